Context: an optimization exercise on an open-source flow, tuned for small area, a short achievable clock period and few clock cycles. The choices shown serve that exercise and are no tape-out recipe. Function was checked by simulation only, so behaviour that the tests miss may differ from the original. The runs stand in the order in which they began. Some may have run side by side, so a run need not build on the results above it, and the first need not be the original design. The series may have gaps, and a smaller design here may also do less where the tests do not look. Power is estimated from default activity; no workload was simulated.

==> design.v <==
module top_v1b (
    input clk,
    input rst,
    input wr,
    input [2:0] address,
    input [7:0] wdata,
    output [7:0] rdata,
    output busy
);
reg [7:0] dataBufferIn[0:4];
wire [7:0] dataBufferOut[0:4];
assign rdata = (address <= 3'd4) ? dataBufferOut[address] : 8'd0;
always @(posedge clk) if (wr && (address <= 3'd4)) dataBufferIn[address] <= wdata;
reg Status;  
wire [1:0] Operation = dataBufferIn[4][1:0];
reg [6:0] Seq;  
assign busy = Status;
wire [14:0] A = { dataBufferIn[0][6:0], dataBufferIn[1] };
wire [14:0] B = { dataBufferIn[2][6:0], dataBufferIn[3] };
wire Asign = dataBufferIn[0][7];
wire Bsign = dataBufferIn[2][7];
wire Xsign = Asign ^ Bsign;
wire [14:0] Apos = (Asign == 0) ? A : -A;
wire [14:0] Bpos = (Bsign == 0) ? B : -B;
reg [31:0] Ax;  
reg [31:0] Bx;  
reg [31:0] X;  
assign dataBufferOut[0] = X[31:24];
assign dataBufferOut[1] = X[23:16];
assign dataBufferOut[2] = X[15:8];
assign dataBufferOut[3] = X[7:0];
assign dataBufferOut[4] = { 7'b0, Status };
always @(posedge clk) begin
    if (rst) begin
        Seq <= 7'd0;
        Status <= 1'b0;
    end
    else if (wr && (address == 3'd4)) begin
        Seq <= 7'd0;  
        Status <= 1'b1;
    end
    else if (Status == 1'b1) begin
        Seq <= Seq + 7'd1;
        case (Operation)
        0: begin 
            if (Seq == 7'd0) begin  
                X <= 32'd0;
                Bx <= { 17'd0, Bpos };  
                Ax[14:0] <= Apos;  
            end else if (Seq <= 7'd16) begin 
                if (Ax[0] == 1'b1) X <= X + Bx;
                Ax[14:0] <= Ax[14:0] >> 1;
                Bx <= Bx << 1;
            end else begin
                Status <= 0;  
            end
        end  
        1: begin 
            if (Seq == 7'd0) begin  
                X <= 32'd0;
                Ax <= { 17'd0, Apos };  
                Bx <= { 3'd0, Bpos, 14'd0 };  
            end else if (Seq <= 7'd30) begin  
                if (Seq[0] == 1'd1) begin  
                    if (Bx <= Ax) begin
                        X <= X | (1 << 30-((Seq-1)/2));
                        Ax <= Ax - Bx;
                    end
                end else begin  
                    Bx <= Bx >> 1;
                    if (Ax[14:0] == 15'd0) Seq <= 7'd31;
                end
            end else if (Seq == 7'd31) begin
                X[14:0] <= Ax[14:0];  
            end else begin  
                if (Xsign) begin
                    X[31:16] <= { 1'b1, -X[30:16] };
                    X[15:0] <= -X[15:0];
                end
                Status <= 0;
            end
        end  
        2: begin 
            if (Seq == 7'd0) begin  
                X <= 32'd0;
                Ax <= { 17'd0, Apos };  
                Bx <= { 3'd0, Bpos, 14'd0 };  
            end else if (Seq <= 7'd62) begin  
                if (Seq[0] == 1'd1) begin  
                    if (Bx <= Ax) begin
                        X <= X | (1 << 30-((Seq-1)/2));
                        Ax <= Ax - Bx;
                    end
                end else begin  
                    if (Ax[29:0] == 30'd0) Seq <= 7'd63;
                    if (Seq == 7'd30) begin  
                        Ax <= Ax << 16; 
                        Bx <= Bx << 15;
                    end else Bx <= Bx >> 1;
                end
            end else begin  
                Status <= 0;
            end
        end  
        3: begin
            if (Seq == 7'd0) begin  
                Ax <= { 1'd0, Apos, 16'd0 };  
                X <= 32'd0;  
                Bx <= 32'h40000000;  
            end else if (Seq <= 7'd34) begin  
                if (Seq[0] == 1'd1) begin  
                    if (Bx == 32'd0) begin
                        Seq <= 7'd35;
                    end else if (Ax >= (X + Bx)) begin
                        Ax <= Ax - (X + Bx);
                        X <= X + (Bx << 1);
                    end
                end else begin  
                    X <= X >> 1;
                    Bx <= Bx >> 2;
                end
            end else begin  
                Status <= 1'b0;
                X <= X << 8;  
            end
        end  
    endcase  
    end
end  
endmodule
==> run.sh <==
#!/bin/bash
# synth_recipe.tcl (not shown) runs the flow's synth.tcl, then flattens the netlist and writes it again
# the make line also repeats each setting of config.mk as NAME=value (left out here)
make -C /OpenROAD-flow-scripts/flow DESIGN_CONFIG=/design/flow/config.mk WORK_HOME=/design/flow/orfs CLKGATE_MAP_FILE= SYNTH_SCRIPT=/design/flow/synth_recipe.tcl finish
==> config.mk <==
export PLATFORM = sky130hd
export DESIGN_NAME = top_v1b
export DESIGN_NICKNAME = top_v1b
export VERILOG_FILES = /design/flow/design.v
export SDC_FILE = /design/flow/constraint.sdc
export NUM_CORES = 4
export LEC_CHECK = 0
export CAP_MARGIN = 20
export CORE_MARGIN = 2
export CORE_UTILIZATION = 40
export PLACE_DENSITY = 0.6
export SLEW_MARGIN = 20
==> constraint.sdc <==
create_clock -name core_clock -period 8.0 [get_ports {clk}]
set_input_delay 1.6000 -clock core_clock [delete_from_list [all_inputs] [get_ports {clk}]]
set_output_delay 1.6000 -clock core_clock [all_outputs]
set_load 0.01 [all_outputs]
==> notes.md, run 1 <==
* Status: timing/DRC/antenna clean
* GRT met2 Usage at 53.1%
* Simple-Gate Fraction of Synth Area at 19.8%
* Die height at 214 um
* CTS Buf Count at 17
* Clock latency on the worst-skew pair at 0.48 ns
* Slew @ Worst Pin at 1.07 ns
* DRC viols at 0
* CP max FO at 17
* # hold bufs at CTS at 0
* Die width at 214 um
* WP data arrival at 6.63 ns
* # Post-CTS Setup Buffers at 0
* # IOs at 23
* Final Max Tran Viols at 0
* TritonCTS clock tree: built
* Fin. Hold Viols at 0
* First-pass GRT wire length at 116000 um
* Placed Area at 18400 sq um
* Layout cell share with drive strength beyond 1 at 6.76%
* Post-synthesis mux area share at 3.04%
* Syn Std Cell Area at 17600 sq um
* Flop pwr share at 39.3%
* Leak at 7.20 nW
* Via count at 19100
* Antenna viol nets, final at 0
* Number of flops mapped to enable cells by yosys at 130
* Finished Cell Area at 19000 sq um
* HPWL after DPL at 62700 um
* Register bit total from synthesis at 138
* Largest family of logic cells by synthesized area: compound AO/OA/AOI/OAI gates
* Num Clock Sinks at 138
* Synth Net Count at 2380
* Port Buf Inserts at 22
* # Max-Cap Violations at 0
* GRT Residual Overflow at 0
* DR iter-0 viols at 3063
* Global route hottest layer: met2
* Synth Area in Adders at 10.6%
* Met1 usage at 45.6%
* RSZ-0062 raised after global routing: false
* Xor-xnor portion of the synthesized cell area at 6.73%
* GR Util met3 at 6.94%
* Post-synthesis cell type count at 106
* Row cnt at 76
* Initial core utilization at 40.7%
* Max VDD drop at 0.000149 V
* Worst rel slew slack at 27.8%
* # H-tree levels at 4
* First-pass iteration count of the detailed router at 8
* Area fraction in compound gates after synthesis at 32.5%
* Worst setup EP type: flop
* Setup TNS at 0 ns
* Ys Warns at 1
* Final WL at 81000 um
* Critical Path RT at 8.15 ns
* Area delta synth->final at 8.24%
* Antenna diodes at 0
* Gr usage total at 35.0%
* NetSw at 712 uW
* Mean Syn Cell Area at 7.91 sq um
* Crit path kind: reg -> reg
* Int Power at 1.40 mW
* Number of gates resized after CTS at 0
* Nets@finish at 2350
* # fillers at 4457
* Largest net degree at the start of global routing at 51
* Clock skew at 0.0159 ns
* Drt via density at 6.85
* Core Box Area at 43200 sq um
* Share of synthesized flip-flops with an asynchronous set or reset at 0%
* Root buf cell: clkbuf_16
* Tcrit/Tclk final at 81.0%
* Setup-failing EPs final at 0
* Vias in the first global route at 17400
* WL per Instance at 29.0 um
* PD cells at 111 nW/um^2
* Worst min path class: reg -> reg
* F_max at 0.154 GHz
* Clock network fraction of design power at 40.0%
* Gate Count Post-Synth at 2221
* Die Area at 45600 sq um
* Final min period at 6.48 ns
* RD Place Congestion at 1.04
* Reg clk slew, reported paths at 0.07 ns
* Antenna violations before repair at 1
* CTS max path bufs at 2
* Sequential area share after synthesis at 23.1%
* Combinational Power Share at 20.7%
* Sw frac at 33.7%
* Startpoint types: flop
* Main synth FF type: edfxtp_1
flip-flops by register name (all words and copies together), names as in the netlist:
name and flops:
Status 1, Ax 32, Bx 32, X 32
dataBufferIn 34, Seq 7
critical path, cell delays in order, from the launching register on:
cell and delay (ns):
edfxtp_1 0.54, ha_1 0.30, inv_1 0.07, fa_1 0.21, nor2b_1 0.08, o31a_1 0.27, o211ai_1 0.31, nand2_1 0.17
a2111oi_1 0.53, o31ai_1 0.21, a31oi_1 0.23, xor2_1 0.38, ha_1 0.33, nand3_1 0.14, nor3_1 0.42, nand3_1 0.13
nor4_1 0.23, o31ai_1 0.15, a311oi_1 0.33, o22ai_1 0.27, o21a_1 0.28, nor4_2 0.26, buf_4 0.31
layer usage:
metal	vias up	part of all wire [%]	wire [um]
li1	8485	-	-
met1	9031	40	32200
met2	1317	42	34300
met3	270	11	8870
met4	2	7.0	5640
met5	-	0.019	15
synth_stat cells, drive strengths merged (25+ instances only):
| library cell | number | area [sq um] |
|---|---|---|
| o21ai | 178 | 898 |
| nor3 | 54 | 295 |
| a31oi | 28 | 181 |
| ha | 141 | 1760 |
| nand2 | 207 | 777 |
| mux2i | 32 | 320 |
| edfxtp | 130 | 3900 |
| clkbuf | 88 | 332 |
| o31ai | 25 | 206 |
| xnor2 | 74 | 648 |
| inv | 78 | 293 |
| nand3 | 51 | 260 |
| a21oi | 219 | 1100 |
| xor2 | 61 | 534 |
| nor4 | 26 | 169 |
| a21o | 74 | 556 |
| a211oi | 27 | 208 |
| nor2 | 190 | 726 |
| nor2b | 27 | 169 |
| o211ai | 57 | 433 |
| o22ai | 34 | 213 |
worst paths after layout:
| check | from | to | slack (ns) | depth (start not counted) |
|---|---|---|---|---|
| setup / recovery | X[0] | Ax[16] | 1.52 | 22 |
| hold / removal | Status | Seq[0] | 0.68 | 2 |
| setup reg to reg | X[0] | Ax[16] | 1.52 | 22 |
| hold reg to reg | Status | Seq[0] | 0.68 | 2 |
power groups by stage:
stage	Sequential, mW	Clock, mW	Combinational [mW]
2_1_floorplan	0.832	0	0.287
3_3_place_gp	0.843	0	0.419
3_5_place_dp	0.843	0	0.420
4_1_cts	0.827	0.837	0.423
5_1_grt	0.829	0.860	0.464
6_report	0.828	0.844	0.438
cells by family (layout without fill, tap and decap cells):
logic type / count (synthesis) / count (layout)
compound gates: 859 / 859
xor+xnor: 135 / 135
flops: 138 / 138
fa+ha+maj: 146 / 146
buf+inv: 190 / 173
simple gates: 709 / 709
mux: 44 / 44
area by class of cell:
class | instances | area [sq um] | area share, %
well taps | 585 | 732 | 3.85
repair buffers | 62 | 524 | 2.76
flip-flops and latches | 138 | 4070 | 21.4
multi-input cells | 1893 | 12800 | 67.4
clock inverters | 15 | 150 | 0.789
clock buffers | 17 | 425 | 2.24
inverters | 79 | 297 | 1.56
stage by stage:
stage | util (%) | setup slack [ns] | cells | hold slack (ns) | power, mW
global placement | 42.7 | 1.86 | 2756 | 0.667 | 1.26
finish | 44.1 | 1.52 | 2789 | 0.677 | 2.11
CTS | 44.0 | 1.64 | 2788 | 0.685 | 2.09
floorplan | - | 1.42 | 2221 | 0.595 | 1.12
detailed placement | 42.7 | 1.71 | 2756 | 0.673 | 1.26
global route | 44.1 | 1.18 | 2789 | 0.710 | 2.15
cell usage in the layout, fill, tap and decap left out, drive strengths merged, types with 19 or more instances in the layout:
master	count
o21ai	178
nor2	190
a211oi	27
xnor2	74
inv	88
o211ai	57
ha	141
nand3	51
and3	22
nor3	54
edfxtp	130
a221oi	20
xor2	61
a31oi	28
nor4	26
o31ai	25
o21a	19
o221ai	20
a21o	74
buf	40
nand4	22
mux2i	32
o22ai	34
nor2b	27
clkdlybuf4s50	22
or3	23
nand2	207
a21oi	219
nand2b	22
Testbench counts, summed over its fixed seeds: cycles 359,684.
==> run 2: changes to the inputs <==
==> design.v (replaced) <==
module top_v1b (
    input clk,
    input rst,
    input wr,
    input [2:0] address,
    input [7:0] wdata,
    output [7:0] rdata,
    output busy
);
localparam K = 2;
reg [7:0] ah, al, bh, bl;
always @(posedge clk) if (wr) begin
    case (address)
    3'd0: ah <= wdata;
    3'd1: al <= wdata;
    3'd2: bh <= wdata;
    3'd3: bl <= wdata;
    default: ;
    endcase
end
wire sa = ah[7];
wire sb = bh[7];
wire [14:0] ma = sa ? -{ah[6:0], al} : {ah[6:0], al};
wire [14:0] mb = sb ? -{bh[6:0], bl} : {bh[6:0], bl};
wire ma_zero = (ma == 15'd0);
wire mb_zero = (mb == 15'd0);
reg        Status;
reg [1:0]  op;
reg [4:0]  cnt;
reg        fix;      
reg [31:0] X;
reg [16:0] R;
reg [15:0] D;
assign busy = Status;
assign rdata = (address == 3'd0) ? X[31:24] :
               (address == 3'd1) ? X[23:16] :
               (address == 3'd2) ? X[15:8]  :
               (address == 3'd3) ? X[7:0]   :
               (address == 3'd4) ? {7'b0, Status} : 8'd0;
reg [31:0] x;
reg [16:0] r;
reg [15:0] d;
reg [18:0] opa, opb, sum;
reg        sub, ge;
integer i;
always @* begin
    x = X; r = R; d = D;
    for (i = 0; i < K; i = i + 1) begin
        sub = (op != 2'd0);
        if (op == 2'd0) begin
            opa = {3'b0, x[31:16]};
            opb = x[0] ? {4'b0, mb} : 19'd0;
        end else if (op == 2'd3) begin
            opa = {r[16:0], d[15:14]};
            opb = {1'b0, x[23:8], 2'b01};
        end else begin
            opa = {2'b0, r[15:0], d[15]};
            opb = {4'b0, mb};
        end
        sum = sub ? opa - opb : opa + opb;
        ge = ~sum[18];
        case (op)
        2'd0: x = {1'b0, sum[15:0], x[15:1]};
        2'd3: begin
            r = ge ? sum[16:0] : opa[16:0];
            x = {8'b0, x[22:8], ge, 8'b0};
            d = {d[13:0], 2'b00};
        end
        default: begin
            r = ge ? {1'b0, sum[15:0]} : {1'b0, opa[15:0]};
            x = {x[30:0], ge};
            d = {d[14:0], 1'b0};
        end
        endcase
    end
end
wire [14:0] q = X[14:0];
wire [15:0] qfix = (ma_zero & mb_zero) ? 16'h4000 : {1'b0, q};
wire [14:0] qneg = -qfix[14:0];
wire [15:0] rneg = -R[15:0];
always @(posedge clk) begin
    if (rst) begin
        Status <= 1'b0;
        fix <= 1'b0;
    end else if (wr && address == 3'd4) begin
        Status <= 1'b1;
        fix <= 1'b0;
        op <= wdata[1:0];
        cnt <= (wdata[1:0] == 2'd2) ? 5'd16 : 5'd8;
        R <= 17'd0;
        D <= {1'b0, ma};
        X <= (wdata[1:0] == 2'd0) ? {17'b0, ma} : 32'd0;
    end else if (Status) begin
        if (fix) begin
            X[31:16] <= (sa ^ sb) ? {1'b1, qneg} : qfix;
            X[15:0]  <= (sa ^ sb) ? rneg : R[15:0];
            Status <= 1'b0;
        end else begin
            cnt <= cnt - 5'd1;
            X <= x; R <= r; D <= d;
            if (cnt == 5'd1) begin
                if (op == 2'd1) fix <= 1'b1;
                else Status <= 1'b0;
                if (op == 2'd2) begin
                    if (mb_zero & ma_zero) X <= 32'h40000000;
                    else if (mb_zero & (ma == 15'h4000)) X <= 32'h7FFF8000;
                    else X <= {1'b0, x[30:0]};
                end
            end
        end
    end
end
endmodule
==> notes.md, run 2 <==
* Nets@finish at 1564 (was 2350)
* First-pass iteration count of the detailed router at 9 (was 8)
* WP data arrival at 8.28 ns (was 6.63 ns)
* Number of flops mapped to enable cells by yosys at 104 (was 130)
* Worst path slowest cell: or4b_4 (was edfxtp_1)
* Largest net degree at the start of global routing at 69 (was 51)
* Antenna diodes at 0 (unchanged)
* Setup-failing EPs final at 17 (was 0)
* Mean Syn Cell Area at 8.13 sq um (was 7.91 sq um)
* DRC viols at 0 (unchanged)
* Post-synthesis cell type count at 84 (was 106)
* Ys Warns at 1 (unchanged)
* Register bit total from synthesis at 106 (was 138)
* # Max-Cap Violations at 0 (unchanged)
* Total power at 1.82 mW (was 2.11 mW)
* Synth Net Count at 1429 (was 2380)
* Num Clock Sinks at 106 (was 138)
* Biggest regs: X (32), R (17), D (16)
* Largest Register: X (was dataBufferIn)
* DR iter-0 viols at 1750 (was 3063)
* Clock latency on the worst-skew pair at 0.37 ns (was 0.48 ns)
* Top post-synthesis cells by count: nand2_1, nor2_1, o21ai_0 (was a21oi_1, nand2_1, nor2_1)
* Critical Path RT at 8.19 ns (was 8.15 ns)
* CP max FO at 6 (was 17)
* Commonest non-fill, non-tap cell in the layout: buf_4 (was a21oi_1)
* CTS max path bufs at 2 (unchanged)
* Max VDD drop at 0.000119 V (was 0.000149 V)
* Via count at 11900 (was 19100)
* # IOs at 23 (unchanged)
* Initial core utilization at 40.9% (was 40.7%)
* Leak at 5.21 nW (was 7.20 nW)
* F_max at 0.124 GHz (was 0.154 GHz)
* Max FFs per register at 32 (was 34)
* Layout cell share with drive strength beyond 1 at 21.7% (was 6.76%)
* Gr usage total at 30.0% (was 35.0%)
* Sequential area share after synthesis at 28.6% (was 23.1%)
* Tcrit/Tclk final at 101% (was 81.0%)
* GRT Residual Overflow at 0 (unchanged)
* Die width at 170 um (was 214 um)
* Status: failed layout checks (was timing/DRC/antenna clean)
* # H-tree levels at 3 (was 4)
* Worst min path class: reg -> reg (unchanged)
* TritonCTS clock tree: built (unchanged)
* WHS at 0.615 ns (was 0.677 ns)
* Count leader, synth: nand2_1 (was a21oi_1)
* Final WS setup at -0.0897 ns (was 1.52 ns)
* Vias in the first global route at 11200 (was 17400)
* # hold bufs at CTS at 0 (unchanged)
* Die height at 170 um (was 214 um)
* Fin. Hold Viols at 0 (unchanged)
* Final WL at 44100 um (was 81000 um)
* Reg clk slew, reported paths at 0.08 ns (was 0.07 ns)
* # fillers at 2600 (was 4457)
* HPWL after DPL at 33600 um (was 62700 um)
* Antenna viol nets, final at 0 (unchanged)
* CTS Buf Count at 9 (was 17)
* Port Buf Inserts at 22 (unchanged)
* Row cnt at 60 (was 76)
* Synth top area share at 28.2% (was 22.2%)
* Setup TNS at -0.801 ns (was 0 ns)
* Final Max Tran Viols at 0 (unchanged)
* Dominant cells by area after synthesis: edfxtp_1, ha_1, o21ai_0, xnor2_1, nand2_1 (was edfxtp_1, ha_1, a21oi_1, o21ai_0, nand2_1)
* Synth area leader: edfxtp_1 (unchanged)
* Slew @ Worst Pin at 1.01 ns (was 1.07 ns)
* Core Box Area at 27100 sq um (was 43200 sq um)
* Root buf cell: clkbuf_16 (unchanged)
* Most used cells in the layout excluding fill and tap cells: buf_4, nand2_1, nor2_1, o21ai_0, edfxtp_1 (was a21oi_1, nand2_1, nor2_1, o21ai_0, ha_1)
* Worst path max stage delay at 0.52 ns (was 0.54 ns)
* Crit path kind: reg -> reg (unchanged)
* Violated checks: setup timing
* RSZ-0062 raised after global routing: true (was false)
* Worst rel slew slack at 32.5% (was 27.8%)
* Clock skew at 0.0177 ns (was 0.0159 ns)
* RD Place Congestion at 1.01 (was 1.04)
* PD cells at 132 nW/um^2 (was 111 nW/um^2)
* Syn Std Cell Area at 11100 sq um (was 17600 sq um)
* First-pass GRT wire length at 66000 um (was 116000 um)
* Worst setup EP type: flop (unchanged)
* Die Area at 29000 sq um (was 45600 sq um)
* WL per Instance at 23.5 um (was 29.0 um)
* Cell mode on critical path: buf_4
* Main synth FF type: edfxtp_1 (unchanged)
* Drt via density at 6.35 (was 6.85)
* Gate Count Post-Synth at 1363 (was 2221)
* Startpoint types: flop (unchanged)
* Share of synthesized flip-flops with an asynchronous set or reset at 0% (unchanged)
* Antenna violations before repair at 0 (was 1)
* Area delta synth->final at 24.2% (was 8.24%)
* Final min period at 8.09 ns (was 6.48 ns)
==> run 2: cell types whose count changed after synthesis, moves of 21 or more <==
cell	change
nor2_1	-50
nor4_1	-21
xor2_1	-25
o211ai_1	-47
nand3_1	-30
a21o_1	-64
a21oi_1	-113
ha_1	-91
nor3_1	-23
nand2_1	-57
edfxtp_1	-26
inv_1	-34
o21ai_0	-50
==> run 2: critical path, delay by kind of cell (launching register included) <==
family	cells	cell delay [ns]
DFF	1	0.41
xor gates and xnor gates	4	0.89
and+or+nand+nor	9	1.49
adders and majority gates	4	0.77
muxes	1	0.30
buffers and inverters	6	0.87
AOI/OAI and AO/OA	16	3.19
==> run 2: timing repair <==
action	in CTS	in global routing
pin swaps	6	45
gates resized for setup	8	69
setup endpoints to repair	19	26
hold endpoints to repair	0	0
buffers inserted	1	12
gates cloned	0	2
==> run 2: stage by stage <==
stage / cell area, sq um / utilization (%) / setup slack, ns / instances
finish: 13800 / 50.8 / -0.0897 / 1875
floorplan: 11200 / - / 0.00281 / 1363
CTS: 13300 / 49.0 / 0.00548 / 1862
global route: 13800 / 50.8 / -0.374 / 1875
global placement: 12900 / 47.7 / 0.0578 / 1845
detailed placement: 12900 / 47.7 / -0.0513 / 1845
==> run 2: where the power goes <==
group | total (mW) | leakage (nW) | switching (mW) | internal (mW)
clock | 0.474 | 0.152 | 0.248 | 0.226
sequential | 0.654 | 0.968 | 0.0223 | 0.631
combinational | 0.694 | 4.09 | 0.381 | 0.312
==> run 2: final cells by class <==
cell class	count	area, sq um	share of cell area [%]
tap	372	465	3.38
clock inverter	7	91.3	0.664
multi-input combinational	1119	7880	57.3
timing repair buffer	216	1760	12.8
sequential	106	3160	23.0
clock buffer	9	225	1.64
inverter	46	173	1.25
==> run 2: cells by family (layout without fill, tap and decap cells) <==
logic type               after synthesis  in the layout  share of synthesized area [%]
AO/OA/AOI/OAI                        470            470                           27.9
AND/OR/NAND/NOR                      434            434                           18.1
buffers and inverters                138            278                           4.90
flip-flops                           106            106                           28.6
XOR/XNOR                             102            102                           8.13
multiplexers                          61             61                           6.39
adder cells (fa/ha/maj)               52             52                           6.01
==> run 2: layer usage <==
layer	up-vias	part of all wire (%)	track usage, %
met2	733	44	46.6
met5	-	0	0
met4	0	5.9	15.1
met1	5634	40	40.5
met3	159	10	4.63
li1	5384	-	-
==> run 2: final timing paths <==
path	from	to	slack, ns	cells after the start
max	bl[1]	R[0]	-0.09	40
min	Status	fix	0.61	2
max reg2reg	bl[1]	R[0]	-0.09	40
min reg2reg	Status	fix	0.61	2
Testbench counts for the RTL of run 2, summed over its fixed seeds: cycles 145,735.
==> run 3: changes to the inputs <==
==> design.v (replaced) <==
module top_v1b (
    input clk,
    input rst,
    input wr,
    input [2:0] address,
    input [7:0] wdata,
    output [7:0] rdata,
    output busy
);
reg [7:0] ah, al, bh, bl;
always @(posedge clk) if (wr) begin
    case (address)
    3'd0: ah <= wdata;
    3'd1: al <= wdata;
    3'd2: bh <= wdata;
    3'd3: bl <= wdata;
    default: ;
    endcase
end
wire sa = ah[7];
wire sb = bh[7];
wire xs = sa ^ sb;
wire [14:0] ma = sa ? -{ah[6:0], al} : {ah[6:0], al};
wire [14:0] mb = sb ? -{bh[6:0], bl} : {bh[6:0], bl};
wire ma_zero = (ma == 15'd0);
wire mb_zero = (mb == 15'd0);
function [3:0] blen(input [14:0] v);
    integer j;
    begin
        blen = 4'd0;
        for (j = 0; j < 15; j = j + 1) if (v[j]) blen = j + 1;
    end
endfunction
wire [3:0] la = blen(ma);
wire [3:0] lb = blen(mb);
wire [4:0] ediff = {1'b0, la} - {1'b0, lb};      
wire       eneg = ediff[4];                      
reg        Status;
reg        o_mul, o_div, o_frc, o_sqr;           
reg [4:0]  cnt;
reg        fix;      
reg        fr;       
reg [31:0] X;
reg [16:0] Ax;
reg [15:0] Bx;
assign busy = Status;
reg [7:0] xb;
always @* case (address[1:0])
    2'd0: xb = X[31:24];
    2'd1: xb = X[23:16];
    2'd2: xb = X[15:8];
    default: xb = X[7:0];
endcase
assign rdata = address[2] ? {7'b0, Status & (address[1:0] == 2'd0)} : xb;
wire start = wr && (address == 3'd4);
wire [1:0] nop = wdata[1:0];
wire [3:0] pa = 4'd8 - {1'b0, la[3:1]} - {3'b0, la[0]};    
wire [3:0] sh = (nop == 2'd3) ? {pa[2:0], 1'b0} :
                (nop == 2'd0) ? 4'd0 - {lb[3:0]} :          
                (eneg ? 4'd0 : ediff[3:0]);
wire [15:0] bsrc = (nop == 2'd3) ? {1'b0, ma} : {1'b0, mb};
wire [15:0] bnorm = bsrc << sh;
wire [4:0] ediv = (eneg | mb_zero) ? 5'd0 : ediff + 5'd1;
wire [4:0] n0 = (nop == 2'd0) ? {1'b0, lb} :
                (nop == 2'd1) ? ediv :
                (nop == 2'd2) ? (mb_zero ? 5'd0 : ediv + 5'd16) :
                (ma_zero ? 5'd0 : {1'b0, 4'd8 - pa} + 5'd8);
reg [18:0] opa, opb;
always @* begin
    opa = 19'd0; opb = 19'd0;
    if (o_mul) begin opa = {3'b0, X[14:0], 1'b0}; opb = Bx[15] ? {2'b0, Ax} : 19'd0; end
    if (o_sqr) begin opa = {Ax, Bx[15:14]};       opb = {1'b0, X[23:8], 2'b01}; end
    if (o_div | o_frc) begin
        opa = fr ? {1'b0, Ax, 1'b0} : {2'b0, Ax};
        opb = {3'b0, Bx};
    end
end
wire [19:0] sum = o_mul ? {1'b0, opa} + {1'b0, opb} : {1'b0, opa} - {1'b0, opb};
wire ge = ~sum[19];
wire [15:0] xhi = X[30:15];
wire [15:0] xhi_inc = sum[16] ? xhi + 16'd1 : xhi;
wire [14:0] q = X[14:0];
wire [15:0] qfix = mb_zero ? (ma_zero ? 16'h4000 : 16'h7FFF) : {1'b0, q};
wire [14:0] qneg = -qfix[14:0];
wire [15:0] rneg = -Ax[15:0];
always @(posedge clk) begin
    if (start) begin
        cnt <= n0;
        fr <= (nop == 2'd2) && (ediv == 5'd0);
        Ax <= (nop == 2'd3) ? 17'd0 : {2'b0, ma};
        Bx <= bnorm;
    end else begin
        cnt <= cnt - 5'd1;
        if (cnt == 5'd17) fr <= 1'b1;
        if (o_sqr | o_div | o_frc) Ax <= ge ? sum[16:0] : opa[16:0];
        if (o_mul) Bx <= {Bx[14:0], 1'b0};
        else if (o_sqr) Bx <= {Bx[13:0], 2'b00};
        else if (!(fr || (o_frc && cnt == 5'd17))) Bx <= {1'b0, Bx[15:1]};
    end
end
always @(posedge clk) begin
    if (start) begin
        o_mul <= (nop == 2'd0);
        o_div <= (nop == 2'd1);
        o_frc <= (nop == 2'd2);
        o_sqr <= (nop == 2'd3);
    end
end
always @(posedge clk) begin
    if (rst) begin
        Status <= 1'b0;
        fix <= 1'b0;
    end else if (start) begin
        fix <= (nop == 2'd1);
        Status <= (n0 != 5'd0) || (nop == 2'd1);
        if (nop == 2'd2 && mb_zero)
            X <= ma_zero ? 32'h40000000 : (ma == 15'h4000) ? 32'h7FFF8000 : 32'h7FFFFFFF;
        else
            X <= 32'd0;
    end else if (Status) begin
        if (cnt != 5'd0) begin
            if (cnt == 5'd1 && !fix) Status <= 1'b0;
            if (o_mul) X <= {xhi_inc, sum[15:0]};
            else if (o_sqr) X <= {8'b0, X[22:8], ge, 8'b0};
            else X <= {X[30:0], ge};
        end else begin
            X[31:16] <= xs ? {1'b1, qneg} : qfix;
            X[15:0]  <= xs ? rneg : Ax[15:0];
            fix <= 1'b0;
            Status <= 1'b0;
        end
    end
end
endmodule
--- a/config.mk
+++ b/config.mk
@@ -9,4 +9,5 @@
 export CORE_MARGIN = 2
 export CORE_UTILIZATION = 40
 export PLACE_DENSITY = 0.6
+export SETUP_SLACK_MARGIN = 3.0
 export SLEW_MARGIN = 20
==> notes.md, run 3 <==
* GRT Residual Overflow at 0 (unchanged)
* WHS at 0.486 ns (was 0.615 ns)
* Tcrit/Tclk final at 62.7% (was 101%)
* Final WL at 40400 um (was 44100 um)
* Sequential area share after synthesis at 28.9% (was 28.6%)
* Layout cell share with drive strength beyond 1 at 20.9% (was 21.7%)
* Die width at 170 um (about the same)
* Synth Area in Adders at 4.88% (was 6.01%)
* Simple-Gate Fraction of Synth Area at 18.1% (about the same)
* Number of flops mapped to enable cells by yosys at 102 (was 104)
* Via count at 11400 (was 11900)
* Setup-failing EPs final at 0 (was 17)
* Final min period at 5.01 ns (was 8.09 ns)
* Max VDD drop at 0.000115 V (was 0.000119 V)
* Antenna diodes at 0 (unchanged)
* Area delta synth->final at 23.4% (was 24.2%)
* Reg clk slew, reported paths at 0.09 ns (was 0.08 ns)
* First-pass GRT wire length at 60200 um (was 66000 um)
* Port Buf Inserts at 22 (unchanged)
* Dpl cells at 1643 (was 1845)
* Final Max Tran Viols at 0 (unchanged)
* Area fraction in compound gates after synthesis at 27.2% (was 27.9%)
* Share of synthesized flip-flops with an asynchronous set or reset at 0% (unchanged)
* Start point of the critical path: o_frc (was bl[1])
* F_max at 0.199 GHz (was 0.124 GHz)
* First-pass iteration count of the detailed router at 7 (was 9)
* Non-Filler Instances at 1777 (was 1875)
* Die height at 170 um (about the same)
* RD Place Congestion at 0.929 (was 1.01)
* Root buf cell: clkbuf_16 (unchanged)
* Syn Std Cell Area at 11100 sq um (about the same)
* CP max FO at 6 (unchanged)
* Worst rel slew slack at 22.0% (was 32.5%)
* Die Area at 29000 sq um (about the same)
* Register bit total from synthesis at 109 (was 106)
* Nets@finish at 1456 (was 1564)
* Buf/Inv on CP at 3 (was 6)
* Critical path's top delay family: compound AO/OA/AOI/OAI gates (unchanged)
* Vias in the first global route at 10400 (was 11200)
* Core Box Area at 27100 sq um (unchanged)
* Slew @ Worst Pin at 1.17 ns (was 1.01 ns)
* Count leader, synth: edfxtp_1 (was nand2_1)
* Max FFs per register at 32 (unchanged)
* PD cells at 224 nW/um^2 (was 132 nW/um^2)
* Status: timing/DRC/antenna clean (was failed layout checks)
* Ys Warns at 1 (unchanged)
* Drt via density at 6.43 (was 6.35)
* Most used cells in the layout excluding fill and tap cells: buf_4, edfxtp_1, nand2_1, nor2_1, a21oi_1 (was buf_4, nand2_1, nor2_1, o21ai_0, edfxtp_1)
* DRC viols at 0 (unchanged)
* Worst R2R Start: o_frc (was bl[1])
* Antenna violations before repair at 0 (unchanged)
* Worst path slowest cell: edfxtp_1 (was or4b_4)
* Mean Syn Cell Area at 8.35 sq um (was 8.13 sq um)
* Synth top area share at 27.6% (was 28.2%)
* # hold bufs at CTS at 0 (unchanged)
* WL per Instance at 22.7 um (was 23.5 um)
* Crit path cell chain: or2_4, buf_12, a21boi_1, o2111ai_4, nor3_4, a31oi_1, xnor2_1, ha_1, buf_4, and3_1, a21oi_1, o311ai_4, a311oi_2, o21ai_0, a21o_1, a21oi_4, xnor2_4, clkbuf_16, mux2i_1, o22ai_1
* Worst Hold Launch: fix (was Status)
* Util after Layout at 50.5% (was 50.8%)
* Num Clock Sinks at 109 (was 106)
* Setup TNS at 0 ns (was -0.801 ns)
* Clock skew at 0.00947 ns (was 0.0177 ns)
* CTS Buf Count at 9 (unchanged)
* Xor-xnor portion of the synthesized cell area at 8.14% (was 8.13%)
* Row cnt at 60 (unchanged)
* Dominant cells by area after synthesis: edfxtp_1, mux2i_1, xnor2_1, ha_1, a21oi_1 (was edfxtp_1, ha_1, o21ai_0, xnor2_1, nand2_1)
* Largest family of logic cells by synthesized area: compound AO/OA/AOI/OAI gates (unchanged)
* Crit path kind: reg -> reg (unchanged)
* Worst setup EP type: flop (unchanged)
* Worst path max stage delay at 0.45 ns (was 0.52 ns)
* CTS max path bufs at 2 (unchanged)
* Leak at 5.20 nW (was 5.21 nW)
* Clock latency on the worst-skew pair at 0.38 ns (was 0.37 ns)
* Largest Register: X (unchanged)
* Worst min path class: reg -> reg (unchanged)
* Commonest non-fill, non-tap cell in the layout: buf_4 (unchanged)
* Post-synthesis cell type count at 78 (was 84)
* Fin. Hold Viols at 0 (unchanged)
* Top post-synthesis cells by count: edfxtp_1, nand2_1, nor2_1 (was nand2_1, nor2_1, o21ai_0)
* Gate Count Post-Synth at 1327 (was 1363)
* Post-synthesis mux area share at 7.68% (was 6.39%)
* Synth Net Count at 1383 (was 1429)
* Largest net degree at the start of global routing at 72 (was 69)
* HPWL after DPL at 27600 um (was 33600 um)
* TritonCTS clock tree: built (unchanged)
* Main synth FF type: edfxtp_1 (unchanged)
* Antenna viol nets, final at 0 (unchanged)
* RSZ-0062 raised after global routing: true (unchanged)
* Startpoint types: flop (unchanged)
* Biggest regs: X (32), Ax (17), Bx (16) (was X (32), R (17), D (16))
* DR iter-0 viols at 1465 (was 1750)
* Initial core utilization at 40.9% (about the same)
* Synth area leader: edfxtp_1 (unchanged)
* # Max-Cap Violations at 0 (unchanged)
* WP data arrival at 5.14 ns (was 8.28 ns)
* # H-tree levels at 3 (unchanged)
* # IOs at 23 (unchanged)
* Critical Path RT at 8.12 ns (was 8.19 ns)
* Gr usage total at 26.6% (was 30.0%)
==> run 3: changes by cell type after synthesis, sizes merged, moves of 20 or more <==
cell,delta
mux2i,+21
o21ai,-31
nor2,-39
a22oi,-22
nand2,-52
o22ai,-20
o211ai,+22
nand3,+24
and3,+21
==> run 3: final timing paths <==
| kind | slack (ns) | depth (start not counted) | endpoint |
|---|---|---|---|
| worst max-delay path | 2.99 | 20 | Ax[12] |
| worst min-delay path | 0.49 | 2 | fix |
| worst max register to register | 2.99 | 20 | Ax[12] |
| worst min register to register | 0.49 | 2 | fix |
==> run 3: cells by family (layout without fill, tap and decap cells) <==
family                   Yosys count  after routing
AO/OA/AOI/OAI                    440            440
AND/OR/NAND/NOR                  407            411
buffers and inverters            150            224
flip-flops                       109            109
XOR/XNOR                         103            103
multiplexers                      76             76
adder cells (fa/ha/maj)           42             42
==> run 3: worst register-to-register path, delay by kind of cell, from the launching register on <==
kind | cells | cell delay [ns]
compound gates | 10 | 2.18
fa+ha+maj | 1 | 0.32
buf+inv | 3 | 0.55
simple gates | 3 | 0.67
flops | 1 | 0.45
mux | 1 | 0.21
xor+xnor | 2 | 0.37
==> run 3: stage by stage <==
stage | power [mW] | setup WS, ns | instance area (sq um)
floorplan | 1.97 | 2.98 | 11200
global placement | 2.31 | 1.95 | 11700
detailed placement | 2.33 | 1.93 | 11700
CTS | 2.89 | 2.97 | 12700
global route | 3.23 | 2.79 | 13700
finish | 3.07 | 2.99 | 13700
==> run 3: power breakdown <==
part	switching, mW	internal (mW)
sequential	0.176	0.776
clock	0.268	0.231
combinational	0.894	0.724
==> run 3: repair_timing <==
action                     in CTS  in global routing
resized for setup              62                102
gates cloned                    3                  4
hold endpoints to repair        0                  0
setup endpoints to repair      63                 48
pin swaps                      23                 61
buffers inserted               47                 64
==> run 3: area by class of cell <==
| class | instances | area (sq um) |
|---|---|---|
| clock inverter | 7 | 104 |
| inverter | 45 | 169 |
| tap | 372 | 465 |
| sequential | 109 | 3200 |
| timing repair buffer | 163 | 1380 |
| multi-input combinational | 1072 | 8130 |
| fill | 2562 | 13400 |
| clock buffer | 9 | 225 |
==> run 3: routing by layer <==
| layer | GRT usage [%] | wire length (um) |
|---|---|---|
| met1 | 35.1 | 16500 |
| met2 | 44.7 | 19200 |
| met3 | 3.84 | 3250 |
| met4 | 8.81 | 1490 |
| met5 | 0 | 0 |
Testbench counts for the RTL of run 3, summed over its fixed seeds: cycles 157,093.
==> run 4: changes to the inputs <==
==> flow/run.sh (new file) <==
#!/bin/bash
# The standard layout, with two changes to how it is made:
#  - ports are buffered with buf_4 instead of the delay buffer buffer_ports picks;
#  - timing repair may resize cells across footprints.
# The make output (every ORFS step, plus ORFS's own per-step logs under orfs/logs)
# goes to flow_make.log in this folder.
set -euo pipefail
bash standard.sh MATCH_CELL_FOOTPRINT=0 "BUFFER_PORTS_ARGS=-buffer_cell sky130_fd_sc_hd__buf_4" finish > flow_make.log 2>&1
==> standard.sh (new file) <==
#!/bin/bash
# synth_recipe.tcl (not shown) runs the flow's synth.tcl, then flattens the netlist and writes it again
# the make line also repeats each setting of config.mk as NAME=value (left out here)
make -C /OpenROAD-flow-scripts/flow DESIGN_CONFIG=/design/flow/config.mk WORK_HOME=/design/flow/orfs CLKGATE_MAP_FILE= SYNTH_SCRIPT=/design/flow/synth_recipe.tcl "${@:-finish}"
--- a/config.mk
+++ b/config.mk
@@ -9,5 +9,5 @@
 export CORE_MARGIN = 2
 export CORE_UTILIZATION = 40
 export PLACE_DENSITY = 0.6
-export SETUP_SLACK_MARGIN = 3.0
+export SETUP_SLACK_MARGIN = 3.3
 export SLEW_MARGIN = 20
removed: run.sh
==> notes.md, run 4 <==
* Syn Std Cell Area at 11100 sq um (unchanged)
* Biggest regs: X (32), Ax (17), Bx (16) (unchanged)
* Largest net degree at the start of global routing at 73 (was 72)
* Ys Warns at 1 (unchanged)
* HPWL after DPL at 27100 um (was 27600 um)
* Gr usage total at 27.7% (was 26.6%)
* Synth top area share at 27.6% (unchanged)
* Initial core utilization at 40.9% (unchanged)
* Commonest non-fill, non-tap cell in the layout: buf_4 (unchanged)
* PD cells at 228 nW/um^2 (was 224 nW/um^2)
* Row cnt at 60 (unchanged)
* Die height at 170 um (unchanged)
* WL per Instance at 23.5 um (was 22.7 um)
* CTS Buf Count at 9 (unchanged)
* Non-Filler Instances at 1792 (was 1777)
* Main synth FF type: edfxtp_1 (unchanged)
* Share of synthesized flip-flops with an asynchronous set or reset at 0% (unchanged)
* Total power at 3.28 mW (was 3.07 mW)
* Port Buf Inserts at 22 (unchanged)
* Drt via density at 6.53 (was 6.43)
* DR iter-0 viols at 1415 (was 1465)
* Clock network fraction of design power at 15.1% (was 16.3%)
* R2R Path End: Ax[12] (unchanged)
* Hold depth at 2 (unchanged)
* RD Place Congestion at 0.933 (was 0.929)
* Die width at 170 um (unchanged)
* TritonCTS clock tree: built (unchanged)
* # Max-Cap Violations at 0 (unchanged)
* WP data arrival at 5.06 ns (was 5.14 ns)
* DRC viols at 0 (unchanged)
* Worst R2R Start: o_mul (was o_frc)
* Antenna diodes at 0 (unchanged)
* Count leader, synth: edfxtp_1 (unchanged)
* Sequential area share after synthesis at 28.9% (unchanged)
* Clock latency on the worst-skew pair at 0.37 ns (was 0.38 ns)
* CTS max path bufs at 2 (unchanged)
* Slew @ Worst Pin at 0.950 ns (was 1.17 ns)
* Crit path kind: reg -> reg (unchanged)
* Via count at 11700 (was 11400)
* Tcrit/Tclk final at 62.2% (was 62.7%)
* GRT Residual Overflow at 0 (unchanged)
* Final WL at 42000 um (was 40400 um)
* Nets@finish at 1471 (was 1456)
* Dpl cells at 1636 (was 1643)
* Worst min path class: reg -> reg (unchanged)
* R2R setup slack at 3.02 ns (was 2.99 ns)
* Setup TNS at 0 ns (unchanged)
* Top post-synthesis cells by count: edfxtp_1, nand2_1, nor2_1 (unchanged)
* Worst Hold Launch: fix (unchanged)
* Reg clk slew, reported paths at 0.09 ns (about the same)
* F_max at 0.201 GHz (was 0.199 GHz)
* First-pass iteration count of the detailed router at 6 (was 7)
* CP max FO at 4 (was 6)
* Placed Area at 11700 sq um (about the same)
* Gate Count Post-Synth at 1327 (unchanged)
* Int Power at 1.84 mW (was 1.73 mW)
* Die Area at 29000 sq um (unchanged)
* Largest Register: X (unchanged)
* Setup WS pre-CTS at 2.01 ns (was 1.93 ns)
* Mean Syn Cell Area at 8.35 sq um (unchanged)
* Clock skew at 0.00984 ns (was 0.00947 ns)
* Layout cell share with drive strength beyond 1 at 28.2% (was 20.9%)
* # H-tree levels at 3 (unchanged)
* Synth Net Count at 1383 (unchanged)
* Area delta synth->final at 29.9% (was 23.4%)
* Vias in the first global route at 10700 (was 10400)
* Root buf cell: clkbuf_16 (unchanged)
* Worst rel slew slack at 36.4% (was 22.0%)
* Leak at 5.45 nW (was 5.20 nW)
* RSZ-0062 raised after global routing: true (unchanged)
* Post-synthesis cell type count at 78 (unchanged)
* Dominant cells by area after synthesis: edfxtp_1, mux2i_1, xnor2_1, ha_1, a21oi_1 (unchanged)
* Finished Cell Area at 14400 sq um (was 13700 sq um)
* Num Clock Sinks at 109 (unchanged)
* Final Max Tran Viols at 0 (unchanged)
* Flop pwr share at 28.9% (was 31.0%)
* Util after Layout at 53.1% (was 50.5%)
* NetSw at 1.45 mW (was 1.34 mW)
* Max FFs per register at 32 (unchanged)
* Worst setup EP type: flop (unchanged)
* WHS at 0.472 ns (was 0.486 ns)
* Critical Path RT at 8.08 ns (was 8.12 ns)
* Core Box Area at 27100 sq um (unchanged)
* R2R cell count at 24 (was 20)
* Most used cells in the layout excluding fill and tap cells: buf_4, edfxtp_1, nand2_1, nor2_1, a21oi_1 (unchanged)
* Sw frac at 44.1% (was 43.6%)
* Status: timing/DRC/antenna clean (unchanged)
* Register bit total from synthesis at 109 (unchanged)
* Max VDD drop at 0.000131 V (was 0.000115 V)
* Fin. Hold Viols at 0 (unchanged)
* Final WS setup at 3.02 ns (was 2.99 ns)
* Antenna viol nets, final at 0 (unchanged)
* Startpoint types: flop (unchanged)
* Setup-failing EPs final at 0 (unchanged)
* Combinational Power Share at 56.1% (was 52.7%)
* Synth area leader: edfxtp_1 (unchanged)
* Number of flops mapped to enable cells by yosys at 102 (unchanged)
* Antenna violations before repair at 0 (unchanged)
* Final min period at 4.98 ns (was 5.01 ns)
* First-pass GRT wire length at 62600 um (was 60200 um)
* # IOs at 23 (unchanged)
* Hold worst-path end: fix (unchanged)
-- run 4: cell count changes in the layout (fill, tap and decap cells not counted), sizes merged --
| cell | previous run | this run |
|---|---|---|
| nand2b | 17 | 16 |
| clkdlybuf4s15 | 1 | 0 |
| buf | 141 | 177 |
| or2 | 13 | 14 |
| clkdlybuf4s50 | 19 | 0 |
| and3 | 26 | 25 |
-- run 4: cells by family after synthesis --
group / share of synthesized area, %
compound gates: 27.2
mux: 7.68
fa+ha+maj: 4.88
xor+xnor: 8.14
buf+inv: 5.15
flops: 28.9
simple gates: 18.1
-- run 4: cell type report --
cell class              count  area [sq um]
repair buffers            179          1560
clock buffers               9           225
well taps                 372           465
fillers                  2428         12700
clock inverters             7          96.3
inverters                  45           169
multi-input cells        1071          8670
flip-flops and latches    109          3200
-- run 4: power groups by stage --
stage	Combinational, mW	Clock, mW	Sequential [mW]
after global routing	1.98	0.514	0.958
after floorplan	1.14	0	0.850
final	1.84	0.495	0.948
after CTS	1.65	0.498	0.938
after detailed placement	1.41	0	0.951
after global placement	1.41	0	0.955
-- run 4: worst max path at each step --
stage / to / slack (ns) / start / depth (start not counted)
floorplan: X[31] / 3.16 / o_mul / 24
global placement: Ax[9] / 1.94 / o_mul / 19
detailed placement: Bx[9] / 2.01 / bl[2] / 18
CTS: X[31] / 3.09 / o_mul / 21
global route: Ax[5] / 2.91 / o_mul / 24
finish: Ax[12] / 3.02 / o_mul / 24
-- run 4: timing repair --
item / 4_1_cts / 5_1_grt
pin swaps: 60 / 78
gates cloned: 5 / 1
hold buffers: 0 / 0
endpoints found under the setup margin: 60 / 51
gates resized for setup: 124 / 135
setup buffers: 84 / 50
-- run 4: worst max-delay path, stage by stage (launching register included) --
cell and delay (ns):
edfxtp_1 0.44, nor2b_4 0.15, buf_6 0.13, and3_4 0.22
buf_6 0.14, a22oi_2 0.21, ha_4 0.20, inv_2 0.04
nor3_4 0.22, buf_6 0.13, and3_4 0.19, buf_4 0.12
a21oi_1 0.07, xor2_1 0.15, ha_1 0.37, and4_1 0.24
a311oi_2 0.33, o21ai_1 0.12, a21o_1 0.17, a21oi_2 0.17
xnor2_2 0.16, buf_12 0.15, buf_12 0.13, mux2i_4 0.30
o22ai_2 0.12
-- run 4: metal layers --
metal | wire length (um) | vias up | global-route usage [%]
met5 | 0 | - | 0
met3 | 3480 | 131 | 4.81
met1 | 16800 | 5707 | 36.1
li1 | - | 5244 | -
met4 | 1580 | 0 | 10.2
met2 | 20200 | 621 | 46.1
==> run 5: changes to the inputs <==
==> run.sh (new file) <==
#!/bin/bash
# synth_recipe.tcl (not shown) runs the flow's synth.tcl, then flattens the netlist and writes it again
# the make line also repeats each setting of config.mk as NAME=value (left out here)
make -C /OpenROAD-flow-scripts/flow DESIGN_CONFIG=/design/flow/config.mk WORK_HOME=/design/flow/orfs CLKGATE_MAP_FILE= SYNTH_SCRIPT=/design/flow/synth_recipe.tcl finish
--- a/config.mk
+++ b/config.mk
@@ -5,9 +5,10 @@
 export SDC_FILE = /design/flow/constraint.sdc
 export NUM_CORES = 4
 export LEC_CHECK = 0
+export ABC_AREA = 1
 export CAP_MARGIN = 20
 export CORE_MARGIN = 2
 export CORE_UTILIZATION = 40
 export PLACE_DENSITY = 0.6
-export SETUP_SLACK_MARGIN = 3.3
+export SETUP_SLACK_MARGIN = 3.4
 export SLEW_MARGIN = 20
removed: flow/run.sh
removed: standard.sh
==> notes.md, run 5 <==
* Nets@finish at 1832 (was 1471)
* Status: timing/DRC/antenna clean (unchanged)
* Worst rel slew slack at 25.3% (was 36.4%)
* CTS max path bufs at 2 (unchanged)
* Xor-xnor portion of the synthesized cell area at 4.42% (was 8.14%)
* Final min period at 4.53 ns (was 4.98 ns)
* Fin. Hold Viols at 0 (unchanged)
* CTS Buf Count at 9 (unchanged)
* Clock latency on the worst-skew pair at 0.38 ns (was 0.37 ns)
* Num Clock Sinks at 109 (unchanged)
* Area fraction in compound gates after synthesis at 18.9% (was 27.2%)
* Final WL at 43400 um (was 42000 um)
* Simple-Gate Fraction of Synth Area at 32.3% (was 18.1%)
* Slew @ Worst Pin at 1.12 ns (was 0.950 ns)
* Top post-synthesis cells by count: nand2_1, inv_1, nand3_1 (was edfxtp_1, nand2_1, nor2_1)
* Biggest regs: X (32), Ax (17), Bx (16) (unchanged)
* Most used cells in the layout excluding fill and tap cells: nand2_1, inv_1, nand3_1, nor2_1, o21ai_0 (was buf_4, edfxtp_1, nand2_1, nor2_1, a21oi_1)
* Startpoint types: primary input (was flop)
* Sequential area share after synthesis at 28.4% (was 28.9%)
* Post-synthesis mux area share at 0.177% (was 7.68%)
* Max FFs per register at 32 (unchanged)
* Core Box Area at 27800 sq um (was 27100 sq um)
* Ys Warns at 1 (unchanged)
* DR iter-0 viols at 1505 (was 1415)
* Worst setup EP type: flop (unchanged)
* Via count at 12500 (was 11700)
* WHS at 0.510 ns (was 0.472 ns)
* WL per Instance at 20.1 um (was 23.5 um)
* Initial core utilization at 40.6% (was 40.9%)
* Dominant cells by area after synthesis: edfxtp_1, nand2_1, nand3_1, inv_1, o21ai_0 (was edfxtp_1, mux2i_1, xnor2_1, ha_1, a21oi_1)
* GRT Residual Overflow at 0 (unchanged)
* Crit path kind: in -> reg (was reg -> reg)
* Largest net degree at the start of global routing at 36 (was 73)
* HPWL after DPL at 30700 um (was 27100 um)
* Port Buf Inserts at 22 (unchanged)
* Drt via density at 5.79 (was 6.53)
* Vias in the first global route at 11400 (was 10700)
* Gate Count Post-Synth at 1705 (was 1327)
* Largest Register: X (unchanged)
* Setup TNS at 0 ns (unchanged)
* Antenna viol nets, final at 0 (unchanged)
* Antenna diodes at 0 (unchanged)
* Total power at 3.05 mW (was 3.28 mW)
* RSZ-0062 raised after global routing: true (unchanged)
* Worst min path class: reg -> reg (unchanged)
* Tcrit/Tclk final at 56.6% (was 62.2%)
* F_max at 0.221 GHz (was 0.201 GHz)
* Root buf cell: clkbuf_16 (unchanged)
* DRC viols at 0 (unchanged)
* Post-synthesis cell type count at 59 (was 78)
* Die Area at 29600 sq um (was 29000 sq um)
* Die width at 172 um (was 170 um)
* Number of flops mapped to enable cells by yosys at 102 (unchanged)
* Max VDD drop at 0.000105 V (was 0.000131 V)
* Die height at 172 um (was 170 um)
* Commonest non-fill, non-tap cell in the layout: nand2_1 (was buf_4)
* Synth Net Count at 1761 (was 1383)
* # hold bufs at CTS at 0 (unchanged)
* Synth Area in Adders at 4.79% (was 4.88%)
* Register bit total from synthesis at 109 (unchanged)
* Critical Path RT at 8.17 ns (was 8.08 ns)
* Main synth FF type: edfxtp_1 (unchanged)
* Mean Syn Cell Area at 6.62 sq um (was 8.35 sq um)
* Row cnt at 61 (was 60)
* Syn Std Cell Area at 11300 sq um (was 11100 sq um)
* CP max FO at 25 (was 4)
* Synth area leader: edfxtp_1 (unchanged)
* First-pass iteration count of the detailed router at 8 (was 6)
* Gr usage total at 28.5% (was 27.7%)
* # IOs at 23 (unchanged)
* Setup-failing EPs final at 0 (unchanged)
* PD cells at 222 nW/um^2 (was 228 nW/um^2)
* # Max-Cap Violations at 0 (unchanged)
* Final Max Tran Viols at 0 (unchanged)
* Area delta synth->final at 21.6% (was 29.9%)
* Antenna violations before repair at 0 (unchanged)
* WP data arrival at 4.70 ns (was 5.06 ns)
* RD Place Congestion at 0.970 (was 0.933)
* Share of synthesized flip-flops with an asynchronous set or reset at 0% (unchanged)
* Leak at 6.15 nW (was 5.45 nW)
* Largest family of logic cells by synthesized area: simple AND/OR/NAND/NOR gates (was compound AO/OA/AOI/OAI gates)
* Reg clk slew, reported paths at 0.09 ns (about the same)
* Layout cell share with drive strength beyond 1 at 18.4% (was 28.2%)
* # fillers at 2871 (was 2428)
* Clock skew at 0.0166 ns (was 0.00984 ns)
* Final WS setup at 3.47 ns (was 3.02 ns)
* TritonCTS clock tree: built (unchanged)
* Setup WS pre-CTS at 2.02 ns (was 2.01 ns)
* Synth top area share at 27.1% (was 27.6%)
* Count leader, synth: nand2_1 (was edfxtp_1)
* # H-tree levels at 3 (unchanged)
* First-pass GRT wire length at 64500 um (was 62600 um)
* Util after Layout at 49.4% (was 53.1%)
-- run 5: cell count changes after synthesis, sizes merged, moves of 25 or more --
| cell | before | now |
|---|---|---|
| clkbuf | 88 | 38 |
| and3 | 25 | 0 |
| nand2 | 98 | 431 |
| xnor2 | 60 | 14 |
| nand3 | 44 | 199 |
| nor2 | 98 | 141 |
| o21ai | 90 | 161 |
| mux2i | 67 | 2 |
| inv | 45 | 241 |
-- run 5: area by class of cell --
cell class / count / area, sq um / area share (%)
multi-input cells: 1292 / 7730 / 56.3
flip-flops and latches: 109 / 3200 / 23.3
repair buffers: 114 / 1010 / 7.39
inverters: 246 / 983 / 7.17
well taps: 378 / 473 / 3.45
clock buffers: 10 / 229 / 1.67
clock inverters: 6 / 53.8 / 0.392
repair inverters: 4 / 33.8 / 0.246
-- run 5: logic make-up (layout without fill, tap and decap cells) --
| logic type | Yosys count | after routing |
|---|---|---|
| XOR/XNOR | 54 | 55 |
| AO/OA/AOI/OAI | 351 | 351 |
| AND/OR/NAND/NOR | 837 | 842 |
| multiplexers | 2 | 2 |
| adder cells (fa/ha/maj) | 42 | 42 |
| buffers and inverters | 310 | 380 |
| flip-flops | 109 | 109 |
-- run 5: worst paths after layout --
path	end	startpoint	slack [ns]	depth (start not counted)
max	Ax[8]	address[0]	3.47	8
min	fix	fix	0.51	2
max reg2reg	X[25]	o_sqr	3.50	26
min reg2reg	fix	fix	0.51	2
-- run 5: metal layers --
layer  track usage (%)  wire length, um
met3              5.49             3520
met4              16.5             2610
met1              35.1            17100
met5                 0                0
met2              46.4            20100
-- run 5: where the power goes --
part / leakage [nW] / switching [mW] / internal (mW) / total [mW]
sequential: 1.04 / 0.110 / 0.768 / 0.878
clock: 0.136 / 0.246 / 0.219 / 0.464
combinational: 4.97 / 1.08 / 0.627 / 1.71
-- run 5: worst max-delay path, stage by stage --
cell and delay, ns:
clkdlybuf4s15_2 0.24, nor2_4 0.17, buf_4 0.15, nand3_2 0.51
clkinv_1 0.62, buf_4 0.42, nand2_1 0.50, o22ai_1 0.47
-- run 5: repair_timing --
item / 4_1_cts / 5_1_grt
setup endpoints to repair: 102 / 64
pin swaps: 10 / 67
gates resized for setup: 67 / 165
buffers inserted: 28 / 51
cloned: 6 / 5
-- run 5: through the flow --
step | instances | cell area (sq um)
floorplan | 1705 | 11300
global placement | 2052 | 11800
detailed placement | 2052 | 11800
CTS | 2102 | 12600
global route | 2159 | 13700
finish | 2159 | 13700
==> run 6: changes to the inputs <==
--- a/design.v
+++ b/design.v
@@ -84,11 +84,15 @@
 wire [14:0] qneg = -qfix[14:0];
 wire [15:0] rneg = -Ax[15:0];
 always @(posedge clk) begin
-    if (start) begin
+    if (!Status) begin
         cnt <= n0;
         fr <= (nop == 2'd2) && (ediv == 5'd0);
         Ax <= (nop == 2'd3) ? 17'd0 : {2'b0, ma};
         Bx <= bnorm;
+        o_mul <= (nop == 2'd0);
+        o_div <= (nop == 2'd1);
+        o_frc <= (nop == 2'd2);
+        o_sqr <= (nop == 2'd3);
     end else begin
         cnt <= cnt - 5'd1;
         if (cnt == 5'd17) fr <= 1'b1;
@@ -98,14 +102,22 @@
         else if (!(fr || (o_frc && cnt == 5'd17))) Bx <= {1'b0, Bx[15:1]};
     end
 end
-always @(posedge clk) begin
-    if (start) begin
-        o_mul <= (nop == 2'd0);
-        o_div <= (nop == 2'd1);
-        o_frc <= (nop == 2'd2);
-        o_sqr <= (nop == 2'd3);
+reg [31:0] xinit, xstep;
+always @* begin
+    if (nop == 2'd2 && mb_zero)
+        xinit = ma_zero ? 32'h40000000 : (ma == 15'h4000) ? 32'h7FFF8000 : 32'h7FFFFFFF;
+    else
+        xinit = 32'd0;
+    if (cnt != 5'd0) begin
+        if (o_mul) xstep = {xhi_inc, sum[15:0]};
+        else if (o_sqr) xstep = {8'b0, X[22:8], ge, 8'b0};
+        else xstep = {X[30:0], ge};
+    end else begin
+        xstep[31:16] = xs ? {1'b1, qneg} : qfix;
+        xstep[15:0]  = xs ? rneg : Ax[15:0];
     end
 end
+always @(posedge clk) if (start | Status) X <= Status ? xstep : xinit;
 always @(posedge clk) begin
     if (rst) begin
         Status <= 1'b0;
@@ -113,19 +125,10 @@
     end else if (start) begin
         fix <= (nop == 2'd1);
         Status <= (n0 != 5'd0) || (nop == 2'd1);
-        if (nop == 2'd2 && mb_zero)
-            X <= ma_zero ? 32'h40000000 : (ma == 15'h4000) ? 32'h7FFF8000 : 32'h7FFFFFFF;
-        else
-            X <= 32'd0;
     end else if (Status) begin
         if (cnt != 5'd0) begin
             if (cnt == 5'd1 && !fix) Status <= 1'b0;
-            if (o_mul) X <= {xhi_inc, sum[15:0]};
-            else if (o_sqr) X <= {8'b0, X[22:8], ge, 8'b0};
-            else X <= {X[30:0], ge};
         end else begin
-            X[31:16] <= xs ? {1'b1, qneg} : qfix;
-            X[15:0]  <= xs ? rneg : Ax[15:0];
             fix <= 1'b0;
             Status <= 1'b0;
         end
--- a/config.mk
+++ b/config.mk
@@ -10,5 +10,5 @@
 export CORE_MARGIN = 2
 export CORE_UTILIZATION = 40
 export PLACE_DENSITY = 0.6
-export SETUP_SLACK_MARGIN = 3.4
+export SETUP_SLACK_MARGIN = 3.6
 export SLEW_MARGIN = 20
==> notes.md, run 6 <==
* Worst R2R Start: o_div (was o_sqr)
* Nets@finish at 1862 (was 1832)
* Final min period at 4.48 ns (was 4.53 ns)
* Synth Net Count at 1750 (was 1761)
* Global route hottest layer: met2 (unchanged)
* Clock skew at 0.0168 ns (was 0.0166 ns)
* Synth area leader: edfxtp_1 (unchanged)
* Port Buf Inserts at 22 (unchanged)
* Final WL at 45200 um (was 43400 um)
* Root buf cell: clkbuf_16 (unchanged)
* RD Place Congestion at 0.967 (was 0.970)
* Count leader, synth: nand2_1 (unchanged)
* Ys Warns at 1 (unchanged)
* Gr usage total at 29.0% (was 28.5%)
* NetSw at 1.36 mW (was 1.44 mW)
* DR iter-0 viols at 1604 (was 1505)
* Die width at 172 um (about the same)
* Crit path kind: reg -> reg (was in -> reg)
* Register bit total from synthesis at 109 (unchanged)
* Core Box Area at 27800 sq um (unchanged)
* Tcrit/Tclk final at 56.0% (was 56.6%)
* Met1 usage at 35.8% (was 35.1%)
* Setup-failing EPs final at 0 (unchanged)
* Vias in the first global route at 11600 (was 11400)
* Setup WS pre-CTS at 2.54 ns (was 2.02 ns)
* Final WS setup at 3.52 ns (was 3.47 ns)
* Area delta synth->final at 27.6% (was 21.6%)
* Num Clock Sinks at 109 (unchanged)
* Max FFs per register at 32 (unchanged)
* Worst setup EP type: flop (unchanged)
* R2R cell count at 25 (was 26)
* Leak at 6.45 nW (was 6.15 nW)
* Finished Cell Area at 14400 sq um (was 13700 sq um)
* Largest Register: X (unchanged)
* CTS Buf Count at 9 (unchanged)
* # hold bufs at CTS at 0 (unchanged)
* Via count at 12900 (was 12500)
* # fillers at 2734 (was 2871)
* Worst rel slew slack at 27.4% (was 25.3%)
* Placed Area at 11800 sq um (about the same)
* Start point of the critical path: o_div (was address[0])
* Clock network fraction of design power at 17.4% (was 15.2%)
* Int Power at 1.54 mW (was 1.61 mW)
* Largest net degree at the start of global routing at 46 (was 36)
* Clock latency on the worst-skew pair at 0.39 ns (was 0.38 ns)
* Fin. Hold Viols at 0 (unchanged)
* Final Max Tran Viols at 0 (unchanged)
* Antenna violations before repair at 1 (was 0)
* Sw frac at 46.9% (was 47.1%)
* R2R Path End: Ax[5] (was X[25])
* Dominant cells by area after synthesis: edfxtp_1, nand2_1, nand3_1, inv_1, o21ai_0 (unchanged)
* WL per Instance at 20.6 um (was 20.1 um)
* Syn Std Cell Area at 11300 sq um (about the same)
* Flop pwr share at 26.3% (was 28.8%)
* Commonest non-fill, non-tap cell in the layout: nand2_1 (unchanged)
* Post-synthesis cell type count at 62 (was 59)
* CTS max path bufs at 2 (unchanged)
* Worst min path class: reg -> reg (unchanged)
* Main synth FF type: edfxtp_1 (unchanged)
* # Max-Cap Violations at 0 (unchanged)
* Number of flops mapped to enable cells by yosys at 102 (unchanged)
* Top post-synthesis cells by count: nand2_1, inv_1, nand3_1 (unchanged)
* GR Util met3 at 5.93% (was 5.49%)
* Initial core utilization at 40.6% (about the same)
* First-pass iteration count of the detailed router at 8 (unchanged)
* Slew @ Worst Pin at 1.08 ns (was 1.12 ns)
* Most used cells in the layout excluding fill and tap cells: nand2_1, inv_1, nand3_1, o21ai_0, nor2_1 (was nand2_1, inv_1, nand3_1, nor2_1, o21ai_0)
* WP data arrival at 4.61 ns (was 4.70 ns)
* Reg clk slew, reported paths at 0.10 ns (was 0.09 ns)
* # IOs at 23 (unchanged)
* Share of synthesized flip-flops with an asynchronous set or reset at 0% (unchanged)
* Biggest regs: X (32), Ax (17), Bx (16) (unchanged)
* Sequential area share after synthesis at 28.4% (about the same)
* TritonCTS clock tree: built (unchanged)
* Mean Syn Cell Area at 6.66 sq um (was 6.62 sq um)
* RSZ-0062 raised after global routing: true (unchanged)
* Layout cell share with drive strength beyond 1 at 24.5% (was 18.4%)
* Antenna viol nets, final at 0 (unchanged)
* Critical Path RT at 8.13 ns (was 8.17 ns)
* CP max FO at 8 (was 25)
* Die Area at 29600 sq um (about the same)
* Combinational Power Share at 56.3% (was 56.0%)
* Die height at 172 um (about the same)
* Max VDD drop at 0.000119 V (was 0.000105 V)
* First-pass GRT wire length at 65800 um (was 64500 um)
* HPWL after DPL at 30700 um (about the same)
* Status: timing/DRC/antenna clean (unchanged)
* Startpoint types: flop (was primary input)
* Worst setup path endpoint: Ax[5] (was Ax[8])
* Setup TNS at 0 ns (unchanged)
* GRT Residual Overflow at 0 (unchanged)
* F_max at 0.223 GHz (was 0.221 GHz)
* DRC viols at 0 (unchanged)
* Synth top area share at 27.1% (about the same)
* Row cnt at 61 (unchanged)
* PD cells at 202 nW/um^2 (was 222 nW/um^2)
* R2R setup slack at 3.52 ns (was 3.50 ns)
* Drt via density at 5.89 (was 5.79)
* GRT met2 Usage at 47.9% (was 46.4%)
* Gate Count Post-Synth at 1694 (was 1705)
* # H-tree levels at 3 (unchanged)
run 6: cell count changes in the layout (fill, tap and decap cells not counted), sizes merged, moves of 12 or more:
cell	previous run	this run
inv	245	226
nand3	200	182
o21ai	161	176
xor2	41	29
buf	90	135
nor2	144	157
run 6: worst min-delay path by stage:
stage | from | end | slack (ns) | depth (start not counted)
after CTS | fix | fix | 0.51 | 2
final | fix | fix | 0.51 | 2
after global placement | fix | fix | 0.48 | 2
after detailed placement | fix | fix | 0.50 | 2
after global routing | cnt[0] | cnt[0] | 0.55 | 1
after floorplan | fix | fix | 0.47 | 2
run 6: timing repair:
| action | CTS | global route |
|---|---|---|
| gates resized for setup | 103 | 253 |
| endpoints found under the setup margin | 68 | 68 |
| hold endpoints to repair | 0 | 0 |
| pin swaps | 17 | 80 |
| setup buffers | 41 | 78 |
| cloned | 6 | 6 |
run 6: worst max-delay path, cell delays in order (launching register included):
cell	delay (ns)
edfxtp_1	0.42
buf_6	0.15
nor2_8	0.19
clkinv_8	0.10
a22oi_2	0.23
ha_2	0.23
nand3b_1	0.13
nor2_2	0.16
nand3_2	0.11
nor2_2	0.12
nand3_2	0.11
buf_6	0.16
buf_6	0.10
nor2_4	0.10
a31oi_2	0.09
xnor2_1	0.16
ha_1	0.37
a21oi_2	0.18
o21ai_2	0.08
a21oi_2	0.17
nand3_2	0.17
nand2_8	0.12
buf_12	0.15
clkinv_16	0.08
o211ai_4	0.21
o21ai_1	0.10
run 6: per-layer routing:
metal	vias to the layer above	part of all wire, %
li1	5992	-
met1	5985	39
met2	726	46
met3	207	8.5
met4	0	6.2
met5	-	0
run 6: per-stage QoR:
stage	power [mW]	instances	util, %	hold slack, ns
after CTS	2.46	2105	45.9	0.509
after global placement	1.86	2042	42.3	0.484
after global routing	3.04	2190	51.8	0.552
after floorplan	1.57	1694	-	0.466
final	2.91	2190	51.8	0.508
after detailed placement	1.86	2042	42.3	0.498
run 6: cells by family after synthesis:
| logic type | Yosys count | share of synthesized area [%] |
|---|---|---|
| simple gates | 831 | 32.6 |
| compound gates | 368 | 19.6 |
| buf+inv | 292 | 10.5 |
| flops | 109 | 28.4 |
| xor+xnor | 50 | 3.88 |
| fa+ha+maj | 42 | 4.79 |
| mux | 2 | 0.177 |
run 6: power by group through the flow:
stage	clock network [mW]	registers, mW	logic (mW)
after global placement	0	0.775	1.08
after global routing	0.524	0.768	1.75
final	0.506	0.764	1.64
after CTS	0.511	0.759	1.19
after detailed placement	0	0.775	1.09
after floorplan	0	0.733	0.841
run 6: cell type report:
cell class                      instances  area (sq um)  share of cell area (%)
Sequential cell                       109          3200                    22.3
Tap cell                              378           473                    3.28
Multi-Input combinational cell       1297          8030                    55.8
Clock inverter                          7          93.8                   0.652
Timing Repair Buffer                  156          1380                    9.57
Inverter                              227           926                    6.43
Antenna cell                            1          2.50                  0.0174
Clock buffer                            9           225                    1.56
Timing Repair inverter                  6          65.1                   0.452
Testbench counts for the RTL of run 6, summed over its fixed seeds: cycles 157,093.
==> run 7: changes to the inputs <==
--- a/config.mk
+++ b/config.mk
@@ -10,5 +10,5 @@
 export CORE_MARGIN = 2
 export CORE_UTILIZATION = 40
 export PLACE_DENSITY = 0.6
-export SETUP_SLACK_MARGIN = 3.6
+export SETUP_SLACK_MARGIN = 3.4
 export SLEW_MARGIN = 20
==> notes.md, run 7 <==
* Status: timing/DRC/antenna clean (unchanged)
* Sequential area share after synthesis at 28.4% (unchanged)
* Worst min path class: reg -> reg (unchanged)
* Setup TNS at 0 ns (unchanged)
* Synth area leader: edfxtp_1 (unchanged)
* Die width at 172 um (unchanged)
* NetSw at 1.19 mW (was 1.36 mW)
* Vias in the first global route at 11500 (was 11600)
* Critical path's top delay family: buffers and inverters (was simple AND/OR/NAND/NOR gates)
* Antenna diodes at 0 (was 1)
* Largest Register: X (unchanged)
* # H-tree levels at 3 (unchanged)
* # fillers at 2896 (was 2734)
* Fin. Hold Viols at 0 (unchanged)
* Biggest regs: X (32), Ax (17), Bx (16) (unchanged)
* Synth Net Count at 1750 (unchanged)
* Gr usage total at 28.6% (was 29.0%)
* Int Power at 1.37 mW (was 1.54 mW)
* Row cnt at 61 (unchanged)
* Slew @ Worst Pin at 1.16 ns (was 1.08 ns)
* Root buf cell: clkbuf_16 (unchanged)
* Antenna violations before repair at 0 (was 1)
* First-pass GRT wire length at 64900 um (was 65800 um)
* Leak at 5.96 nW (was 6.45 nW)
* Buf/Inv on CP at 4 (was 6)
* Register bit total from synthesis at 109 (unchanged)
* Commonest non-fill, non-tap cell in the layout: nand2_1 (unchanged)
* F_max at 0.220 GHz (was 0.223 GHz)
* RD Place Congestion at 0.967 (unchanged)
* Area delta synth->final at 16.7% (was 27.6%)
* Top post-synthesis cells by count: nand2_1, inv_1, nand3_1 (unchanged)
* Mean Syn Cell Area at 6.66 sq um (unchanged)
* CTS Buf Count at 9 (unchanged)
* Critical Path RT at 6.40 ns (was 8.13 ns)
* Core Box Area at 27800 sq um (unchanged)
* HPWL after DPL at 30700 um (unchanged)
* Reg clk slew, reported paths at 0.08 ns (was 0.10 ns)
* Number of flops mapped to enable cells by yosys at 102 (unchanged)
* Startpoint types: primary input (was flop)
* Clock latency on the worst-skew pair at 0.39 ns (about the same)
* Crit path cell chain: clkdlybuf4s50_1, inv_2, buf_4, o32ai_2, dlygate4sd2_1
* Global route hottest layer: met2 (unchanged)
* WP data arrival at 2.95 ns (was 4.61 ns)
* Max FFs per register at 32 (unchanged)
* GR Util met3 at 5.33% (was 5.93%)
* Worst setup EP type: primary output (was flop)
* CP max FO at 4 (was 8)
* Ys Warns at 1 (unchanged)
* Gate Count Post-Synth at 1694 (unchanged)
* Worst path slowest cell: clkdlybuf4s50_1 (was edfxtp_1)
* Num Clock Sinks at 109 (unchanged)
* Most used cells in the layout excluding fill and tap cells: nand2_1, inv_1, nand3_1, o21ai_0, nor2_1 (unchanged)
* Setup-failing EPs final at 0 (unchanged)
* Main synth FF type: edfxtp_1 (unchanged)
* GRT met2 Usage at 47.0% (was 47.9%)
* Worst rel slew slack at 22.6% (was 27.4%)
* DR iter-0 viols at 1484 (was 1604)
* Flop pwr share at 29.8% (was 26.3%)
* Final WS setup at 3.45 ns (was 3.52 ns)
* Share of synthesized flip-flops with an asynchronous set or reset at 0% (unchanged)
* Met1 usage at 35.8% (about the same)
* Max VDD drop at 0.000119 V (about the same)
* DRC viols at 0 (unchanged)
* Nets@finish at 1805 (was 1862)
* First-pass iteration count of the detailed router at 6 (was 8)
* Crit path kind: in -> out (was reg -> reg)
* Synth top area share at 27.1% (unchanged)
* Via count at 12400 (was 12900)
* Drt via density at 5.83 (was 5.89)
* TritonCTS clock tree: built (unchanged)
* Antenna viol nets, final at 0 (unchanged)
* Die Area at 29600 sq um (unchanged)
* RSZ-0062 raised after global routing: true (unchanged)
* Final Max Tran Viols at 0 (unchanged)
* Dominant cells by area after synthesis: edfxtp_1, nand2_1, nand3_1, inv_1, o21ai_0 (unchanged)
* Final WL at 42600 um (was 45200 um)
* Clock skew at 0.0199 ns (was 0.0168 ns)
* WL per Instance at 20.0 um (was 20.6 um)
* WHS at 0.516 ns (was 0.508 ns)
* Tcrit/Tclk final at 56.9% (was 56.0%)
* Post-synthesis cell type count at 62 (unchanged)
* Syn Std Cell Area at 11300 sq um (unchanged)
* Layout cell share with drive strength beyond 1 at 16.0% (was 24.5%)
* Combinational Power Share at 50.6% (was 56.3%)
* GRT Residual Overflow at 0 (unchanged)
* # Max-Cap Violations at 0 (unchanged)
* Largest net degree at the start of global routing at 46 (unchanged)
* Count leader, synth: nand2_1 (unchanged)
* Worst path max stage delay at 0.53 ns (was 0.42 ns)
* Clock network fraction of design power at 19.6% (was 17.4%)
* Port Buf Inserts at 22 (unchanged)
* Initial core utilization at 40.6% (unchanged)
* PD cells at 195 nW/um^2 (was 202 nW/um^2)
* # IOs at 23 (unchanged)
* Sw frac at 46.4% (was 46.9%)
* Final min period at 4.55 ns (was 4.48 ns)
* Setup WS pre-CTS at 2.54 ns (unchanged)
* CTS max path bufs at 2 (unchanged)
* Die height at 172 um (unchanged)
[run 7: cell count changes in the layout (fill, tap and decap cells not counted), moves of 7 or more]
cell and change:
a21oi_1 +9, a21oi_2 -7, buf_4 -35, buf_6 -12
inv_1 +7, inv_2 -7, nand2_1 +20, nand2_2 -14
nand3_1 +28, nand3_2 -26, nor2_1 +10, o21ai_0 +14
o21ai_2 -8
[run 7: power groups by stage]
| stage | combinational (mW) | sequential (mW) | clock, mW |
|---|---|---|---|
| 2_1_floorplan | 0.841 | 0.733 | 0 |
| 3_3_place_gp | 1.08 | 0.775 | 0 |
| 3_5_place_dp | 1.09 | 0.775 | 0 |
| 4_1_cts | 1.15 | 0.759 | 0.511 |
| 5_1_grt | 1.41 | 0.766 | 0.525 |
| 6_report | 1.30 | 0.764 | 0.503 |
[run 7: cells by family after synthesis]
family	after synthesis	share of synthesized area [%]
and+or+nand+nor	831	32.6
adders and majority gates	42	4.79
AOI/OAI and AO/OA	368	19.6
buffers and inverters	292	10.5
muxes	2	0.177
xor gates and xnor gates	50	3.88
DFF	109	28.4
[run 7: timing repair]
| action | in CTS | in global routing |
|---|---|---|
| buffers inserted | 29 | 37 |
| cloned | 5 | 3 |
| resized for setup | 63 | 113 |
| pin swaps | 7 | 31 |
| endpoints found under the setup margin | 67 | 61 |
| hold endpoints to repair | 0 | 0 |
| hold buffers | 0 | 0 |
[run 7: metal layers]
metal / up-vias / part of all wire (%) / wire (um)
met5: - / 0 / 0
li1: 5879 / - / -
met2: 663 / 46 / 19600
met3: 162 / 8.4 / 3580
met1: 5726 / 40 / 16900
met4: 0 / 5.8 / 2490
[run 7: worst reg2reg max path: cells and delay by family (launching register included)]
| kind | cells | cell delay (ns) |
|---|---|---|
| xor+xnor | 1 | 0.16 |
| flops | 1 | 0.42 |
| buf+inv | 5 | 0.58 |
| fa+ha+maj | 2 | 0.53 |
| simple gates | 16 | 1.96 |
| compound gates | 4 | 0.54 |
[run 7: path summary, 6_finish.rpt]
path	start	endpoint	slack [ns]	cells past startpoint
hold / removal	fix	fix	0.52	2
setup reg to reg	o_div	X[31]	3.55	28
hold reg to reg	fix	fix	0.52	2
setup / recovery	address[2]	rdata[0]	3.45	5
[run 7: metrics by stage]
stage                     cell area, sq um  std cells  power [mW]  utilization (%)
after floorplan                      11300       1694        1.57                -
after detailed placement             11800       2042        1.86             42.3
after CTS                            12500       2092        2.42             45.0
after global placement               11800       2042        1.86             42.3
final                                13200       2132        2.57             47.4
after global routing                 13200       2132        2.70             47.4
[run 7: area by class of cell]
| cell class | instances | area, sq um | share of cell area, % |
|---|---|---|---|
| Multi-Input combinational cell | 1297 | 7400 | 56.2 |
| Sequential cell | 109 | 3200 | 24.3 |
| Inverter | 227 | 907 | 6.89 |
| Timing Repair Buffer | 102 | 845 | 6.41 |
| Tap cell | 378 | 473 | 3.59 |
| Clock buffer | 9 | 225 | 1.71 |
| Clock inverter | 7 | 93.8 | 0.712 |
| Timing Repair inverter | 3 | 25.0 | 0.190 |
==> run 8: changes to the inputs <==
--- a/config.mk
+++ b/config.mk
@@ -10,5 +10,5 @@
 export CORE_MARGIN = 2
 export CORE_UTILIZATION = 40
 export PLACE_DENSITY = 0.6
-export SETUP_SLACK_MARGIN = 3.4
+export SETUP_SLACK_MARGIN = 3.2
 export SLEW_MARGIN = 20
==> notes.md, run 8 <==
* Status: timing/DRC/antenna clean (unchanged)
* Flop pwr share at 30.6% (was 29.8%)
* Clock skew at 0.0156 ns (was 0.0199 ns)
* Register bit total from synthesis at 109 (unchanged)
* Met1 usage at 35.6% (was 35.8%)
* First-pass iteration count of the detailed router at 6 (unchanged)
* Largest Register: X (unchanged)
* DRC viols at 0 (unchanged)
* Row cnt at 61 (unchanged)
* Most used cells in the layout excluding fill and tap cells: nand2_1, inv_1, nand3_1, o21ai_0, nor2_1 (unchanged)
* Post-synthesis cell type count at 62 (unchanged)
* # H-tree levels at 3 (unchanged)
* Share of synthesized flip-flops with an asynchronous set or reset at 0% (unchanged)
* DR iter-0 viols at 1535 (was 1484)
* Util after Layout at 46.1% (was 47.4%)
* Layout cell share with drive strength beyond 1 at 12.3% (was 16.0%)
* Area delta synth->final at 13.5% (was 16.7%)
* Startpoint types: primary input (unchanged)
* Global route hottest layer: met2 (unchanged)
* Combinational Power Share at 49.4% (was 50.6%)
* Clock network fraction of design power at 20.0% (was 19.6%)
* Drt via density at 5.82 (was 5.83)
* Die width at 172 um (unchanged)
* # hold bufs at CTS at 0 (unchanged)
* Final WL at 41800 um (was 42600 um)
* First-pass GRT wire length at 63700 um (was 64900 um)
* Setup TNS at 0 ns (unchanged)
* Ys Warns at 1 (unchanged)
* Antenna viol nets, final at 0 (unchanged)
* GRT met2 Usage at 47.0% (about the same)
* # IOs at 23 (unchanged)
* Slew @ Worst Pin at 1.07 ns (was 1.16 ns)
* RSZ-0062 raised after global routing: false (was true)
* Synth area leader: edfxtp_1 (unchanged)
* Worst setup EP type: primary output (unchanged)
* Antenna violations before repair at 0 (unchanged)
* WP data arrival at 3.11 ns (was 2.95 ns)
* Die height at 172 um (unchanged)
* Worst min path class: reg -> reg (unchanged)
* Root buf cell: clkbuf_16 (unchanged)
* Mean Syn Cell Area at 6.66 sq um (unchanged)
* GRT Residual Overflow at 0 (unchanged)
* Gr usage total at 28.0% (was 28.6%)
* NetSw at 1.15 mW (was 1.19 mW)
* Reg clk slew, reported paths at 0.09 ns (was 0.08 ns)
* Commonest non-fill, non-tap cell in the layout: nand2_1 (unchanged)
* Sw frac at 46.2% (was 46.4%)
* CTS max path bufs at 2 (unchanged)
* Core Box Area at 27800 sq um (unchanged)
* Critical Path RT at 6.40 ns (about the same)
* WHS at 0.510 ns (was 0.516 ns)
* Final Max Tran Viols at 0 (unchanged)
* Count leader, synth: nand2_1 (unchanged)
* Gate Count Post-Synth at 1694 (unchanged)
* HPWL after DPL at 30700 um (unchanged)
* Setup-failing EPs final at 0 (unchanged)
* Biggest regs: X (32), Ax (17), Bx (16) (unchanged)
* Number of flops mapped to enable cells by yosys at 102 (unchanged)
* Die Area at 29600 sq um (unchanged)
* Worst rel slew slack at 28.5% (was 22.6%)
* RD Place Congestion at 0.967 (unchanged)
* Vias in the first global route at 11200 (was 11500)
* Largest net degree at the start of global routing at 48 (was 46)
* Leak at 5.84 nW (was 5.96 nW)
* # Max-Cap Violations at 0 (unchanged)
* Dominant cells by area after synthesis: edfxtp_1, nand2_1, nand3_1, inv_1, o21ai_0 (unchanged)
* Main synth FF type: edfxtp_1 (unchanged)
* WL per Instance at 19.8 um (was 20.0 um)
* Tcrit/Tclk final at 58.8% (was 56.9%)
* Max VDD drop at 0.000119 V (about the same)
* TritonCTS clock tree: built (unchanged)
* Num Clock Sinks at 109 (unchanged)
* Final min period at 4.71 ns (was 4.55 ns)
* Antenna diodes at 0 (unchanged)
* Top post-synthesis cells by count: nand2_1, inv_1, nand3_1 (unchanged)
* Nets@finish at 1785 (was 1805)
* Sequential area share after synthesis at 28.4% (unchanged)
* Int Power at 1.34 mW (was 1.37 mW)
* Crit path kind: in -> out (unchanged)
* CTS Buf Count at 9 (unchanged)
* PD cells at 195 nW/um^2 (about the same)
* Syn Std Cell Area at 11300 sq um (unchanged)
* Initial core utilization at 40.6% (unchanged)
* Max FFs per register at 32 (unchanged)
* GR Util met3 at 4.69% (was 5.33%)
* F_max at 0.212 GHz (was 0.220 GHz)
* Synth Net Count at 1750 (unchanged)
* Clock latency on the worst-skew pair at 0.39 ns (about the same)
* Port Buf Inserts at 22 (unchanged)
* Fin. Hold Viols at 0 (unchanged)
* CP max FO at 6 (was 4)
* Via count at 12300 (was 12400)
* Synth top area share at 27.1% (unchanged)
## run 8: cell counts after synthesis
No cell type changed its count.
## run 8: stage by stage
step / instances / worst slack [ns] / cell area (sq um) / total power [mW]
after floorplan: 1694 / 3.90 / 11300 / 1.57
after global placement: 2042 / 2.56 / 11800 / 1.86
after detailed placement: 2042 / 2.54 / 11800 / 1.86
after CTS: 2072 / 3.19 / 12300 / 2.39
after global routing: 2112 / 3.15 / 12800 / 2.64
final: 2112 / 3.29 / 12800 / 2.50
## run 8: final timing paths
check	slack, ns	cells after the start	from	end
setup / recovery	3.29	6	address[2]	rdata[1]
hold / removal	0.51	2	fix	fix
setup reg to reg	3.39	25	o_div	X[29]
hold reg to reg	0.51	2	fix	fix
## run 8: power by group through the flow
| stage | clock network, mW | registers (mW) | logic (mW) |
|---|---|---|---|
| floorplan | 0 | 0.733 | 0.841 |
| global placement | 0 | 0.775 | 1.08 |
| detailed placement | 0 | 0.775 | 1.09 |
| CTS | 0.511 | 0.762 | 1.12 |
| global route | 0.524 | 0.768 | 1.35 |
| finish | 0.500 | 0.764 | 1.23 |
## run 8: kinds of logic (layout without fill, tap and decap cells)
kind of cell               count (synthesis)  in the layout  synth area share, %
AOI/OAI and AO/OA                        368            368                 19.6
xor gates and xnor gates                  50             50                 3.88
adders and majority gates                 42             42                 4.79
buffers and inverters                    292            329                 10.5
DFF                                      109            109                 28.4
muxes                                      2              2                0.177
and+or+nand+nor                          831            834                 32.6
## run 8: area by class of cell
class	instances	area [sq um]
clock buffer	9	225
sequential	109	3200
fill	2928	15000
inverter	227	912
multi-input combinational	1296	7170
timing repair inverter	1	11.3
timing repair buffer	85	719
tap	378	473
clock inverter	7	93.8
## run 8: timing repair
action / in CTS / in global routing
setup buffers: 12 / 38
resized for setup: 29 / 69
endpoints found under the setup margin: 62 / 64
pin swaps: 4 / 10
cloned: 2 / 2
## run 8: worst max-delay path, stage by stage
cell	delay (ns)
clkdlybuf4s50_1	0.49
inv_2	0.15
buf_4	0.13
o211ai_1	0.12
inv_1	0.08
clkdlybuf4s50_1	0.54
## run 8: layer usage
layer | part of all wire (%) | up-vias
met5 | 0 | -
met4 | 4.9 | 0
met3 | 7.9 | 145
met2 | 47 | 590
met1 | 41 | 5711
li1 | - | 5845
==> run 9: changes to the inputs <==
--- a/config.mk
+++ b/config.mk
@@ -10,5 +10,5 @@
 export CORE_MARGIN = 2
 export CORE_UTILIZATION = 40
 export PLACE_DENSITY = 0.6
-export SETUP_SLACK_MARGIN = 3.2
+export SETUP_SLACK_MARGIN = 3.5
 export SLEW_MARGIN = 20
==> notes.md, run 9 <==
* Sw frac at 46.5% (was 46.2%)
* Largest net degree at the start of global routing at 46 (was 48)
* Dominant cells by area after synthesis: edfxtp_1, nand2_1, nand3_1, inv_1, o21ai_0 (unchanged)
* WL per Instance at 20.2 um (was 19.8 um)
* Synth top area share at 27.1% (unchanged)
* Final min period at 4.52 ns (was 4.71 ns)
* Fin. Hold Viols at 0 (unchanged)
* Area fraction in compound gates after synthesis at 19.6% (unchanged)
* Share of synthesized flip-flops with an asynchronous set or reset at 0% (unchanged)
* CTS max path bufs at 2 (unchanged)
* Status: timing/DRC/antenna clean (unchanged)
* Synth area leader: edfxtp_1 (unchanged)
* RSZ-0062 raised after global routing: true (was false)
* Reg clk slew, reported paths at 0.10 ns (was 0.09 ns)
* CP max FO at 6 (unchanged)
* Slew @ Worst Pin at 1.13 ns (was 1.07 ns)
* Sequential area share after synthesis at 28.4% (unchanged)
* Start point of the critical path: o_div (was address[2])
* Combinational Power Share at 52.2% (was 49.4%)
* Drt via density at 5.84 (was 5.82)
* Worst path max stage delay at 0.42 ns (was 0.54 ns)
* CTS Buf Count at 9 (unchanged)
* Nets@finish at 1824 (was 1785)
* PD cells at 196 nW/um^2 (was 195 nW/um^2)
* Startpoint types: flop (was primary input)
* Largest family of logic cells by synthesized area: simple AND/OR/NAND/NOR gates (unchanged)
* Die width at 172 um (unchanged)
* GR Util met3 at 5.38% (was 4.69%)
* Xor-xnor portion of the synthesized cell area at 3.88% (unchanged)
* Worst setup path endpoint: X[23] (was rdata[1])
* Antenna viol nets, final at 0 (unchanged)
* Root buf cell: clkbuf_16 (unchanged)
* GRT Residual Overflow at 0 (unchanged)
* Post-synthesis cell type count at 62 (unchanged)
* Num Clock Sinks at 109 (unchanged)
* RD Place Congestion at 0.967 (unchanged)
* F_max at 0.221 GHz (was 0.212 GHz)
* Register bit total from synthesis at 109 (unchanged)
* # hold bufs at CTS at 0 (unchanged)
* Worst min path class: reg -> reg (unchanged)
* Clock skew at 0.0204 ns (was 0.0156 ns)
* # IOs at 23 (unchanged)
* Total power at 2.67 mW (was 2.50 mW)
* Worst path slowest cell: edfxtp_1 (was clkdlybuf4s50_1)
* Final WL at 43500 um (was 41800 um)
* Max VDD drop at 0.000119 V (about the same)
* Die height at 172 um (unchanged)
* # fillers at 2835 (was 2928)
* Mean Syn Cell Area at 6.66 sq um (unchanged)
* Port Buf Inserts at 22 (unchanged)
* Final WS setup at 3.48 ns (was 3.29 ns)
* Worst R2R Start: o_div (unchanged)
* Worst setup EP type: flop (was primary output)
* Synth Area in Adders at 4.79% (unchanged)
* DR iter-0 viols at 1593 (was 1535)
* Via count at 12600 (was 12300)
* TritonCTS clock tree: built (unchanged)
* First-pass GRT wire length at 64900 um (was 63700 um)
* Clock latency on the worst-skew pair at 0.40 ns (was 0.39 ns)
* Final Max Tran Viols at 0 (unchanged)
* Largest Register: X (unchanged)
* Post-synthesis mux area share at 0.177% (unchanged)
* NetSw at 1.24 mW (was 1.15 mW)
* FF+latch area at 3200 sq um (unchanged)
* Worst rel slew slack at 24.5% (was 28.5%)
* Core Box Area at 27800 sq um (unchanged)
* GRT met2 Usage at 47.2% (was 47.0%)
* R2R Path End: X[23] (was X[29])
* First-pass iteration count of the detailed router at 7 (was 6)
* # H-tree levels at 3 (unchanged)
* Die Area at 29600 sq um (unchanged)
* Multi-input logic area at 7660 sq um (was 7170 sq um)
* R2R setup slack at 3.48 ns (was 3.39 ns)
* Clock network fraction of design power at 19.1% (was 20.0%)
* Row cnt at 61 (unchanged)
* Setup-failing EPs final at 0 (unchanged)
* Ys Warns at 1 (unchanged)
* Simple-Gate Fraction of Synth Area at 32.6% (unchanged)
* Top post-synthesis cells by count: nand2_1, inv_1, nand3_1 (unchanged)
* Int Power at 1.43 mW (was 1.34 mW)
* Initial core utilization at 40.6% (unchanged)
* R2R cell count at 28 (was 25)
* Area delta synth->final at 20.7% (was 13.5%)
* Crit path kind: reg -> reg (was in -> out)
* Number of flops mapped to enable cells by yosys at 102 (unchanged)
* Synth Net Count at 1750 (unchanged)
* Global route hottest layer: met2 (unchanged)
* HPWL after DPL at 30700 um (unchanged)
* Flop pwr share at 28.7% (was 30.6%)
* Gate Count Post-Synth at 1694 (unchanged)
* Setup TNS at 0 ns (unchanged)
* Count leader, synth: nand2_1 (unchanged)
* Met1 usage at 35.7% (was 35.6%)
* Max FFs per register at 32 (unchanged)
* Gr usage total at 28.6% (was 28.0%)
* Critical Path RT at 8.15 ns (was 6.40 ns)
* Main synth FF type: edfxtp_1 (unchanged)
* WP data arrival at 4.67 ns (was 3.11 ns)
* Biggest regs: X (32), Ax (17), Bx (16) (unchanged)
* Commonest non-fill, non-tap cell in the layout: nand2_1 (unchanged)
* Tcrit/Tclk final at 56.5% (was 58.8%)
* # Max-Cap Violations at 0 (unchanged)
* Leak at 6.13 nW (was 5.84 nW)
* DRC viols at 0 (unchanged)
* Most used cells in the layout excluding fill and tap cells: nand2_1, inv_1, nand3_1, o21ai_0, nor2_1 (unchanged)
* Antenna violations before repair at 1 (was 0)
* Syn Std Cell Area at 11300 sq um (unchanged)
* Setup WS pre-CTS at 2.54 ns (unchanged)
* Vias in the first global route at 11500 (was 11200)
* Layout cell share with drive strength beyond 1 at 19.0% (was 12.3%)
==> run 9: cell count changes in the layout (fill, tap and decap cells not counted), sizes merged <==
cell           change
inv                -2
diode              +1
dlygate4sd2        +5
a21oi              +1
nand3              +1
clkbuf             -1
clkinv             +3
buf               +37
clkdlybuf4s50      -4
dlymetal6s2s       -2
clkinvlp           +1
==> run 9: area by class of cell <==
type,instances,area share [%]
Timing Repair inverter,3,0.156
Inverter,227,6.74
Timing Repair Buffer,120,7.47
Multi-Input combinational cell,1298,56.3
Tap cell,378,3.47
Clock buffer,9,1.65
Antenna cell,1,0.0184
Sequential cell,109,23.5
Clock inverter,7,0.689
==> run 9: what timing repair did <==
action / CTS / global route
gates resized for setup: 76 / 166
pin swaps: 7 / 52
endpoints found under the setup margin: 67 / 66
gates cloned: 5 / 4
setup buffers: 28 / 56
==> run 9: power groups by stage <==
stage	Combinational [mW]	Sequential [mW]	Clock [mW]
2_1_floorplan	0.841	0.733	0
3_3_place_gp	1.08	0.775	0
3_5_place_dp	1.09	0.775	0
4_1_cts	1.16	0.759	0.511
5_1_grt	1.51	0.769	0.524
6_report	1.39	0.766	0.509
==> run 9: how the worst min path moves through the flow <==
stage                 from      to  slack (ns)  cells after the start
floorplan              fix     fix        0.47                      2
global placement       fix     fix        0.48                      2
detailed placement     fix     fix        0.50                      2
CTS                    fix     fix        0.51                      2
global route        cnt[0]  cnt[0]        0.55                      1
finish                 fix     fix        0.52                      2
==> run 9: critical path, delay by kind of cell (launching register included) <==
kind,cells,cell delay [ns]
and+or+nand+nor,16,1.90
AOI/OAI and AO/OA,4,0.61
adders and majority gates,2,0.52
buffers and inverters,4,0.50
DFF,1,0.42
xor gates and xnor gates,2,0.31
==> run 9: through the flow <==
| stage | cell area (sq um) | hold WS, ns | cells | utilization [%] |
|---|---|---|---|---|
| 5_1_grt | 13600 | 0.552 | 2151 | 49.0 |
| 6_report | 13600 | 0.517 | 2152 | 49.0 |
| 4_1_cts | 12600 | 0.509 | 2091 | 45.2 |
| 3_3_place_gp | 11800 | 0.484 | 2042 | 42.3 |
| 2_1_floorplan | 11300 | 0.466 | 1694 | - |
| 3_5_place_dp | 11800 | 0.498 | 2042 | 42.3 |
==> run 9: per-layer routing <==
| layer | vias up | routed length [um] |
|---|---|---|
| li1 | 5926 | - |
| met1 | 5807 | 17100 |
| met2 | 658 | 20100 |
| met3 | 184 | 3720 |
| met4 | 0 | 2590 |
| met5 | - | 0 |
==> run 9: kinds of logic (layout without fill, tap and decap cells) <==
family,after synthesis,in the layout
adder cells (fa/ha/maj),42,42
AND/OR/NAND/NOR,831,835
buffers and inverters,292,366
multiplexers,2,2
other,0,1
AO/OA/AOI/OAI,368,369
XOR/XNOR,50,50
flip-flops,109,109
==> run 10: changes to the inputs <==
--- a/config.mk
+++ b/config.mk
@@ -8,7 +8,7 @@
 export ABC_AREA = 1
 export CAP_MARGIN = 20
 export CORE_MARGIN = 2
-export CORE_UTILIZATION = 40
-export PLACE_DENSITY = 0.6
-export SETUP_SLACK_MARGIN = 3.5
+export CORE_UTILIZATION = 55
+export PLACE_DENSITY = 0.75
+export SETUP_SLACK_MARGIN = 3.4
 export SLEW_MARGIN = 20
==> notes.md, run 10 <==
* Status: timing/DRC/antenna clean (unchanged)
* Crit path kind: reg -> reg (unchanged)
* Count leader, synth: nand2_1 (unchanged)
* Worst setup path endpoint: Ax[5] (was X[23])
* WP data arrival at 4.64 ns (was 4.67 ns)
* FF+latch area at 3200 sq um (unchanged)
* Startpoint types: flop (unchanged)
* Main synth FF type: edfxtp_1 (unchanged)
* Biggest regs: X (32), Ax (17), Bx (16) (unchanged)
* Final WL at 41000 um (was 43500 um)
* Core Box Area at 20200 sq um (was 27800 sq um)
* Simple-Gate Fraction of Synth Area at 32.6% (unchanged)
* Share of synthesized flip-flops with an asynchronous set or reset at 0% (unchanged)
* R2R Path End: Ax[5] (was X[23])
* Hold depth at 2 (unchanged)
* # H-tree levels at 3 (unchanged)
* Util after Layout at 64.8% (was 49.0%)
* Register bit total from synthesis at 109 (unchanged)
* Clock latency on the worst-skew pair at 0.37 ns (was 0.40 ns)
* Final min period at 4.53 ns (was 4.52 ns)
* Initial core utilization at 56.0% (was 40.6%)
* Top post-synthesis cells by count: nand2_1, inv_1, nand3_1 (unchanged)
* RSZ-0062 raised after global routing: true (unchanged)
* Synth area leader: edfxtp_1 (unchanged)
* Xor-xnor portion of the synthesized cell area at 3.88% (unchanged)
* Clock network fraction of design power at 18.5% (was 19.1%)
* Cell mode on critical path: nand3_2
* First-pass iteration count of the detailed router at 7 (unchanged)
* DR iter-0 viols at 1623 (was 1593)
* Drt via density at 6.30 (was 5.84)
* Root buf cell: clkbuf_16 (unchanged)
* Critical Path RT at 8.11 ns (was 8.15 ns)
* Ys Warns at 1 (unchanged)
* Die Area at 21700 sq um (was 29600 sq um)
* First-pass GRT wire length at 61200 um (was 64900 um)
* Fin. Hold Viols at 0 (unchanged)
* Reg clk slew, reported paths at 0.09 ns (was 0.10 ns)
* Gr usage total at 36.2% (was 28.6%)
* F_max at 0.221 GHz (about the same)
* RD Place Congestion at 1.02 (was 0.967)
* CTS Buf Count at 9 (unchanged)
* Crit path cell chain: clkinv_4, nand2_8, nor2_4, inv_2, nor3_2, a221oi_4, nand2_1, nor2_2, nand3_2, nor2_2, nand3_2, o21ai_2, xor2_1, inv_1, ha_4, a21oi_1, o2111ai_2, a21oi_2, nand3_2, nand2_8, clkinv_8, o211ai_2, o21ai_1
* # IOs at 23 (unchanged)
* Synth top area share at 27.1% (unchanged)
* TritonCTS clock tree: built (unchanged)
* Critical path's top delay family: compound AO/OA/AOI/OAI gates (was simple AND/OR/NAND/NOR gates)
* Largest Register: X (unchanged)
* Die width at 147 um (was 172 um)
* Row cnt at 52 (was 61)
* Syn Std Cell Area at 11300 sq um (unchanged)
* Worst min path class: reg -> reg (unchanged)
* Worst rel slew slack at 26.9% (was 24.5%)
* Multi-input logic area at 7440 sq um (was 7660 sq um)
* Slew @ Worst Pin at 1.09 ns (was 1.13 ns)
* Tcrit/Tclk final at 56.6% (was 56.5%)
* Antenna diodes at 0 (was 1)
* R2R setup slack at 3.47 ns (was 3.48 ns)
* Final Max Tran Viols at 0 (unchanged)
* Total power at 2.55 mW (was 2.67 mW)
* HPWL after DPL at 28400 um (was 30700 um)
* Antenna viol nets, final at 0 (unchanged)
* NetSw at 1.18 mW (was 1.24 mW)
* Start point of the critical path: o_sqr (was o_div)
* Setup-failing EPs final at 0 (unchanged)
* # fillers at 1822 (was 2835)
* Num Clock Sinks at 109 (unchanged)
* Placed Area at 11600 sq um (was 11800 sq um)
* Layout cell share with drive strength beyond 1 at 15.5% (was 19.0%)
* Combinational Power Share at 51.6% (was 52.2%)
* Worst setup EP type: flop (unchanged)
* Worst path max stage delay at 0.52 ns (was 0.42 ns)
* # Max-Cap Violations at 0 (unchanged)
* # hold bufs at CTS at 0 (unchanged)
* Setup TNS at 0 ns (unchanged)
* Dominant cells by area after synthesis: edfxtp_1, nand2_1, nand3_1, inv_1, o21ai_0 (unchanged)
* Area fraction in compound gates after synthesis at 19.6% (unchanged)
* Max FFs per register at 32 (unchanged)
* Number of flops mapped to enable cells by yosys at 102 (unchanged)
* CP max FO at 24 (was 6)
* Commonest non-fill, non-tap cell in the layout: nand2_1 (unchanged)
* Sw frac at 46.2% (was 46.5%)
* CTS max path bufs at 2 (unchanged)
* Post-synthesis mux area share at 0.177% (unchanged)
* Mean Syn Cell Area at 6.66 sq um (unchanged)
* GRT Residual Overflow at 0 (unchanged)
* Largest family of logic cells by synthesized area: simple AND/OR/NAND/NOR gates (unchanged)
* Synth Area in Adders at 4.79% (unchanged)
* Most used cells in the layout excluding fill and tap cells: nand2_1, inv_1, nand3_1, o21ai_0, nor2_1 (unchanged)
* Int Power at 1.37 mW (was 1.43 mW)
* WHS at 0.514 ns (was 0.517 ns)
* Post-synthesis cell type count at 62 (unchanged)
* Largest net degree at the start of global routing at 57 (was 46)
* Gate Count Post-Synth at 1694 (unchanged)
* Max VDD drop at 0.000134 V (was 0.000119 V)
* Vias in the first global route at 11300 (was 11500)
* WL per Instance at 20.3 um (was 20.2 um)
* Leak at 5.95 nW (was 6.13 nW)
* Sequential area share after synthesis at 28.4% (unchanged)
* R2R cell count at 23 (was 28)
* Flop pwr share at 29.9% (was 28.7%)
* DRC viols at 0 (unchanged)
* PD cells at 195 nW/um^2 (was 196 nW/um^2)
* Area delta synth->final at 15.7% (was 20.7%)
* Via count at 12700 (was 12600)
* Buf/Inv on CP at 4 (unchanged)
* Port Buf Inserts at 22 (unchanged)
* Die height at 147 um (was 172 um)
* Worst path slowest cell: edfxtp_1 (unchanged)
* Antenna violations before repair at 0 (was 1)
* Nets@finish at 1801 (was 1824)
* Finished Cell Area at 13100 sq um (was 13600 sq um)
* Critical Path Stages at 23 (was 28)
* Clock skew at 0.0123 ns (was 0.0204 ns)
* Worst R2R Start: o_sqr (was o_div)
* Synth Net Count at 1750 (unchanged)
[run 10: layout make-up]
class,count,share of cell area [%]
multi-input cells,1297,57.0
well taps,270,2.59
clock buffers,10,1.75
clock inverters,6,0.421
repair buffers,98,6.44
flip-flops and latches,109,24.5
inverters,227,7.12
repair inverters,3,0.163
[run 10: worst reg2reg max path: stages, from the launching register on]
cell and delay, ns:
edfxtp_1 0.52, clkinv_4 0.16, nand2_8 0.15, nor2_4 0.07
inv_2 0.14, nor3_2 0.07, a221oi_4 0.24, nand2_1 0.10
nor2_2 0.15, nand3_2 0.13, nor2_2 0.18, nand3_2 0.12
o21ai_2 0.16, xor2_1 0.16, inv_1 0.09, ha_4 0.27
a21oi_1 0.29, o2111ai_2 0.27, a21oi_2 0.25, nand3_2 0.16
nand2_8 0.19, clkinv_8 0.16, o211ai_2 0.19, o21ai_1 0.08
[run 10: power groups by stage]
stage	combinational (mW)	sequential (mW)	clock, mW
detailed placement	1.08	0.772	0
floorplan	0.841	0.733	0
finish	1.32	0.761	0.472
global route	1.43	0.765	0.488
CTS	1.13	0.756	0.469
global placement	1.07	0.771	0
[run 10: cell families after synthesis]
group                    Yosys count
buffers and inverters            292
XOR/XNOR                          50
flip-flops                       109
adder cells (fa/ha/maj)           42
AND/OR/NAND/NOR                  831
multiplexers                       2
AO/OA/AOI/OAI                    368
[run 10: repair_timing]
item                       in CTS  in global routing
gates resized for setup        56                113
pin swaps                       6                 37
setup buffers                  18                 47
setup endpoints to repair      67                 60
gates cloned                    4                  3
[run 10: worst min-delay path by stage]
| stage | start | end | slack, ns |
|---|---|---|---|
| floorplan | fix | fix | 0.47 |
| global placement | fix | fix | 0.48 |
| detailed placement | fix | fix | 0.50 |
| CTS | fix | fix | 0.51 |
| global route | fix | fix | 0.56 |
| finish | fix | fix | 0.51 |
[run 10: metal layers]
| metal | vias to the layer above | track usage (%) | share of wire, % |
|---|---|---|---|
| met3 | 212 | 7.45 | 11 |
| met1 | 5720 | 45.5 | 37 |
| met2 | 907 | 58.1 | 45 |
| met4 | 0 | 20.3 | 6.8 |
| li1 | 5878 | - | - |
| met5 | - | 0 | 0 |
[run 10: metrics by stage]
stage	setup slack (ns)	instances
2_1_floorplan	3.90	1694
3_3_place_gp	2.60	1932
3_5_place_dp	2.43	1932
4_1_cts	3.36	1970
5_1_grt	3.20	2020
6_report	3.47	2020
==> run 11: changes to the inputs <==
--- a/design.v
+++ b/design.v
@@ -20,10 +20,13 @@
 wire sa = ah[7];
 wire sb = bh[7];
 wire xs = sa ^ sb;
-wire [14:0] ma = sa ? -{ah[6:0], al} : {ah[6:0], al};
-wire [14:0] mb = sb ? -{bh[6:0], bl} : {bh[6:0], bl};
-wire ma_zero = (ma == 15'd0);
-wire mb_zero = (mb == 15'd0);
+wire [14:0] ra = {ah[6:0], al};
+wire [14:0] rb = {bh[6:0], bl};
+wire [14:0] ma = sa ? -ra : ra;
+wire [14:0] mb = sb ? -rb : rb;
+wire ma_zero = (ra == 15'd0);
+wire mb_zero = (rb == 15'd0);
+wire ma_4000 = (ra == 15'h4000);                 
 function [3:0] blen(input [14:0] v);
     integer j;
     begin
@@ -38,7 +41,10 @@
 reg        Status;
 reg        o_mul, o_div, o_frc, o_sqr;           
 reg [4:0]  cnt;
-reg        fix;      
+reg        dv;       
+reg        fx1;      
+reg        fx2;      
+reg        q0a, q0b;  
 reg        fr;       
 reg [31:0] X;
 reg [16:0] Ax;
@@ -65,24 +71,23 @@
                 (nop == 2'd1) ? ediv :
                 (nop == 2'd2) ? (mb_zero ? 5'd0 : ediv + 5'd16) :
                 (ma_zero ? 5'd0 : {1'b0, 4'd8 - pa} + 5'd8);
+wire [15:0] qfix = q0b ? (q0a ? 16'h4000 : 16'h7FFF) : {1'b0, X[14:0]};
 reg [18:0] opa, opb;
 always @* begin
     opa = 19'd0; opb = 19'd0;
     if (o_mul) begin opa = {3'b0, X[14:0], 1'b0}; opb = Bx[15] ? {2'b0, Ax} : 19'd0; end
     if (o_sqr) begin opa = {Ax, Bx[15:14]};       opb = {1'b0, X[23:8], 2'b01}; end
-    if (o_div | o_frc) begin
+    if (dv | o_frc) begin
         opa = fr ? {1'b0, Ax, 1'b0} : {2'b0, Ax};
         opb = {3'b0, Bx};
     end
+    if (fx1) opb = {4'b0, qfix[14:0]};
+    if (fx2) opb = {2'b0, Ax};
 end
 wire [19:0] sum = o_mul ? {1'b0, opa} + {1'b0, opb} : {1'b0, opa} - {1'b0, opb};
 wire ge = ~sum[19];
 wire [15:0] xhi = X[30:15];
 wire [15:0] xhi_inc = sum[16] ? xhi + 16'd1 : xhi;
-wire [14:0] q = X[14:0];
-wire [15:0] qfix = mb_zero ? (ma_zero ? 16'h4000 : 16'h7FFF) : {1'b0, q};
-wire [14:0] qneg = -qfix[14:0];
-wire [15:0] rneg = -Ax[15:0];
 always @(posedge clk) begin
     if (!Status) begin
         cnt <= n0;
@@ -93,45 +98,42 @@
         o_div <= (nop == 2'd1);
         o_frc <= (nop == 2'd2);
         o_sqr <= (nop == 2'd3);
+        dv <= (nop == 2'd1) && (ediv != 5'd0);
+        fx1 <= (nop == 2'd1) && (ediv == 5'd0);
+        fx2 <= 1'b0;
+        q0a <= ma_zero;
+        q0b <= mb_zero;
     end else begin
         cnt <= cnt - 5'd1;
         if (cnt == 5'd17) fr <= 1'b1;
-        if (o_sqr | o_div | o_frc) Ax <= ge ? sum[16:0] : opa[16:0];
+        if (cnt == 5'd1) dv <= 1'b0;
+        fx1 <= dv && (cnt == 5'd1);
+        fx2 <= fx1 && xs;
+        if (o_sqr | dv | o_frc) Ax <= ge ? sum[16:0] : opa[16:0];
         if (o_mul) Bx <= {Bx[14:0], 1'b0};
         else if (o_sqr) Bx <= {Bx[13:0], 2'b00};
         else if (!(fr || (o_frc && cnt == 5'd17))) Bx <= {1'b0, Bx[15:1]};
     end
 end
 reg [31:0] xinit, xstep;
+wire sp = (nop == 2'd2) && mb_zero;
 always @* begin
-    if (nop == 2'd2 && mb_zero)
-        xinit = ma_zero ? 32'h40000000 : (ma == 15'h4000) ? 32'h7FFF8000 : 32'h7FFFFFFF;
-    else
-        xinit = 32'd0;
-    if (cnt != 5'd0) begin
-        if (o_mul) xstep = {xhi_inc, sum[15:0]};
-        else if (o_sqr) xstep = {8'b0, X[22:8], ge, 8'b0};
-        else xstep = {X[30:0], ge};
-    end else begin
-        xstep[31:16] = xs ? {1'b1, qneg} : qfix;
-        xstep[15:0]  = xs ? rneg : Ax[15:0];
-    end
+    xinit = {1'b0, sp, {15{sp & ~ma_zero}}, {15{sp & ~ma_zero & ~ma_4000}}};
+    if (fx1) xstep = xs ? {1'b1, sum[14:0], X[15:0]} : {qfix, Ax[15:0]};
+    else if (fx2) xstep = {X[31:16], sum[15:0]};
+    else if (o_mul) xstep = {xhi_inc, sum[15:0]};
+    else if (o_sqr) xstep = {8'b0, X[22:8], ge, 8'b0};
+    else xstep = {X[30:0], ge};
 end
 always @(posedge clk) if (start | Status) X <= Status ? xstep : xinit;
 always @(posedge clk) begin
-    if (rst) begin
+    if (rst)
         Status <= 1'b0;
-        fix <= 1'b0;
-    end else if (start) begin
-        fix <= (nop == 2'd1);
+    else if (start)
         Status <= (n0 != 5'd0) || (nop == 2'd1);
-    end else if (Status) begin
-        if (cnt != 5'd0) begin
-            if (cnt == 5'd1 && !fix) Status <= 1'b0;
-        end else begin
-            fix <= 1'b0;
-            Status <= 1'b0;
-        end
+    else if (Status) begin
+        if (fx1) Status <= xs;
+        else if (fx2 || (cnt == 5'd1 && !o_div)) Status <= 1'b0;
     end
 end
 endmodule
--- a/config.mk
+++ b/config.mk
@@ -8,7 +8,7 @@
 export ABC_AREA = 1
 export CAP_MARGIN = 20
 export CORE_MARGIN = 2
-export CORE_UTILIZATION = 55
-export PLACE_DENSITY = 0.75
+export CORE_UTILIZATION = 40
+export PLACE_DENSITY = 0.6
 export SETUP_SLACK_MARGIN = 3.4
 export SLEW_MARGIN = 20
==> notes.md, run 11 <==
* Worst min path class: reg -> reg (unchanged)
* RD Place Congestion at 1.01 (was 1.02)
* Die Area at 28300 sq um (was 21700 sq um)
* Largest Register: X (unchanged)
* Syn Std Cell Area at 10800 sq um (was 11300 sq um)
* Count leader, synth: nand2_1 (unchanged)
* Synth top area share at 29.2% (was 27.1%)
* WL per Instance at 21.8 um (was 20.3 um)
* Multi-input logic area at 7060 sq um (was 7440 sq um)
* Antenna diodes at 0 (unchanged)
* Sequential area share after synthesis at 30.7% (was 28.4%)
* Setup-failing EPs final at 0 (unchanged)
* Status: timing/DRC/antenna clean (unchanged)
* Layout cell share with drive strength beyond 1 at 18.2% (was 15.5%)
* Gate Count Post-Synth at 1584 (was 1694)
* Final Max Tran Viols at 0 (unchanged)
* Core Box Area at 26700 sq um (was 20200 sq um)
* GRT Residual Overflow at 0 (unchanged)
* Worst path max stage delay at 0.58 ns (was 0.52 ns)
* Most used cells in the layout excluding fill and tap cells: nand2_1, inv_1, nand3_1, nor2_1, o21ai_0 (was nand2_1, inv_1, nand3_1, o21ai_0, nor2_1)
* Worst rel slew slack at 33.2% (was 26.9%)
* # Max-Cap Violations at 0 (unchanged)
* Startpoint types: primary input (was flop)
* CTS Buf Count at 17 (was 9)
* CTS max path bufs at 2 (unchanged)
* FF+latch area at 3320 sq um (was 3200 sq um)
* Hold depth at 1 (was 2)
* Max FFs per register at 32 (unchanged)
* Antenna violations before repair at 0 (unchanged)
* Clock skew at 0.0249 ns (was 0.0123 ns)
* WP data arrival at 2.97 ns (was 4.64 ns)
* Max VDD drop at 0.000133 V (was 0.000134 V)
* Number of flops mapped to enable cells by yosys at 105 (was 102)
* Synth area leader: edfxtp_1 (unchanged)
* Tcrit/Tclk final at 57.1% (was 56.6%)
* Slew @ Worst Pin at 0.999 ns (was 1.09 ns)
* Main synth FF type: edfxtp_1 (unchanged)
* HPWL after DPL at 31900 um (was 28400 um)
* Clock latency on the worst-skew pair at 0.45 ns (was 0.37 ns)
* Vias in the first global route at 11300 (about the same)
* Drt via density at 6.03 (was 6.30)
* Largest net degree at the start of global routing at 52 (was 57)
* Initial core utilization at 40.4% (was 56.0%)
* Critical Path RT at 6.40 ns (was 8.11 ns)
* Port Buf Inserts at 22 (unchanged)
* # H-tree levels at 4 (was 3)
* F_max at 0.219 GHz (was 0.221 GHz)
* Antenna viol nets, final at 0 (unchanged)
* DRC viols at 0 (unchanged)
* Top post-synthesis cells by count: nand2_1, inv_1, nand3_1 (unchanged)
* Register bit total from synthesis at 113 (was 109)
* Row cnt at 60 (was 52)
* RSZ-0062 raised after global routing: true (unchanged)
* R2R cell count at 24 (was 23)
* Dominant cells by area after synthesis: edfxtp_1, nand2_1, inv_1, nand3_1, o21ai_0 (was edfxtp_1, nand2_1, nand3_1, inv_1, o21ai_0)
* Final min period at 4.57 ns (was 4.53 ns)
* Final WL at 44000 um (was 41000 um)
* Total power at 3.30 mW (was 2.55 mW)
* # IOs at 23 (unchanged)
* Via count at 12200 (was 12700)
* Gr usage total at 30.0% (was 36.2%)
* Crit path kind: in -> out (was reg -> reg)
* DR iter-0 viols at 1624 (was 1623)
* Worst path slowest cell: clkdlybuf4s50_1 (was edfxtp_1)
* Share of synthesized flip-flops with an asynchronous set or reset at 0% (unchanged)
* CP max FO at 4 (was 24)
* Fin. Hold Viols at 0 (unchanged)
* TritonCTS clock tree: built (unchanged)
* Die width at 168 um (was 147 um)
* Num Clock Sinks at 113 (was 109)
* Commonest non-fill, non-tap cell in the layout: nand2_1 (unchanged)
* Reg clk slew, reported paths at 0.06 ns (was 0.09 ns)
* Area delta synth->final at 23.9% (was 15.7%)
* Biggest regs: X (32), Ax (17), Bx (16) (unchanged)
* Root buf cell: clkbuf_16 (unchanged)
* Leak at 5.88 nW (was 5.95 nW)
* Crit path cell chain: clkdlybuf4s50_1, inv_2, buf_4, o32ai_2, dlygate4sd2_1 (was clkinv_4, nand2_8, nor2_4, inv_2, nor3_2, a221oi_4, nand2_1, nor2_2, nand3_2, nor2_2, nand3_2, o21ai_2, xor2_1, inv_1, ha_4, a21oi_1, o2111ai_2, a21oi_2, nand3_2, nand2_8, clkinv_8, o211ai_2, o21ai_1)
* Ys Warns at 1 (unchanged)
* Nets@finish at 1718 (was 1801)
* PD cells at 247 nW/um^2 (was 195 nW/um^2)
* Mean Syn Cell Area at 6.81 sq um (was 6.66 sq um)
* Synth Net Count at 1636 (was 1750)
* First-pass iteration count of the detailed router at 6 (was 7)
* First-pass GRT wire length at 65000 um (was 61200 um)
* Worst setup EP type: primary output (was flop)
* Setup TNS at 0 ns (unchanged)
* Post-synthesis cell type count at 58 (was 62)
* Die height at 168 um (was 147 um)
* # fillers at 2672 (was 1822)
-- run 11: cell types whose count changed in the layout (fill, tap and decap cells not counted), sizes merged, moves of 14 or more --
cell	change
inv	-15
nand2	-72
nand3	-38
a21oi	+17
buf	+30
nor2	-15
xor2	+14
-- run 11: logic make-up (layout without fill, tap and decap cells) --
kind of cell	Yosys count	in the layout	synth area share (%)
and+or+nand+nor	703	705	28.1
AOI/OAI and AO/OA	396	396	21.8
buffers and inverters	280	373	10.4
DFF	113	113	30.7
xor gates and xnor gates	52	52	4.22
adders and majority gates	38	38	4.55
muxes	2	2	0.186
-- run 11: timing repair --
item / in CTS / in global routing
endpoints found under the setup margin: 75 / 67
pin swaps: 8 / 60
hold endpoints to repair: 0 / 0
resized for setup: 83 / 138
gates cloned: 1 / 4
buffers inserted: 22 / 68
hold buffers: 0 / 0
-- run 11: final timing paths --
path	slack [ns]	endpoint	start
worst max-delay path	3.43	rdata[0]	address[2]
worst max register to register	3.45	Ax[2]	o_frc
worst min register to register	0.52	cnt[0]	cnt[0]
worst min-delay path	0.52	cnt[0]	cnt[0]
-- run 11: critical path: cells and delay by family --
family | cells | cell delay [ns]
compound gates | 1 | 0.26
buf+inv | 4 | 1.11
-- run 11: area by class of cell --
class                           instances  area share, %
Tap cell                              341           3.19
Clock buffer                           17           3.18
Multi-Input combinational cell       1193           52.8
Inverter                              212           6.47
Clock inverter                         15           1.49
Timing Repair inverter                  1         0.0842
Timing Repair Buffer                  128           7.90
Sequential cell                       113           24.8
-- run 11: layer usage --
metal | GRT usage (%) | share of wire (%)
met2 | 50.7 | 48
met4 | 16.0 | 5.7
met5 | 0 | 0
met3 | 5.12 | 7.8
met1 | 36.5 | 39
-- run 11: stage by stage --
| stage | cells | cell area, sq um | hold slack, ns | utilization, % | worst slack, ns |
|---|---|---|---|---|---|
| 6_report | 2020 | 13400 | 0.519 | 50.0 | 3.43 |
| 5_1_grt | 2020 | 13400 | 0.565 | 50.0 | 3.21 |
| 4_1_cts | 1948 | 12300 | 0.522 | 45.9 | 3.39 |
| 3_5_place_dp | 1893 | 11200 | 0.519 | 42.0 | 1.59 |
| 3_3_place_gp | 1893 | 11200 | 0.500 | 42.0 | 1.61 |
| 2_1_floorplan | 1584 | 10800 | 0.472 | - | 3.91 |
-- run 11: where the power goes --
group,internal (mW),total (mW),switching [mW]
sequential,0.709,0.759,0.0500
clock,0.501,0.845,0.344
combinational,0.570,1.70,1.13
total,1.78,3.30,1.52
Testbench counts for the RTL of run 11, summed over its fixed seeds: cycles 158,091.
==> run 12: changes to the inputs <==
--- a/config.mk
+++ b/config.mk
@@ -10,5 +10,5 @@
 export CORE_MARGIN = 2
 export CORE_UTILIZATION = 40
 export PLACE_DENSITY = 0.6
-export SETUP_SLACK_MARGIN = 3.4
+export SETUP_SLACK_MARGIN = 3.2
 export SLEW_MARGIN = 20
==> notes.md, run 12 <==
* Worst R2R Start: dv (was o_frc)
* TritonCTS clock tree: built (unchanged)
* Start point of the critical path: address[2] (unchanged)
* Fin. Hold Viols at 0 (unchanged)
* Worst setup EP type: primary output (unchanged)
* Gate Count Post-Synth at 1584 (unchanged)
* # H-tree levels at 4 (unchanged)
* Drt via density at 6.05 (was 6.03)
* Critical Path RT at 6.40 ns (about the same)
* Synth area leader: edfxtp_1 (unchanged)
* Highest routed layer: met4 (unchanged)
* Final Max Tran Viols at 0 (unchanged)
* CTS max path bufs at 2 (unchanged)
* R2R setup slack at 3.38 ns (was 3.45 ns)
* Antenna diodes at 0 (unchanged)
* Simple-Gate Fraction of Synth Area at 28.1% (unchanged)
* Leak at 5.72 nW (was 5.88 nW)
* RSZ-0062 raised after global routing: false (was true)
* Post-synthesis mux area share at 0.186% (unchanged)
* Count leader, synth: nand2_1 (unchanged)
* Core Box Area at 26700 sq um (unchanged)
* DR iter-0 viols at 1643 (was 1624)
* Max FFs per register at 32 (unchanged)
* Via count at 12100 (was 12200)
* Total power at 3.20 mW (was 3.30 mW)
* Slew @ Worst Pin at 1.02 ns (was 0.999 ns)
* Clock latency on the worst-skew pair at 0.45 ns (about the same)
* Num Clock Sinks at 113 (unchanged)
* WHS at 0.516 ns (was 0.519 ns)
* Xor-xnor portion of the synthesized cell area at 4.22% (unchanged)
* Met2 wire length at 20500 um (was 21100 um)
* Synth Net Count at 1636 (unchanged)
* Root buf cell: clkbuf_16 (unchanged)
* Syn Std Cell Area at 10800 sq um (unchanged)
* Vias in the first global route at 11100 (was 11300)
* Final WL at 43400 um (was 44000 um)
* R2R cell count at 28 (was 24)
* Nets@finish at 1700 (was 1718)
* Crit path kind: in -> out (unchanged)
* Synth Area in Adders at 4.55% (unchanged)
* Hold depth at 1 (unchanged)
* DRC viols at 0 (unchanged)
* Layout cell share with drive strength beyond 1 at 15.7% (was 18.2%)
* Row cnt at 60 (unchanged)
* RD Place Congestion at 1.01 (unchanged)
* Die height at 168 um (unchanged)
* Post-synthesis cell type count at 58 (unchanged)
* Number of flops mapped to enable cells by yosys at 105 (unchanged)
* Port Buf Inserts at 22 (unchanged)
* Share of synthesized flip-flops with an asynchronous set or reset at 0% (unchanged)
* Synth top area share at 29.2% (unchanged)
* Initial core utilization at 40.4% (unchanged)
* # IOs at 23 (unchanged)
* Status: timing/DRC/antenna clean (unchanged)
* WP data arrival at 3.14 ns (was 2.97 ns)
* Setup-failing EPs final at 0 (unchanged)
* Largest Register: X (unchanged)
* # hold bufs at CTS at 0 (unchanged)
* HPWL after DPL at 31900 um (unchanged)
* Worst rel slew slack at 31.7% (was 33.2%)
* Antenna violations before repair at 0 (unchanged)
* Setup TNS at 0 ns (unchanged)
* F_max at 0.211 GHz (was 0.219 GHz)
* Biggest regs: X (32), Ax (17), Bx (16) (unchanged)
* Hold worst-path end: cnt[0] (unchanged)
* Max VDD drop at 0.000138 V (was 0.000133 V)
* Clock skew at 0.0219 ns (was 0.0249 ns)
* Register bit total from synthesis at 113 (unchanged)
* Die width at 168 um (unchanged)
* Dominant cells by area after synthesis: edfxtp_1, nand2_1, inv_1, nand3_1, o21ai_0 (unchanged)
* Worst min path class: reg -> reg (unchanged)
* Gr usage total at 29.6% (was 30.0%)
* Worst Hold Launch: cnt[0] (unchanged)
* GRT Residual Overflow at 0 (unchanged)
* Sequential area share after synthesis at 30.7% (unchanged)
* Met3 wire length at 3540 um (was 3420 um)
* DRT met1 WL at 16600 um (was 17000 um)
* Largest net degree at the start of global routing at 52 (unchanged)
* Area delta synth->final at 21.1% (was 23.9%)
* Startpoint types: primary input (unchanged)
* WL per Instance at 21.7 um (was 21.8 um)
* Main synth FF type: edfxtp_1 (unchanged)
* CP max FO at 8 (was 4)
* CTS Buf Count at 17 (unchanged)
* Largest family of logic cells by synthesized area: simple AND/OR/NAND/NOR gates (unchanged)
* Tcrit/Tclk final at 59.3% (was 57.1%)
* Reg clk slew, reported paths at 0.06 ns (about the same)
* R2R Path End: X[23] (was Ax[2])
* # Max-Cap Violations at 0 (unchanged)
* Area fraction in compound gates after synthesis at 21.8% (unchanged)
* Ys Warns at 1 (unchanged)
* Top post-synthesis cells by count: nand2_1, inv_1, nand3_1 (unchanged)
* First-pass iteration count of the detailed router at 8 (was 6)
* Most used cells in the layout excluding fill and tap cells: nand2_1, inv_1, nand3_1, nor2_1, o21ai_0 (unchanged)
* PD cells at 245 nW/um^2 (was 247 nW/um^2)
* Commonest non-fill, non-tap cell in the layout: nand2_1 (unchanged)
* First-pass GRT wire length at 64300 um (was 65000 um)
* Mean Syn Cell Area at 6.81 sq um (unchanged)
* Die Area at 28300 sq um (unchanged)
* Final min period at 4.74 ns (was 4.57 ns)
* Antenna viol nets, final at 0 (unchanged)
==> run 12: logic make-up (layout without fill, tap and decap cells) <==
logic type	after synthesis	count (layout)
AOI/OAI and AO/OA	396	396
xor gates and xnor gates	52	52
adders and majority gates	38	38
buffers and inverters	280	355
DFF	113	113
muxes	2	2
and+or+nand+nor	703	705
==> run 12: report_power, final <==
| group | internal (mW) | total [mW] | switching (mW) |
|---|---|---|---|
| combinational | 0.507 | 1.59 | 1.08 |
| clock | 0.501 | 0.845 | 0.344 |
| sequential | 0.709 | 0.759 | 0.0499 |
| total | 1.72 | 3.20 | 1.48 |
==> run 12: metal layers <==
metal / vias to the layer above / GRT usage, %
li1: 5589 / -
met1: 5614 / 35.9
met3: 186 / 5.08
met4: 0 / 16.4
met2: 732 / 50.1
met5: - / 0
==> run 12: stage by stage <==
step	util [%]	setup slack [ns]	instances	cell area [sq um]
floorplan	-	3.91	1584	10800
CTS	45.2	3.19	1937	12100
detailed placement	42.0	1.59	1893	11200
global placement	42.0	1.61	1893	11200
finish	48.9	3.26	2002	13100
global route	48.9	3.06	2002	13100
==> run 12: final cells by class <==
type | count | area (sq um)
clock buffers | 17 | 425
clock inverters | 15 | 199
fillers | 2686 | 13700
inverters | 212 | 863
multi-input cells | 1193 | 6890
flip-flops and latches | 113 | 3320
well taps | 341 | 427
repair buffers | 110 | 926
repair inverters | 1 | 11.3
==> run 12: repair_timing <==
action                     4_1_cts  5_1_grt
setup endpoints to repair       68       68
cloned                           1        5
gates resized for setup         45      129
buffers inserted                11       60
pin swaps                        6       35
==> run 12: critical path, cell delays in order <==
cell and delay [ns]:
clkdlybuf4s50_1 0.57, inv_2 0.11, o32ai_2 0.28, clkdlybuf4s50_1 0.58
==> run 12: worst max path at each step <==
stage	endpoint	cells past startpoint
3_3_place_gp	X[20]	25
6_report	rdata[0]	4
2_1_floorplan	X[19]	25
4_1_cts	X[24]	28
3_5_place_dp	X[20]	25
5_1_grt	X[20]	26
==> run 13: changes to the inputs <==
==> design.v: back to that of run 6 <==
==> flow/run.sh (new file) <==
#!/bin/bash
# The standard layout, with two changes to how it is made:
#  - ports are buffered with buf_4 instead of the delay buffer buffer_ports picks;
#  - timing repair may resize cells across footprints.
# The make output (every ORFS step, plus ORFS's own per-step logs under orfs/logs)
# goes to flow_make.log in this folder.
set -euo pipefail
bash standard.sh MATCH_CELL_FOOTPRINT=0 "BUFFER_PORTS_ARGS=-buffer_cell sky130_fd_sc_hd__buf_4" finish > flow_make.log 2>&1
==> standard.sh (new file) <==
#!/bin/bash
# synth_recipe.tcl (not shown) runs the flow's synth.tcl, then flattens the netlist and writes it again
# the make line also repeats each setting of config.mk as NAME=value (left out here)
make -C /OpenROAD-flow-scripts/flow DESIGN_CONFIG=/design/flow/config.mk WORK_HOME=/design/flow/orfs CLKGATE_MAP_FILE= SYNTH_SCRIPT=/design/flow/synth_recipe.tcl "${@:-finish}"
--- a/config.mk
+++ b/config.mk
@@ -10,5 +10,5 @@
 export CORE_MARGIN = 2
 export CORE_UTILIZATION = 40
 export PLACE_DENSITY = 0.6
-export SETUP_SLACK_MARGIN = 3.2
+export SETUP_SLACK_MARGIN = 3.4
 export SLEW_MARGIN = 20
removed: run.sh
==> notes.md, run 13 <==
* Status: timing/DRC/antenna clean (unchanged)
* Vias in the first global route at 11100 (about the same)
* Nets@finish at 1796 (was 1700)
* Gate Count Post-Synth at 1694 (was 1584)
* Syn Std Cell Area at 11300 sq um (was 10800 sq um)
* Worst Hold Launch: fix (was cnt[0])
* R2R Path End: X[26] (was X[23])
* TritonCTS clock tree: built (unchanged)
* Util after Layout at 46.7% (was 48.9%)
* Die Area at 29600 sq um (was 28300 sq um)
* Clock skew at 0.0182 ns (was 0.0219 ns)
* Max FFs per register at 32 (unchanged)
* DR iter-0 viols at 1347 (was 1643)
* Die width at 172 um (was 168 um)
* Worst min path class: reg -> reg (unchanged)
* # fillers at 2816 (was 2686)
* # Max-Cap Violations at 0 (unchanged)
* Reg clk slew, reported paths at 0.08 ns (was 0.06 ns)
* Row cnt at 61 (was 60)
* PD cells at 195 nW/um^2 (was 245 nW/um^2)
* Number of flops mapped to enable cells by yosys at 102 (was 105)
* Worst R2R Start: o_div (was dv)
* Fin. Hold Viols at 0 (unchanged)
* Core Box Area at 27800 sq um (was 26700 sq um)
* Most used cells in the layout excluding fill and tap cells: nand2_1, inv_1, nand3_1, o21ai_0, nor2_1 (was nand2_1, inv_1, nand3_1, nor2_1, o21ai_0)
* Via count at 12300 (was 12100)
* Largest net degree at the start of global routing at 70 (was 52)
* Share of synthesized flip-flops with an asynchronous set or reset at 0% (unchanged)
* Sequential area share after synthesis at 28.4% (was 30.7%)
* FF+latch area at 3200 sq um (was 3320 sq um)
* DRC viols at 0 (unchanged)
* Leak at 5.86 nW (was 5.72 nW)
* Num Clock Sinks at 109 (was 113)
* Largest Register: X (unchanged)
* Worst setup EP type: primary output (unchanged)
* R2R cell count at 26 (was 28)
* Post-synthesis cell type count at 62 (was 58)
* RD Place Congestion at 0.935 (was 1.01)
* Antenna violations before repair at 0 (unchanged)
* Initial core utilization at 40.6% (was 40.4%)
* Final min period at 4.48 ns (was 4.74 ns)
* CP max FO at 8 (unchanged)
* WP data arrival at 2.88 ns (was 3.14 ns)
* Top post-synthesis cells by count: nand2_1, inv_1, nand3_1 (unchanged)
* Setup-failing EPs final at 0 (unchanged)
* Clock latency on the worst-skew pair at 0.38 ns (was 0.45 ns)
* # H-tree levels at 3 (was 4)
* Layout cell share with drive strength beyond 1 at 15.6% (was 15.7%)
* # IOs at 23 (unchanged)
* Count leader, synth: nand2_1 (unchanged)
* Final Max Tran Viols at 0 (unchanged)
* HPWL after DPL at 30300 um (was 31900 um)
* Port Buf Inserts at 22 (unchanged)
* Startpoint types: primary input (unchanged)
* Register bit total from synthesis at 109 (was 113)
* Tcrit/Tclk final at 56.0% (was 59.3%)
* Multi-input logic area at 7280 sq um (was 6890 sq um)
* GRT Residual Overflow at 0 (unchanged)
* Worst setup path endpoint: rdata[1] (was rdata[0])
* Crit path kind: in -> out (unchanged)
* Synth Net Count at 1750 (was 1636)
* Biggest regs: X (32), Ax (17), Bx (16) (unchanged)
* Start point of the critical path: address[1] (was address[2])
* Max VDD drop at 0.000101 V (was 0.000138 V)
* Setup TNS at 0 ns (unchanged)
* Antenna viol nets, final at 0 (unchanged)
* Final WL at 41500 um (was 43400 um)
* CTS max path bufs at 2 (unchanged)
* Main synth FF type: edfxtp_1 (unchanged)
* F_max at 0.223 GHz (was 0.211 GHz)
* Worst rel slew slack at 26.2% (was 31.7%)
* First-pass iteration count of the detailed router at 8 (unchanged)
* Root buf cell: clkbuf_16 (unchanged)
* Slew @ Worst Pin at 1.10 ns (was 1.02 ns)
* Drt via density at 5.78 (was 6.05)
* Critical Path RT at 6.40 ns (about the same)
* Ys Warns at 1 (unchanged)
* R2R setup slack at 3.57 ns (was 3.38 ns)
* RSZ-0062 raised after global routing: true (was false)
* # hold bufs at CTS at 0 (unchanged)
* Die height at 172 um (was 168 um)
* Gr usage total at 28.1% (was 29.6%)
* Dominant cells by area after synthesis: edfxtp_1, nand2_1, nand3_1, inv_1, o21ai_0 (was edfxtp_1, nand2_1, inv_1, nand3_1, o21ai_0)
* Synth area leader: edfxtp_1 (unchanged)
* Mean Syn Cell Area at 6.66 sq um (was 6.81 sq um)
* WL per Instance at 19.6 um (was 21.7 um)
* Synth top area share at 27.1% (was 29.2%)
* CTS Buf Count at 9 (was 17)
* Area delta synth->final at 15.0% (was 21.1%)
* First-pass GRT wire length at 63500 um (was 64300 um)
* Antenna diodes at 0 (unchanged)
* Commonest non-fill, non-tap cell in the layout: nand2_1 (unchanged)
[run 13: changes by cell type in the layout (fill, tap and decap cells not counted), sizes merged, moves of 10 or more]
cell / previous run / this run
nor2: 142 / 156
nand3: 145 / 182
inv: 208 / 222
o211ai: 37 / 25
nand2: 356 / 428
a21oi: 95 / 78
o21ai: 166 / 176
clkdlybuf4s50: 18 / 0
xor2: 43 / 29
xnor2: 9 / 21
[run 13: what timing repair did]
| action | in CTS | in global routing |
|---|---|---|
| pin swaps | 5 | 27 |
| endpoints found under the setup margin | 58 | 59 |
| setup buffers | 25 | 38 |
| gates cloned | 3 | 0 |
| resized for setup | 41 | 92 |
[run 13: logic make-up (layout without fill, tap and decap cells)]
kind of cell    Yosys count  in the layout  share of synthesized area [%]
compound gates          368            368                           19.6
mux                       2              2                          0.177
fa+ha+maj                42             42                           4.79
flops                   109            109                           28.4
simple gates            831            833                           32.6
xor+xnor                 50             50                           3.88
buf+inv                 292            341                           10.5
[run 13: power by group]
group          internal (mW)  switching (mW)
Sequential             0.689          0.0690
Clock                  0.225           0.270
Combinational          0.450           0.832
[run 13: area by class of cell]
class	instances	area share, %
Timing Repair Buffer	97	5.98
Multi-Input combinational cell	1295	56.1
Tap cell	378	3.64
Timing Repair inverter	1	0.0386
Clock inverter	7	0.665
Clock buffer	9	1.74
Inverter	227	7.13
Sequential cell	109	24.7
[run 13: worst min-delay path by stage]
stage | cells past startpoint | end
2_1_floorplan | 2 | fix
3_3_place_gp | 2 | fix
4_1_cts | 2 | fix
3_5_place_dp | 2 | fix
6_report | 2 | fix
5_1_grt | 2 | fix
[run 13: metrics by stage]
| step | power (mW) | instance area, sq um | setup slack [ns] | hold slack [ns] | instances |
|---|---|---|---|---|---|
| final | 2.54 | 13000 | 3.52 | 0.511 | 2123 |
| after detailed placement | 1.86 | 11700 | 2.37 | 0.494 | 2041 |
| after global routing | 2.68 | 13000 | 3.32 | 0.537 | 2123 |
| after CTS | 2.41 | 12400 | 3.41 | 0.510 | 2085 |
| after global placement | 1.86 | 11700 | 2.37 | 0.481 | 2041 |
| after floorplan | 1.57 | 11300 | 3.90 | 0.466 | 1694 |
[run 13: critical path, stage by stage]
cell      delay, ns
buf_4          0.14
nor2_2         0.30
inv_1          0.18
o221ai_1       0.27
o211ai_1       0.19
inv_1          0.09
buf_4          0.11
[run 13: routing by layer]
metal  vias to the layer above  global-route usage (%)  share of wire [%]
met2                       554                    46.7                 46
met4                         0                    12.3                5.0
li1                       5851                       -                  -
met5                         -                       0                  0
met1                      5750                    36.7                 41
met3                       124                    3.66                7.4
Testbench counts for the RTL of run 13, summed over its fixed seeds: cycles 157,093.
==> run 14: changes to the inputs <==
--- a/config.mk
+++ b/config.mk
@@ -10,5 +10,5 @@
 export CORE_MARGIN = 2
 export CORE_UTILIZATION = 40
 export PLACE_DENSITY = 0.6
-export SETUP_SLACK_MARGIN = 3.4
+export SETUP_SLACK_MARGIN = 3.6
 export SLEW_MARGIN = 20
==> notes.md, run 14 <==
* Status: timing/DRC/antenna clean (unchanged)
* Sw frac at 46.3% (was 46.2%)
* # Max-Cap Violations at 0 (unchanged)
* Commonest non-fill, non-tap cell in the layout: nand2_1 (unchanged)
* Synth Area in Adders at 4.79% (unchanged)
* Worst min path class: reg -> reg (unchanged)
* R2R setup slack at 3.55 ns (was 3.57 ns)
* Startpoint types: flop (was primary input)
* Gate Count Post-Synth at 1694 (unchanged)
* GRT Residual Overflow at 0 (unchanged)
* Core Box Area at 27800 sq um (unchanged)
* Fin. Hold Viols at 0 (unchanged)
* Number of flops mapped to enable cells by yosys at 102 (unchanged)
* Leak at 6.13 nW (was 5.86 nW)
* TritonCTS clock tree: built (unchanged)
* Sequential area share after synthesis at 28.4% (unchanged)
* Synth area leader: edfxtp_1 (unchanged)
* Max VDD drop at 0.000102 V (was 0.000101 V)
* Gr usage total at 28.6% (was 28.1%)
* Hold depth at 2 (unchanged)
* Xor-xnor portion of the synthesized cell area at 3.88% (unchanged)
* Clock network fraction of design power at 18.6% (was 19.5%)
* Int Power at 1.43 mW (was 1.36 mW)
* RD Place Congestion at 0.935 (unchanged)
* Post-synthesis cell type count at 62 (unchanged)
* Drt via density at 5.83 (was 5.78)
* Tcrit/Tclk final at 55.6% (was 56.0%)
* Antenna viol nets, final at 0 (unchanged)
* Num Clock Sinks at 109 (unchanged)
* HPWL after DPL at 30300 um (unchanged)
* R2R Path End: X[26] (unchanged)
* Initial core utilization at 40.6% (unchanged)
* # fillers at 2753 (was 2816)
* Mean Syn Cell Area at 6.66 sq um (unchanged)
* DR iter-0 viols at 1490 (was 1347)
* Ys Warns at 1 (unchanged)
* Simple-Gate Fraction of Synth Area at 32.6% (unchanged)
* Share of synthesized flip-flops with an asynchronous set or reset at 0% (unchanged)
* WL per Instance at 20.0 um (was 19.6 um)
* Via count at 12500 (was 12300)
* Main synth FF type: edfxtp_1 (unchanged)
* WHS at 0.512 ns (was 0.511 ns)
* First-pass iteration count of the detailed router at 9 (was 8)
* Die height at 172 um (unchanged)
* # H-tree levels at 3 (unchanged)
* Setup TNS at 0 ns (unchanged)
* CTS max path bufs at 2 (unchanged)
* Top post-synthesis cells by count: nand2_1, inv_1, nand3_1 (unchanged)
* Layout cell share with drive strength beyond 1 at 20.6% (was 15.6%)
* Area delta synth->final at 20.9% (was 15.0%)
* Worst setup EP type: flop (was primary output)
* Reg clk slew, reported paths at 0.08 ns (about the same)
* R2R cell count at 25 (was 26)
* Largest Register: X (unchanged)
* Area fraction in compound gates after synthesis at 19.6% (unchanged)
* Die width at 172 um (unchanged)
* Synth Net Count at 1750 (unchanged)
* Setup-failing EPs final at 0 (unchanged)
* DRC viols at 0 (unchanged)
* Total power at 2.65 mW (was 2.54 mW)
* First-pass GRT wire length at 64600 um (was 63500 um)
* Biggest regs: X (32), Ax (17), Bx (16) (unchanged)
* Synth top area share at 27.1% (unchanged)
* Start point of the critical path: o_div (was address[1])
* Antenna violations before repair at 0 (unchanged)
* Largest net degree at the start of global routing at 70 (unchanged)
* Setup WS pre-CTS at 2.37 ns (unchanged)
* Critical Path RT at 8.12 ns (was 6.40 ns)
* F_max at 0.225 GHz (was 0.223 GHz)
* Nets@finish at 1819 (was 1796)
* Antenna diodes at 0 (unchanged)
* # IOs at 23 (unchanged)
* WP data arrival at 4.57 ns (was 2.88 ns)
* Dominant cells by area after synthesis: edfxtp_1, nand2_1, nand3_1, inv_1, o21ai_0 (unchanged)
* Post-synthesis mux area share at 0.177% (unchanged)
* Root buf cell: clkbuf_16 (unchanged)
* CP max FO at 13 (was 8)
* Slew @ Worst Pin at 1.07 ns (was 1.10 ns)
* Port Buf Inserts at 22 (unchanged)
* Final Max Tran Viols at 0 (unchanged)
* Max FFs per register at 32 (unchanged)
* Syn Std Cell Area at 11300 sq um (unchanged)
* Flop pwr share at 28.6% (was 29.9%)
* Combinational Power Share at 52.8% (was 50.6%)
* Final min period at 4.45 ns (was 4.48 ns)
* Final WS setup at 3.55 ns (was 3.52 ns)
* Most used cells in the layout excluding fill and tap cells: nand2_1, inv_1, nand3_1, o21ai_0, nor2_1 (unchanged)
* Worst setup path endpoint: X[26] (was rdata[1])
* Largest family of logic cells by synthesized area: simple AND/OR/NAND/NOR gates (unchanged)
* Register bit total from synthesis at 109 (unchanged)
* Worst R2R Start: o_div (unchanged)
* Crit path kind: reg -> reg (was in -> out)
* Vias in the first global route at 11400 (was 11100)
* PD cells at 194 nW/um^2 (was 195 nW/um^2)
* Die Area at 29600 sq um (unchanged)
* RSZ-0062 raised after global routing: true (unchanged)
* Count leader, synth: nand2_1 (unchanged)
* NetSw at 1.23 mW (was 1.17 mW)
* CTS Buf Count at 9 (unchanged)
* Worst rel slew slack at 28.7% (was 26.2%)
* Multi-input logic area at 7720 sq um (was 7280 sq um)
* # hold bufs at CTS at 0 (unchanged)
* Row cnt at 61 (unchanged)
* FF+latch area at 3200 sq um (unchanged)
* Clock skew at 0.0168 ns (was 0.0182 ns)
* Final WL at 43000 um (was 41500 um)
* Clock latency on the worst-skew pair at 0.38 ns (about the same)
run 14: changes by cell type in the layout (fill, tap and decap cells not counted), sizes merged:
| cell | previous run | this run |
|---|---|---|
| clkbuf | 11 | 12 |
| nand3 | 182 | 183 |
| clkinv | 11 | 12 |
| buf | 95 | 115 |
run 14: final cells by class:
type,instances,area share [%]
timing repair inverter,2,0.119
clock buffer,9,1.65
inverter,227,6.90
sequential,109,23.5
tap,378,3.47
timing repair buffer,118,7.17
clock inverter,7,0.633
multi-input combinational,1296,56.6
run 14: power by group through the flow:
stage | Clock (mW) | Combinational, mW | Sequential, mW
after floorplan | 0 | 0.841 | 0.733
after global placement | 0 | 1.08 | 0.774
after detailed placement | 0 | 1.08 | 0.773
after CTS | 0.498 | 1.21 | 0.756
after global routing | 0.514 | 1.52 | 0.761
final | 0.494 | 1.40 | 0.759
run 14: per-layer routing:
layer | part of all wire [%] | vias to the layer above | wire length (um) | GRT usage [%]
met3 | 7.0 | 170 | 3010 | 4.10
li1 | - | 5896 | - | -
met1 | 41 | 5836 | 17700 | 37.0
met2 | 46 | 617 | 19700 | 46.5
met5 | 0 | - | 0 | 0
met4 | 6.0 | 0 | 2600 | 15.1
run 14: kinds of logic (layout without fill, tap and decap cells):
logic type                 count (synthesis)  count (layout)
buffers and inverters                    292             363
and+or+nand+nor                          831             834
muxes                                      2               2
adders and majority gates                 42              42
xor gates and xnor gates                  50              50
AOI/OAI and AO/OA                        368             368
DFF                                      109             109
run 14: timing repair:
action,in CTS,in global routing
gates cloned,4,2
pin swaps,23,69
gates resized for setup,90,144
setup endpoints to repair,64,66
setup buffers,48,35
run 14: how the worst min path moves through the flow:
stage | start | end | slack, ns
after floorplan | fix | fix | 0.47
after global placement | fix | fix | 0.48
after detailed placement | fix | fix | 0.49
after CTS | fix | fix | 0.51
after global routing | fix | fix | 0.54
final | fix | fix | 0.51
run 14: critical path: stages, from the launching register on:
cell and delay, ns:
edfxtp_1 0.48, nor2_8 0.25, clkinv_8 0.10, buf_4 0.21, nor3_1 0.37, a221oi_4 0.09, nand2_1 0.08, inv_1 0.04
nand2_2 0.10, nand2_1 0.08, xnor2_1 0.26, inv_1 0.08, ha_1 0.34, a21oi_1 0.19, o21ai_1 0.09, a21oi_1 0.16
nand2_2 0.10, nand2_1 0.09, nand2_2 0.08, nor2_4 0.22, buf_6 0.14, nand3_2 0.06, o211ai_1 0.32, o21ai_1 0.12
nand2_1 0.07, nand2_1 0.06
run 14: through the flow:
step           util (%)  area [sq um]  std cells
2_1_floorplan         -         11300       1694
3_3_place_gp       42.1         11700       2041
3_5_place_dp       42.1         11700       2041
4_1_cts            45.9         12800       2109
5_1_grt            49.1         13600       2146
6_report           49.1         13600       2146
==> run 15: changes to the inputs <==
--- a/config.mk
+++ b/config.mk
@@ -10,5 +10,5 @@
 export CORE_MARGIN = 2
 export CORE_UTILIZATION = 40
 export PLACE_DENSITY = 0.6
-export SETUP_SLACK_MARGIN = 3.6
+export SETUP_SLACK_MARGIN = 3.2
 export SLEW_MARGIN = 20
==> notes.md, run 15 <==
* TritonCTS clock tree: built (unchanged)
* WP data arrival at 3.03 ns (was 4.57 ns)
* Num Clock Sinks at 109 (unchanged)
* Drt via density at 5.83 (about the same)
* Initial core utilization at 40.6% (unchanged)
* Most used cells in the layout excluding fill and tap cells: nand2_1, inv_1, nand3_1, o21ai_0, nor2_1 (unchanged)
* R2R Path End: Ax[4] (was X[26])
* CTS Buf Count at 9 (unchanged)
* Xor-xnor portion of the synthesized cell area at 3.88% (unchanged)
* Nets@finish at 1774 (was 1819)
* Largest family of logic cells by synthesized area: simple AND/OR/NAND/NOR gates (unchanged)
* # IOs at 23 (unchanged)
* Tcrit/Tclk final at 57.8% (was 55.6%)
* Worst Hold Launch: fix (unchanged)
* Number of flops mapped to enable cells by yosys at 102 (unchanged)
* Combinational Power Share at 49.0% (was 52.8%)
* Largest Register: X (unchanged)
* Worst path slowest cell: nor2_1 (was edfxtp_1)
* Hold depth at 2 (unchanged)
* RD Place Congestion at 0.935 (unchanged)
* WHS at 0.510 ns (was 0.512 ns)
* R2R cell count at 24 (was 25)
* Antenna violations before repair at 0 (unchanged)
* Area fraction in compound gates after synthesis at 19.6% (unchanged)
* Sw frac at 46.4% (was 46.3%)
* First-pass GRT wire length at 62900 um (was 64600 um)
* Critical path's top delay family: buffers and inverters (was simple AND/OR/NAND/NOR gates)
* WL per Instance at 19.7 um (was 20.0 um)
* Biggest regs: X (32), Ax (17), Bx (16) (unchanged)
* Final Max Tran Viols at 0 (unchanged)
* First-pass iteration count of the detailed router at 6 (was 9)
* Share of synthesized flip-flops with an asynchronous set or reset at 0% (unchanged)
* Register bit total from synthesis at 109 (unchanged)
* Clock network fraction of design power at 20.2% (was 18.6%)
* Main synth FF type: edfxtp_1 (unchanged)
* Crit path kind: in -> out (was reg -> reg)
* Crit path cell chain: buf_4, nor2_1, inv_1, o221ai_1, o211ai_1, inv_1, buf_4
* Synth Net Count at 1750 (unchanged)
* Root buf cell: clkbuf_16 (unchanged)
* Largest net degree at the start of global routing at 70 (unchanged)
* Simple-Gate Fraction of Synth Area at 32.6% (unchanged)
* Sequential area share after synthesis at 28.4% (unchanged)
* Antenna diodes at 0 (unchanged)
* Final WL at 41400 um (was 43000 um)
* Clock skew at 0.0156 ns (was 0.0168 ns)
* Leak at 5.73 nW (was 6.13 nW)
* DR iter-0 viols at 1397 (was 1490)
* FF+latch area at 3200 sq um (unchanged)
* PD cells at 195 nW/um^2 (was 194 nW/um^2)
* F_max at 0.216 GHz (was 0.225 GHz)
* Dpl cells at 2041 (unchanged)
* Max VDD drop at 0.000102 V (about the same)
* Final min period at 4.63 ns (was 4.45 ns)
* Synth top area share at 27.1% (unchanged)
* Worst min path class: reg -> reg (unchanged)
* Post-synthesis mux area share at 0.177% (unchanged)
* Startpoint types: primary input (was flop)
* Reg clk slew, reported paths at 0.08 ns (about the same)
* Multi-input logic area at 7160 sq um (was 7720 sq um)
* Hold worst-path end: fix (unchanged)
* Die width at 172 um (unchanged)
* Status: timing/DRC/antenna clean (unchanged)
* # Max-Cap Violations at 0 (unchanged)
* Ys Warns at 1 (unchanged)
* Gate Count Post-Synth at 1694 (unchanged)
* Synth Area in Adders at 4.79% (unchanged)
* DRC viols at 0 (unchanged)
* Critical Path RT at 6.40 ns (was 8.12 ns)
* Buf/Inv on CP at 4 (was 5)
* Area delta synth->final at 12.1% (was 20.9%)
* CTS max path bufs at 2 (unchanged)
* Flop pwr share at 30.8% (was 28.6%)
* # fillers at 2874 (was 2753)
* HPWL after DPL at 30300 um (unchanged)
* Synth area leader: edfxtp_1 (unchanged)
* Core Box Area at 27800 sq um (unchanged)
* R2R setup slack at 3.44 ns (was 3.55 ns)
* Setup-failing EPs final at 0 (unchanged)
* Die Area at 29600 sq um (unchanged)
* Worst path max stage delay at 0.42 ns (was 0.48 ns)
* Slew @ Worst Pin at 1.11 ns (was 1.07 ns)
* Commonest non-fill, non-tap cell in the layout: nand2_1 (unchanged)
* Top post-synthesis cells by count: nand2_1, inv_1, nand3_1 (unchanged)
* Setup TNS at 0 ns (unchanged)
* RSZ-0062 raised after global routing: true (unchanged)
* Non-Filler Instances at 2101 (was 2146)
* Count leader, synth: nand2_1 (unchanged)
* NetSw at 1.15 mW (was 1.23 mW)
* Die height at 172 um (unchanged)
* GRT Residual Overflow at 0 (unchanged)
* Worst setup EP type: primary output (was flop)
* # H-tree levels at 3 (unchanged)
* Row cnt at 61 (unchanged)
* Int Power at 1.33 mW (was 1.43 mW)
* CP max FO at 8 (was 13)
* Port Buf Inserts at 22 (unchanged)
* Max FFs per register at 32 (unchanged)
* Gr usage total at 27.9% (was 28.6%)
* Via count at 12200 (was 12500)
* Clock latency on the worst-skew pair at 0.39 ns (was 0.38 ns)
* Syn Std Cell Area at 11300 sq um (unchanged)
* Layout cell share with drive strength beyond 1 at 12.8% (was 20.6%)
* Worst rel slew slack at 25.4% (was 28.7%)
* Fin. Hold Viols at 0 (unchanged)
* Mean Syn Cell Area at 6.66 sq um (unchanged)
* Total power at 2.47 mW (was 2.65 mW)
* Dominant cells by area after synthesis: edfxtp_1, nand2_1, nand3_1, inv_1, o21ai_0 (unchanged)
* Antenna viol nets, final at 0 (unchanged)
* Post-synthesis cell type count at 62 (unchanged)
* Worst R2R Start: o_div (unchanged)
* Vias in the first global route at 11000 (was 11400)
run 15: tightest hold or removal path, delay by kind of cell, from the launching register on:
kind           cells  cell delay [ns]
AO/OA/AOI/OAI      2             0.16
flip-flops         1             0.32
run 15: cell families (layout without fill, tap and decap cells):
kind of cell | after synthesis | count (layout)
xor+xnor | 50 | 50
flops | 109 | 109
mux | 2 | 2
compound gates | 368 | 368
simple gates | 831 | 833
buf+inv | 292 | 319
fa+ha+maj | 42 | 42
run 15: repair_timing:
| action | in CTS | in global routing |
|---|---|---|
| cloned | 2 | 1 |
| buffers inserted | 13 | 28 |
| pin swaps | 2 | 16 |
| endpoints found under the hold margin | 0 | 0 |
| gates resized for setup | 24 | 57 |
| endpoints found under the setup margin | 54 | 56 |
| hold buffers | 0 | 0 |
run 15: worst max path at each step:
stage               startpoint  endpoint  cells past startpoint
CTS                      o_frc     X[30]                     27
global placement         o_mul     X[30]                     27
global route             al[0]    Bx[14]                     29
detailed placement       o_mul     X[30]                     27
finish              address[0]  rdata[1]                      7
floorplan                o_div     X[23]                     27
run 15: through the flow:
step | area [sq um] | worst slack (ns) | util, %
floorplan | 11300 | 3.90 | -
global placement | 11700 | 2.37 | 42.1
detailed placement | 11700 | 2.37 | 42.1
CTS | 12200 | 3.17 | 43.9
global route | 12600 | 3.15 | 45.5
finish | 12600 | 3.37 | 45.5
run 15: layer usage:
layer	vias up	global-route usage, %	wire length (um)
met1	5681	36.4	16900
met3	133	4.03	3350
met4	0	12.1	1950
met2	623	46.2	19100
met5	-	0	0
li1	5803	-	-
run 15: power by group through the flow:
stage	registers [mW]	logic (mW)	clock network (mW)
2_1_floorplan	0.733	0.841	0
3_5_place_dp	0.773	1.08	0
4_1_cts	0.756	1.13	0.498
3_3_place_gp	0.774	1.08	0
5_1_grt	0.764	1.33	0.515
6_report	0.762	1.21	0.499
run 15: layout make-up:
type | instances | area share, %
Tap cell | 378 | 3.74
Clock inverter | 7 | 0.682
Timing Repair Buffer | 75 | 4.59
Multi-Input combinational cell | 1295 | 56.6
Clock buffer | 9 | 1.78
Sequential cell | 109 | 25.3
Inverter | 227 | 7.21
Timing Repair inverter | 1 | 0.0396
==> run 16: changes to the inputs <==
--- a/config.mk
+++ b/config.mk
@@ -8,7 +8,7 @@
 export ABC_AREA = 1
 export CAP_MARGIN = 20
 export CORE_MARGIN = 2
-export CORE_UTILIZATION = 40
-export PLACE_DENSITY = 0.6
-export SETUP_SLACK_MARGIN = 3.2
+export CORE_UTILIZATION = 60
+export PLACE_DENSITY = 0.8
+export SETUP_SLACK_MARGIN = 3.4
 export SLEW_MARGIN = 20
==> notes.md, run 16 <==
* Core Box Area at 18600 sq um (was 27800 sq um)
* Setup WS pre-CTS at 2.56 ns (was 2.37 ns)
* CTS max path bufs at 2 (unchanged)
* Crit path kind: reg -> reg (was in -> out)
* Drt via density at 6.49 (was 5.83)
* Worst path slowest cell: edfxtp_1 (was nor2_1)
* R2R Path End: X[28] (was Ax[4])
* Share of synthesized flip-flops with an asynchronous set or reset at 0% (unchanged)
* Mean Syn Cell Area at 6.66 sq um (unchanged)
* Initial core utilization at 60.7% (was 40.6%)
* Max FFs per register at 32 (unchanged)
* # Max-Cap Violations at 0 (unchanged)
* Main synth FF type: edfxtp_1 (unchanged)
* Post-synthesis cell type count at 62 (unchanged)
* Register bit total from synthesis at 109 (unchanged)
* DR iter-0 viols at 1963 (was 1397)
* Final Max Tran Viols at 0 (unchanged)
* Startpoint types: flop (was primary input)
* Critical Path Stages at 28 (was 7)
* # IOs at 23 (unchanged)
* Leak at 5.84 nW (was 5.73 nW)
* Nets@finish at 1787 (was 1774)
* Setup-failing EPs final at 0 (unchanged)
* Synth top area share at 27.1% (unchanged)
* Via count at 12800 (was 12200)
* Area delta synth->final at 13.4% (was 12.1%)
* R2R cell count at 28 (was 24)
* Ys Warns at 1 (unchanged)
* Worst rel slew slack at 32.4% (was 25.4%)
* Biggest regs: X (32), Ax (17), Bx (16) (unchanged)
* CTS Buf Count at 9 (unchanged)
* Antenna viol nets, final at 0 (unchanged)
* Num Clock Sinks at 109 (unchanged)
* R2R setup slack at 3.44 ns (about the same)
* Slew @ Worst Pin at 1.01 ns (was 1.11 ns)
* Start point of the critical path: o_div (was address[0])
* Die width at 141 um (was 172 um)
* Cell mode on critical path: nand2_2
* DRC viols at 0 (unchanged)
* Largest net degree at the start of global routing at 47 (was 70)
* Buf/Inv on CP at 5 (was 4)
* WL per Instance at 20.5 um (was 19.7 um)
* Syn Std Cell Area at 11300 sq um (unchanged)
* Fin. Hold Viols at 0 (unchanged)
* Final min period at 4.56 ns (was 4.63 ns)
* Row cnt at 50 (was 61)
* Top post-synthesis cells by count: nand2_1, inv_1, nand3_1 (unchanged)
* Most used cells in the layout excluding fill and tap cells: nand2_1, inv_1, nand3_1, o21ai_0, nor2_1 (unchanged)
* First-pass GRT wire length at 60700 um (was 62900 um)
* # H-tree levels at 3 (unchanged)
* Antenna violations before repair at 0 (unchanged)
* Status: timing/DRC/antenna clean (unchanged)
* Clock latency on the worst-skew pair at 0.39 ns (about the same)
* Setup TNS at 0 ns (unchanged)
* Sequential area share after synthesis at 28.4% (unchanged)
* Tcrit/Tclk final at 57.0% (was 57.8%)
* RSZ-0062 raised after global routing: true (unchanged)
* Die Area at 19900 sq um (was 29600 sq um)
* Count leader, synth: nand2_1 (unchanged)
* TritonCTS clock tree: built (unchanged)
* CP max FO at 9 (was 8)
* GRT Residual Overflow at 0 (unchanged)
* Final WS setup at 3.44 ns (was 3.37 ns)
* Die height at 141 um (was 172 um)
* Layout cell share with drive strength beyond 1 at 15.2% (was 12.8%)
* Final WL at 40500 um (was 41400 um)
* Worst setup EP type: flop (was primary output)
* Vias in the first global route at 11500 (was 11000)
* Number of flops mapped to enable cells by yosys at 102 (unchanged)
* PD cells at 201 nW/um^2 (was 195 nW/um^2)
* Max VDD drop at 0.000122 V (was 0.000102 V)
* F_max at 0.219 GHz (was 0.216 GHz)
* Worst R2R Start: o_div (unchanged)
* Antenna diodes at 0 (unchanged)
* Worst min path class: reg -> reg (unchanged)
* Port Buf Inserts at 22 (unchanged)
* Reg clk slew, reported paths at 0.08 ns (about the same)
* WP data arrival at 4.69 ns (was 3.03 ns)
* Clock skew at 0.0184 ns (was 0.0156 ns)
* Synth Net Count at 1750 (unchanged)
* Worst path max stage delay at 0.49 ns (was 0.42 ns)
* HPWL after DPL at 28200 um (was 30300 um)
* Gr usage total at 39.1% (was 27.9%)
* Critical Path RT at 8.14 ns (was 6.40 ns)
* Critical path's top delay family: simple AND/OR/NAND/NOR gates (was buffers and inverters)
* RD Place Congestion at 1.04 (was 0.935)
* Largest Register: X (unchanged)
* Root buf cell: clkbuf_16 (unchanged)
* Dominant cells by area after synthesis: edfxtp_1, nand2_1, nand3_1, inv_1, o21ai_0 (unchanged)
* First-pass iteration count of the detailed router at 6 (unchanged)
* Gate Count Post-Synth at 1694 (unchanged)
* Util after Layout at 68.9% (was 45.5%)
* Worst setup path endpoint: X[28] (was rdata[1])
* Synth area leader: edfxtp_1 (unchanged)
* Commonest non-fill, non-tap cell in the layout: nand2_1 (unchanged)
==> run 16: cell counts after synthesis <==
Identical to the previous run, type by type.
==> run 16: through the flow <==
stage | hold slack, ns | cell area, sq um | power, mW | std cells
5_1_grt | 0.519 | 12800 | 2.68 | 1970
3_5_place_dp | 0.487 | 11500 | 1.84 | 1896
2_1_floorplan | 0.466 | 11300 | 1.57 | 1694
6_report | 0.496 | 12800 | 2.57 | 1970
3_3_place_gp | 0.481 | 11500 | 1.83 | 1896
4_1_cts | 0.498 | 12100 | 2.37 | 1934
==> run 16: layer usage <==
| layer | global-route usage, % | up-vias | part of all wire (%) | wire length, um |
|---|---|---|---|---|
| li1 | - | 5835 | - | - |
| met4 | 26.1 | 0 | 8.1 | 3270 |
| met1 | 48.3 | 5706 | 35 | 14100 |
| met2 | 61.9 | 977 | 44 | 17900 |
| met5 | 0 | - | 0 | 0 |
| met3 | 7.98 | 264 | 13 | 5200 |
==> run 16: where the power goes <==
| group | total (mW) | switching [mW] | internal (mW) |
|---|---|---|---|
| registers | 0.767 | 0.0774 | 0.689 |
| logic | 1.31 | 0.850 | 0.457 |
| clock network | 0.492 | 0.267 | 0.225 |
| total | 2.57 | 1.19 | 1.37 |
==> run 16: logic make-up after synthesis <==
group           count (synthesis)  share of synthesized area, %
compound gates                368                          19.6
xor+xnor                       50                          3.88
fa+ha+maj                      42                          4.79
buf+inv                       292                          10.5
flops                         109                          28.4
mux                             2                         0.177
simple gates                  831                          32.6
==> run 16: area by class of cell <==
type | count | area, sq um
Multi-Input combinational cell | 1296 | 7360
Fill cell | 1554 | 5790
Sequential cell | 109 | 3200
Inverter | 227 | 920
Timing Repair Buffer | 87 | 701
Tap cell | 234 | 293
Clock buffer | 9 | 225
Clock inverter | 7 | 86.3
Timing Repair inverter | 1 | 8.76
==> run 16: worst min path at each step <==
stage,from,to,slack [ns],depth (start not counted)
finish,fix,fix,0.50,2
global route,fix,fix,0.52,2
CTS,fix,fix,0.50,2
detailed placement,fix,fix,0.49,2
global placement,fix,fix,0.48,2
floorplan,fix,fix,0.47,2
==> run 16: tightest hold or removal path, stage by stage, from the launching register on <==
cell	delay, ns
dfxtp_1	0.31
o211ai_1	0.08
a21oi_1	0.06
==> run 16: timing repair <==
action / CTS / global route
pin swaps: 3 / 30
buffers inserted: 19 / 34
gates resized for setup: 35 / 103
hold buffers: 0 / 0
gates cloned: 3 / 2
endpoints found under the setup margin: 59 / 60
==> run 17: changes to the inputs <==
--- a/config.mk
+++ b/config.mk
@@ -10,5 +10,5 @@
 export CORE_MARGIN = 2
 export CORE_UTILIZATION = 60
 export PLACE_DENSITY = 0.8
-export SETUP_SLACK_MARGIN = 3.4
+export SETUP_SLACK_MARGIN = 3.2
 export SLEW_MARGIN = 20
==> notes.md, run 17 <==
* Placed Area at 11500 sq um (unchanged)
* WP data arrival at 3.11 ns (was 4.69 ns)
* DR iter-0 viols at 1818 (was 1963)
* Worst R2R Start: o_sqr (was o_div)
* DRC viols at 0 (unchanged)
* Syn Std Cell Area at 11300 sq um (unchanged)
* Max VDD drop at 0.000120 V (was 0.000122 V)
* Area delta synth->final at 10.2% (was 13.4%)
* Worst Hold Launch: fix (unchanged)
* R2R setup slack at 3.37 ns (was 3.44 ns)
* Synth Net Count at 1750 (unchanged)
* Util after Layout at 66.9% (was 68.9%)
* Count leader, synth: nand2_1 (unchanged)
* # fillers at 1624 (was 1554)
* Slew @ Worst Pin at 1.01 ns (about the same)
* Hold depth at 2 (unchanged)
* # H-tree levels at 3 (unchanged)
* Crit path cell chain: buf_4, nor2_1, inv_1, o221ai_1, o211ai_1, inv_1, buf_4
* Root buf cell: clkbuf_16 (unchanged)
* Xor-xnor portion of the synthesized cell area at 3.88% (unchanged)
* Simple-Gate Fraction of Synth Area at 32.6% (unchanged)
* Post-synthesis cell type count at 62 (unchanged)
* Dominant cells by area after synthesis: edfxtp_1, nand2_1, nand3_1, inv_1, o21ai_0 (unchanged)
* Ys Warns at 1 (unchanged)
* CP max FO at 8 (was 9)
* Reg clk slew, reported paths at 0.08 ns (about the same)
* CTS Buf Count at 9 (unchanged)
* Top post-synthesis cells by count: nand2_1, inv_1, nand3_1 (unchanged)
* GRT Residual Overflow at 0 (unchanged)
* Port Buf Inserts at 22 (unchanged)
* First-pass GRT wire length at 60100 um (was 60700 um)
* HPWL after DPL at 28200 um (unchanged)
* Register bit total from synthesis at 109 (unchanged)
* Main synth FF type: edfxtp_1 (unchanged)
* Layout cell share with drive strength beyond 1 at 12.3% (was 15.2%)
* Share of synthesized flip-flops with an asynchronous set or reset at 0% (unchanged)
* Worst rel slew slack at 32.3% (was 32.4%)
* Area fraction in compound gates after synthesis at 19.6% (unchanged)
* # Max-Cap Violations at 0 (unchanged)
* RD Place Congestion at 1.04 (unchanged)
* Largest family of logic cells by synthesized area: simple AND/OR/NAND/NOR gates (unchanged)
* TritonCTS clock tree: built (unchanged)
* Antenna viol nets, final at 0 (unchanged)
* Startpoint types: primary input (was flop)
* Setup-failing EPs final at 0 (unchanged)
* Worst setup EP type: primary output (was flop)
* Post-synthesis mux area share at 0.177% (unchanged)
* Biggest regs: X (32), Ax (17), Bx (16) (unchanged)
* Final WL at 39300 um (was 40500 um)
* Final Max Tran Viols at 0 (unchanged)
* CTS max path bufs at 2 (unchanged)
* Mean Syn Cell Area at 6.66 sq um (unchanged)
* RSZ-0062 raised after global routing: false (was true)
* Setup TNS at 0 ns (unchanged)
* R2R Path End: X[31] (was X[28])
* WL per Instance at 20.2 um (was 20.5 um)
* Crit path kind: in -> out (was reg -> reg)
* Gr usage total at 38.6% (was 39.1%)
* Num Clock Sinks at 109 (unchanged)
* Most used cells in the layout excluding fill and tap cells: nand2_1, inv_1, nand3_1, o21ai_0, nor2_1 (unchanged)
* Row cnt at 50 (unchanged)
* Worst path slowest cell: nor2_1 (was edfxtp_1)
* Largest Register: X (unchanged)
* Commonest non-fill, non-tap cell in the layout: nand2_1 (unchanged)
* Initial core utilization at 60.7% (unchanged)
* First-pass iteration count of the detailed router at 7 (was 6)
* Number of flops mapped to enable cells by yosys at 102 (unchanged)
* Die Area at 19900 sq um (unchanged)
* Worst path max stage delay at 0.50 ns (was 0.49 ns)
* Fin. Hold Viols at 0 (unchanged)
* R2R cell count at 26 (was 28)
* Final WS setup at 3.29 ns (was 3.44 ns)
* Sequential area share after synthesis at 28.4% (unchanged)
* Vias in the first global route at 11400 (was 11500)
* Die height at 141 um (unchanged)
* Die width at 141 um (unchanged)
* Synth top area share at 27.1% (unchanged)
* Core Box Area at 18600 sq um (unchanged)
* Drt via density at 6.49 (about the same)
* Clock latency on the worst-skew pair at 0.39 ns (about the same)
* Tcrit/Tclk final at 58.8% (was 57.0%)
* Status: timing/DRC/antenna clean (unchanged)
* Gate Count Post-Synth at 1694 (unchanged)
* Final min period at 4.71 ns (was 4.56 ns)
* Max FFs per register at 32 (unchanged)
* Total power at 2.48 mW (was 2.57 mW)
* Multi-input logic area at 7170 sq um (was 7360 sq um)
* F_max at 0.213 GHz (was 0.219 GHz)
* Synth Area in Adders at 4.79% (unchanged)
* Clock skew at 0.0213 ns (was 0.0184 ns)
* Hold worst-path end: fix (unchanged)
* Synth area leader: edfxtp_1 (unchanged)
* Antenna violations before repair at 0 (unchanged)
* FF+latch area at 3200 sq um (unchanged)
* Antenna diodes at 0 (unchanged)
* Leak at 5.70 nW (was 5.84 nW)
* Worst min path class: reg -> reg (unchanged)
* PD cells at 200 nW/um^2 (was 201 nW/um^2)
* Largest net degree at the start of global routing at 48 (was 47)
* Via count at 12600 (was 12800)
* Finished Cell Area at 12400 sq um (was 12800 sq um)
* Nets@finish at 1766 (was 1787)
* # IOs at 23 (unchanged)
* Setup WS pre-CTS at 2.56 ns (unchanged)
* Critical Path RT at 6.40 ns (was 8.14 ns)
run 17: timing repair:
action	4_1_cts	5_1_grt
hold buffers	0	0
gates resized for setup	17	66
pin swaps	3	15
setup endpoints to repair	53	55
buffers inserted	13	21
gates cloned	2	1
run 17: where the power goes:
group	total [mW]	internal, mW	leakage, nW	switching [mW]
Clock	0.486	0.225	0.150	0.261
Combinational	1.23	0.422	4.47	0.809
Sequential	0.764	0.689	1.08	0.0747
run 17: cell families (layout without fill, tap and decap cells):
kind of cell / after synthesis / in the layout
buffers and inverters: 292 / 310
DFF: 109 / 109
adders and majority gates: 42 / 42
muxes: 2 / 2
and+or+nand+nor: 831 / 833
AOI/OAI and AO/OA: 368 / 369
xor gates and xnor gates: 50 / 50
run 17: final cells by class:
class / instances / share of cell area, %
repair buffers: 67 / 4.34
clock buffers: 9 / 1.81
flip-flops and latches: 109 / 25.8
multi-input cells: 1296 / 57.7
inverters: 227 / 7.35
well taps: 234 / 2.35
clock inverters: 7 / 0.694
run 17: worst max-delay path: cells and delay by family:
family          cells  cell delay, ns
buf+inv             4            0.56
simple gates        1            0.50
compound gates      2            0.44
run 17: stage by stage:
stage               hold WS (ns)  instances
finish                     0.496       1949
floorplan                  0.466       1694
CTS                        0.498       1927
global placement           0.481       1896
detailed placement         0.487       1896
global route               0.519       1949
run 17: metal layers:
layer | vias up | track usage (%) | routed length (um)
met5 | - | 0 | 41
met4 | 2 | 25.0 | 2940
met3 | 252 | 7.37 | 4590
met2 | 931 | 61.7 | 17600
met1 | 5662 | 47.7 | 14100
li1 | 5800 | - | -
run 17: worst max-delay path by stage:
stage                           from       end  slack (ns)  cells past startpoint
final                     address[1]  rdata[1]        3.29                      7
after global routing           al[0]    Bx[14]        3.12                     28
after CTS                      o_frc     X[30]        3.19                     27
after detailed placement       o_mul     X[30]        2.56                     28
after global placement         o_mul     X[30]        2.61                     28
after floorplan                o_div     X[23]        3.90                     27
==> run 18: changes to the inputs <==
==> config.mk (replaced) <==
export PLATFORM = sky130hd
export DESIGN_NAME = top_v1b
export DESIGN_NICKNAME = top_v1b
export VERILOG_FILES = /design/flow/design.v
export SDC_FILE = /design/flow/constraint.sdc
export NUM_CORES = 4
export LEC_CHECK = 0
export ABC_AREA = 1
export CAP_MARGIN = 5
export CORE_MARGIN = 2
export CORE_UTILIZATION = 40
export PLACE_DENSITY = 0.6
export SETUP_SLACK_MARGIN = 3.4
export SLEW_MARGIN = 5
==> notes.md, run 18 <==
* Antenna diodes at 0 (unchanged)
* Final Max Tran Viols at 0 (unchanged)
* Largest Register: X (unchanged)
* Count leader, synth: nand2_1 (unchanged)
* Synth top area share at 27.1% (unchanged)
* Register bit total from synthesis at 109 (unchanged)
* Crit path cell chain: buf_4, nor2_2, inv_1, o221ai_1, o211ai_1, inv_1, buf_4 (was buf_4, nor2_1, inv_1, o221ai_1, o211ai_1, inv_1, buf_4)
* Gate Count Post-Synth at 1694 (unchanged)
* Antenna violations before repair at 0 (unchanged)
* Final min period at 4.48 ns (was 4.71 ns)
* Num Clock Sinks at 109 (unchanged)
* # IOs at 23 (unchanged)
* Commonest non-fill, non-tap cell in the layout: nand2_1 (unchanged)
* Setup TNS at 0 ns (unchanged)
* Sequential area share after synthesis at 28.4% (unchanged)
* CTS Buf Count at 9 (unchanged)
* Antenna viol nets, final at 0 (unchanged)
* Die width at 172 um (was 141 um)
* Vias in the first global route at 11100 (was 11400)
* WP data arrival at 2.88 ns (was 3.11 ns)
* Drt via density at 5.78 (was 6.49)
* Dominant cells by area after synthesis: edfxtp_1, nand2_1, nand3_1, inv_1, o21ai_0 (unchanged)
* Worst path slowest cell: nor2_2 (was nor2_1)
* Gr usage total at 28.1% (was 38.6%)
* Row cnt at 61 (was 50)
* Largest net degree at the start of global routing at 70 (was 48)
* Layout cell share with drive strength beyond 1 at 15.6% (was 12.3%)
* Reg clk slew, reported paths at 0.08 ns (about the same)
* Hold worst-path end: fix (unchanged)
* R2R Path End: X[26] (was X[31])
* Die Area at 29600 sq um (was 19900 sq um)
* Non-Filler Instances at 2123 (was 1949)
* GRT Residual Overflow at 0 (unchanged)
* Leak at 5.86 nW (was 5.70 nW)
* R2R cell count at 26 (unchanged)
* Synth Net Count at 1750 (unchanged)
* Setup-failing EPs final at 0 (unchanged)
* Final WL at 41500 um (was 39300 um)
* Ys Warns at 1 (unchanged)
* Slew @ Worst Pin at 1.10 ns (was 1.01 ns)
* Syn Std Cell Area at 11300 sq um (unchanged)
* RD Place Congestion at 0.935 (was 1.04)
* Root buf cell: clkbuf_16 (unchanged)
* Port Buf Inserts at 22 (unchanged)
* Critical Path RT at 6.40 ns (about the same)
* R2R setup slack at 3.57 ns (was 3.37 ns)
* Status: timing/DRC/antenna clean (unchanged)
* DR iter-0 viols at 1347 (was 1818)
* Clock latency on the worst-skew pair at 0.38 ns (was 0.39 ns)
* Worst R2R Start: o_div (was o_sqr)
* Tcrit/Tclk final at 56.0% (was 58.8%)
* Util after Layout at 46.7% (was 66.9%)
* TritonCTS clock tree: built (unchanged)
* Share of synthesized flip-flops with an asynchronous set or reset at 0% (unchanged)
* Via count at 12300 (was 12600)
* Worst min path class: reg -> reg (unchanged)
* Post-synthesis cell type count at 62 (unchanged)
* Main synth FF type: edfxtp_1 (unchanged)
* Synth area leader: edfxtp_1 (unchanged)
* CP max FO at 8 (unchanged)
* Worst path max stage delay at 0.30 ns (was 0.50 ns)
* Number of flops mapped to enable cells by yosys at 102 (unchanged)
* WL per Instance at 19.6 um (was 20.2 um)
* HPWL after DPL at 30300 um (was 28200 um)
* Worst setup EP type: primary output (unchanged)
* Max VDD drop at 0.000101 V (was 0.000120 V)
* F_max at 0.223 GHz (was 0.213 GHz)
* Core Box Area at 27800 sq um (was 18600 sq um)
* Worst rel slew slack at 26.2% (was 32.3%)
* Most used cells in the layout excluding fill and tap cells: nand2_1, inv_1, nand3_1, o21ai_0, nor2_1 (unchanged)
* # Max-Cap Violations at 0 (unchanged)
* Mean Syn Cell Area at 6.66 sq um (unchanged)
* Die height at 172 um (was 141 um)
* RSZ-0062 raised after global routing: true (was false)
* First-pass iteration count of the detailed router at 8 (was 7)
* Crit path kind: in -> out (unchanged)
* First-pass GRT wire length at 63500 um (was 60100 um)
* Area delta synth->final at 15.0% (was 10.2%)
* Hold depth at 2 (unchanged)
* # H-tree levels at 3 (unchanged)
* DRC viols at 0 (unchanged)
* Clock skew at 0.0182 ns (was 0.0213 ns)
* Worst Hold Launch: fix (unchanged)
* Nets@finish at 1796 (was 1766)
* Initial core utilization at 40.6% (was 60.7%)
* Startpoint types: primary input (unchanged)
* Dpl cells at 2041 (was 1896)
* PD cells at 195 nW/um^2 (was 200 nW/um^2)
* Biggest regs: X (32), Ax (17), Bx (16) (unchanged)
* Fin. Hold Viols at 0 (unchanged)
* CTS max path bufs at 2 (unchanged)
* Top post-synthesis cells by count: nand2_1, inv_1, nand3_1 (unchanged)
* Max FFs per register at 32 (unchanged)
## run 18: cell counts after synthesis
Identical to the previous run, type by type.
## run 18: logic make-up after synthesis
kind of cell               Yosys count  synth area share (%)
AOI/OAI and AO/OA                  368                  19.6
xor gates and xnor gates            50                  3.88
adders and majority gates           42                  4.79
buffers and inverters              292                  10.5
DFF                                109                  28.4
muxes                                2                 0.177
and+or+nand+nor                    831                  32.6
## run 18: what timing repair did
item                                    CTS  global route
buffers inserted                         25            38
gates cloned                              3             0
pin swaps                                 5            27
hold buffers                              0             0
endpoints found under the setup margin   58            59
resized for setup                        41            92
## run 18: critical path: cells and delay by family
family	cells	cell delay [ns]
compound gates	2	0.46
buf+inv	4	0.52
simple gates	1	0.30
## run 18: how the worst max path moves through the flow
stage | start | end | cells after the start
floorplan | o_div | X[23] | 27
global placement | o_mul | X[30] | 27
detailed placement | o_mul | X[30] | 27
CTS | al[0] | Bx[15] | 22
global route | o_div | X[28] | 27
finish | address[1] | rdata[1] | 7
## run 18: cell type report
cell class,count,area (sq um)
flip-flops and latches,109,3200
multi-input cells,1295,7280
fillers,2816,14800
clock buffers,9,225
repair inverters,1,5.00
clock inverters,7,86.3
well taps,378,473
repair buffers,97,776
inverters,227,925
## run 18: per-layer routing
metal / vias to the layer above / track usage, % / part of all wire [%]
li1: 5851 / - / -
met1: 5750 / 36.7 / 41
met3: 124 / 3.66 / 7.4
met5: - / 0 / 0
met4: 0 / 12.3 / 5.0
met2: 554 / 46.7 / 46
## run 18: metrics by stage
step	area [sq um]	power (mW)	setup slack [ns]	hold slack, ns
3_3_place_gp	11700	1.86	2.37	0.481
5_1_grt	13000	2.68	3.32	0.537
3_5_place_dp	11700	1.86	2.37	0.494
4_1_cts	12400	2.41	3.41	0.510
2_1_floorplan	11300	1.57	3.90	0.466
6_report	13000	2.54	3.52	0.511
## run 18: power by group
part	internal, mW	total (mW)	switching, mW
Sequential	0.689	0.758	0.0690
Clock	0.225	0.495	0.270
Combinational	0.450	1.28	0.832
Total	1.36	2.54	1.17
==> run 19: changes to the inputs <==
--- a/config.mk
+++ b/config.mk
@@ -6,9 +6,10 @@
 export NUM_CORES = 4
 export LEC_CHECK = 0
 export ABC_AREA = 1
-export CAP_MARGIN = 5
+export CAP_MARGIN = 20
 export CORE_MARGIN = 2
 export CORE_UTILIZATION = 40
 export PLACE_DENSITY = 0.6
 export SETUP_SLACK_MARGIN = 3.4
-export SLEW_MARGIN = 5
+export SLEW_MARGIN = 20
+export TNS_END_PERCENT = 20
==> notes.md, run 19 <==
* Clock latency on the worst-skew pair at 0.38 ns (about the same)
* # fillers at 2834 (was 2816)
* Worst path max stage delay at 0.53 ns (was 0.30 ns)
* Util after Layout at 46.2% (was 46.7%)
* Max VDD drop at 0.000100 V (was 0.000101 V)
* Initial core utilization at 40.6% (unchanged)
* # IOs at 23 (unchanged)
* Mean Syn Cell Area at 6.66 sq um (unchanged)
* Port Buf Inserts at 22 (unchanged)
* Die Area at 29600 sq um (unchanged)
* GRT Residual Overflow at 0 (unchanged)
* Leak at 5.81 nW (was 5.86 nW)
* Fin. Hold Viols at 0 (unchanged)
* Syn Std Cell Area at 11300 sq um (unchanged)
* Final min period at 4.51 ns (was 4.48 ns)
* Clock skew at 0.0195 ns (was 0.0182 ns)
* Worst path slowest cell: edfxtp_1 (was nor2_2)
* Max FFs per register at 32 (unchanged)
* Worst setup EP type: flop (was primary output)
* HPWL after DPL at 30300 um (unchanged)
* Met1 usage at 36.9% (was 36.7%)
* Worst min path class: reg -> reg (unchanged)
* Worst rel slew slack at 28.7% (was 26.2%)
* Die height at 172 um (unchanged)
* Gate Count Post-Synth at 1694 (unchanged)
* # hold bufs at CTS at 0 (unchanged)
* Global route hottest layer: met2 (unchanged)
* Status: timing/DRC/antenna clean (unchanged)
* Synth area leader: edfxtp_1 (unchanged)
* Register bit total from synthesis at 109 (unchanged)
* DR iter-0 viols at 1433 (was 1347)
* Die width at 172 um (unchanged)
* Drt via density at 5.83 (was 5.78)
* Main synth FF type: edfxtp_1 (unchanged)
* Reg clk slew, reported paths at 0.08 ns (about the same)
* Critical Path RT at 8.13 ns (was 6.40 ns)
* Number of flops mapped to enable cells by yosys at 102 (unchanged)
* Final WL at 41500 um (about the same)
* Via count at 12300 (about the same)
* WL per Instance at 19.6 um (about the same)
* Crit path kind: reg -> reg (was in -> out)
* TritonCTS clock tree: built (unchanged)
* # H-tree levels at 3 (unchanged)
* Post-synthesis cell type count at 62 (unchanged)
* Layout cell share with drive strength beyond 1 at 14.2% (was 15.6%)
* Num Clock Sinks at 109 (unchanged)
* Area delta synth->final at 13.7% (was 15.0%)
* Antenna violations before repair at 0 (unchanged)
* CTS Buf Count at 9 (unchanged)
* RD Place Congestion at 0.935 (unchanged)
* Largest net degree at the start of global routing at 70 (unchanged)
* PD cells at 195 nW/um^2 (about the same)
* Tcrit/Tclk final at 56.4% (was 56.0%)
* Final Max Tran Viols at 0 (unchanged)
* Antenna viol nets, final at 0 (unchanged)
* Slew @ Worst Pin at 1.07 ns (was 1.10 ns)
* Antenna diodes at 0 (unchanged)
* Commonest non-fill, non-tap cell in the layout: nand2_1 (unchanged)
* F_max at 0.222 GHz (was 0.223 GHz)
* Top post-synthesis cells by count: nand2_1, inv_1, nand3_1 (unchanged)
* Nets@finish at 1786 (was 1796)
* # Max-Cap Violations at 0 (unchanged)
* Setup TNS at 0 ns (unchanged)
* Dominant cells by area after synthesis: edfxtp_1, nand2_1, nand3_1, inv_1, o21ai_0 (unchanged)
* Startpoint types: flop (was primary input)
* First-pass iteration count of the detailed router at 5 (was 8)
* Count leader, synth: nand2_1 (unchanged)
* RSZ-0062 raised after global routing: true (unchanged)
* Gr usage total at 28.1% (unchanged)
* Share of synthesized flip-flops with an asynchronous set or reset at 0% (unchanged)
* Sequential area share after synthesis at 28.4% (unchanged)
* CTS max path bufs at 2 (unchanged)
* WP data arrival at 4.64 ns (was 2.88 ns)
* Ys Warns at 1 (unchanged)
* GR Util met3 at 3.55% (was 3.66%)
* Core Box Area at 27800 sq um (unchanged)
* Setup-failing EPs final at 0 (unchanged)
* Biggest regs: X (32), Ax (17), Bx (16) (unchanged)
* Vias in the first global route at 11100 (about the same)
* Synth top area share at 27.1% (unchanged)
* Synth Net Count at 1750 (unchanged)
* Root buf cell: clkbuf_16 (unchanged)
* Cell mode on critical path: nand2_1
* First-pass GRT wire length at 63500 um (about the same)
* Largest Register: X (unchanged)
* Most used cells in the layout excluding fill and tap cells: nand2_1, inv_1, nand3_1, o21ai_0, nor2_1 (unchanged)
* GRT met2 Usage at 46.7% (about the same)
* DRC viols at 0 (unchanged)
* CP max FO at 5 (was 8)
* R2R setup slack at 3.49 ns (was 3.57 ns)
* Row cnt at 61 (unchanged)
run 19: cell counts after synthesis:
Identical to the previous run, type by type.
run 19: area by class of cell:
class | count | area [sq um] | share of cell area (%)
multi-input combinational | 1295 | 7230 | 56.3
tap | 378 | 473 | 3.69
clock buffer | 9 | 225 | 1.75
inverter | 227 | 917 | 7.15
timing repair buffer | 87 | 697 | 5.43
clock inverter | 7 | 86.3 | 0.673
timing repair inverter | 1 | 5.00 | 0.0390
sequential | 109 | 3200 | 25.0
run 19: layer usage:
| layer | part of all wire (%) | up-vias |
|---|---|---|
| met5 | 0 | - |
| met4 | 4.8 | 0 |
| met3 | 7.3 | 115 |
| met2 | 46 | 584 |
| met1 | 42 | 5780 |
| li1 | - | 5831 |
run 19: through the flow:
step | instances | cell area, sq um | hold WS, ns | worst slack [ns] | power, mW
after global placement | 2041 | 11700 | 0.481 | 2.37 | 1.86
after detailed placement | 2041 | 11700 | 0.494 | 2.37 | 1.86
after floorplan | 1694 | 11300 | 0.466 | 3.90 | 1.57
final | 2113 | 12800 | 0.509 | 3.49 | 2.50
after CTS | 2085 | 12400 | 0.510 | 3.38 | 2.41
after global routing | 2113 | 12800 | 0.537 | 3.27 | 2.64
run 19: cells by family after synthesis:
group / Yosys count / share of synthesized area (%)
xor+xnor: 50 / 3.88
buf+inv: 292 / 10.5
compound gates: 368 / 19.6
flops: 109 / 28.4
simple gates: 831 / 32.6
fa+ha+maj: 42 / 4.79
mux: 2 / 0.177
run 19: final timing paths:
path                             from    end  cells past startpoint
worst min-delay path              fix    fix                      2
worst max register to register  o_sqr  X[26]                     28
worst min register to register    fix    fix                      2
worst max-delay path            o_sqr  X[26]                     28
run 19: power by group:
part | internal [mW] | switching (mW) | total, mW
Sequential | 0.689 | 0.0696 | 0.759
Combinational | 0.430 | 0.814 | 1.24
Clock | 0.225 | 0.268 | 0.493
run 19: what timing repair did:
item,CTS,global route
endpoints found under the setup margin,58,59
pin swaps,5,19
gates resized for setup,40,70
endpoints found under the hold margin,0,0
gates cloned,3,0
buffers inserted,25,28
run 19: worst max-delay path, delay by kind of cell (launching register included):
kind                     cells  cell delay (ns)
buffers and inverters        4             0.45
AO/OA/AOI/OAI                5             0.84
AND/OR/NAND/NOR             17             1.94
flip-flops                   1             0.53
adder cells (fa/ha/maj)      1             0.29
XOR/XNOR                     1             0.17
==> run 20: changes to the inputs <==
--- a/config.mk
+++ b/config.mk
@@ -10,6 +10,6 @@
 export CORE_MARGIN = 2
 export CORE_UTILIZATION = 40
 export PLACE_DENSITY = 0.6
-export SETUP_SLACK_MARGIN = 3.4
+export SETUP_SLACK_MARGIN = 3.6
 export SLEW_MARGIN = 20
 export TNS_END_PERCENT = 20
==> notes.md, run 20 <==
* Status: timing/DRC/antenna clean (unchanged)
* Antenna viol nets, final at 0 (unchanged)
* Register bit total from synthesis at 109 (unchanged)
* WL per Instance at 19.9 um (was 19.6 um)
* Util after Layout at 48.3% (was 46.2%)
* Synth Net Count at 1750 (unchanged)
* Gate Count Post-Synth at 1694 (unchanged)
* Setup TNS at 0 ns (unchanged)
* Nets@finish at 1810 (was 1786)
* Row cnt at 61 (unchanged)
* First-pass iteration count of the detailed router at 10 (was 5)
* CTS Buf Count at 9 (unchanged)
* Dpl cells at 2041 (unchanged)
* Synth area leader: edfxtp_1 (unchanged)
* DRC viols at 0 (unchanged)
* Post-synthesis mux area share at 0.177% (unchanged)
* Worst rel slew slack at 28.3% (was 28.7%)
* Core Box Area at 27800 sq um (unchanged)
* Post-synthesis cell type count at 62 (unchanged)
* Synth Area in Adders at 4.79% (unchanged)
* Die height at 172 um (unchanged)
* Biggest regs: X (32), Ax (17), Bx (16) (unchanged)
* # IOs at 23 (unchanged)
* Dominant cells by area after synthesis: edfxtp_1, nand2_1, nand3_1, inv_1, o21ai_0 (unchanged)
* Root buf cell: clkbuf_16 (unchanged)
* PD cells at 194 nW/um^2 (was 195 nW/um^2)
* Worst min path class: reg -> reg (unchanged)
* # Max-Cap Violations at 0 (unchanged)
* Most used cells in the layout excluding fill and tap cells: nand2_1, inv_1, nand3_1, o21ai_0, nor2_1 (unchanged)
* Final Max Tran Viols at 0 (unchanged)
* Synth top area share at 27.1% (unchanged)
* Xor-xnor portion of the synthesized cell area at 3.88% (unchanged)
* GRT Residual Overflow at 0 (unchanged)
* Syn Std Cell Area at 11300 sq um (unchanged)
* Ys Warns at 1 (unchanged)
* Crit path kind: reg -> reg (unchanged)
* Largest family of logic cells by synthesized area: simple AND/OR/NAND/NOR gates (unchanged)
* TritonCTS clock tree: built (unchanged)
* RD Place Congestion at 0.935 (unchanged)
* Drt via density at 5.84 (was 5.83)
* F_max at 0.224 GHz (was 0.222 GHz)
* Vias in the first global route at 11300 (was 11100)
* Die Area at 29600 sq um (unchanged)
* Port Buf Inserts at 22 (unchanged)
* Gr usage total at 28.4% (was 28.1%)
* Simple-Gate Fraction of Synth Area at 32.6% (unchanged)
* Slew @ Worst Pin at 1.07 ns (about the same)
* Main synth FF type: edfxtp_1 (unchanged)
* Placed Area at 11700 sq um (unchanged)
* Via count at 12500 (was 12300)
* # H-tree levels at 3 (unchanged)
* Largest Register: X (unchanged)
* Critical Path RT at 8.13 ns (about the same)
* Worst setup EP type: flop (unchanged)
* Final WL at 42600 um (was 41500 um)
* Leak at 6.04 nW (was 5.81 nW)
* Setup-failing EPs final at 0 (unchanged)
* First-pass GRT wire length at 64100 um (was 63500 um)
* DR iter-0 viols at 1408 (was 1433)
* Max FFs per register at 32 (unchanged)
* CTS max path bufs at 2 (unchanged)
* Layout cell share with drive strength beyond 1 at 19.3% (was 14.2%)
* Antenna violations before repair at 0 (unchanged)
* Reg clk slew, reported paths at 0.08 ns (about the same)
* CP max FO at 6 (was 5)
* Initial core utilization at 40.6% (unchanged)
* Top post-synthesis cells by count: nand2_1, inv_1, nand3_1 (unchanged)
* Count leader, synth: nand2_1 (unchanged)
* Largest net degree at the start of global routing at 70 (unchanged)
* Antenna diodes at 0 (unchanged)
* Num Clock Sinks at 109 (unchanged)
* Final min period at 4.47 ns (was 4.51 ns)
* Clock latency on the worst-skew pair at 0.39 ns (was 0.38 ns)
* Startpoint types: flop (unchanged)
* Non-Filler Instances at 2137 (was 2113)
* Area fraction in compound gates after synthesis at 19.6% (unchanged)
* Share of synthesized flip-flops with an asynchronous set or reset at 0% (unchanged)
* Tcrit/Tclk final at 55.9% (was 56.4%)
* Sequential area share after synthesis at 28.4% (unchanged)
* WP data arrival at 4.60 ns (was 4.64 ns)
* Finished Cell Area at 13400 sq um (was 12800 sq um)
* Fin. Hold Viols at 0 (unchanged)
* RSZ-0062 raised after global routing: true (unchanged)
* Number of flops mapped to enable cells by yosys at 102 (unchanged)
* # fillers at 2785 (was 2834)
* HPWL after DPL at 30300 um (unchanged)
* Die width at 172 um (unchanged)
* Clock skew at 0.0181 ns (was 0.0195 ns)
* Max VDD drop at 0.000102 V (was 0.000100 V)
* Mean Syn Cell Area at 6.66 sq um (unchanged)
* Area delta synth->final at 19.0% (was 13.7%)
* Commonest non-fill, non-tap cell in the layout: nand2_1 (unchanged)
-- run 20: kinds of logic after synthesis --
kind of cell               count (synthesis)
AOI/OAI and AO/OA                        368
and+or+nand+nor                          831
muxes                                      2
buffers and inverters                    292
adders and majority gates                 42
xor gates and xnor gates                  50
DFF                                      109
-- run 20: final cells by class --
cell class              count  area, sq um  area share (%)
multi-input cells        1296         7580            56.5
flip-flops and latches    109         3200            23.9
inverters                 227          925            6.89
repair buffers            109          916            6.82
well taps                 378          473            3.52
clock buffers               9          225            1.68
clock inverters             7         86.3           0.643
repair inverters            2         16.3           0.121
-- run 20: worst paths after layout --
| path | startpoint | cells past startpoint | end | slack [ns] |
|---|---|---|---|---|
| max | o_div | 26 | X[26] | 3.53 |
| min reg2reg | fix | 2 | fix | 0.51 |
| min | fix | 2 | fix | 0.51 |
| max reg2reg | o_div | 26 | X[26] | 3.53 |
-- run 20: critical path, cell delays in order (launching register included) --
cell	delay, ns
edfxtp_1	0.48
nor2_8	0.26
clkinv_8	0.10
a22oi_2	0.25
ha_2	0.22
nand3b_1	0.11
nor2_2	0.17
nand3_2	0.12
nor2_2	0.12
nand3_2	0.10
o21ai_2	0.15
xor2_1	0.17
inv_1	0.10
ha_4	0.31
nand2_4	0.06
nor2_4	0.09
nand3_2	0.09
nand2_2	0.11
or2_1	0.12
nand2_2	0.08
nor2_4	0.24
buf_6	0.15
nand3_2	0.06
o211ai_1	0.32
o21ai_1	0.12
nand2_1	0.07
nand2_1	0.06
-- run 20: layer usage --
metal	share of wire [%]	wire length (um)	vias up	track usage (%)
met5	0	0	-	0
met1	41	17500	5817	36.7
li1	-	-	5889	-
met2	46	19700	620	46.2
met3	7.0	2990	159	4.12
met4	5.7	2430	0	14.7
-- run 20: power by group --
group          switching [mW]  leakage, nW  internal (mW)
registers              0.0696         1.08          0.689
clock network           0.273        0.150          0.225
logic                   0.864         4.81          0.486
total                    1.21         6.04           1.40
-- run 20: what timing repair did --
item                                    4_1_cts  5_1_grt
hold buffers                                  0        0
setup buffers                                38       35
endpoints found under the setup margin       64       68
cloned                                        4        3
pin swaps                                    18       54
resized for setup                            75      133
-- run 20: metrics by stage --
| step | setup slack (ns) | total power, mW | hold slack [ns] |
|---|---|---|---|
| 2_1_floorplan | 3.90 | 1.57 | 0.466 |
| 3_3_place_gp | 2.37 | 1.86 | 0.481 |
| 3_5_place_dp | 2.37 | 1.86 | 0.494 |
| 4_1_cts | 3.45 | 2.45 | 0.510 |
| 5_1_grt | 3.32 | 2.74 | 0.537 |
| 6_report | 3.53 | 2.61 | 0.511 |
==> run 21: changes to the inputs <==
--- a/config.mk
+++ b/config.mk
@@ -10,6 +10,6 @@
 export CORE_MARGIN = 2
 export CORE_UTILIZATION = 40
 export PLACE_DENSITY = 0.6
-export SETUP_SLACK_MARGIN = 3.6
+export SETUP_SLACK_MARGIN = 3.5
 export SLEW_MARGIN = 20
-export TNS_END_PERCENT = 20
+export TNS_END_PERCENT = 10
==> notes.md, run 21 <==
* Xor-xnor portion of the synthesized cell area at 3.88% (unchanged)
* Largest Register: X (unchanged)
* CTS max path bufs at 2 (unchanged)
* Post-synthesis mux area share at 0.177% (unchanged)
* DRC viols at 0 (unchanged)
* Slew @ Worst Pin at 1.08 ns (was 1.07 ns)
* # fillers at 2804 (was 2785)
* Final WL at 42000 um (was 42600 um)
* Synth Net Count at 1750 (unchanged)
* Global route hottest layer: met2 (unchanged)
* Synth area leader: edfxtp_1 (unchanged)
* Largest net degree at the start of global routing at 70 (unchanged)
* Placed Area at 11700 sq um (unchanged)
* Count leader, synth: nand2_1 (unchanged)
* Startpoint types: flop (unchanged)
* Critical Path RT at 8.13 ns (about the same)
* WHS at 0.512 ns (was 0.511 ns)
* Area fraction in compound gates after synthesis at 19.6% (unchanged)
* Vias in the first global route at 11200 (was 11300)
* Final WS setup at 3.53 ns (about the same)
* Die height at 172 um (unchanged)
* Tcrit/Tclk final at 55.9% (about the same)
* WL per Instance at 19.7 um (was 19.9 um)
* Final min period at 4.47 ns (about the same)
* Port Buf Inserts at 22 (unchanged)
* Fin. Hold Viols at 0 (unchanged)
* Core Box Area at 27800 sq um (unchanged)
* Die width at 172 um (unchanged)
* Biggest regs: X (32), Ax (17), Bx (16) (unchanged)
* F_max at 0.224 GHz (about the same)
* Max FFs per register at 32 (unchanged)
* Commonest non-fill, non-tap cell in the layout: nand2_1 (unchanged)
* Most used cells in the layout excluding fill and tap cells: nand2_1, inv_1, nand3_1, o21ai_0, nor2_1 (unchanged)
* Worst rel slew slack at 27.4% (was 28.3%)
* Main synth FF type: edfxtp_1 (unchanged)
* # H-tree levels at 3 (unchanged)
* Setup TNS at 0 ns (unchanged)
* Status: timing/DRC/antenna clean (unchanged)
* Finished Cell Area at 13100 sq um (was 13400 sq um)
* Worst setup EP type: flop (unchanged)
* PD cells at 195 nW/um^2 (was 194 nW/um^2)
* CTS Buf Count at 9 (unchanged)
* HPWL after DPL at 30300 um (unchanged)
* Setup WS pre-CTS at 2.37 ns (unchanged)
* Mean Syn Cell Area at 6.66 sq um (unchanged)
* Util after Layout at 47.3% (was 48.3%)
* Final Max Tran Viols at 0 (unchanged)
* Synth top area share at 27.1% (unchanged)
* Syn Std Cell Area at 11300 sq um (unchanged)
* Reg clk slew, reported paths at 0.08 ns (about the same)
* Ys Warns at 1 (unchanged)
* Worst Hold Launch: fix (unchanged)
* Worst min path class: reg -> reg (unchanged)
* Top post-synthesis cells by count: nand2_1, inv_1, nand3_1 (unchanged)
* Hold depth at 2 (unchanged)
* Cell mode on critical path: nand3_2 (unchanged)
* Gate Count Post-Synth at 1694 (unchanged)
* Dominant cells by area after synthesis: edfxtp_1, nand2_1, nand3_1, inv_1, o21ai_0 (unchanged)
* # hold bufs at CTS at 0 (unchanged)
* # IOs at 23 (unchanged)
* Drt via density at 5.80 (was 5.84)
* First-pass iteration count of the detailed router at 6 (was 10)
* DR iter-0 viols at 1440 (was 1408)
* Layout cell share with drive strength beyond 1 at 16.5% (was 19.3%)
* Clock latency on the worst-skew pair at 0.39 ns (about the same)
* Row cnt at 61 (unchanged)
* GRT Residual Overflow at 0 (unchanged)
* Max VDD drop at 0.000103 V (was 0.000102 V)
* Clock skew at 0.0207 ns (was 0.0181 ns)
* R2R cell count at 26 (unchanged)
* TritonCTS clock tree: built (unchanged)
* Gr usage total at 28.1% (was 28.4%)
* Die Area at 29600 sq um (unchanged)
* WP data arrival at 4.60 ns (about the same)
* Via count at 12400 (was 12500)
* Number of flops mapped to enable cells by yosys at 102 (unchanged)
* Area delta synth->final at 16.5% (was 19.0%)
* Antenna diodes at 0 (unchanged)
* Multi-input logic area at 7390 sq um (was 7580 sq um)
* Nets@finish at 1804 (was 1810)
* Root buf cell: clkbuf_16 (unchanged)
* RD Place Congestion at 0.935 (unchanged)
* Share of synthesized flip-flops with an asynchronous set or reset at 0% (unchanged)
* Initial core utilization at 40.6% (unchanged)
* Worst path slowest cell: edfxtp_1 (unchanged)
* Start point of the critical path: o_div (unchanged)
* # Max-Cap Violations at 0 (unchanged)
* Crit path kind: reg -> reg (unchanged)
* FF+latch area at 3200 sq um (unchanged)
* Met1 usage at 36.6% (was 36.7%)
* GRT met2 Usage at 46.6% (was 46.2%)
* GR Util met3 at 3.48% (was 4.12%)
* Antenna violations before repair at 0 (unchanged)
* First-pass GRT wire length at 63500 um (was 64100 um)
* Setup-failing EPs final at 0 (unchanged)
* Antenna viol nets, final at 0 (unchanged)
* Post-synthesis cell type count at 62 (unchanged)
* Worst path max stage delay at 0.48 ns (about the same)
* RSZ-0062 raised after global routing: true (unchanged)
* Leak at 5.93 nW (was 6.04 nW)
* CP max FO at 8 (was 6)
* Simple-Gate Fraction of Synth Area at 32.6% (unchanged)
* Worst R2R Start: o_div (unchanged)
* Register bit total from synthesis at 109 (unchanged)
* Sequential area share after synthesis at 28.4% (unchanged)
* Synth Area in Adders at 4.79% (unchanged)
* Num Clock Sinks at 109 (unchanged)
* Largest family of logic cells by synthesized area: simple AND/OR/NAND/NOR gates (unchanged)
## run 21: cell types whose count changed in the layout (fill, tap and decap cells not counted), sizes merged
cell  before  now
buf      107  101
## run 21: worst paths after layout
kind	to	slack (ns)
worst max register to register	X[26]	3.53
worst min-delay path	fix	0.51
worst max-delay path	X[26]	3.53
worst min register to register	fix	0.51
## run 21: cell families (layout without fill, tap and decap cells)
kind of cell	after synthesis	in the layout
adder cells (fa/ha/maj)	42	42
AND/OR/NAND/NOR	831	834
XOR/XNOR	50	50
flip-flops	109	109
AO/OA/AOI/OAI	368	368
buffers and inverters	292	348
multiplexers	2	2
## run 21: worst max-delay path, delay by kind of cell (launching register included)
kind            cells  cell delay (ns)
buf+inv             3             0.36
simple gates       16             1.88
compound gates      4             0.80
fa+ha+maj           2             0.53
xor+xnor            1             0.17
flops               1             0.48
## run 21: metal layers
layer | wire (um) | up-vias | part of all wire, %
met4 | 2320 | 0 | 5.5
met2 | 19200 | 625 | 46
li1 | - | 5877 | -
met5 | 0 | - | 0
met3 | 2960 | 149 | 7.0
met1 | 17500 | 5716 | 42
## run 21: repair_timing
| item | 4_1_cts | 5_1_grt |
|---|---|---|
| resized for setup | 51 | 99 |
| buffers inserted | 29 | 40 |
| cloned | 3 | 2 |
| endpoints found under the setup margin | 61 | 61 |
| pin swaps | 9 | 28 |
## run 21: layout make-up
| type | count | area share (%) |
|---|---|---|
| clock inverters | 7 | 0.657 |
| clock buffers | 9 | 1.71 |
| repair inverters | 2 | 0.124 |
| flip-flops and latches | 109 | 24.4 |
| inverters | 227 | 7.03 |
| repair buffers | 103 | 6.33 |
| well taps | 378 | 3.60 |
| multi-input cells | 1296 | 56.2 |
## run 21: per-stage QoR
stage	power (mW)	cells
after floorplan	1.57	1694
after global placement	1.86	2041
after detailed placement	1.86	2041
after CTS	2.42	2089
after global routing	2.70	2131
final	2.56	2131
## run 21: power by group
part | switching [mW] | leakage [nW] | internal [mW]
registers | 0.0685 | 1.08 | 0.689
clock network | 0.272 | 0.150 | 0.225
logic | 0.842 | 4.70 | 0.465

==> afterwards: timing with drivers on the ports <==
No port has a modelled driver above. Below, the same layouts with a new extraction and two added sets of constraints.
Step 1: set_driving_cell puts a clkbuf_16 on clk and a buf_2 on each other input, an assumption about the parent block.
Step 2 moves the port delays by t, midway between the first and last clock arrival at a register: inputs arrive t later, outputs are due t later. That takes back most of the time a late clock gives input paths.
Slacks: ideal / step 1 / step 2; pairs: ideal / step 1.
| run | t (ns) | setup slack, ns | hold WS [ns] | clock arrival spread, ns |
|---|---|---|---|---|
| run 1 | 0.524 | 1.521 / 1.521 / 1.521 | 0.677 / 0.677 / 0.677 | 0.016 / 0.015 |
| run 2 | 0.406 | -0.090 / -0.090 / -0.090 | 0.615 / 0.615 / 0.615 | 0.017 / 0.017 |
| run 3 | 0.426 | 2.985 / 2.985 / 2.985 | 0.486 / 0.486 / 0.486 | 0.010 / 0.009 |
| run 4 | 0.418 | 3.025 / 3.025 / 3.025 | 0.472 / 0.472 / 0.472 | 0.010 / 0.010 |
| run 5 | 0.417 | 3.470 / 3.470 / 3.074 | 0.510 / 0.510 / 0.510 | 0.017 / 0.016 |
| run 6 | 0.433 | 3.522 / 3.522 / 3.357 | 0.508 / 0.508 / 0.508 | 0.016 / 0.017 |
| run 7 | 0.436 | 3.452 / 3.418 / 3.404 | 0.516 / 0.516 / 0.516 | 0.020 / 0.020 |
| run 8 | 0.429 | 3.293 / 3.256 / 3.256 | 0.510 / 0.510 / 0.510 | 0.016 / 0.016 |
| run 9 | 0.436 | 3.476 / 3.476 / 3.359 | 0.517 / 0.517 / 0.517 | 0.021 / 0.020 |
| run 10 | 0.415 | 3.472 / 3.462 / 3.279 | 0.514 / 0.514 / 0.514 | 0.012 / 0.012 |
| run 11 | 0.483 | 3.429 / 3.402 / 3.357 | 0.519 / 0.519 / 0.519 | 0.025 / 0.025 |
| run 12 | 0.483 | 3.257 / 3.231 / 3.231 | 0.516 / 0.516 / 0.516 | 0.022 / 0.022 |
| run 13 | 0.423 | 3.522 / 3.491 / 3.491 | 0.511 / 0.511 / 0.511 | 0.018 / 0.019 |
| run 14 | 0.420 | 3.553 / 3.553 / 3.553 | 0.512 / 0.512 / 0.512 | 0.017 / 0.017 |
| run 15 | 0.428 | 3.375 / 3.345 / 3.345 | 0.510 / 0.510 / 0.510 | 0.016 / 0.015 |
| run 16 | 0.430 | 3.442 / 3.442 / 3.442 | 0.496 / 0.496 / 0.496 | 0.018 / 0.018 |
| run 17 | 0.430 | 3.295 / 3.270 / 3.270 | 0.496 / 0.496 / 0.496 | 0.021 / 0.021 |
| run 18 | 0.423 | 3.522 / 3.491 / 3.491 | 0.511 / 0.511 / 0.511 | 0.018 / 0.019 |
| run 19 | 0.424 | 3.487 / 3.487 / 3.487 | 0.509 / 0.509 / 0.509 | 0.020 / 0.019 |
| run 20 | 0.424 | 3.531 / 3.531 / 3.531 | 0.511 / 0.511 / 0.511 | 0.018 / 0.019 |
| run 21 | 0.425 | 3.532 / 3.532 / 3.532 | 0.512 / 0.512 / 0.512 | 0.021 / 0.021 |
For run 5, which loses most, drivers alone change the setup slack by 0.000 ns; drivers and shift together by -0.396 ns.
